Context: an optimization exercise on an open-source flow, tuned for small area and a short achievable clock period. The choices shown serve that exercise and are no tape-out recipe.
RTL that was checked went through simulation tests only; none was proved equivalent to the original.
Order is by start time. A run may have started before the one above it ended, and the first run may already hold edits.
Not every run is shown, and edits may drop behaviour that the tests do not exercise.
The RTL of runs 2, 10, 15, 16, 26 and 28 was laid out without a check of its function.
The clock cells of runs 13 to 32 come from the design's own scripts or RTL, not from TritonCTS.
The clock port is modelled as an ideal driver, which makes a skipped or thinned clock tree look cheaper than it is; a real chip needs a root buffer or a tree.

==> flow/design.v <==
module mul_radix2 #(
    parameter int BIT_WIDTH = 32   
) (
    input  logic        clk,
    input  logic        rst,             
    input  logic        start,           
    input  logic [3:0]  data_in,         
    output logic [3:0]  data_out,        
    output logic        data_out_valid,   
    output logic        result_complete,  
    output logic        ready            
);
    localparam int NIBBLES_PER_INPUT = BIT_WIDTH / 4;   
    localparam int OUTPUT_WIDTH = BIT_WIDTH;        
    localparam int OUTPUT_NIBBLES = OUTPUT_WIDTH / 4;   
    localparam int NIBBLE_COUNTER_WIDTH = $clog2(NIBBLES_PER_INPUT);  
    localparam int BIT_COUNTER_WIDTH = $clog2(BIT_WIDTH);        
    typedef enum logic [1:0] {
        IDLE         = 2'b00,
        RECV_A       = 2'b01,
        RECV_B_MUL   = 2'b10,   
        DONE         = 2'b11    
    } state_t;
    state_t current_state;
    state_t next_state;
    logic [OUTPUT_WIDTH-1:0] product;                            
    logic [BIT_COUNTER_WIDTH-1:0] bit_counter;                   
    logic [NIBBLE_COUNTER_WIDTH-1:0] nibble_counter;             
    logic [BIT_WIDTH-1:0] recv_shift_reg;   
    always_ff @(posedge clk) begin
        if (rst)
            current_state <= IDLE;
        else
            current_state <= next_state;
    end
    always_comb begin
        next_state = current_state;
        case (current_state)
            IDLE: begin
                if (start) begin
                    next_state = RECV_A;
                end
            end
            RECV_A: begin
                if (nibble_counter == NIBBLES_PER_INPUT - 1) begin   
                    next_state = RECV_B_MUL;
                end
            end
            RECV_B_MUL: begin
                if (nibble_counter == NIBBLES_PER_INPUT - 1) begin   
                    next_state = DONE;
                end
            end
            DONE: begin
                next_state = IDLE;
            end
        endcase
    end
    always_ff @(posedge clk) begin
        if (rst) begin
            nibble_counter <= '0;
            recv_shift_reg <= '0;
        end else
        case (current_state)
            IDLE: begin
                if (start) begin
                    recv_shift_reg <= {data_in, recv_shift_reg[BIT_WIDTH-1:4]};
                    nibble_counter <= 1'b1;  
                end
                else begin
                    nibble_counter <= '0;
                    recv_shift_reg <= '0;
                end
            end
            RECV_A: begin
                recv_shift_reg <= {data_in, recv_shift_reg[BIT_WIDTH-1:4]};
                nibble_counter <= nibble_counter + 1'b1;
                if (nibble_counter == NIBBLES_PER_INPUT - 1) begin
                    nibble_counter <= '0;
                end
            end
            RECV_B_MUL: begin
                nibble_counter <= nibble_counter + 1'b1;
                if (nibble_counter == NIBBLES_PER_INPUT - 1) begin
                    nibble_counter <= '0;
                end
            end
            default: begin
                nibble_counter <= '0;
            end
        endcase
    end
    always_ff @(posedge clk) begin
        case (current_state)
            RECV_B_MUL: begin
                product <= product + 
                            (data_in[0] ? ({{(OUTPUT_WIDTH-BIT_WIDTH){1'b0}}, recv_shift_reg} << (bit_counter + 0)) : '0) +
                            (data_in[1] ? ({{(OUTPUT_WIDTH-BIT_WIDTH){1'b0}}, recv_shift_reg} << (bit_counter + 1)) : '0) +
                            (data_in[2] ? ({{(OUTPUT_WIDTH-BIT_WIDTH){1'b0}}, recv_shift_reg} << (bit_counter + 2)) : '0) +
                            (data_in[3] ? ({{(OUTPUT_WIDTH-BIT_WIDTH){1'b0}}, recv_shift_reg} << (bit_counter + 3)) : '0);
                bit_counter <= bit_counter + 4;  
            end
            default: begin
                product <= '0;
                bit_counter <= '0;
            end
        endcase
    end
    always_ff @(posedge clk) begin
        if (rst) begin
            ready <= 1'b1;
            data_out_valid <= 1'b0;
            result_complete <= 1'b0;
            data_out <= 4'h0;
        end else
        case (current_state)
            IDLE: begin
                ready <= 1'b1;
                data_out_valid <= 1'b0;
                result_complete <= 1'b0;
                data_out <= 4'h0;
            end
            RECV_A: begin
                ready <= 1'b0;
                data_out_valid <= 1'b0;
                result_complete <= 1'b0;
            end
            RECV_B_MUL: begin
                ready <= 1'b0;
                result_complete <= 1'b0;
                if (nibble_counter > 0) begin
                    data_out_valid <= 1'b1;
                    data_out <= product[(nibble_counter - 1) * 4 +: 4];
                end else begin
                    data_out_valid <= 1'b0;
                    data_out <= 4'h0;
                end
            end
            DONE: begin
                ready <= 1'b0;
                result_complete <= 1'b1;
                data_out_valid <= 1'b1;   
                data_out <= product[(OUTPUT_NIBBLES - 1) * 4 +: 4];
            end
        endcase
    end
endmodule
==> flow/run.sh <==
#!/bin/bash
# synth_recipe.tcl (not shown) runs the flow's synth.tcl, then flattens the netlist and writes it again
# the make line also repeats each setting of config.mk as NAME=value (left out here)
make -C /OpenROAD-flow-scripts/flow DESIGN_CONFIG=/design/flow/config.mk WORK_HOME=/design/flow/orfs CLKGATE_MAP_FILE= SYNTH_SCRIPT=/design/flow/synth_recipe.tcl finish
==> flow/config.mk <==
export PLATFORM = sky130hd
export DESIGN_NAME = mul_radix2
export DESIGN_NICKNAME = mul_radix2
export VERILOG_FILES = /design/flow/design.v
export SDC_FILE = /design/flow/constraint.sdc
export NUM_CORES = 4
export LEC_CHECK = 0
export CAP_MARGIN = 20
export CORE_MARGIN = 2
export CORE_UTILIZATION = 40
export SLEW_MARGIN = 20
==> flow/constraint.sdc <==
create_clock -name core_clock -period 10.0 [get_ports {clk}]
set_input_delay 2.0000 -clock core_clock [delete_from_list [all_inputs] [get_ports {clk}]]
set_output_delay 2.0000 -clock core_clock [all_outputs]
set_load 0.01 [all_outputs]
==> results of run 1 <==
[per-stage QoR]
step	std cells	util, %
final	1205	43.8
after global routing	1205	43.8
after CTS	1205	43.8
after detailed placement	1189	42.2
after global placement	1189	42.2
after floorplan	943	-
[cells in the final DEF (no fill, tap or decap), drive strengths merged, types with 11 or more instances in the layout]
cell	instances
a21oi	35
mux2i	34
nor2	81
and2	44
dfxtp	79
buf	12
nor2b	16
mux4	17
a21o	14
nand3	12
ha	42
inv	163
clkdlybuf4s50	13
a22oi	33
o21ai	24
a211oi	11
fa	88
xnor2	17
nand2	87
[worst paths after layout]
| kind | cells past startpoint | end | slack (ns) | startpoint |
|---|---|---|---|---|
| worst max-delay path | 18 | product[29]$_SDFF_PN0_ | 2.87 | data_in[1] |
| worst min-delay path | 2 | data_out[2]$_SDFFE_PP0P_ | 0.49 | data_out[2]$_SDFFE_PP0P_ |
| worst max register to register | 20 | product[31]$_SDFF_PN0_ | 4.02 | bit_counter[2]$_SDFF_PN0_ |
| worst min register to register | 2 | data_out[2]$_SDFFE_PP0P_ | 0.49 | data_out[2]$_SDFFE_PP0P_ |
[kinds of logic after synthesis]
logic type	count (synthesis)
compound gates	155
simple gates	280
flops	79
xor+xnor	27
buf+inv	211
fa+ha+maj	130
mux	61
[routing by layer]
layer / GRT usage, % / up-vias / routed length (um)
li1: - / 3031 / -
met1: 26.1 / 3142 / 8790
met2: 32.0 / 144 / 9630
met3: 4.53 / 17 / 1220
met4: 4.61 / 0 / 273
met5: 0 / - / 0
[worst min-delay path, stage by stage (launching register included)]
cell     delay, ns
dfxtp_1       0.32
a21oi_1       0.06
nor2_1        0.07
[final cells by class]
class / instances / area share, %
Multi-Input combinational cell: 653 / 65.0
Tap cell: 270 / 3.85
Inverter: 162 / 6.93
Clock inverter: 7 / 1.10
Timing Repair Buffer: 25 / 2.51
Clock buffer: 9 / 2.57
Sequential cell: 79 / 18.0
==> impl_results.md, run 1 <==
* Top-area cell type share of the netlist area at ~22%
* Fin Clk Skew at between 0.01 and 0.015 ns
* Largest delay share family, worst path: adder cells
* Post-Route WL at 19,900 um
* First-pass GRT wire length at about 33,000 um
* Post-DP Area at between 8000 and 9000 sq um
* Dpl ws at roughly 2.5 ns
* Dpl hpwl at approximately 15,000 um
* HP Class: register to register
* WP buf/inv at 5
* Mapped cell area at approximately 8000 sq um
* Crit-path cells: clkdlybuf4s50_1, buf_4, nand3_1, fa_1, inv_1, fa_1, inv_1, fa_1, inv_1, fa_1, a211oi_1, o21a_1, a211oi_1, o21ai_0, a21oi_1, a31oi_1, xor2_1, nor2_1
* Most instantiated cells after synthesis: inv_1, fa_1, nand2_1
* H-tree depth at 3
* CTS buffer count at 9
* Die Y at around 150 um
* Clk sinks at 79
* Top FF cell, synth: dfxtp_1
* I/O pin cnt at 14
* Ys Warns at 1
* Most frequent cell after synthesis: inv_1
* Register area share after synthesis at 19.5%
* RSZ-0062 raised after global routing: no
* Area of the multi-input gates at between 5000 and 6000 sq um
* Max cap viols at 0
* Clock period minus worst slack at approximately 7 ns
* Crit path required time at around 10 ns
* Min Hold Slack at just under 0.5 ns
* Slowest CP cell: clkdlybuf4s50_1
* Final hold viol count at 0
* Reg area at 1580 sq um
* Post-route setup slack at 2.87 ns
* Post-DR wirelength/cell at roughly 17 um
* First drt pass iteration count at 5
* Ant. Diodes at 0
* Vias at 6,334
* Area growth from synthesis to layout at 8.41%
* CP arrival at between 7 and 8 ns
* Initial antenna violation count at 0
* Vias in the first global route at between 6k and 7k
* Root buffer cell: clkbuf_16
* Status: timing/DRC/antenna clean
* Mux cell area share after synthesis at between 10% and 20%
* Detail Route Antenna Nets at 0
* Most area-consuming cells after synthesis: fa_1, dfxtp_1, inv_1, ha_1, mux4_2
* Layout cells sized above 1 at between 6 and 7%
* Die X-Extent at ~150 um
* Post-synth cell types at between 50 and 60
* Crit path max fanout at 20
* Final setup vio count at 0
* Fraction of the mapped netlist area in adder cells at between 20% and 30%
* Crit-path most repeated cell: fa_1
* Drt initial violations at approximately 410
* GRT overflow at 0
* Resize count post-CTS at 0
* Setup TNS at 0 ns
* Post-Synth Simple-Gate Area at about 16%
* Final worst path period share at 71.3%
* Max Root-Sink Buffers at 2
* IO Port Bufs at 13
* Synth Area in Compound Gates at 12.6%
* Delay of the slowest critical-path stage at just under 0.9 ns
* Nets@finish at 1,067
* Core box area at 20,000 sq um
* Global-route usage over all layers at 19.4%
* Cell area after layout at 8780 sq um
* Slew @ Worst Pin at about 1.0 ns
* Clock transition at path regs at ~0.070 ns
* Number of vias per cell at roughly 5.3
* Largest net degree at the start of global routing at 47
* Initial Util at 40.4%
* Ys async rst share at 0%
* Seq cells post-synth at slightly below 80
* Cts hold-fix bufs at 0
* Fill count at between 2k and 2.5k
* Post-synth EDFFs at 0
* Routability Congestion at roughly 0.86
* Xor/xnor share of the synthesized area at 2.92%
* CP endpoint kind: register
* Rel. slew slack at about 31%
* Setup CP Type: primary input to register
* Later-pin clock latency in the skew report at about 0.35 ns
* Post-synthesis cell count at around 940
* Rows at 52
* Main combinational cell family by area after synthesis: adder cells
* DRC errors left at 0
* Setup Buffers After CTS at 0
* Crit path launch type: primary input
* Avg Synthesized Cell Area at ~8.6 sq um
* Die area at around 21,000 sq um
* TritonCTS clock tree: done
* Post-Syn Nets at 1,080
* Fmax at roughly 140 MHz
* Fin. max-slew vios at 0
* Leading area contributor after synthesis: fa_1
Power of run 1 is not shown: the default activity estimate is doubtful for this run.
==> run 2: changes to the inputs <==
==> flow/design.v (replaced) <==
module mul_radix2 #(
    parameter int BIT_WIDTH = 32
) (
    input  logic        clk,
    input  logic        rst,
    input  logic        start,
    input  logic [3:0]  data_in,
    output logic [3:0]  data_out,
    output logic        data_out_valid,
    output logic        result_complete,
    output logic        ready
);
    logic [4:0]  cnt;
    logic [31:0] a_reg;
    logic [3:0]  b_reg;
    logic        b_prev;
    logic [27:0] s_reg, c_reg;
    logic        cin;
    wire idle = (cnt == 5'd0);
    wire step = cnt[4] | (cnt[3] & (cnt[2:0] != 3'd0));    
    wire a_en = ~cnt[4] & ~cnt[3];                         
    always_ff @(posedge clk) begin
        if (rst)
            cnt <= 5'd0;
        else if (idle)
            cnt <= {4'd0, start};
        else if (cnt[4])
            cnt <= 5'd0;
        else
            cnt <= cnt + 5'd1;
    end
    always_ff @(posedge clk) begin
        if (a_en)
            a_reg <= {data_in, a_reg[31:4]};
        b_reg  <= data_in;
        b_prev <= b_reg[3];
    end
    wire xm1 = b_prev & (cnt != 5'd9);
    wire [2:0] g0 = {b_reg[1], b_reg[0], xm1};
    wire [2:0] g1 = {b_reg[3], b_reg[2], b_reg[1]};
    wire one0 = step & (g0[1] ^ g0[0]);
    wire two0 = step & ((g0[2] & ~g0[1] & ~g0[0]) | (~g0[2] & g0[1] & g0[0]));
    wire neg0 = step & g0[2];
    wire one1 = step & (g1[1] ^ g1[0]);
    wire two1 = step & ((g1[2] & ~g1[1] & ~g1[0]) | (~g1[2] & g1[1] & g1[0]));
    wire neg1 = step & g1[2];
    wire [32:0] a_ext = {a_reg, 1'b0};
    logic [31:0] r0, r1;
    always_comb begin
        for (int i = 0; i < 32; i++) begin
            r0[i] = ((one0 & a_ext[i+1]) | (two0 & a_ext[i])) ^ neg0;
        end
        r1[0] = neg1;
        r1[1] = neg1;
        for (int i = 2; i < 32; i++) begin
            r1[i] = ((one1 & a_ext[i-1]) | (two1 & a_ext[i-2])) ^ neg1;
        end
    end
    wire [31:0] s_in = {4'd0, s_reg};
    wire [31:0] c_in = {4'd0, c_reg};
    wire [31:0] x  = s_in ^ c_in ^ r0;
    wire [31:0] yc = (s_in & c_in) | (s_in & r0) | (c_in & r0);
    wire [31:0] y  = {yc[30:0], neg0};
    wire [31:0] s1 = x ^ y ^ r1;
    wire [31:0] cc = (x & y) | (x & r1) | (y & r1);
    wire [31:0] c1 = {cc[30:0], neg1};
    wire [4:0] nib = {1'b0, s1[3:0]} + {1'b0, c1[3:0]} + {4'd0, cin};
    always_ff @(posedge clk) begin
        s_reg    <= s1[31:4];
        c_reg    <= c1[31:4];
        cin      <= nib[4];
        data_out <= nib[3:0];
    end
    always_ff @(posedge clk) begin
        if (rst) begin
            ready           <= 1'b1;
            data_out_valid  <= 1'b0;
            result_complete <= 1'b0;
        end else begin
            ready           <= idle;
            data_out_valid  <= step;
            result_complete <= cnt[4];
        end
    end
endmodule
==> run 2 against run 1 <==
Compared with the run above:
- worst hold slack worse by 0.023 ns
- critical path depth is 2 lower
- utilization is 1.6 points higher
- fmax is 57% higher
- largest cell class unchanged
- non-clock buffer count is 7 lower
- first-iteration DRC count is 71% lower
- global-route usage is 6.1 points lower
- synthesized cell count is 58% lower
- still clean
==> impl_results.md, run 2 <==
* Clk sinks at 106 (+34%)
* Slowest CP cell: inv_1
* Later-pin clock latency in the skew report at 0.34 ns (about the same)
* HP Class: register to register
* Leading area contributor after synthesis: dfxtp_1
* Area of the multi-input gates at 2800 sq um (-51%)
* Top-area cell type share of the netlist area at 27.2% (+5.4 points)
* Area growth from synthesis to layout at 10.8%
* Max cap viols at 0 (unchanged)
* Clock period minus worst slack at 4.55 ns (-2.58 ns)
* TritonCTS clock tree: done
* Post-Route WL at 8750 um (-56%)
* DRC errors left at 0 (unchanged)
* Most frequent cells in the layout: dfxtp_1, fa_1, xnor2_1, edfxtp_1, a22oi_2
* DR top layer: met4
* Ys async rst share at 0% (unchanged)
* Seq cells post-synth at 106 (+34%)
* Slew @ Worst Pin at 0.950 ns (-0.0835 ns)
* Setup Buffers After CTS at 0 (unchanged)
* Final hold viol count at 0 (unchanged)
* Metal3 WL at 162 um (-87%)
* Fill count at 1,180 (-43%)
* Ant. Diodes at 0 (unchanged)
* Post-DR wirelength/cell at 15.0 um (-9.3%)
* Vias in the first global route at 3,011 (-51%)
* Rel. slew slack at 36.4% (+5.3 points)
* Min Hold Slack at 0.464 ns (-0.0231 ns)
* Largest register FFs at 32
* Largest net degree at the start of global routing at 33 (-30%)
* First drt pass iteration count at 5 (unchanged)
* Post-synth cell types at 36 (-32%)
* CP endpoint kind: register
* Core box area at 13,300 sq um (-34%)
* Routability Congestion at 0.761 (-12%)
* Vias at 2,822 (-55%)
* Dpl hpwl at 6350 um (-59%)
* CP arrival at 4.76 ns (-2.60 ns)
* Fmax at 220 MHz (+57%)
* Initial antenna violation count at 0 (unchanged)
* Most instantiated cells after synthesis: dfxtp_1, fa_1, xnor2_1
* Most area-consuming cells after synthesis: dfxtp_1, fa_1, edfxtp_1, a22oi_2, xnor2_1
* Layout cells sized above 1 at 14.2% (+7.6 points)
* H-tree depth at 3 (unchanged)
* Post-synthesis cell count at 392 (-58%)
* Clock transition at path regs at 0.07 ns (about the same)
* Reg area at 2440 sq um (+54%)
* Crit path max fanout at 16 (-20%)
* Cts hold-fix bufs at 0 (unchanged)
* Crit-path cells: inv_1, ha_1, nand2b_1, a21o_1, nand2_1, inv_1, buf_4, xnor2_1, fa_1, inv_1, fa_1, inv_1, ha_1, nor4_1, a2111oi_0, o311ai_1
* Global-route usage over all layers at 13.4% (-6.1 points)
* Ys Warns at 1 (unchanged)
* Nets@finish at 477 (-55%)
* Die Y at 121 um (-17%)
* Crit path required time at 10.21 ns (-0.02 ns)
* Rows at 42 (-19%)
* Drt initial violations at 118 (-71%)
* Root buffer cell: clkbuf_16
* Detail Route Antenna Nets at 0 (unchanged)
* Worst setup startpoint: cnt[0]$_SDFF_PP0_
* Fin. max-slew vios at 0 (unchanged)
* Setup TNS at 0 ns (unchanged)
* Register area share after synthesis at 44.8% (+25 points)
* Status: timing/DRC/antenna clean
* Crit path launch type: register
* Setup CP Type: register to register
* Post-synth EDFFs at 32 (+32)
* Most frequent cell after synthesis: dfxtp_1
* CTS buffer count at 9 (unchanged)
* Fin Clk Skew at 0.00637 ns (-0.00448 ns)
* Mapped cell area at 5450 sq um (-33%)
* I/O pin cnt at 14 (unchanged)
* Most common library cell in the layout ignoring fill and taps: dfxtp_1
* Avg Synthesized Cell Area at 13.9 sq um (+62%)
* FF-to-FF Start: cnt[0]$_SDFF_PP0_
* IO Port Bufs at 13 (unchanged)
* Hold_sp: b_reg[3]$_DFF_P_
* Wire length on met1 at 4180 um (-52%)
* RSZ-0062 raised after global routing: no
* Final worst path period share at 45.5% (-26 points)
* Final setup vio count at 0 (unchanged)
* Die X-Extent at 121 um (-17%)
* DR WL met2 at 4240 um (-56%)
* Delay of the slowest critical-path stage at 0.61 ns (-0.27 ns)
* Number of vias per cell at 4.83 (-8.1%)
* Crit-path most repeated cell: inv_1
* Resize count post-CTS at 0 (unchanged)
* Post-Syn Nets at 466 (-57%)
* First-pass GRT wire length at 15,100 um (-54%)
* Die area at 14,600 sq um (-32%)
* GRT overflow at 0 (unchanged)
* Top FF cell, synth: dfxtp_1
* Max Root-Sink Buffers at 2 (unchanged)
* Initial Util at 41.0% (+0.58 points)
-- run 2: layout make-up --
| type | instances | area share [%] |
|---|---|---|
| clock inverter | 7 | 1.14 |
| tap | 176 | 3.65 |
| sequential | 106 | 40.4 |
| inverter | 25 | 1.55 |
| timing repair buffer | 18 | 3.11 |
| clock buffer | 9 | 3.73 |
| multi-input combinational | 243 | 46.4 |
-- run 2: path summary, 6_finish.rpt --
| path | to | slack, ns | cells past startpoint |
|---|---|---|---|
| hold / removal | b_prev$_DFF_P_ | 0.46 | 0 |
| hold reg to reg | b_prev$_DFF_P_ | 0.46 | 0 |
| setup reg to reg | data_out[3]$_DFF_P_ | 5.45 | 16 |
| setup / recovery | data_out[3]$_DFF_P_ | 5.45 | 16 |
-- run 2: kinds of logic (layout without fill, tap and decap cells) --
family	Yosys count	count (layout)	share of synthesized area, %
adder cells (fa/ha/maj)	67	67	23.4
AND/OR/NAND/NOR	31	31	3.01
flip-flops	106	106	44.8
multiplexers	3	3	0.551
XOR/XNOR	67	67	10.8
AO/OA/AOI/OAI	75	75	13.4
buffers and inverters	43	59	4.13
-- run 2: layer usage --
layer | global-route usage (%) | vias to the layer above
met5 | 0 | -
met4 | 5.89 | 0
met3 | 2.12 | 13
met2 | 21.3 | 25
met1 | 18.1 | 1413
li1 | - | 1371
-- run 2: critical path, delay by kind of cell, from the launching register on --
kind                       cells  cell delay [ns]
DFF                            1             0.41
xor gates and xnor gates       1             0.16
AOI/OAI and AO/OA              3             0.75
and+or+nand+nor                3             0.34
adders and majority gates      4             1.57
buffers and inverters          5             1.19
-- run 2: through the flow --
step | instances | cell area (sq um) | setup slack [ns] | util (%)
global route | 584 | 6040 | 5.05 | 45.4
CTS | 584 | 6040 | 5.41 | 45.4
global placement | 567 | 5710 | 5.43 | 43.0
floorplan | 392 | 5450 | 6.18 | -
detailed placement | 568 | 5740 | 5.48 | 43.2
finish | 584 | 6040 | 5.45 | 45.4
Power of run 2 is not shown: the default activity estimate is doubtful for this run.
==> run 3: changes to the inputs <==
--- a/flow/design.v
+++ b/flow/design.v
@@ -14,4 +14,2 @@
     logic [31:0] a_reg;
-    logic [3:0]  b_reg;
-    logic        b_prev;
     logic [27:0] s_reg, c_reg;
@@ -31,2 +29,25 @@
     end
+    logic        d3;                  
+    logic        one0, two0, neg0, one1, two1, neg1;
+    logic [3:0]  lr0;                 
+    logic [1:0]  lr1;                 
+    wire stepn = ~cnt[4] & cnt[3];                         
+    wire xm1   = d3 & (cnt[2:0] != 3'd0);                  
+    wire [2:0] g0 = {data_in[1], data_in[0], xm1};
+    wire [2:0] g1 = {data_in[3], data_in[2], data_in[1]};
+    wire n_one0 = stepn & (g0[1] ^ g0[0]);
+    wire n_two0 = stepn & ((g0[2] & ~g0[1] & ~g0[0]) | (~g0[2] & g0[1] & g0[0]));
+    wire n_neg0 = stepn & g0[2];
+    wire n_one1 = stepn & (g1[1] ^ g1[0]);
+    wire n_two1 = stepn & ((g1[2] & ~g1[1] & ~g1[0]) | (~g1[2] & g1[1] & g1[0]));
+    wire n_neg1 = stepn & g1[2];
+    wire [32:0] a_ext = {a_reg, 1'b0};
+    logic [3:0] n_lr0;
+    logic [1:0] n_lr1;
+    always_comb begin
+        for (int i = 0; i < 4; i++)
+            n_lr0[i] = ((n_one0 & a_ext[i+1]) | (n_two0 & a_ext[i])) ^ n_neg0;
+        for (int i = 2; i < 4; i++)
+            n_lr1[i-2] = ((n_one1 & a_ext[i-1]) | (n_two1 & a_ext[i-2])) ^ n_neg1;
+    end
     always_ff @(posedge clk) begin
@@ -34,25 +55,18 @@
             a_reg <= {data_in, a_reg[31:4]};
-        b_reg  <= data_in;
-        b_prev <= b_reg[3];
+        d3   <= data_in[3];
+        one0 <= n_one0; two0 <= n_two0; neg0 <= n_neg0;
+        one1 <= n_one1; two1 <= n_two1; neg1 <= n_neg1;
+        lr0  <= n_lr0;
+        lr1  <= n_lr1;
     end
-    wire xm1 = b_prev & (cnt != 5'd9);
-    wire [2:0] g0 = {b_reg[1], b_reg[0], xm1};
-    wire [2:0] g1 = {b_reg[3], b_reg[2], b_reg[1]};
-    wire one0 = step & (g0[1] ^ g0[0]);
-    wire two0 = step & ((g0[2] & ~g0[1] & ~g0[0]) | (~g0[2] & g0[1] & g0[0]));
-    wire neg0 = step & g0[2];
-    wire one1 = step & (g1[1] ^ g1[0]);
-    wire two1 = step & ((g1[2] & ~g1[1] & ~g1[0]) | (~g1[2] & g1[1] & g1[0]));
-    wire neg1 = step & g1[2];
-    wire [32:0] a_ext = {a_reg, 1'b0};
     logic [31:0] r0, r1;
     always_comb begin
-        for (int i = 0; i < 32; i++) begin
+        r0[3:0] = lr0;
+        for (int i = 4; i < 32; i++)
             r0[i] = ((one0 & a_ext[i+1]) | (two0 & a_ext[i])) ^ neg0;
-        end
         r1[0] = neg1;
         r1[1] = neg1;
-        for (int i = 2; i < 32; i++) begin
+        r1[3:2] = lr1;
+        for (int i = 4; i < 32; i++)
             r1[i] = ((one1 & a_ext[i-1]) | (two1 & a_ext[i-2])) ^ neg1;
-        end
     end
==> run 3 against run 2 <==
Compared with the run above:
- synthesized cell count grew 7.1%
- still clean on timing, DRC and antenna
- fmax grew 39%
- global-route usage grew 1.1 points
- critical endpoint is now lr1[1]$_DFF_P_
==> impl_results.md, run 3 <==
* Setup CP Type: primary input to register
* Post-synth cell types at 38 (+5.6%)
* Reg area at 2600 sq um (+6.6%)
* Status: timing/DRC/antenna clean
* Crit path required time at 10.34 ns (+0.13 ns)
* Reg2reg path depth at 4 (-12)
* CP endpoint kind: register
* HP Class: register to register
* Avg Synthesized Cell Area at 13.2 sq um (-5.3%)
* Fin Clk Skew at 0.00770 ns (+0.00133 ns)
* Final setup vio count at 0 (unchanged)
* Root buffer cell: clkbuf_16
* Later-pin clock latency in the skew report at 0.41 ns (+0.07 ns)
* Rows at 42 (unchanged)
* Global-route usage over all layers at 14.5% (+1.1 points)
* Layout cells sized above 1 at 10.1% (-4.1 points)
* WHS Path Cells at 0 (unchanged)
* Routability Congestion at 0.755 (-0.83%)
* Most frequent cell after synthesis: dfxtp_1
* Initial antenna violation count at 0 (unchanged)
* First-pass GRT wire length at 16,100 um (+6.7%)
* Most area-consuming cells after synthesis: dfxtp_1, fa_1, edfxtp_1, xnor2_1, a22oi_1
* Initial Util at 41.4% (+0.42 points)
* Clock period minus worst slack at 3.26 ns (-1.29 ns)
* Post-route setup slack at 6.74 ns (+1.29 ns)
* Post-synthesis cell count at 420 (+7.1%)
* Fill count at 1,233 (+4.5%)
* TritonCTS clock tree: done
* Register area share after synthesis at 47.1% (+2.3 points)
* Detail Route Antenna Nets at 0 (unchanged)
* DRC errors left at 0 (unchanged)
* Post-Route WL at 9350 um (+6.9%)
* Final hold viol count at 0 (unchanged)
* Cts hold-fix bufs at 0 (unchanged)
* H-tree depth at 4 (+1)
* Clock transition at path regs at 0.06 ns (about the same)
* Largest net degree at the start of global routing at 34 (+3.0%)
* Largest register FFs at 32 (unchanged)
* Post-DR wirelength/cell at 15.0 um (+0.33%)
* Top-area cell type share of the netlist area at 29.7% (+2.5 points)
* Most frequent cells in the layout: dfxtp_1, xnor2_1, fa_1, a22oi_1, edfxtp_1
* Fin. max-slew vios at 0 (unchanged)
* IO Port Bufs at 13 (unchanged)
* RSZ-0062 raised after global routing: no
* Number of vias per cell at 4.96 (+2.6%)
* Post-synth EDFFs at 32 (unchanged)
* Area growth from synthesis to layout at 13.8%
* Ys Warns at 1 (unchanged)
* I/O pin cnt at 14 (unchanged)
* Die X-Extent at 122 um (+0.68%)
* First drt pass iteration count at 4 (-1)
* Most instantiated cells after synthesis: dfxtp_1, xnor2_1, fa_1
* Max Root-Sink Buffers at 2 (unchanged)
* Seq cells post-synth at 114 (+7.5%)
* Crit path launch type: primary input
* Area of the multi-input gates at 2710 sq um (-3.2%)
* Rel. slew slack at 30.5% (-5.9 points)
* Ys async rst share at 0% (unchanged)
* Post-Syn Nets at 493 (+5.8%)
* Setup TNS at 0 ns (unchanged)
* Max cap viols at 0 (unchanged)
* Leading area contributor after synthesis: dfxtp_1
* Most common library cell in the layout ignoring fill and taps: dfxtp_1
* CP arrival at 3.60 ns (-1.16 ns)
* Vias at 3,084 (+9.3%)
* Nets@finish at 506 (+6.1%)
* Setup Buffers After CTS at 0 (unchanged)
* CTS buffer count at 17 (+8)
* Ant. Diodes at 0 (unchanged)
* Clk sinks at 114 (+7.5%)
* GRT overflow at 0 (unchanged)
* Mapped cell area at 5530 sq um (+1.4%)
* Resize count post-CTS at 0 (unchanged)
* Fmax at 307 MHz (+39%)
* Die area at 14,800 sq um (+1.4%)
* Dpl ws at 6.35 ns (+0.864 ns)
* Dpl hpwl at 6530 um (+2.9%)
* Final worst path period share at 32.6% (-13 points)
* Vias in the first global route at 3,228 (+7.2%)
* Slew @ Worst Pin at 1.04 ns (+0.0904 ns)
* Core box area at 13,300 sq um (+0.39%)
* Drt initial violations at 164 (+39%)
* Top FF cell, synth: dfxtp_1
* Die Y at 122 um (+0.68%)
* Crit path max fanout at 12 (-4)
-- run 3: routing by layer --
layer	up-vias	track usage (%)	wire length (um)
li1	1466	-	-
met1	1531	18.2	4200
met2	68	23.2	4600
met3	19	4.96	409
met4	0	5.82	139
met5	-	0	0
-- run 3: worst paths after layout --
path | from | to | slack, ns
worst max register to register | two0$_DFF_P_ | s_reg[17]$_DFF_P_ | 7.42
worst min register to register | a_reg[31]$_DFFE_PP_ | a_reg[27]$_DFFE_PP_ | 0.48
worst min-delay path | a_reg[31]$_DFFE_PP_ | a_reg[27]$_DFFE_PP_ | 0.48
worst max-delay path | data_in[1] | lr1[1]$_DFF_P_ | 6.74
-- run 3: cell families after synthesis --
| kind of cell | share of synthesized area [%] |
|---|---|
| flip-flops | 47.1 |
| AO/OA/AOI/OAI | 10.9 |
| adder cells (fa/ha/maj) | 22.8 |
| XOR/XNOR | 10.1 |
| buffers and inverters | 3.89 |
| AND/OR/NAND/NOR | 4.35 |
| multiplexers | 0.815 |
-- run 3: critical path, cell delays in order --
cell and delay (ns):
clkdlybuf4s50_1 0.64, nor2_1 0.27, mux2_4 0.32, a31o_1 0.22, a21oi_2 0.14
-- run 3: cell type report --
class | count | area share, %
well taps | 176 | 3.50
multi-input cells | 259 | 43.1
flip-flops and latches | 114 | 41.4
clock buffers | 21 | 7.00
inverters | 26 | 1.59
repair buffers | 15 | 2.31
clock inverters | 11 | 1.05
-- run 3: per-stage QoR --
step                      util [%]  std cells  hold WS [ns]  area, sq um
after floorplan                  -        420         0.427         5530
after global placement        43.3        590         0.455         5780
after detailed placement      43.3        590         0.449         5780
after CTS                     47.1        622         0.478         6290
after global routing          47.1        622         0.494         6290
final                         47.1        622         0.477         6290
Power of run 3 is not shown: the default activity estimate is doubtful for this run.
==> run 4: changes to the inputs <==
--- a/flow/config.mk
+++ b/flow/config.mk
@@ -9,3 +9,5 @@
 export CORE_MARGIN = 2
-export CORE_UTILIZATION = 40
+export CORE_UTILIZATION = 60
+export CTS_BUF_LIST = sky130_fd_sc_hd__clkbuf_4
+export CTS_CLUSTER_SIZE = 30
 export SLEW_MARGIN = 20
==> run 4 against run 3 <==
Compared with the run above:
- clock skew increased by 0.010 ns
- die area decreased by 32%
- count of clock-buffer cells in the layout shrank 4
- flip-flop and latch count did not move
- critical path type is now register to primary output
- routed wire length decreased by 2.1%
- worst setup slack lost 0.069 ns
- sequential share of layout area up 2.2 points
- highest routed layer unchanged
- still clean on timing, DRC and antenna
- fmax decreased by 2.1%
==> impl_results.md, run 4 <==
* Status: timing/DRC/antenna clean
* Post-synth EDFFs at 32 (unchanged)
* DRC errors left at 0 (unchanged)
* CP endpoint kind: primary output
* Final worst path period share at 33.3% (+0.69 points)
* Avg Synthesized Cell Area at 13.2 sq um (unchanged)
* Post-synthesis cell count at 420 (unchanged)
* Area growth from synthesis to layout at 8.17%
* Crit path max fanout at 1 (-11)
* Nets@finish at 505 (-0.20%)
* First drt pass iteration count at 4 (unchanged)
* Crit-path cells: clkdlybuf4s50_1
* I/O pin cnt at 14 (unchanged)
* Fin Clk Skew at 0.0177 ns (+0.00997 ns)
* Top-area cell type share of the netlist area at 29.7% (unchanged)
* Slowest CP cell: clkdlybuf4s50_1
* Slew @ Worst Pin at 1.07 ns (+0.0327 ns)
* Die area at 10000 sq um (-32%)
* Hold_sp: a_reg[31]$_DFFE_PP_
* Fraction of the mapped netlist area in adder cells at 22.8% (unchanged)
* Fmax at 300 MHz (-2.1%)
* Die X-Extent at 100 um (-18%)
* Die Y at 100 um (-18%)
* CTS buffer count at 17 (unchanged)
* Largest net degree at the start of global routing at 33 (-2.9%)
* Post-Layout Cell Count at 556 (-11%)
* Inst Count DP at 524 (-11%)
* Drt initial violations at 215 (+31%)
* Post-Syn Nets at 493 (unchanged)
* Reg area at 2610 sq um (about the same)
* Final setup vio count at 0 (unchanged)
* Main combinational cell family by area after synthesis: adder cells
* Global-route usage over all layers at 20.9% (+6.4 points)
* Root buffer cell: clkbuf_4
* Ys async rst share at 0% (unchanged)
* Xor/xnor share of the synthesized area at 10.1% (unchanged)
* Setup TNS at 0 ns (unchanged)
* Most common library cell in the layout ignoring fill and taps: dfxtp_1
* Clock period minus worst slack at 3.33 ns (+0.0686 ns)
* First-pass GRT wire length at 15,800 um (-1.7%)
* GRT overflow at 0 (unchanged)
* Register area share after synthesis at 47.1% (unchanged)
* Detail Route Antenna Nets at 0 (unchanged)
* Initial Util at 60.7% (+19 points)
* Clk sinks at 114 (unchanged)
* RSZ-0062 raised after global routing: no
* FF-to-FF Start: one0$_DFF_P_
* Number of vias per cell at 5.59 (+13%)
* Post-synth cell types at 38 (unchanged)
* WP buf/inv at 1 (unchanged)
* Most frequent cell after synthesis: dfxtp_1
* Synth Area in Compound Gates at 10.9% (unchanged)
* TritonCTS clock tree: done
* Vias at 3,106 (+0.71%)
* Routability Congestion at 0.757 (+0.30%)
* Setup Buffers After CTS at 0 (unchanged)
* Seq cells post-synth at 114 (unchanged)
* Initial antenna violation count at 0 (unchanged)
* Vias in the first global route at 3,213 (-0.46%)
* Max Root-Sink Buffers at 2 (unchanged)
* Resize count post-CTS at 0 (unchanged)
* Most frequent cells in the layout: dfxtp_1, xnor2_1, fa_1, a22oi_1, edfxtp_1
* CP arrival at 1.33 ns (-2.27 ns)
* Most area-consuming cells after synthesis: dfxtp_1, fa_1, edfxtp_1, xnor2_1, a22oi_1
* Delay of the slowest critical-path stage at 0.52 ns (-0.12 ns)
* Rel. slew slack at 28.4% (-2.2 points)
* Top FF cell, synth: dfxtp_1
* Reg2reg path depth at 4 (unchanged)
* Final hold viol count at 0 (unchanged)
* WHS Path Cells at 0 (unchanged)
* Fill count at 718 (-42%)
* Ant. Diodes at 0 (unchanged)
* Max cap viols at 0 (unchanged)
* Area of the multi-input gates at 2710 sq um (unchanged)
* Cts hold-fix bufs at 0 (unchanged)
* Post-DR wirelength/cell at 16.5 um (+9.6%)
* Largest delay share family, worst path: buffers and inverters
* Layout cells sized above 1 at 11.2% (+1.1 points)
* Largest register FFs at 32 (unchanged)
* Mapped cell area at 5530 sq um (unchanged)
* Worst path depth at 1 (-4)
* HP Class: register to register
* Post-Synth Simple-Gate Area at 4.35% (unchanged)
* Rows at 35 (-17%)
* H-tree depth at 4 (unchanged)
* Worst setup startpoint: ready$_SDFF_PP1_
* Dpl hpwl at 6400 um (-2.1%)
* IO Port Bufs at 13 (unchanged)
* Setup CP Type: register to primary output
* Ys Warns at 1 (unchanged)
* Clock transition at path regs at 0.12 ns (+0.06 ns)
* Later-pin clock latency in the skew report at 0.48 ns (+0.07 ns)
* Leading area contributor after synthesis: dfxtp_1
* Core box area at 9110 sq um (-32%)
* Crit path required time at 8.00 ns (-2.34 ns)
* Post-Route WL at 9160 um (-2.1%)
* Fin. max-slew vios at 0 (unchanged)
* Crit path launch type: register
* Post-DP Area at 5690 sq um (-1.5%)
* Cell area after layout at 5980 sq um (-4.9%)
* Mux cell area share after synthesis at 0.815% (unchanged)
* Most instantiated cells after synthesis: dfxtp_1, xnor2_1, fa_1
run 4: cell counts after synthesis:
No cell type changed its count.
run 4: layout make-up:
type                            count  share of cell area (%)
Tap cell                          111                    2.32
Multi-Input combinational cell    259                    45.4
Timing Repair Buffer               14                    2.30
Sequential cell                   114                    43.6
Clock buffer                       17                    2.13
Inverter                           26                    1.67
Clock inverter                     15                    2.64
run 4: layer usage:
layer	share of wire [%]	global-route usage [%]	routed length, um
met1	45	27.5	4080
met2	49	32.9	4450
met3	5.4	6.55	495
met4	1.4	7.69	131
met5	0	0	0
run 4: path summary, 6_finish.rpt:
| path | endpoint | slack (ns) |
|---|---|---|
| setup / recovery | ready | 6.67 |
| hold / removal | a_reg[27]$_DFFE_PP_ | 0.48 |
| setup reg to reg | s_reg[1]$_DFF_P_ | 7.42 |
| hold reg to reg | a_reg[27]$_DFFE_PP_ | 0.48 |
run 4: cells by family after synthesis:
group / Yosys count
flip-flops: 114
AO/OA/AOI/OAI: 82
adder cells (fa/ha/maj): 66
XOR/XNOR: 64
buffers and inverters: 47
AND/OR/NAND/NOR: 43
multiplexers: 4
run 4: metrics by stage:
stage / util (%) / hold slack (ns) / setup slack [ns]
3_5_place_dp: 62.5 / 0.463 / 6.35
2_1_floorplan: - / 0.427 / 7.15
4_1_cts: 65.6 / 0.478 / 6.61
6_report: 65.6 / 0.476 / 6.67
5_1_grt: 65.6 / 0.495 / 6.58
3_3_place_gp: 62.5 / 0.440 / 6.41
Power of run 4 is not shown: the default activity estimate is doubtful for this run.
==> run 5: changes to the inputs <==
==> flow/flow/run.sh (new file) <==
#!/bin/bash
set -euo pipefail
export BUFFER_PORTS_ARGS="-buffer_cell sky130_fd_sc_hd__buf_2"
bash standard.sh > flow_standard.log 2>&1
==> flow/standard.sh (new file) <==
#!/bin/bash
# synth_recipe.tcl (not shown) runs the flow's synth.tcl, then flattens the netlist and writes it again
# the make line also repeats each setting of config.mk as NAME=value (left out here)
make -C /OpenROAD-flow-scripts/flow DESIGN_CONFIG=/design/flow/config.mk WORK_HOME=/design/flow/orfs CLKGATE_MAP_FILE= SYNTH_SCRIPT=/design/flow/synth_recipe.tcl "${@:-finish}"
--- a/flow/config.mk
+++ b/flow/config.mk
@@ -10,4 +10,5 @@
 export CORE_UTILIZATION = 60
-export CTS_BUF_LIST = sky130_fd_sc_hd__clkbuf_4
-export CTS_CLUSTER_SIZE = 30
+export CTS_BUF_LIST = sky130_fd_sc_hd__clkbuf_8
+export CTS_CLUSTER_DIAMETER = 100
+export CTS_CLUSTER_SIZE = 40
 export SLEW_MARGIN = 20
removed: flow/run.sh
==> run 5 against run 4 <==
Compared with the run above:
- still clean on timing, DRC and antenna
- register-to-register slack worse by 0.03 ns
- worst setup slack improved by 0.48 ns
- critical path type unchanged
- die area unchanged
- global-route usage up 0.12 points
==> impl_results.md, run 5 <==
* Most frequent cell after synthesis: dfxtp_1
* Mapped cell area at 5530 sq um (unchanged)
* Seq cells post-synth at 114 (unchanged)
* Most area-consuming cells after synthesis: dfxtp_1, fa_1, edfxtp_1, xnor2_1, a22oi_1
* Die area at 10000 sq um (unchanged)
* Die Y at 100 um (unchanged)
* Ys Warns at 1 (unchanged)
* Slowest CP cell: dfxtp_1
* I/O pin cnt at 14 (unchanged)
* Delay of the slowest critical-path stage at 0.31 ns (-0.21 ns)
* Core box area at 9110 sq um (unchanged)
* Most instantiated cells after synthesis: dfxtp_1, xnor2_1, fa_1
* Largest net degree at the start of global routing at 34 (+3.0%)
* Post-Route WL at 9250 um (+0.97%)
* Register area share after synthesis at 47.1% (unchanged)
* Final hold viol count at 0 (unchanged)
* Max Root-Sink Buffers at 2 (unchanged)
* Dpl hpwl at 6260 um (-2.2%)
* CP arrival at 0.85 ns (-0.48 ns)
* Met2 Usage GRT at 33.4% (+0.47 points)
* Ant. Diodes at 0 (unchanged)
* First drt pass iteration count at 4 (unchanged)
* Final setup vio count at 0 (unchanged)
* Max cap viols at 0 (unchanged)
* Min Hold Slack at 0.462 ns (-0.0142 ns)
* Final worst path period share at 28.5% (-4.8 points)
* Post-synth cell types at 38 (unchanged)
* WP buf/inv at 1 (unchanged)
* Reg2Reg Setup Slack at 7.39 ns (-0.03 ns)
* Crit path to: result_complete
* Hold_sp: a_reg[31]$_DFFE_PP_
* TritonCTS clock tree: done
* Most common library cell in the layout ignoring fill and taps: dfxtp_1
* Detail Route Antenna Nets at 0 (unchanged)
* Clock period minus worst slack at 2.85 ns (-0.482 ns)
* CP endpoint kind: primary output
* Fin Clk Skew at 0.0129 ns (-0.00473 ns)
* Post-route setup slack at 7.15 ns (+0.482 ns)
* Vias at 3,080 (-0.84%)
* M1 GR Usage at 28.3% (+0.83 points)
* Initial Util at 60.7% (unchanged)
* HP Class: register to register
* Cts hold-fix bufs at 0 (unchanged)
* FF-to-FF Start: one0$_DFF_P_
* Ys async rst share at 0% (unchanged)
* Initial antenna violation count at 0 (unchanged)
* Clk sinks at 114 (unchanged)
* IO Port Bufs at 13 (unchanged)
* Crit path max fanout at 1 (unchanged)
* Avg Synthesized Cell Area at 13.2 sq um (unchanged)
* Crit-path cells: buf_2
* Number of vias per cell at 5.54 (-0.84%)
* Nets@finish at 505 (unchanged)
* H-tree depth at 4 (unchanged)
* Worst setup startpoint: result_complete$_SDFF_PP0_
* Vias in the first global route at 3,234 (+0.65%)
* Top-area cell type share of the netlist area at 29.7% (unchanged)
* Fmax at 351 MHz (+17%)
* Post-synth EDFFs at 32 (unchanged)
* Later-pin clock latency in the skew report at 0.41 ns (-0.07 ns)
* Largest delay share family, worst path: flip-flops
* First-pass GRT wire length at 16,000 um (+1.1%)
* Rel. slew slack at 26.9% (-1.4 points)
* Resize count post-CTS at 0 (unchanged)
* Clock transition at path regs at 0.07 ns (-0.05 ns)
* Inst Count DP at 524 (unchanged)
* Drt initial violations at 131 (-39%)
* Post-synthesis cell count at 420 (unchanged)
* Routability Congestion at 0.739 (-2.4%)
* Crit path launch type: register
* Setup TNS at 0 ns (unchanged)
* Slew @ Worst Pin at 1.09 ns (+0.0216 ns)
* Leading area contributor after synthesis: dfxtp_1
* Setup Buffers After CTS at 0 (unchanged)
* Die X-Extent at 100 um (unchanged)
* Root buffer cell: clkbuf_8
* Reg2reg path depth at 4 (unchanged)
* Reg2reg end: s_reg[3]$_DFF_P_
* RSZ-0062 raised after global routing: no
* Global-route usage over all layers at 21.0% (+0.12 points)
* Top Usage Layer GRT: met2
* Area growth from synthesis to layout at 10.8%
* Layout cells sized above 1 at 13.7% (+2.5 points)
* CTS buffer count at 17 (unchanged)
* GRT overflow at 0 (unchanged)
* Grt met3 use at 4.87% (-1.7 points)
* Post-Layout Cell Count at 556 (unchanged)
* Top FF cell, synth: dfxtp_1
* Status: timing/DRC/antenna clean
* Largest register FFs at 32 (unchanged)
* Post-DR wirelength/cell at 16.6 um (+0.97%)
* Rows at 35 (unchanged)
* Worst path depth at 1 (unchanged)
* DRC errors left at 0 (unchanged)
* Most frequent cells in the layout: dfxtp_1, xnor2_1, fa_1, a22oi_1, edfxtp_1
* Crit path required time at 8.00 ns (about the same)
* Post-Syn Nets at 493 (unchanged)
* Fin. max-slew vios at 0 (unchanged)
* Dpl ws at 6.89 ns (+0.540 ns)
* Setup CP Type: register to primary output
run 5: cell counts after synthesis:
Identical to the previous run, type by type.
run 5: through the flow:
step	instance area, sq um	utilization (%)
after floorplan	5530	-
after global placement	5630	61.8
after detailed placement	5630	61.8
after CTS	6120	67.2
after global routing	6120	67.2
final	6120	67.2
run 5: layout make-up:
class / instances / area, sq um
fill: 687 / 2990
multi-input combinational: 259 / 2710
sequential: 114 / 2610
clock buffer: 21 / 289
clock inverter: 11 / 205
tap: 111 / 139
inverter: 26 / 100
timing repair buffer: 14 / 72.6
run 5: layer usage:
| metal | wire length (um) | share of wire [%] |
|---|---|---|
| met1 | 4230 | 46 |
| met2 | 4630 | 50 |
| met3 | 318 | 3.4 |
| met4 | 69 | 0.75 |
| met5 | 0 | 0 |
run 5: kinds of logic (layout without fill, tap and decap cells):
| logic type | after synthesis | after routing | share of synthesized area (%) |
|---|---|---|---|
| mux | 4 | 4 | 0.815 |
| fa+ha+maj | 66 | 66 | 22.8 |
| buf+inv | 47 | 72 | 3.89 |
| flops | 114 | 114 | 47.1 |
| compound gates | 82 | 82 | 10.9 |
| xor+xnor | 64 | 64 | 10.1 |
| simple gates | 43 | 43 | 4.35 |
run 5: worst min-delay path by stage:
stage / endpoint / depth (start not counted)
2_1_floorplan: a_reg[27]$_DFFE_PP_ / 0
3_3_place_gp: a_reg[27]$_DFFE_PP_ / 0
3_5_place_dp: a_reg[27]$_DFFE_PP_ / 0
4_1_cts: a_reg[27]$_DFFE_PP_ / 0
5_1_grt: a_reg[27]$_DFFE_PP_ / 0
6_report: a_reg[27]$_DFFE_PP_ / 0
Power of run 5 is not shown: the default activity estimate is doubtful for this run.
==> run 6: changes to the inputs <==
==> flow/run.sh (new file) <==
#!/bin/bash
# synth_recipe.tcl (not shown) runs the flow's synth.tcl, then flattens the netlist and writes it again
# the make line also repeats each setting of config.mk as NAME=value (left out here)
make -C /OpenROAD-flow-scripts/flow DESIGN_CONFIG=/design/flow/config.mk WORK_HOME=/design/flow/orfs CLKGATE_MAP_FILE= SYNTH_SCRIPT=/design/flow/synth_recipe.tcl finish
removed: flow/flow/run.sh
removed: flow/standard.sh
==> run 6 against run 5 <==
Compared with the run above:
- still clean on timing, DRC and antenna
- cell count did not move
- routed wire length shrank 1.2%
- first-iteration DRC count grew 44%
- fmax down 12%
- register-to-register slack hardly changed
- final area shrank 0.61%
- utilization decreased by 0.41 points
- largest cell class unchanged
==> impl_results.md, run 6 <==
* H-tree depth at 4 (unchanged)
* Initial Util at 60.7% (unchanged)
* Register area share after synthesis at 47.1% (unchanged)
* Slowest CP cell: clkdlybuf4s50_1
* Crit path launch type: register
* Clk sinks at 114 (unchanged)
* Number of vias per cell at 5.60 (+1.1%)
* Fin Clk Skew at 0.0129 ns (+0.00000470 ns)
* RSZ-0062 raised after global routing: no
* Vias at 3,115 (+1.1%)
* Routability Congestion at 0.757 (+2.5%)
* Layout cells sized above 1 at 11.2% (-2.5 points)
* Top-area cell type share of the netlist area at 29.7% (unchanged)
* Die X-Extent at 100 um (unchanged)
* Fill count at 702 (+2.2%)
* Status: timing/DRC/antenna clean
* Reg2Reg Setup Slack at 7.40 ns (about the same)
* HP Class: register to register
* Most area-consuming cells after synthesis: dfxtp_1, fa_1, edfxtp_1, xnor2_1, a22oi_1
* Delay of the slowest critical-path stage at 0.53 ns (+0.22 ns)
* CP endpoint kind: primary output
* Ant. Diodes at 0 (unchanged)
* Worst setup startpoint: data_out_valid$_SDFF_PP0_
* Top FF cell, synth: dfxtp_1
* Core box area at 9110 sq um (unchanged)
* Inst Count DP at 524 (unchanged)
* Crit path required time at 8.00 ns (about the same)
* Fmax at 308 MHz (-12%)
* Worst path depth at 1 (unchanged)
* Later-pin clock latency in the skew report at 0.41 ns (about the same)
* Final core occ at 66.8% (-0.41 points)
* Cts hold-fix bufs at 0 (unchanged)
* Post-DR wirelength/cell at 16.4 um (-1.2%)
* Most common library cell in the layout ignoring fill and taps: dfxtp_1
* Final worst path period share at 32.5% (+4.0 points)
* TritonCTS clock tree: done
* First-pass GRT wire length at 15,800 um (-0.99%)
* Drt initial violations at 189 (+44%)
* WP buf/inv at 1 (unchanged)
* Leading area contributor after synthesis: dfxtp_1
* Most frequent cells in the layout: dfxtp_1, xnor2_1, fa_1, a22oi_1, edfxtp_1
* Initial antenna violation count at 0 (unchanged)
* I/O pin cnt at 14 (unchanged)
* Post-DP Area at 5690 sq um (+1.2%)
* Slew @ Worst Pin at 1.05 ns (-0.0496 ns)
* Max Root-Sink Buffers at 2 (unchanged)
* Detail Route Antenna Nets at 0 (unchanged)
* Max cap viols at 0 (unchanged)
* Most frequent cell after synthesis: dfxtp_1
* FF-to-FF Start: two0$_DFF_P_
* Rel. slew slack at 30.2% (+3.3 points)
* Nets@finish at 505 (unchanged)
* Largest register FFs at 32 (unchanged)
* Die area at 10000 sq um (unchanged)
* GRT overflow at 0 (unchanged)
* Fin. max-slew vios at 0 (unchanged)
* Seq cells post-synth at 114 (unchanged)
* Clock period minus worst slack at 3.25 ns (+0.401 ns)
* IO Port Bufs at 13 (unchanged)
* Crit-path cells: clkdlybuf4s50_1
* CTS buffer count at 17 (unchanged)
* Root buffer cell: clkbuf_8
* Setup Buffers After CTS at 0 (unchanged)
* Post-Layout Cell Count at 556 (unchanged)
* Reg2reg end: s_reg[22]$_DFF_P_
* Largest delay share family, worst path: buffers and inverters
* Die Y at 100 um (unchanged)
* Avg Synthesized Cell Area at 13.2 sq um (unchanged)
* Most instantiated cells after synthesis: dfxtp_1, xnor2_1, fa_1
* Rows at 35 (unchanged)
* Setup TNS at 0 ns (unchanged)
* Cell area after layout at 6090 sq um (-0.61%)
* Mapped cell area at 5530 sq um (unchanged)
* Post-Route WL at 9140 um (-1.2%)
* Crit path to: data_out_valid
* Area growth from synthesis to layout at 10.1%
* Resize count post-CTS at 0 (unchanged)
* Dpl hpwl at 6400 um (+2.3%)
* Post-synth cell types at 38 (unchanged)
* DRC errors left at 0 (unchanged)
* Largest net degree at the start of global routing at 33 (-2.9%)
* Ys Warns at 1 (unchanged)
* Global-route usage over all layers at 20.8% (-0.17 points)
* CP arrival at 1.25 ns (+0.40 ns)
* Ys async rst share at 0% (unchanged)
* Clock transition at path regs at 0.07 ns (about the same)
* Post-Syn Nets at 493 (unchanged)
* First drt pass iteration count at 5 (+1)
* Vias in the first global route at 3,217 (-0.53%)
* Setup CP Type: register to primary output
* Reg2reg path depth at 4 (unchanged)
* Post-synthesis cell count at 420 (unchanged)
* Final setup vio count at 0 (unchanged)
* Post-synth EDFFs at 32 (unchanged)
* Crit path max fanout at 1 (unchanged)
* Final hold viol count at 0 (unchanged)
run 6: cell count changes in the layout (fill, tap and decap cells not counted):
cell,change
buf_2,-13
clkdlybuf4s50_1,+13
inv_1,-2
clkinv_4,+3
inv_6,+3
clkinv_2,+1
clkinvlp_4,+3
bufinv_16,-4
clkbuf_8,-4
run 6: worst reg2reg max path, delay by kind of cell, from the launching register on:
family | cells | cell delay, ns
xor+xnor | 1 | 0.21
fa+ha+maj | 2 | 1.02
compound gates | 1 | 0.25
flops | 1 | 1.01
run 6: worst min path at each step:
stage                              startpoint             endpoint  slack [ns]  cells past startpoint
after floorplan           a_reg[31]$_DFFE_PP_  a_reg[27]$_DFFE_PP_        0.43                      0
after global placement    a_reg[31]$_DFFE_PP_  a_reg[27]$_DFFE_PP_        0.44                      0
after detailed placement  a_reg[31]$_DFFE_PP_  a_reg[27]$_DFFE_PP_        0.46                      0
after CTS                 a_reg[31]$_DFFE_PP_  a_reg[27]$_DFFE_PP_        0.47                      0
after global routing      a_reg[31]$_DFFE_PP_  a_reg[27]$_DFFE_PP_        0.49                      0
final                     a_reg[31]$_DFFE_PP_  a_reg[27]$_DFFE_PP_        0.47                      0
run 6: cell type report:
| class | count | area, sq um | area share [%] |
|---|---|---|---|
| clock buffer | 17 | 234 | 3.84 |
| clock inverter | 15 | 158 | 2.59 |
| inverter | 26 | 100 | 1.64 |
| multi-input combinational | 259 | 2710 | 44.6 |
| sequential | 114 | 2610 | 42.8 |
| tap | 111 | 139 | 2.28 |
| timing repair buffer | 14 | 138 | 2.26 |
run 6: stage by stage:
| stage | hold slack (ns) | setup WS [ns] |
|---|---|---|
| CTS | 0.470 | 6.72 |
| floorplan | 0.427 | 7.15 |
| global route | 0.486 | 6.69 |
| detailed placement | 0.463 | 6.35 |
| global placement | 0.440 | 6.41 |
| finish | 0.467 | 6.75 |
run 6: metal layers:
| layer | track usage [%] | wire length (um) |
|---|---|---|
| met5 | 0 | 0 |
| met4 | 8.43 | 164 |
| met3 | 5.71 | 365 |
| met2 | 33.0 | 4480 |
| met1 | 27.5 | 4130 |
run 6: logic make-up after synthesis:
group	after synthesis	share of synthesized area (%)
compound gates	82	10.9
buf+inv	47	3.89
flops	114	47.1
xor+xnor	64	10.1
simple gates	43	4.35
fa+ha+maj	66	22.8
mux	4	0.815
Power of run 6 is not shown: the default activity estimate is doubtful for this run.
==> run 7: changes to the inputs <==
==> flow/flow/run.sh (new file) <==
#!/bin/bash
set -euo pipefail
export BUFFER_PORTS_ARGS="-buffer_cell sky130_fd_sc_hd__buf_2"
export CTS_ARGS="-sink_clustering_enable -repair_clock_nets -dont_use_dummy_load -buf_list sky130_fd_sc_hd__clkbuf_4 -sink_clustering_size 25 -sink_clustering_max_diameter 60"
bash standard.sh > flow_standard.log 2>&1
==> flow/standard.sh (new file) <==
#!/bin/bash
# synth_recipe.tcl (not shown) runs the flow's synth.tcl, then flattens the netlist and writes it again
# the make line also repeats each setting of config.mk as NAME=value (left out here)
make -C /OpenROAD-flow-scripts/flow DESIGN_CONFIG=/design/flow/config.mk WORK_HOME=/design/flow/orfs CLKGATE_MAP_FILE= SYNTH_SCRIPT=/design/flow/synth_recipe.tcl "${@:-finish}"
removed: flow/run.sh
==> run 7 against run 6 <==
Compared with the run above:
- still clean
- count of clock-buffer cells in the layout unchanged
- via count fell by 2.6%
- critical path depth unchanged
- critical path type unchanged
- critical endpoint unchanged
==> impl_results.md, run 7 <==
* Max cap viols at 0 (unchanged)
* Core box area at 9110 sq um (unchanged)
* Setup CP Type: register to primary output
* TritonCTS clock tree: done
* First-pass GRT wire length at 15,600 um (-1.1%)
* Dpl hpwl at 6260 um (-2.2%)
* Crit path launch type: register
* Reg2reg path depth at 4 (unchanged)
* CP endpoint kind: primary output
* CTS buffer count at 17 (unchanged)
* Post-DR wirelength/cell at 16.6 um (+0.76%)
* Largest net degree at the start of global routing at 34 (+3.0%)
* Largest register FFs at 32 (unchanged)
* GRT overflow at 0 (unchanged)
* Vias at 3,033 (-2.6%)
* H-tree depth at 4 (unchanged)
* Final worst path period share at 29.2% (-3.3 points)
* Worst setup startpoint: data_out_valid$_SDFF_PP0_
* Setup Buffers After CTS at 0 (unchanged)
* Register area share after synthesis at 47.1% (unchanged)
* Die X-Extent at 100 um (unchanged)
* DRC errors left at 0 (unchanged)
* Final hold viol count at 0 (unchanged)
* Most frequent cells in the layout: dfxtp_1, xnor2_1, fa_1, a22oi_1, edfxtp_1
* Post-synthesis cell count at 420 (unchanged)
* Crit path to: data_out_valid
* Reg2Reg Setup Slack at 7.37 ns (-0.03 ns)
* First drt pass iteration count at 5 (unchanged)
* Clock period minus worst slack at 2.92 ns (-0.326 ns)
* Status: timing/DRC/antenna clean
* Min Hold Slack at 0.470 ns (+0.00287 ns)
* IO Port Bufs at 13 (unchanged)
* WP buf/inv at 1 (unchanged)
* Most area-consuming cells after synthesis: dfxtp_1, fa_1, edfxtp_1, xnor2_1, a22oi_1
* Initial antenna violation count at 0 (unchanged)
* Drt initial violations at 143 (-24%)
* Largest delay share family, worst path: flip-flops
* Die Y at 100 um (unchanged)
* Reg2reg end: s_reg[3]$_DFF_P_
* Fill count at 740 (+5.4%)
* Worst path depth at 1 (unchanged)
* Post-Syn Nets at 493 (unchanged)
* Ys Warns at 1 (unchanged)
* Fin Clk Skew at 0.0332 ns (+0.0203 ns)
* Fmax at 342 MHz (+11%)
* Nets@finish at 505 (unchanged)
* Area growth from synthesis to layout at 4.14%
* Mapped cell area at 5530 sq um (unchanged)
* Final core occ at 63.2% (-3.6 points)
* Post-Route WL at 8960 um (-2.0%)
* CP arrival at 0.92 ns (-0.33 ns)
* Rows at 35 (unchanged)
* Delay of the slowest critical-path stage at 0.31 ns (-0.22 ns)
* Root buffer cell: clkbuf_4
* Area of the multi-input gates at 2710 sq um (unchanged)
* Cts hold-fix bufs at 0 (unchanged)
* Clk sinks at 114 (unchanged)
* Post-synth cell types at 38 (unchanged)
* Setup TNS at 0 ns (unchanged)
* Fin. max-slew vios at 0 (unchanged)
* Crit path required time at 8.00 ns (about the same)
* Post-synth EDFFs at 32 (unchanged)
* Vias in the first global route at 3,207 (-0.31%)
* Rel. slew slack at 29.1% (-1.2 points)
* Avg Synthesized Cell Area at 13.2 sq um (unchanged)
* Top-area cell type share of the netlist area at 29.7% (unchanged)
* Max Root-Sink Buffers at 2 (unchanged)
* HP Class: register to register
* RSZ-0062 raised after global routing: no
* Slew @ Worst Pin at 1.06 ns (+0.0172 ns)
* Reg area at 2610 sq um (unchanged)
* Number of vias per cell at 5.61 (about the same)
* FF-to-FF Start: one0$_DFF_P_
* Most frequent cell after synthesis: dfxtp_1
* Crit path max fanout at 1 (unchanged)
* I/O pin cnt at 14 (unchanged)
* Seq cells post-synth at 114 (unchanged)
* Initial Util at 60.7% (unchanged)
* Ant. Diodes at 0 (unchanged)
* Clock transition at path regs at 0.10 ns (+0.03 ns)
* Most common library cell in the layout ignoring fill and taps: dfxtp_1
* Crit-path cells: buf_2
* Slowest CP cell: dfxtp_1
* Later-pin clock latency in the skew report at 0.49 ns (+0.08 ns)
* Most instantiated cells after synthesis: dfxtp_1, xnor2_1, fa_1
* Routability Congestion at 0.739 (-2.4%)
* Leading area contributor after synthesis: dfxtp_1
* Final setup vio count at 0 (unchanged)
* Die area at 10000 sq um (unchanged)
* Ys async rst share at 0% (unchanged)
* Global-route usage over all layers at 20.5% (-0.31 points)
* Resize count post-CTS at 0 (unchanged)
* Top FF cell, synth: dfxtp_1
* Detail Route Antenna Nets at 0 (unchanged)
* Layout cells sized above 1 at 11.2% (-0.073 points)
==> run 7: cell counts after synthesis <==
No cell type changed its count.
==> run 7: logic make-up after synthesis <==
family          count (synthesis)  synth area share, %
xor+xnor                       64                 10.1
simple gates                   43                 4.35
flops                         114                 47.1
fa+ha+maj                      66                 22.8
compound gates                 82                 10.9
buf+inv                        47                 3.89
mux                             4                0.815
==> run 7: through the flow <==
| stage | setup WS, ns | area, sq um | std cells |
|---|---|---|---|
| floorplan | 7.15 | 5530 | 420 |
| global placement | 6.92 | 5630 | 524 |
| detailed placement | 6.89 | 5630 | 524 |
| CTS | 7.04 | 5760 | 541 |
| global route | 7.01 | 5760 | 541 |
| finish | 7.08 | 5760 | 541 |
==> run 7: worst min path at each step <==
stage | start | to | slack (ns) | cells past startpoint
floorplan | a_reg[31]$_DFFE_PP_ | a_reg[27]$_DFFE_PP_ | 0.43 | 0
global placement | a_reg[31]$_DFFE_PP_ | a_reg[27]$_DFFE_PP_ | 0.44 | 0
detailed placement | a_reg[31]$_DFFE_PP_ | a_reg[27]$_DFFE_PP_ | 0.44 | 0
CTS | a_reg[31]$_DFFE_PP_ | a_reg[27]$_DFFE_PP_ | 0.47 | 0
global route | a_reg[31]$_DFFE_PP_ | a_reg[27]$_DFFE_PP_ | 0.49 | 0
finish | a_reg[31]$_DFFE_PP_ | a_reg[27]$_DFFE_PP_ | 0.47 | 0
==> run 7: routing by layer <==
metal / GRT usage [%] / up-vias / wire (um)
met2: 32.7 / 56 / 4430
li1: - / 1449 / -
met1: 27.6 / 1517 / 4110
met5: 0 / - / 0
met4: 6.85 / 0 / 111
met3: 5.50 / 11 / 306
==> run 7: final cells by class <==
| type | instances | share of cell area [%] |
|---|---|---|
| repair buffers | 14 | 1.26 |
| clock buffers | 17 | 2.22 |
| multi-input cells | 259 | 47.1 |
| well taps | 111 | 2.41 |
| inverters | 26 | 1.74 |
| flip-flops and latches | 114 | 45.3 |
Power of run 7 is not shown: the default activity estimate is doubtful for this run.
==> run 8: changes to the inputs <==
==> flow/flow/run.sh (replaced) <==
#!/bin/bash
set -euo pipefail
export BUFFER_PORTS_ARGS="-buffer_cell sky130_fd_sc_hd__buf_2"
export CTS_ARGS="-sink_clustering_enable -repair_clock_nets -dont_use_dummy_load -buf_list sky130_fd_sc_hd__clkbuf_8"
bash standard.sh > flow_standard.log 2>&1
==> run 8 against run 7 <==
Compared with the run above:
- final area grew 1.8%
- worst setup slack gained 0.082 ns
- utilization grew 1.2 points
- routed wire length grew 1.9%
- worst hold slack lost 0.0033 ns
- critical endpoint is now result_complete
==> impl_results.md, run 8 <==
* Rel. slew slack at 29.0% (-0.099 points)
* WP buf/inv at 1 (unchanged)
* Nets@finish at 505 (unchanged)
* Max cap viols at 0 (unchanged)
* Xor/xnor share of the synthesized area at 10.1% (unchanged)
* Most instantiated cells after synthesis: dfxtp_1, xnor2_1, fa_1
* Rows at 35 (unchanged)
* Largest register FFs at 32 (unchanged)
* Mux cell area share after synthesis at 0.815% (unchanged)
* DRC errors left at 0 (unchanged)
* Avg Synthesized Cell Area at 13.2 sq um (unchanged)
* Main combinational cell family by area after synthesis: adder cells
* Vias at 3,051 (+0.59%)
* Post-synthesis cell count at 420 (unchanged)
* Crit path max fanout at 1 (unchanged)
* GRT overflow at 0 (unchanged)
* HP Class: register to register
* Clk sinks at 114 (unchanged)
* H-tree depth at 4 (unchanged)
* Register area share after synthesis at 47.1% (unchanged)
* Routability Congestion at 0.739 (unchanged)
* Setup TNS at 0 ns (unchanged)
* Final core occ at 64.4% (+1.2 points)
* Status: timing/DRC/antenna clean
* CTS buffer count at 17 (unchanged)
* Final hold viol count at 0 (unchanged)
* Largest delay share family, worst path: flip-flops
* Initial Util at 60.7% (unchanged)
* Clock period minus worst slack at 2.84 ns (-0.0821 ns)
* Die X-Extent at 100 um (unchanged)
* Post-Syn Nets at 493 (unchanged)
* Crit-path cells: buf_2
* Drt initial violations at 187 (+31%)
* Post-Synth Simple-Gate Area at 4.35% (unchanged)
* Area growth from synthesis to layout at 6.07%
* Most frequent cells in the layout: dfxtp_1, xnor2_1, fa_1, a22oi_1, edfxtp_1
* Cts hold-fix bufs at 0 (unchanged)
* Initial antenna violation count at 0 (unchanged)
* Number of vias per cell at 5.64 (+0.59%)
* Post-DP Area at 5630 sq um (unchanged)
* RSZ-0062 raised after global routing: no
* Ys Warns at 1 (unchanged)
* Largest net degree at the start of global routing at 34 (unchanged)
* Post-synth EDFFs at 32 (unchanged)
* Post-synth cell types at 38 (unchanged)
* Mapped cell area at 5530 sq um (unchanged)
* Die Y at 100 um (unchanged)
* Leading area contributor after synthesis: dfxtp_1
* Fmax at 352 MHz (+2.9%)
* Root buffer cell: clkbuf_8
* TritonCTS clock tree: done
* Cell area after layout at 5860 sq um (+1.8%)
* IO Port Bufs at 13 (unchanged)
* Synth Area in Compound Gates at 10.9% (unchanged)
* Core box area at 9110 sq um (unchanged)
* Crit path launch type: register
* First drt pass iteration count at 4 (-1)
* Clock transition at path regs at 0.06 ns (-0.04 ns)
* Dpl ws at 6.89 ns (unchanged)
* Global-route usage over all layers at 20.9% (+0.35 points)
* Post-Route WL at 9130 um (+1.9%)
* Max Root-Sink Buffers at 2 (unchanged)
* Top FF cell, synth: dfxtp_1
* First-pass GRT wire length at 15,800 um (+0.93%)
* Fin Clk Skew at 0.0232 ns (-0.0101 ns)
* Later-pin clock latency in the skew report at 0.41 ns (-0.08 ns)
* Layout cells sized above 1 at 11.2% (unchanged)
* Top-area cell type share of the netlist area at 29.7% (unchanged)
* Dpl hpwl at 6260 um (unchanged)
* Setup Buffers After CTS at 0 (unchanged)
* Delay of the slowest critical-path stage at 0.31 ns (about the same)
* Vias in the first global route at 3,214 (+0.22%)
* CP arrival at 0.84 ns (-0.08 ns)
* Slew @ Worst Pin at 1.06 ns (+0.00149 ns)
* Fraction of the mapped netlist area in adder cells at 22.8% (unchanged)
* Resize count post-CTS at 0 (unchanged)
* Crit path required time at 8.00 ns (about the same)
* Fin. max-slew vios at 0 (unchanged)
* Most frequent cell after synthesis: dfxtp_1
* I/O pin cnt at 14 (unchanged)
* CP endpoint kind: primary output
* Seq cells post-synth at 114 (unchanged)
* Detail Route Antenna Nets at 0 (unchanged)
* Most common library cell in the layout ignoring fill and taps: dfxtp_1
* Die area at 10000 sq um (unchanged)
* Post-DR wirelength/cell at 16.9 um (+1.9%)
* Ys async rst share at 0% (unchanged)
* Most area-consuming cells after synthesis: dfxtp_1, fa_1, edfxtp_1, xnor2_1, a22oi_1
* Ant. Diodes at 0 (unchanged)
* Final worst path period share at 28.4% (-0.82 points)
* Post-route setup slack at 7.16 ns (+0.0821 ns)
* Setup CP Type: register to primary output
* Final setup vio count at 0 (unchanged)
* Slowest CP cell: dfxtp_1
## run 8: routing by layer
metal / global-route usage [%] / vias up / wire length, um
li1: - / 1446 / -
met1: 28.1 / 1547 / 4210
met2: 33.0 / 45 / 4550
met3: 4.67 / 13 / 227
met4: 9.06 / 0 / 142
met5: 0 / - / 0
## run 8: cells by family after synthesis
kind of cell	after synthesis
compound gates	82
flops	114
buf+inv	47
xor+xnor	64
fa+ha+maj	66
mux	4
simple gates	43
## run 8: path summary, 6_finish.rpt
check,start,to,slack (ns),depth (start not counted)
worst max-delay path,result_complete$_SDFF_PP0_,result_complete,7.16,1
worst min-delay path,a_reg[31]$_DFFE_PP_,a_reg[27]$_DFFE_PP_,0.47,0
worst min register to register,a_reg[31]$_DFFE_PP_,a_reg[27]$_DFFE_PP_,0.47,0
worst max register to register,two0$_DFF_P_,s_reg[22]$_DFF_P_,7.39,4
## run 8: cell type report
class / count / area, sq um
fillers: 720 / 3250
multi-input cells: 259 / 2710
flip-flops and latches: 114 / 2610
clock buffers: 17 / 234
well taps: 111 / 139
inverters: 26 / 100
repair buffers: 14 / 72.6
## run 8: stage by stage
stage / std cells / hold slack (ns)
after global placement: 524 / 0.442
after detailed placement: 524 / 0.444
final: 541 / 0.466
after global routing: 541 / 0.483
after CTS: 541 / 0.461
after floorplan: 420 / 0.427
Power of run 8 is not shown: the default activity estimate is doubtful for this run.
==> run 9: changes to the inputs <==
--- a/flow/design.v
+++ b/flow/design.v
@@ -29,3 +29,2 @@
     end
-    logic        d3;                  
     logic        one0, two0, neg0, one1, two1, neg1;
@@ -34,3 +33,3 @@
     wire stepn = ~cnt[4] & cnt[3];                         
-    wire xm1   = d3 & (cnt[2:0] != 3'd0);                  
+    wire xm1   = neg1;
     wire [2:0] g0 = {data_in[1], data_in[0], xm1};
@@ -55,3 +54,2 @@
             a_reg <= {data_in, a_reg[31:4]};
-        d3   <= data_in[3];
         one0 <= n_one0; two0 <= n_two0; neg0 <= n_neg0;
==> run 9 against run 8 <==
Compared with the run above:
- still clean
- worst hold slack gained 0.013 ns
- first-iteration DRC count shrank 26%
- area after synthesis grew 0.59%
- count of clock-buffer cells in the layout is the same
- critical path type unchanged
==> impl_results.md, run 9 <==
* Status: timing/DRC/antenna clean
* Post-DR wirelength/cell at 16.3 um (-3.4%)
* Slowest CP cell: dfxtp_1
* Number of vias per cell at 5.55 (-1.7%)
* Post-Route WL at 8950 um (-2.0%)
* Dpl ws at 7.07 ns (+0.183 ns)
* Layout cells sized above 1 at 8.90% (-2.3 points)
* Leading area contributor after synthesis: dfxtp_1
* IO Port Bufs at 13 (unchanged)
* Ys async rst share at 0% (unchanged)
* Clock transition at path regs at 0.07 ns (about the same)
* Post-Syn Nets at 503 (+2.0%)
* Max cap viols at 0 (unchanged)
* Most common library cell in the layout ignoring fill and taps: dfxtp_1
* Initial Util at 61.0% (+0.36 points)
* Core box area at 9110 sq um (unchanged)
* Rows at 35 (unchanged)
* Dpl hpwl at 6130 um (-2.0%)
* Resize count post-CTS at 0 (unchanged)
* Crit-path cells: buf_2
* Clock period minus worst slack at 2.85 ns (+0.0144 ns)
* Final hold viol count at 0 (unchanged)
* CP endpoint kind: primary output
* Post-route setup slack at 7.15 ns (-0.0144 ns)
* Reg2reg end: s_reg[3]$_DFF_P_
* Delay of the slowest critical-path stage at 0.31 ns (about the same)
* WHS Path Cells at 0 (unchanged)
* Top Usage Layer GRT: met2
* Hold EP: a_reg[27]$_DFFE_PP_
* Post-synth EDFFs at 32 (unchanged)
* Clk sinks at 113 (-0.88%)
* First drt pass iteration count at 4 (unchanged)
* Mapped cell area at 5560 sq um (+0.59%)
* Largest delay share family, worst path: flip-flops
* Max Root-Sink Buffers at 2 (unchanged)
* Nets@finish at 513 (+1.6%)
* Met2 Usage GRT at 32.5% (-0.43 points)
* Register area share after synthesis at 46.4% (-0.64 points)
* Final worst path period share at 28.5% (+0.14 points)
* Reg2reg path depth at 4 (unchanged)
* Setup TNS at 0 ns (unchanged)
* Most instantiated cells after synthesis: dfxtp_1, xnor2_1, fa_1
* First-pass GRT wire length at 15,600 um (-1.4%)
* Seq cells post-synth at 113 (-0.88%)
* H-tree depth at 4 (unchanged)
* Ys Warns at 1 (unchanged)
* Post-synthesis cell count at 430 (+2.4%)
* DRC errors left at 0 (unchanged)
* GRT overflow at 0 (unchanged)
* Most frequent cells in the layout: dfxtp_1, xnor2_1, fa_1, a22oi_1, edfxtp_1
* Fin Clk Skew at 0.0232 ns (+0.0000529 ns)
* Largest register FFs at 32 (unchanged)
* Routability Congestion at 0.726 (-1.7%)
* Largest net degree at the start of global routing at 41 (+21%)
* Drt initial violations at 139 (-26%)
* Reg area at 2580 sq um (-0.77%)
* Final setup vio count at 0 (unchanged)
* Area of the multi-input gates at 2750 sq um (+1.5%)
* Cts hold-fix bufs at 0 (unchanged)
* Fill count at 723 (+0.42%)
* CTS buffer count at 17 (unchanged)
* FF-to-FF Start: one0$_DFF_P_
* Initial antenna violation count at 0 (unchanged)
* Setup CP Type: register to primary output
* Later-pin clock latency in the skew report at 0.42 ns (about the same)
* I/O pin cnt at 14 (unchanged)
* Most frequent cell after synthesis: dfxtp_1
* Area growth from synthesis to layout at 5.92%
* CP arrival at 0.85 ns (about the same)
* Ant. Diodes at 0 (unchanged)
* Root buffer cell: clkbuf_8
* Vias in the first global route at 3,166 (-1.5%)
* Die Y at 100 um (+0.28%)
* Setup Buffers After CTS at 0 (unchanged)
* Crit path required time at 8.00 ns (about the same)
* Fin. max-slew vios at 0 (unchanged)
* Crit path launch type: register
* Top-area cell type share of the netlist area at 29.2% (-0.53 points)
* Crit path max fanout at 1 (unchanged)
* Global-route usage over all layers at 20.6% (-0.24 points)
* Die X-Extent at 100 um (+0.28%)
* Rel. slew slack at 30.0% (+0.97 points)
* Slew @ Worst Pin at 1.05 ns (-0.0146 ns)
* WP buf/inv at 1 (unchanged)
* Post-synth cell types at 37 (-2.6%)
* Most area-consuming cells after synthesis: dfxtp_1, fa_1, edfxtp_1, xnor2_1, a22oi_1
* Hold_sp: a_reg[31]$_DFFE_PP_
* Reg2Reg Setup Slack at 7.39 ns (about the same)
* RSZ-0062 raised after global routing: no
* Vias at 3,045 (-0.20%)
* HP Class: register to register
* Avg Synthesized Cell Area at 12.9 sq um (-1.8%)
* Fmax at 350 MHz (-0.51%)
* Detail Route Antenna Nets at 0 (unchanged)
* Grt met3 use at 6.96% (+2.3 points)
* Top FF cell, synth: dfxtp_1
* M1 GR Usage at 27.2% (-0.83 points)
* TritonCTS clock tree: done
* Die area at 10,100 sq um (+0.56%)
[run 9: cells by family after synthesis]
kind of cell	after synthesis	synth area share [%]
DFF	113	46.4
AOI/OAI and AO/OA	86	11.0
adders and majority gates	66	22.7
xor gates and xnor gates	64	10.1
buffers and inverters	50	4.07
and+or+nand+nor	50	5.58
muxes	1	0.180
[run 9: cell type report]
type	count	share of cell area [%]
Multi-Input combinational cell	267	46.8
Timing Repair Buffer	15	1.36
Clock buffer	17	3.97
Tap cell	111	2.36
Sequential cell	113	43.9
Inverter	26	1.66
[run 9: routing by layer]
metal  vias to the layer above  part of all wire, %
met5                         -                    0
met2                        60                   48
li1                       1481                    -
met4                         0                  1.0
met1                      1495                   47
met3                         9                  3.2
[run 9: per-stage QoR]
stage          hold WS (ns)  cells  utilization [%]  area [sq um]
3_3_place_gp          0.453    532             62.1          5660
3_5_place_dp          0.455    532             62.1          5660
4_1_cts               0.488    549             64.7          5890
5_1_grt               0.503    549             64.7          5890
6_report              0.480    549             64.7          5890
2_1_floorplan         0.427    430                -          5560
[run 9: worst max path at each step]
| stage | start | to | slack, ns | cells past startpoint |
|---|---|---|---|---|
| 3_3_place_gp | data_in[0] | lr0[0]$_DFF_P_ | 7.11 | 4 |
| 5_1_grt | data_out[0]$_DFF_P_ | data_out[0] | 7.08 | 1 |
| 2_1_floorplan | data_in[0] | two0$_DFF_P_ | 7.18 | 4 |
| 6_report | ready$_SDFF_PP1_ | ready | 7.15 | 1 |
| 4_1_cts | ready$_SDFF_PP1_ | ready | 7.11 | 1 |
| 3_5_place_dp | data_in[0] | lr0[0]$_DFF_P_ | 7.07 | 4 |
Power of run 9 is not shown: the default activity estimate is doubtful for this run.
==> run 10: changes to the inputs <==
--- a/flow/design.v
+++ b/flow/design.v
@@ -13,3 +13,3 @@
     logic [4:0]  cnt;
-    logic [31:0] a_reg;
+    logic [31:0] a_n;      
     logic [27:0] s_reg, c_reg;
@@ -42,3 +42,3 @@
     wire n_neg1 = stepn & g1[2];
-    wire [32:0] a_ext = {a_reg, 1'b0};
+    wire [32:0] a_ext = {~a_n, 1'b0};
     logic [3:0] n_lr0;
@@ -53,3 +53,3 @@
         if (a_en)
-            a_reg <= {data_in, a_reg[31:4]};
+            a_n <= {~data_in, a_n[31:4]};
         one0 <= n_one0; two0 <= n_two0; neg0 <= n_neg0;
--- a/flow/config.mk
+++ b/flow/config.mk
@@ -7,2 +7,3 @@
 export LEC_CHECK = 0
+export ABC_AREA = 1
 export CAP_MARGIN = 20
@@ -10,5 +11,2 @@
 export CORE_UTILIZATION = 60
-export CTS_BUF_LIST = sky130_fd_sc_hd__clkbuf_8
-export CTS_CLUSTER_DIAMETER = 100
-export CTS_CLUSTER_SIZE = 40
 export SLEW_MARGIN = 20
==> run 10 against run 9 <==
Compared with the run above:
- die area decreased by 3.5%
- utilization increased by 1.2 points
- routed wire length increased by 0.89%
- synthesized cell count increased by 1.6%
- via count increased by 2.4%
- flip-flop and latch count unchanged
- worst hold slack improved by 0.011 ns
- critical path type unchanged
==> impl_results.md, run 10 <==
* Crit path launch type: register
* Rel. slew slack at 32.4% (+2.4 points)
* Post-Layout Cell Count at 562 (+2.4%)
* Seq cells post-synth at 113 (unchanged)
* Main combinational cell family by area after synthesis: adder cells
* Crit path required time at 8.00 ns (about the same)
* Largest delay share family, worst path: flip-flops
* Most frequent cells in the layout: dfxtp_1, xor2_1, fa_1, o22ai_1, inv_1
* CP arrival at 0.84 ns (about the same)
* Xor/xnor share of the synthesized area at 9.81% (-0.27 points)
* Most area-consuming cells after synthesis: dfxtp_1, fa_1, edfxtp_1, xor2_1, o22ai_1
* DRC errors left at 0 (unchanged)
* Later-pin clock latency in the skew report at 0.41 ns (about the same)
* Leading area contributor after synthesis: dfxtp_1
* Initial Util at 61.7% (+0.69 points)
* Nets@finish at 529 (+3.1%)
* Detail Route Antenna Nets at 0 (unchanged)
* Clock transition at path regs at 0.06 ns (about the same)
* Resize count post-CTS at 0 (unchanged)
* Slew @ Worst Pin at 1.01 ns (-0.0352 ns)
* Global-route usage over all layers at 21.0% (+0.36 points)
* Most common library cell in the layout ignoring fill and taps: dfxtp_1
* Delay of the slowest critical-path stage at 0.31 ns (about the same)
* Max Root-Sink Buffers at 2 (unchanged)
* Fin. max-slew vios at 0 (unchanged)
* Register area share after synthesis at 48.2% (+1.8 points)
* Max cap viols at 0 (unchanged)
* Crit path max fanout at 1 (unchanged)
* Worst path depth at 1 (unchanged)
* Die Y at 98.5 um (-1.8%)
* Cts hold-fix bufs at 0 (unchanged)
* Fin Clk Skew at 0.0214 ns (-0.00187 ns)
* WP buf/inv at 1 (unchanged)
* Rows at 34 (-2.9%)
* CTS buffer count at 17 (unchanged)
* Synth Area in Compound Gates at 7.50% (-3.5 points)
* Fraction of the mapped netlist area in adder cells at 23.5% (+0.86 points)
* Most frequent cell after synthesis: dfxtp_1
* GRT overflow at 0 (unchanged)
* Ys async rst share at 0% (unchanged)
* Vias at 3,119 (+2.4%)
* Root buffer cell: clkbuf_8
* Status: timing/DRC/antenna clean
* Clk sinks at 113 (unchanged)
* HP Class: register to register
* Fmax at 352 MHz (+0.53%)
* Top-area cell type share of the netlist area at 30.3% (+1.1 points)
* Crit-path cells: buf_2
* Top FF cell, synth: dfxtp_1
* Reg area at 2580 sq um (about the same)
* Ys Warns at 1 (unchanged)
* TritonCTS clock tree: done
* Final worst path period share at 28.4% (-0.15 points)
* Layout cells sized above 1 at 9.69% (+0.79 points)
* Clock period minus worst slack at 2.84 ns (-0.0151 ns)
* Vias in the first global route at 3,237 (+2.2%)
* Largest register FFs at 32 (unchanged)
* Worst setup startpoint: result_complete$_SDFF_PP0_
* Post-synthesis cell count at 437 (+1.6%)
* FF-to-FF Start: neg0$_DFF_P_
* Avg Synthesized Cell Area at 12.3 sq um (-5.2%)
* Die area at 9700 sq um (-3.5%)
* Post-DR wirelength/cell at 16.1 um (-1.4%)
* RSZ-0062 raised after global routing: no
* Fill count at 698 (-3.5%)
* WHS Path Cells at 0 (unchanged)
* Core box area at 8680 sq um (-4.7%)
* Mapped cell area at 5360 sq um (-3.6%)
* Inst Count DP at 545 (+2.4%)
* Ant. Diodes at 0 (unchanged)
* Area of the multi-input gates at 2520 sq um (-8.3%)
* H-tree depth at 4 (unchanged)
* I/O pin cnt at 14 (unchanged)
* Final hold viol count at 0 (unchanged)
* Most instantiated cells after synthesis: dfxtp_1, fa_1, xor2_1
* Setup TNS at 0 ns (unchanged)
* IO Port Bufs at 13 (unchanged)
* Largest net degree at the start of global routing at 35 (-15%)
* Die X-Extent at 98.5 um (-1.8%)
* Initial antenna violation count at 0 (unchanged)
* Setup CP Type: register to primary output
* Reg2reg path depth at 4 (unchanged)
* Setup Buffers After CTS at 0 (unchanged)
* Post-synth EDFFs at 32 (unchanged)
* Area growth from synthesis to layout at 6.68%
* Routability Congestion at 0.790 (+8.8%)
* Post-Synth Simple-Gate Area at 6.24% (+0.65 points)
* First drt pass iteration count at 5 (+1)
* Mux cell area share after synthesis at 0% (-0.18 points)
* Slowest CP cell: dfxtp_1
* Hold_sp: a_n[30]$_DFFE_PP_
* Post-Route WL at 9030 um (+0.89%)
* Number of vias per cell at 5.55 (about the same)
* Dpl hpwl at 6250 um (+1.9%)
* CP endpoint kind: primary output
* Post-synth cell types at 26 (-30%)
* Drt initial violations at 139 (unchanged)
* Final setup vio count at 0 (unchanged)
* Post-Syn Nets at 510 (+1.4%)
* First-pass GRT wire length at 15,500 um (-0.31%)
run 10: changes by cell type after synthesis, sizes merged, moves of 14 or more:
| cell | previous run | this run |
|---|---|---|
| xnor2 | 61 | 2 |
| a22oi | 56 | 0 |
| o22ai | 0 | 55 |
| xor2 | 3 | 58 |
| nand2 | 2 | 34 |
| inv | 26 | 42 |
| nand3 | 4 | 18 |
run 10: cell type report:
type	instances	share of cell area (%)
multi-input combinational	267	44.2
timing repair buffer	15	1.40
tap	108	2.36
inverter	42	2.76
clock buffer	17	4.09
sequential	113	45.2
run 10: routing by layer:
metal  vias to the layer above  global-route usage [%]  part of all wire, %
li1                       1487                       -                    -
met1                      1551                    28.1                   46
met2                        62                    32.2                   48
met3                        19                    5.53                  3.2
met4                         0                    10.2                  2.0
met5                         -                       0                    0
run 10: path summary, 6_finish.rpt:
check	end	slack, ns
max	result_complete	7.16
min	a_n[26]$_DFFE_PP_	0.49
max reg2reg	s_reg[12]$_DFF_P_	7.42
min reg2reg	a_n[26]$_DFFE_PP_	0.49
run 10: kinds of logic after synthesis:
| group | Yosys count |
|---|---|
| buf+inv | 57 |
| fa+ha+maj | 66 |
| simple gates | 75 |
| compound gates | 66 |
| flops | 113 |
| xor+xnor | 60 |
run 10: per-stage QoR:
| stage | setup slack, ns | hold slack [ns] | cell area [sq um] | utilization [%] |
|---|---|---|---|---|
| after floorplan | 7.42 | 0.427 | 5360 | - |
| after global placement | 7.18 | 0.473 | 5480 | 63.2 |
| after detailed placement | 7.14 | 0.480 | 5480 | 63.2 |
| after CTS | 7.13 | 0.496 | 5720 | 65.9 |
| after global routing | 7.12 | 0.507 | 5720 | 65.9 |
| final | 7.16 | 0.491 | 5720 | 65.9 |
Power of run 10 is not shown: the default activity estimate is doubtful for this run.
==> run 11: changes to the inputs <==
--- a/flow/design.v
+++ b/flow/design.v
@@ -12,3 +12,31 @@
 );
-    logic [4:0]  cnt;
+    logic [2:0]  m;
+    wire  s_idle = (ready & ~m[0]) | result_complete;
+    wire  s_one  = ready & m[0];
+    wire  s_recv = ~ready & ~data_out_valid;               
+    wire  s_step = data_out_valid & ~result_complete;      
+    always_ff @(posedge clk) begin
+        if (rst) begin
+            ready           <= 1'b1;
+            data_out_valid  <= 1'b0;
+            result_complete <= 1'b0;
+            m               <= 3'd0;
+        end else if (s_idle) begin
+            ready           <= 1'b1;
+            data_out_valid  <= 1'b0;
+            result_complete <= 1'b0;
+            m               <= {2'd0, start};
+        end else if (s_one) begin
+            ready           <= 1'b0;
+            m               <= 3'd0;
+        end else if (s_recv) begin
+            if (m == 3'd7) data_out_valid <= 1'b1;
+            m <= m + 3'd1;
+        end else begin
+            if (m == 3'd6) result_complete <= 1'b1;
+            m <= m + 3'd1;
+        end
+    end
+    wire a_en  = ~((s_recv & m[2] & m[1]) | s_step);
+    wire stepn = (s_recv & m[2] & m[1]) | (s_step & ~(m[2] & m[1]));
     logic [31:0] a_n;      
@@ -16,15 +44,2 @@
     logic        cin;
-    wire idle = (cnt == 5'd0);
-    wire step = cnt[4] | (cnt[3] & (cnt[2:0] != 3'd0));    
-    wire a_en = ~cnt[4] & ~cnt[3];                         
-    always_ff @(posedge clk) begin
-        if (rst)
-            cnt <= 5'd0;
-        else if (idle)
-            cnt <= {4'd0, start};
-        else if (cnt[4])
-            cnt <= 5'd0;
-        else
-            cnt <= cnt + 5'd1;
-    end
     logic        one0, two0, neg0, one1, two1, neg1;
@@ -32,3 +47,2 @@
     logic [1:0]  lr1;                 
-    wire stepn = ~cnt[4] & cnt[3];                         
     wire xm1   = neg1;
@@ -85,13 +99,2 @@
     end
-    always_ff @(posedge clk) begin
-        if (rst) begin
-            ready           <= 1'b1;
-            data_out_valid  <= 1'b0;
-            result_complete <= 1'b0;
-        end else begin
-            ready           <= idle;
-            data_out_valid  <= step;
-            result_complete <= cnt[4];
-        end
-    end
 endmodule
==> flow/flow/run.sh (replaced) <==
#!/bin/bash
set -euo pipefail
export BUFFER_PORTS_ARGS="-buffer_cell sky130_fd_sc_hd__buf_2"
export CTS_ARGS="-sink_clustering_enable -repair_clock_nets -dont_use_dummy_load -buf_list sky130_fd_sc_hd__clkbuf_8 -root_buf sky130_fd_sc_hd__clkbuf_16"
bash standard.sh > flow_standard.log 2>&1
--- a/flow/config.mk
+++ b/flow/config.mk
@@ -10,3 +10,3 @@
 export CORE_MARGIN = 2
-export CORE_UTILIZATION = 60
+export CORE_UTILIZATION = 70
 export SLEW_MARGIN = 20
==> run 11 against run 10 <==
Compared with the run above:
- critical path depth stayed put
- synthesized cell count down 0.92%
- worst setup slack got worse by 0.099 ns
- count of clock-buffer cells in the layout shrank 8
- fmax decreased by 3.4%
- clock skew down 0.0049 ns
- via count is 1.9% lower
- critical path type unchanged
==> impl_results.md, run 11 <==
* Fin. max-slew vios at 0 (unchanged)
* Seq cells post-synth at 111 (-1.8%)
* Reg2Reg Setup Slack at 7.71 ns (+0.29 ns)
* GRT overflow at 0 (unchanged)
* Delay of the slowest critical-path stage at 0.43 ns (+0.12 ns)
* Post-Route WL at 9240 um (+2.3%)
* Largest delay share family, worst path: flip-flops
* Vias in the first global route at 3,191 (-1.4%)
* Rows at 31 (-8.8%)
* First drt pass iteration count at 5 (unchanged)
* Die Y at 91.7 um (-6.9%)
* Ys async rst share at 0% (unchanged)
* Top-area cell type share of the netlist area at 29.4% (-0.88 points)
* Most instantiated cells after synthesis: dfxtp_1, fa_1, xor2_1
* Largest net degree at the start of global routing at 35 (unchanged)
* Core box area at 7330 sq um (-16%)
* Layout cells sized above 1 at 10.9% (+1.2 points)
* WP buf/inv at 1 (unchanged)
* Fmax at 340 MHz (-3.4%)
* Detail Route Antenna Nets at 0 (unchanged)
* Setup Buffers After CTS at 0 (unchanged)
* Mapped cell area at 5380 sq um (+0.47%)
* Crit path required time at 8.00 ns (about the same)
* Post-synth cell types at 30 (+15%)
* Post-synth EDFFs at 32 (unchanged)
* Leading area contributor after synthesis: dfxtp_1
* CP endpoint kind: primary output
* Ys Warns at 1 (unchanged)
* Dpl hpwl at 6230 um (-0.24%)
* H-tree depth at 3 (-1)
* Post-Syn Nets at 507 (-0.59%)
* Initial antenna violation count at 0 (unchanged)
* Post-synthesis cell count at 433 (-0.92%)
* Vias at 3,061 (-1.9%)
* Post-DP Area at 5470 sq um (-0.30%)
* Fill count at 463 (-34%)
* Initial Util at 73.4% (+12 points)
* Final worst path period share at 29.4% (+0.99 points)
* Die X-Extent at 91.7 um (-6.9%)
* Cell area after layout at 5690 sq um (-0.44%)
* Global-route usage over all layers at 23.9% (+2.9 points)
* Drt initial violations at 167 (+20%)
* RSZ-0062 raised after global routing: no
* Clock period minus worst slack at 2.94 ns (+0.0985 ns)
* Setup CP Type: register to primary output
* HP Class: register to register
* Setup TNS at 0 ns (unchanged)
* Root buffer cell: clkbuf_16
* Most common library cell in the layout ignoring fill and taps: dfxtp_1
* Crit path max fanout at 5 (+4)
* I/O pin cnt at 14 (unchanged)
* Post-DR wirelength/cell at 17.1 um (+6.5%)
* Cts hold-fix bufs at 0 (unchanged)
* Nets@finish at 517 (-2.3%)
* Most frequent cells in the layout: dfxtp_1, fa_1, xor2_1, o22ai_1
* Most area-consuming cells after synthesis: dfxtp_1, fa_1, edfxtp_1, xor2_1, o22ai_1
* Most frequent cell after synthesis: dfxtp_1
* Clk sinks at 111 (-1.8%)
* Clock transition at path regs at 0.07 ns (about the same)
* CTS buffer count at 9 (-8)
* Status: timing/DRC/antenna clean
* Later-pin clock latency in the skew report at 0.34 ns (-0.07 ns)
* DRC errors left at 0 (unchanged)
* Number of vias per cell at 5.67 (+2.1%)
* Routability Congestion at 0.777 (-1.6%)
* CP arrival at 0.94 ns (+0.10 ns)
* Fin Clk Skew at 0.0164 ns (-0.00494 ns)
* Top FF cell, synth: dfxtp_1
* First-pass GRT wire length at 15,400 um (-0.85%)
* Slew @ Worst Pin at 1.01 ns (-0.00435 ns)
* IO Port Bufs at 13 (unchanged)
* Max cap viols at 0 (unchanged)
* Register area share after synthesis at 47.2% (-0.97 points)
* Die area at 8410 sq um (-13%)
* Final setup vio count at 0 (unchanged)
* Area growth from synthesis to layout at 5.72%
* TritonCTS clock tree: done
* Avg Synthesized Cell Area at 12.4 sq um (+1.4%)
* Final hold viol count at 0 (unchanged)
* Crit-path cells: buf_2
* Crit path launch type: register
* Slowest CP cell: dfxtp_1
* Ant. Diodes at 0 (unchanged)
* Largest register FFs at 32 (unchanged)
* Resize count post-CTS at 0 (unchanged)
* Max Root-Sink Buffers at 2 (unchanged)
* Rel. slew slack at 32.7% (+0.29 points)
==> run 11: final timing paths <==
check                                                  from                   to  cells past startpoint
worst max-delay path            data_out_valid$_SDFFE_PP0P_       data_out_valid                      1
worst min-delay path                      a_n[31]$_DFFE_PN_    a_n[27]$_DFFE_PN_                      0
worst max register to register                 neg1$_DFF_P_  data_out[3]$_DFF_P_                      5
worst min register to register            a_n[31]$_DFFE_PN_    a_n[27]$_DFFE_PN_                      0
==> run 11: final cells by class <==
class	count	area (sq um)	share of cell area, %
Clock buffer	9	225	3.96
Inverter	43	161	2.84
Multi-Input combinational cell	263	2560	44.9
Sequential cell	111	2540	44.7
Tap cell	99	124	2.18
Timing Repair Buffer	15	80.1	1.41
==> run 11: layer usage <==
layer | routed length, um | global-route usage [%] | part of all wire [%] | vias to the layer above
met5 | 0 | 0 | 0 | -
met4 | 130 | 6.72 | 1.4 | 0
met3 | 363 | 5.59 | 3.9 | 11
met2 | 4840 | 41.1 | 52 | 77
met1 | 3900 | 30.7 | 42 | 1517
li1 | - | - | - | 1456
==> run 11: per-stage QoR <==
stage	cells	hold WS, ns	utilization, %	worst slack (ns)
floorplan	433	0.427	-	7.37
finish	540	0.474	77.6	7.06
detailed placement	531	0.450	74.6	7.13
global route	540	0.490	77.6	7.03
global placement	531	0.456	74.6	7.16
CTS	540	0.478	77.6	7.05
==> run 11: kinds of logic (layout without fill, tap and decap cells) <==
kind of cell / Yosys count / count (layout) / synth area share (%)
compound gates: 65 / 65 / 7.51
fa+ha+maj: 67 / 67 / 23.7
simple gates: 72 / 72 / 6.62
buf+inv: 59 / 67 / 5.37
xor+xnor: 59 / 59 / 9.60
flops: 111 / 111 / 47.2
Power of run 11 is not shown: the default activity estimate is doubtful for this run.
==> run 12: changes to the inputs <==
==> flow/flow/run.sh (replaced) <==
#!/bin/bash
set -euo pipefail
export BUFFER_PORTS_ARGS="-buffer_cell sky130_fd_sc_hd__buf_2"
export CTS_ARGS="-sink_clustering_enable -repair_clock_nets -dont_use_dummy_load -buf_list sky130_fd_sc_hd__clkbuf_8"
bash standard.sh > flow_standard.log 2>&1
--- a/flow/config.mk
+++ b/flow/config.mk
@@ -10,3 +10,3 @@
 export CORE_MARGIN = 2
-export CORE_UTILIZATION = 70
+export CORE_UTILIZATION = 60
 export SLEW_MARGIN = 20
==> run 12 against run 11 <==
Compared with the run above:
- area after synthesis unchanged
- utilization decreased by 13 points
- fmax shrank 1.0%
- flip-flop and latch count unchanged
- highest routed layer unchanged
- sequential share of layout area increased by 0.72 points
- first-iteration DRC count shrank 25%
- routed wire length is 7.0% lower
- largest cell class unchanged
- count of clock-buffer cells in the layout stayed put
- non-clock buffer count unchanged
- critical endpoint unchanged
- synthesized cell count did not move
- global-route usage shrank 4.8 points
- cell count increased by 1.7%
==> impl_results.md, run 12 <==
* Resize count post-CTS at 0 (unchanged)
* Largest net degree at the start of global routing at 35 (unchanged)
* DRC errors left at 0 (unchanged)
* Drt initial violations at 126 (-25%)
* Ant. Diodes at 0 (unchanged)
* Fill count at 726 (+57%)
* Setup Buffers After CTS at 0 (unchanged)
* Layout cells sized above 1 at 10.9% (unchanged)
* Rows at 34 (+9.7%)
* Most frequent cells in the layout: dfxtp_1, fa_1, xor2_1, o22ai_1
* Most common library cell in the layout ignoring fill and taps: dfxtp_1
* First-pass GRT wire length at 14,400 um (-6.3%)
* Post-Synth Simple-Gate Area at 6.62% (unchanged)
* Initial antenna violation count at 0 (unchanged)
* Ys async rst share at 0% (unchanged)
* Global-route usage over all layers at 19.1% (-4.8 points)
* Dpl hpwl at 6260 um (+0.35%)
* Grt met3 use at 4.54% (-1.0 points)
* TritonCTS clock tree: done
* Final hold viol count at 0 (unchanged)
* Setup CP Type: register to primary output
* Fin Clk Skew at 0.0308 ns (+0.0144 ns)
* Area of the multi-input gates at 2560 sq um (unchanged)
* Ys Warns at 1 (unchanged)
* Crit path required time at 8.00 ns (about the same)
* Status: timing/DRC/antenna clean
* Most instantiated cells after synthesis: dfxtp_1, fa_1, xor2_1
* Top-area cell type share of the netlist area at 29.4% (unchanged)
* CP endpoint kind: primary output
* Area growth from synthesis to layout at 4.04%
* Clock transition at path regs at 0.09 ns (+0.02 ns)
* Post-Layout Cell Count at 549 (+1.7%)
* Final worst path period share at 29.7% (+0.30 points)
* Setup TNS at 0 ns (unchanged)
* Delay of the slowest critical-path stage at 0.44 ns (about the same)
* Most frequent cell after synthesis: dfxtp_1
* IO Port Bufs at 13 (unchanged)
* Final setup vio count at 0 (unchanged)
* Root buffer cell: clkbuf_8
* Top FF cell, synth: dfxtp_1
* Most area-consuming cells after synthesis: dfxtp_1, fa_1, edfxtp_1, xor2_1, o22ai_1
* I/O pin cnt at 14 (unchanged)
* Vias at 2,979 (-2.7%)
* Post-Route WL at 8590 um (-7.0%)
* Avg Synthesized Cell Area at 12.4 sq um (unchanged)
* Crit path launch type: register
* Top Usage Layer GRT: met2
* Vias in the first global route at 2,987 (-6.4%)
* HP Class: register to register
* Main combinational cell family by area after synthesis: adder cells
* Inst Count DP at 540 (+1.7%)
* RSZ-0062 raised after global routing: no
* Met2 Usage GRT at 31.1% (-10 points)
* Mux cell area share after synthesis at 0% (unchanged)
* Later-pin clock latency in the skew report at 0.37 ns (+0.03 ns)
* Post-synth EDFFs at 32 (unchanged)
* M1 GR Usage at 26.0% (-4.7 points)
* Fin. max-slew vios at 0 (unchanged)
* Post-DP Area at 5480 sq um (+0.21%)
* Mapped cell area at 5380 sq um (unchanged)
* Rel. slew slack at 33.7% (+1.0 points)
* Die Y at 98.7 um (+7.7%)
* Cell area after layout at 5600 sq um (-1.6%)
* Clock period minus worst slack at 2.97 ns (+0.0300 ns)
* Max Root-Sink Buffers at 2 (unchanged)
* Largest register FFs at 32 (unchanged)
* Reg area at 2540 sq um (unchanged)
* Die area at 9740 sq um (+16%)
* Clk sinks at 111 (unchanged)
* WP buf/inv at 1 (unchanged)
* GRT overflow at 0 (unchanged)
* Register area share after synthesis at 47.2% (unchanged)
* Crit path max fanout at 5 (unchanged)
* Reg2reg path depth at 4 (-1)
* Number of vias per cell at 5.43 (-4.3%)
* Post-DR wirelength/cell at 15.6 um (-8.6%)
* Die X-Extent at 98.7 um (+7.7%)
* CTS buffer count at 9 (unchanged)
* Synth Area in Compound Gates at 7.51% (unchanged)
* H-tree depth at 3 (unchanged)
* First drt pass iteration count at 4 (-1)
* Slew @ Worst Pin at 0.994 ns (-0.0156 ns)
* Largest delay share family, worst path: flip-flops
* Fmax at 337 MHz (-1.0%)
* Max cap viols at 0 (unchanged)
* Detail Route Antenna Nets at 0 (unchanged)
* Core box area at 8720 sq um (+19%)
* Nets@finish at 517 (unchanged)
* Fraction of the mapped netlist area in adder cells at 23.7% (unchanged)
* Worst path depth at 1 (unchanged)
* CP arrival at 0.97 ns (+0.03 ns)
* Post-Syn Nets at 507 (unchanged)
* Slowest CP cell: dfxtp_1
* WHS Path Cells at 0 (unchanged)
* Seq cells post-synth at 111 (unchanged)
* Crit-path cells: buf_2
* Initial Util at 61.7% (-12 points)
* Post-synthesis cell count at 433 (unchanged)
* Leading area contributor after synthesis: dfxtp_1
* Post-synth cell types at 30 (unchanged)
* Xor/xnor share of the synthesized area at 9.60% (unchanged)
* Cts hold-fix bufs at 0 (unchanged)
* Routability Congestion at 0.751 (-3.4%)
[run 12: worst reg2reg max path, stage by stage, from the launching register on]
cell     delay (ns)
dfxtp_2        0.99
inv_2          0.14
fa_1           0.47
fa_1           0.41
o21ai_0        0.20
[run 12: cell families after synthesis]
group | after synthesis
AOI/OAI and AO/OA | 65
xor gates and xnor gates | 59
adders and majority gates | 67
buffers and inverters | 59
DFF | 111
and+or+nand+nor | 72
[run 12: final cells by class]
type                            count  share of cell area, %
Clock buffer                        9                   2.21
Inverter                           43                   2.88
Multi-Input combinational cell    263                   45.6
Sequential cell                   111                   45.4
Tap cell                          108                   2.41
Timing Repair Buffer               15                   1.43
[run 12: worst paths after layout]
path,startpoint,slack [ns],endpoint
max,data_out_valid$_SDFFE_PP0P_,7.03,data_out_valid
min,a_n[31]$_DFFE_PN_,0.45,a_n[27]$_DFFE_PN_
max reg2reg,neg1$_DFF_P_,7.73,cin$_DFF_P_
min reg2reg,a_n[31]$_DFFE_PN_,0.45,a_n[27]$_DFFE_PN_
[run 12: metal layers]
layer | part of all wire (%) | routed length [um]
met1 | 46 | 3960
met2 | 50 | 4280
met3 | 2.5 | 211
met4 | 1.5 | 130
met5 | 0 | 0
[run 12: metrics by stage]
stage | util [%] | hold WS [ns] | setup WS [ns]
floorplan | - | 0.427 | 7.37
global placement | 62.8 | 0.460 | 7.16
detailed placement | 62.8 | 0.451 | 7.12
CTS | 64.2 | 0.453 | 7.01
global route | 64.2 | 0.459 | 6.95
finish | 64.2 | 0.453 | 7.03
Power of run 12 is not shown: the default activity estimate is doubtful for this run.
==> run 13: changes to the inputs <==
--- a/flow/flow/run.sh
+++ b/flow/flow/run.sh
@@ -4,2 +4,3 @@
 export CTS_ARGS="-sink_clustering_enable -repair_clock_nets -dont_use_dummy_load -buf_list sky130_fd_sc_hd__clkbuf_8"
+export POST_CTS_TCL="$(pwd)/flow/cts_post.tcl"
 bash standard.sh > flow_standard.log 2>&1
==> flow/flow/cts_post.tcl (new file) <==
# Replace the H-tree that clock_tree_synthesis built with a flat tree: the clock port
# drives NGRP buffers, each driving the flip-flops of one region of the core.
set ngrp 4
set bufcell sky130_fd_sc_hd__clkbuf_16
set block [ord::get_db_block]
set db [ord::get_db]
set clk_net [$block findNet clk]

# the flip-flop clock pins and the clock buffers, by walking the clock nets from the port
set sinks {}
set bufs {}
set todo [list $clk_net]
set nets {}
while {[llength $todo]} {
  set net [lindex $todo 0]
  set todo [lrange $todo 1 end]
  lappend nets $net
  foreach it [$net getITerms] {
    if {[$it isOutputSignal]} { continue }
    set inst [$it getInst]
    set m [[$inst getMaster] getName]
    if {[string match "*clkbuf*" $m] || [string match "*clkinv*" $m] || [string match "*buf*" $m] || [string match "*inv*" $m]} {
      lappend bufs $inst
      foreach o [$inst getITerms] {
        if {[$o isOutputSignal] && [$o getNet] ne "NULL"} { lappend todo [$o getNet] }
      }
    } else {
      lappend sinks $it
    }
  }
}
puts "flat clock: [llength $sinks] sinks, removing [llength $bufs] buffers"
foreach it $sinks { $it disconnect }
foreach inst $bufs {
  foreach o [$inst getITerms] { if {[$o getNet] ne "NULL"} { $o disconnect } }
  odb::dbInst_destroy $inst
}
foreach net $nets { if {$net ne $clk_net} { odb::dbNet_destroy $net } }

# split the sinks into ngrp groups: by x into halves, then each half by y
proc sink_xy {it} {
  set b [[$it getInst] getBBox]
  return [list [expr {([$b xMin] + [$b xMax]) / 2}] [expr {([$b yMin] + [$b yMax]) / 2}]]
}
set pts {}
foreach it $sinks { lappend pts [concat [sink_xy $it] [list $it]] }
set byx [lsort -integer -index 0 $pts]
set half [expr {[llength $byx] / 2}]
set groups {}
foreach part [list [lrange $byx 0 [expr {$half - 1}]] [lrange $byx $half end]] {
  if {$ngrp == 4} {
    set byy [lsort -integer -index 1 $part]
    set h2 [expr {[llength $byy] / 2}]
    lappend groups [lrange $byy 0 [expr {$h2 - 1}]] [lrange $byy $h2 end]
  } else {
    lappend groups $part
  }
}
set master [$db findMaster $bufcell]
set g 0
foreach grp $groups {
  set sx 0; set sy 0
  foreach p $grp { incr sx [lindex $p 0]; incr sy [lindex $p 1] }
  set cx [expr {$sx / [llength $grp]}]
  set cy [expr {$sy / [llength $grp]}]
  set b [odb::dbInst_create $block $master "clkflat_$g"]
  $b setLocation $cx $cy
  $b setPlacementStatus PLACED
  set n [odb::dbNet_create $block "clkflat_net_$g"]
  $n setSigType CLOCK
  [$b findITerm A] connect $clk_net
  [$b findITerm X] connect $n
  foreach p $grp { [lindex $p 2] connect $n }
  puts "group $g: [llength $grp] sinks, buffer at $cx $cy"
  incr g
}
detailed_placement
estimate_parasitics -placement
report_checks -path_delay min_max -format end -group_path_count 3
report_clock_skew
==> run 13 against run 12 <==
Compared with the run above:
- register-to-register slack got worse by 0.03 ns
- largest cell class unchanged
- routed wire length decreased by 2.0%
- die area unchanged
- area after synthesis unchanged
- still clean
- via count decreased by 0.84%
- sequential share of layout area increased by 0.19 points
- utilization decreased by 0.27 points
- critical path depth unchanged
- synthesized cell count unchanged
==> impl_results.md, run 13 <==
* Nets@finish at 512 (-0.97%)
* Crit path max fanout at 5 (unchanged)
* Most frequent cells in the layout: dfxtp_1, fa_1, xor2_1, o22ai_1
* Global-route usage over all layers at 18.5% (-0.61 points)
* Final hold viol count at 0 (unchanged)
* Crit path launch type: register
* GRT overflow at 0 (unchanged)
* Reg2reg path depth at 4 (unchanged)
* Ys async rst share at 0% (unchanged)
* Slowest CP cell: dfxtp_1
* Crit path required time at 8.00 ns (about the same)
* RSZ-0062 raised after global routing: no
* Delay of the slowest critical-path stage at 0.44 ns (about the same)
* First drt pass iteration count at 5 (+1)
* Leading area contributor after synthesis: dfxtp_1
* Most frequent cell after synthesis: dfxtp_1
* Slew @ Worst Pin at 1.01 ns (+0.0201 ns)
* Post-Route WL at 8420 um (-2.0%)
* Initial antenna violation count at 0 (unchanged)
* Number of vias per cell at 5.43 (about the same)
* Area growth from synthesis to layout at 3.60%
* Vias at 2,954 (-0.84%)
* Largest delay share family, worst path: flip-flops
* Layout cells sized above 1 at 9.86% (-1.0 points)
* Die Y at 98.7 um (unchanged)
* Routability Congestion at 0.751 (unchanged)
* Worst path depth at 1 (unchanged)
* Crit-path cells: buf_2
* Initial Util at 61.7% (unchanged)
* Detail Route Antenna Nets at 0 (unchanged)
* Post-synth cell types at 30 (unchanged)
* Die area at 9740 sq um (unchanged)
* Final worst path period share at 27.8% (-1.9 points)
* First-pass GRT wire length at 14,200 um (-1.4%)
* Clk sinks at 111 (unchanged)
* Most instantiated cells after synthesis: dfxtp_1, fa_1, xor2_1
* CP endpoint kind: primary output
* Post-synth EDFFs at 32 (unchanged)
* CP arrival at 0.78 ns (-0.19 ns)
* Setup TNS at 0 ns (unchanged)
* I/O pin cnt at 14 (unchanged)
* Fin. max-slew vios at 0 (unchanged)
* Largest register FFs at 32 (unchanged)
* DRC errors left at 0 (unchanged)
* Top FF cell, synth: dfxtp_1
* Top-area cell type share of the netlist area at 29.4% (unchanged)
* Seq cells post-synth at 111 (unchanged)
* Register area share after synthesis at 47.2% (unchanged)
* Fin Clk Skew at 0.0101 ns (-0.0208 ns)
* Post-DR wirelength/cell at 15.5 um (-1.1%)
* Most area-consuming cells after synthesis: dfxtp_1, fa_1, edfxtp_1, xor2_1, o22ai_1
* Largest net degree at the start of global routing at 35 (unchanged)
* Final setup vio count at 0 (unchanged)
* WP buf/inv at 1 (unchanged)
* Most common library cell in the layout ignoring fill and taps: dfxtp_1
* Setup CP Type: register to primary output
* Dpl hpwl at 6260 um (unchanged)
* Later-pin clock latency in the skew report at 0.16 ns (-0.21 ns)
* Rel. slew slack at 32.4% (-1.3 points)
* HP Class: register to register
* Ys Warns at 1 (unchanged)
* Post-Syn Nets at 507 (unchanged)
* Max cap viols at 0 (unchanged)
* Ant. Diodes at 0 (unchanged)
* Avg Synthesized Cell Area at 12.4 sq um (unchanged)
* Clock transition at path regs at 0.10 ns (about the same)
* Vias in the first global route at 2,926 (-2.0%)
* WHS Path Cells at 0 (unchanged)
* Post-synthesis cell count at 433 (unchanged)
* Drt initial violations at 102 (-19%)
* Clock period minus worst slack at 2.78 ns (-0.191 ns)
* Die X-Extent at 98.7 um (unchanged)
* Fmax at 360 MHz (+6.9%)
* Status: timing/DRC/antenna clean
* Core box area at 8720 sq um (unchanged)
* Mapped cell area at 5380 sq um (unchanged)
* IO Port Bufs at 13 (unchanged)
* Rows at 34 (unchanged)
[run 13: cell counts after synthesis]
No cell type changed its count.
[run 13: layout make-up]
class | count | area, sq um
buffer | 4 | 100
fill | 722 | 3140
inverter | 43 | 161
multi-input combinational | 263 | 2560
sequential | 111 | 2540
tap | 108 | 135
timing repair buffer | 15 | 80.1
[run 13: worst paths after layout]
check / start / slack [ns] / endpoint
hold / removal: a_n[31]$_DFFE_PN_ / 0.48 / a_n[27]$_DFFE_PN_
hold reg to reg: a_n[31]$_DFFE_PN_ / 0.48 / a_n[27]$_DFFE_PN_
setup reg to reg: neg1$_DFF_P_ / 7.70 / cin$_DFF_P_
setup / recovery: data_out_valid$_SDFFE_PP0P_ / 7.22 / data_out_valid
[run 13: kinds of logic after synthesis]
kind of cell             Yosys count  synth area share [%]
XOR/XNOR                          59                  9.60
adder cells (fa/ha/maj)           67                  23.7
flip-flops                       111                  47.2
AO/OA/AOI/OAI                     65                  7.51
AND/OR/NAND/NOR                   72                  6.62
buffers and inverters             59                  5.37
[run 13: routing by layer]
layer / vias up / GRT usage, % / part of all wire (%)
met4: 0 / 3.79 / 1.1
met2: 34 / 30.6 / 50
met3: 7 / 3.40 / 2.2
li1: 1442 / - / -
met5: - / 0 / 0
met1: 1471 / 26.2 / 47
[run 13: stage by stage]
stage / std cells / area, sq um / utilization (%) / setup WS, ns / hold slack, ns
floorplan: 433 / 5380 / - / 7.37 / 0.427
global placement: 540 / 5480 / 62.8 / 7.16 / 0.460
detailed placement: 540 / 5480 / 62.8 / 7.12 / 0.451
global route: 544 / 5580 / 63.9 / 7.17 / 0.493
finish: 544 / 5580 / 63.9 / 7.22 / 0.476
Power of run 13 is not shown: the default activity estimate is doubtful for this run.
==> run 14: changes to the inputs <==
--- a/flow/flow/run.sh
+++ b/flow/flow/run.sh
@@ -4,2 +4,3 @@
 export CTS_ARGS="-sink_clustering_enable -repair_clock_nets -dont_use_dummy_load -buf_list sky130_fd_sc_hd__clkbuf_8"
+export SETUP_SLACK_MARGIN=7.4
 export POST_CTS_TCL="$(pwd)/flow/cts_post.tcl"
==> run 14 against run 13 <==
Compared with the run above:
- flip-flop and latch count unchanged
- highest routed layer unchanged
- critical path type is now primary input to register
- worst hold slack worse by 0.0045 ns
- die area did not move
- critical endpoint is now lr0[3]$_DFF_P_
- still clean
==> impl_results.md, run 14 <==
* Status: timing/DRC/antenna clean
* Number of vias per cell at 5.52 (+1.7%)
* Most frequent cell after synthesis: dfxtp_1
* Register area share after synthesis at 47.2% (unchanged)
* Vias in the first global route at 3,092 (+5.7%)
* Detail Route Antenna Nets at 0 (unchanged)
* FF-to-FF Start: neg1$_DFF_P_
* WP buf/inv at 1 (unchanged)
* Most frequent cells in the layout: dfxtp_1, fa_1, xor2_1, o22ai_1, inv_1
* Initial Util at 61.7% (unchanged)
* Max cap viols at 0 (unchanged)
* Global-route usage over all layers at 18.7% (+0.20 points)
* Hold_sp: a_n[31]$_DFFE_PN_
* HP Class: register to register
* Crit-path cells: buf_8, nor2_4, nand2_2, nand2_4, nand3_2, nand2_1, nand2_1, nand2_1
* Drt initial violations at 127 (+25%)
* Hold EP: a_n[27]$_DFFE_PN_
* Ys async rst share at 0% (unchanged)
* Final core occ at 66.0% (+2.1 points)
* Seq cells post-synth at 111 (unchanged)
* Vias at 3,036 (+2.8%)
* Largest register FFs at 32 (unchanged)
* Slowest CP cell: nor2_4
* Crit path required time at 10.11 ns (+2.11 ns)
* IO Port Bufs at 13 (unchanged)
* Nets@finish at 518 (+1.2%)
* Top FF cell, synth: dfxtp_1
* Fin Clk Skew at 0.00990 ns (-0.000156 ns)
* Rel. slew slack at 29.4% (-3.0 points)
* Post-Syn Nets at 507 (unchanged)
* RSZ-0062 raised after global routing: yes
* Most instantiated cells after synthesis: dfxtp_1, fa_1, xor2_1
* Top-area cell type share of the netlist area at 29.4% (unchanged)
* Crit path launch type: primary input
* Avg Synthesized Cell Area at 12.4 sq um (unchanged)
* First-pass GRT wire length at 14,600 um (+2.3%)
* CP arrival at 2.75 ns (+1.97 ns)
* Setup CP Type: primary input to register
* Die area at 9740 sq um (unchanged)
* Clock period minus worst slack at 2.64 ns (-0.141 ns)
* Routability Congestion at 0.740 (-1.5%)
* Die Y at 98.7 um (unchanged)
* Final hold viol count at 0 (unchanged)
* Post-synthesis cell count at 433 (unchanged)
* Slew @ Worst Pin at 1.06 ns (+0.0455 ns)
* Setup TNS at 0 ns (unchanged)
* Post-Route WL at 8640 um (+2.6%)
* First drt pass iteration count at 4 (-1)
* Fmax at 379 MHz (+5.4%)
* Initial antenna violation count at 0 (unchanged)
* Area growth from synthesis to layout at 6.95%
* Crit path max fanout at 4 (-1)
* GRT overflow at 0 (unchanged)
* Later-pin clock latency in the skew report at 0.17 ns (about the same)
* Leading area contributor after synthesis: dfxtp_1
* Mapped cell area at 5380 sq um (unchanged)
* Post-DR wirelength/cell at 15.7 um (+1.5%)
* Post-synth cell types at 30 (unchanged)
* Reg2reg path depth at 4 (unchanged)
* DRC errors left at 0 (unchanged)
* Dpl hpwl at 6180 um (-1.2%)
* Most area-consuming cells after synthesis: dfxtp_1, fa_1, edfxtp_1, xor2_1, o22ai_1
* Fin. max-slew vios at 0 (unchanged)
* Delay of the slowest critical-path stage at 0.15 ns (-0.29 ns)
* Post-synth EDFFs at 32 (unchanged)
* CP endpoint kind: register
* Largest delay share family, worst path: simple AND/OR/NAND/NOR gates
* Largest net degree at the start of global routing at 35 (unchanged)
* Most common library cell in the layout ignoring fill and taps: dfxtp_1
* WHS Path Cells at 0 (unchanged)
* Ant. Diodes at 0 (unchanged)
* Crit-path most repeated cell: nand2_1
* Clock transition at path regs at 0.10 ns (about the same)
* Rows at 34 (unchanged)
* Die X-Extent at 98.7 um (unchanged)
* Ys Warns at 1 (unchanged)
* Layout cells sized above 1 at 15.6% (+5.7 points)
* I/O pin cnt at 14 (unchanged)
* Clk sinks at 111 (unchanged)
* Core box area at 8720 sq um (unchanged)
* Reg2reg end: cin$_DFF_P_
* Final setup vio count at 0 (unchanged)
* Final worst path period share at 26.4% (-1.4 points)
* Reg2Reg Setup Slack at 7.63 ns (-0.07 ns)
[run 14: cell counts after synthesis]
No cell type changed its count.
[run 14: cell families (layout without fill, tap and decap cells)]
family | after synthesis | in the layout | share of synthesized area (%)
fa+ha+maj | 67 | 67 | 23.7
compound gates | 65 | 65 | 7.51
flops | 111 | 111 | 47.2
simple gates | 72 | 72 | 6.62
xor+xnor | 59 | 59 | 9.60
buf+inv | 59 | 68 | 5.37
[run 14: worst max path at each step]
stage	startpoint	endpoint	slack, ns	cells after the start
global placement	data_in[0]	lr0[0]$_DFF_P_	7.14	6
floorplan	data_in[0]	lr0[0]$_DFF_P_	7.37	5
global route	data_in[0]	lr0[3]$_DFF_P_	7.30	8
detailed placement	data_in[0]	lr0[0]$_DFF_P_	7.13	6
finish	data_in[0]	lr0[3]$_DFF_P_	7.36	8
[run 14: final cells by class]
cell class                      count  area [sq um]
Fill cell                         662          2960
Sequential cell                   111          2550
Tap cell                          108           135
Inverter                           43           161
Buffer                              4           100
Timing Repair Buffer               21           156
Multi-Input combinational cell    263          2650
[run 14: layer usage]
metal | wire length (um) | track usage (%)
met1 | 3970 | 25.9
met2 | 4330 | 31.0
met3 | 251 | 3.76
met4 | 90 | 4.43
met5 | 0 | 0
[run 14: stage by stage]
| step | setup slack [ns] | cell area, sq um | hold WS, ns | cells |
|---|---|---|---|---|
| finish | 7.36 | 5760 | 0.472 | 550 |
| global route | 7.30 | 5760 | 0.498 | 550 |
| detailed placement | 7.13 | 5480 | 0.452 | 540 |
| global placement | 7.14 | 5480 | 0.456 | 540 |
| floorplan | 7.37 | 5390 | 0.427 | 433 |
Power of run 14 is not shown: the default activity estimate is doubtful for this run.
==> run 15: changes to the inputs <==
--- a/flow/design.v
+++ b/flow/design.v
@@ -45,4 +45,2 @@
     logic        one0, two0, neg0, one1, two1, neg1;
-    logic [3:0]  lr0;                 
-    logic [1:0]  lr1;                 
     wire xm1   = neg1;
@@ -57,10 +55,2 @@
     wire [32:0] a_ext = {~a_n, 1'b0};
-    logic [3:0] n_lr0;
-    logic [1:0] n_lr1;
-    always_comb begin
-        for (int i = 0; i < 4; i++)
-            n_lr0[i] = ((n_one0 & a_ext[i+1]) | (n_two0 & a_ext[i])) ^ n_neg0;
-        for (int i = 2; i < 4; i++)
-            n_lr1[i-2] = ((n_one1 & a_ext[i-1]) | (n_two1 & a_ext[i-2])) ^ n_neg1;
-    end
     always_ff @(posedge clk) begin
@@ -70,4 +60,2 @@
         one1 <= n_one1; two1 <= n_two1; neg1 <= n_neg1;
-        lr0  <= n_lr0;
-        lr1  <= n_lr1;
     end
@@ -75,4 +63,3 @@
     always_comb begin
-        r0[3:0] = lr0;
-        for (int i = 4; i < 32; i++)
+        for (int i = 0; i < 32; i++)
             r0[i] = ((one0 & a_ext[i+1]) | (two0 & a_ext[i])) ^ neg0;
@@ -80,4 +67,3 @@
         r1[1] = neg1;
-        r1[3:2] = lr1;
-        for (int i = 4; i < 32; i++)
+        for (int i = 2; i < 32; i++)
             r1[i] = ((one1 & a_ext[i-1]) | (two1 & a_ext[i-2])) ^ neg1;
==> run 15 against run 14 <==
Compared with the run above:
- area after synthesis is 3.5% lower
- utilization is 1.8 points higher
- via count is 4.0% lower
- worst hold slack worse by 0.0052 ns
- die area is 3.4% lower
- cell count is 1.6% lower
- routed wire length is 3.0% higher
==> impl_results.md, run 15 <==
* Status: timing/DRC/antenna clean
* Crit path max fanout at 5 (+1)
* HP Class: register to register
* Leading area contributor after synthesis: dfxtp_1
* Die X-Extent at 97.0 um (-1.7%)
* Post-Route WL at 8900 um (+3.0%)
* Clock period minus worst slack at 2.66 ns (+0.0291 ns)
* Area growth from synthesis to layout at 8.38%
* IO Port Bufs at 13 (unchanged)
* Setup TNS at 0 ns (unchanged)
* Dpl hpwl at 5900 um (-4.6%)
* Synth Area in Compound Gates at 8.19% (+0.68 points)
* Post-Syn Nets at 491 (-3.2%)
* Routability Congestion at 0.771 (+4.1%)
* Detail Route Antenna Nets at 0 (unchanged)
* Reg area at 2440 sq um (-4.4%)
* Post-Synth Simple-Gate Area at 4.07% (-2.6 points)
* Mux cell area share after synthesis at 0% (unchanged)
* Delay of the slowest critical-path stage at 0.51 ns (+0.36 ns)
* Vias in the first global route at 3,026 (-2.1%)
* Layout cells sized above 1 at 15.1% (-0.47 points)
* Number of vias per cell at 5.39 (-2.4%)
* CP arrival at 2.73 ns (-0.02 ns)
* Top-area cell type share of the netlist area at 28.1% (-1.2 points)
* Vias at 2,916 (-4.0%)
* Most frequent cells in the layout: dfxtp_1, xor2_1, fa_1, o22ai_1, inv_1
* Die area at 9420 sq um (-3.4%)
* Most common library cell in the layout ignoring fill and taps: dfxtp_1
* Clk sinks at 105 (-5.4%)
* Crit-path cells: clkinvlp_4, o22ai_2, xor2_1, fa_1, inv_2, fa_1, inv_2, ha_4, nand2_2, nand3b_1, nand3_1, nand2_1
* Post-synthesis cell count at 417 (-3.7%)
* Fmax at 375 MHz (-1.1%)
* Nets@finish at 512 (-1.2%)
* Post-synth EDFFs at 32 (unchanged)
* Slowest CP cell: fa_1
* Largest register FFs at 32 (unchanged)
* Clock transition at path regs at 0.10 ns (about the same)
* Crit path launch type: register
* Fraction of the mapped netlist area in adder cells at 24.5% (+0.86 points)
* CP endpoint kind: register
* Setup CP Type: register to register
* Post-synth cell types at 23 (-23%)
* Fin. max-slew vios at 0 (unchanged)
* Most frequent cell after synthesis: dfxtp_1
* Register area share after synthesis at 46.6% (-0.59 points)
* Area of the multi-input gates at 2550 sq um (-4.0%)
* Later-pin clock latency in the skew report at 0.16 ns (about the same)
* Ys async rst share at 0% (unchanged)
* GRT overflow at 0 (unchanged)
* Seq cells post-synth at 105 (-5.4%)
* Final hold viol count at 0 (unchanged)
* Largest net degree at the start of global routing at 37 (+5.7%)
* Reg2reg path depth at 12 (+8)
* Xor/xnor share of the synthesized area at 10.6% (+1.0 points)
* Most area-consuming cells after synthesis: dfxtp_1, fa_1, edfxtp_1, xor2_1, o22ai_1
* I/O pin cnt at 14 (unchanged)
* Post-DR wirelength/cell at 16.4 um (+4.7%)
* Initial antenna violation count at 0 (unchanged)
* WHS Path Cells at 0 (unchanged)
* Crit path required time at 10.07 ns (-0.04 ns)
* Main combinational cell family by area after synthesis: adder cells
* Initial Util at 62.6% (+0.86 points)
* Final setup vio count at 0 (unchanged)
* Rel. slew slack at 63.1% (+34 points)
* Ys Warns at 1 (unchanged)
* Ant. Diodes at 0 (unchanged)
* RSZ-0062 raised after global routing: yes
* Die Y at 97.0 um (-1.7%)
* Slew @ Worst Pin at 0.554 ns (-0.505 ns)
* Top FF cell, synth: dfxtp_1
* Final worst path period share at 26.6% (+0.29 points)
* Max cap viols at 0 (unchanged)
* DRC errors left at 0 (unchanged)
* Rows at 33 (-2.9%)
* Core box area at 8300 sq um (-4.8%)
* Most instantiated cells after synthesis: dfxtp_1, xor2_1, fa_1, o22ai_1, inv_1
* Fill count at 619 (-6.5%)
* First drt pass iteration count at 4 (unchanged)
* Mapped cell area at 5190 sq um (-3.5%)
* Fin Clk Skew at 0.0100 ns (+0.000111 ns)
* First-pass GRT wire length at 14,900 um (+2.2%)
* Reg2Reg Setup Slack at 7.34 ns (-0.29 ns)
* Avg Synthesized Cell Area at 12.5 sq um (+0.19%)
* Drt initial violations at 138 (+8.7%)
* Global-route usage over all layers at 19.7% (+1.0 points)
==> run 15: cell families after synthesis <==
kind of cell | after synthesis
buffers and inverters | 61
adders and majority gates | 67
xor gates and xnor gates | 63
AOI/OAI and AO/OA | 68
and+or+nand+nor | 53
DFF | 105
==> run 15: final cells by class <==
| type | count | area share, % |
|---|---|---|
| Tap cell | 105 | 2.33 |
| Timing Repair Buffer | 31 | 4.02 |
| Sequential cell | 105 | 43.3 |
| Multi-Input combinational cell | 251 | 45.3 |
| Inverter | 43 | 3.00 |
| Timing Repair inverter | 2 | 0.267 |
| Buffer | 4 | 1.78 |
==> run 15: final timing paths <==
check                                  startpoint                  end
worst min register to register  a_n[31]$_DFFE_PN_    a_n[27]$_DFFE_PN_
worst min-delay path            a_n[31]$_DFFE_PN_    a_n[27]$_DFFE_PN_
worst max-delay path                 one0$_DFF_P_  data_out[3]$_DFF_P_
worst max register to register       one0$_DFF_P_  data_out[3]$_DFF_P_
==> run 15: worst max-delay path, delay by kind of cell, from the launching register on <==
| kind | cells | cell delay (ns) |
|---|---|---|
| AND/OR/NAND/NOR | 4 | 0.33 |
| buffers and inverters | 3 | 0.22 |
| adder cells (fa/ha/maj) | 3 | 1.29 |
| flip-flops | 1 | 0.38 |
| XOR/XNOR | 1 | 0.12 |
| AO/OA/AOI/OAI | 1 | 0.22 |
==> run 15: metal layers <==
metal / GRT usage, % / vias to the layer above / wire length, um
li1: - / 1411 / -
met1: 28.2 / 1466 / 4150
met2: 33.0 / 30 / 4430
met3: 2.24 / 9 / 223
met4: 4.33 / 0 / 95
met5: 0 / - / 0
==> run 15: per-stage QoR <==
stage / instances / worst slack [ns] / utilization [%] / hold WS [ns] / cell area [sq um]
floorplan: 417 / 7.42 / - / 0.426 / 5190
global placement: 519 / 6.84 / 63.4 / 0.436 / 5260
detailed placement: 519 / 6.69 / 63.4 / 0.451 / 5260
global route: 541 / 7.24 / 67.8 / 0.479 / 5630
finish: 541 / 7.34 / 67.8 / 0.466 / 5630
Power of run 15 is not shown: the default activity estimate is doubtful for this run.
==> run 16: changes to the inputs <==
--- a/flow/design.v
+++ b/flow/design.v
@@ -42,5 +42,8 @@
     logic [31:0] a_n;      
-    logic [27:0] s_reg, c_reg;
-    logic        cin;
+    logic [27:0] s_reg;    
+    logic [12:0] k_reg;    
+    logic [1:0]  k0;       
     logic        one0, two0, neg0, one1, two1, neg1;
+    logic [3:0]  lr0;                 
+    logic [1:0]  lr1;                 
     wire xm1   = neg1;
@@ -55,2 +58,10 @@
     wire [32:0] a_ext = {~a_n, 1'b0};
+    logic [3:0] n_lr0;
+    logic [1:0] n_lr1;
+    always_comb begin
+        for (int i = 0; i < 4; i++)
+            n_lr0[i] = ((n_one0 & a_ext[i+1]) | (n_two0 & a_ext[i])) ^ n_neg0;
+        for (int i = 2; i < 4; i++)
+            n_lr1[i-2] = ((n_one1 & a_ext[i-1]) | (n_two1 & a_ext[i-2])) ^ n_neg1;
+    end
     always_ff @(posedge clk) begin
@@ -60,2 +71,4 @@
         one1 <= n_one1; two1 <= n_two1; neg1 <= n_neg1;
+        lr0  <= n_lr0;
+        lr1  <= n_lr1;
     end
@@ -63,3 +76,4 @@
     always_comb begin
-        for (int i = 0; i < 32; i++)
+        r0[3:0] = lr0;
+        for (int i = 4; i < 32; i++)
             r0[i] = ((one0 & a_ext[i+1]) | (two0 & a_ext[i])) ^ neg0;
@@ -67,3 +81,4 @@
         r1[1] = neg1;
-        for (int i = 2; i < 32; i++)
+        r1[3:2] = lr1;
+        for (int i = 4; i < 32; i++)
             r1[i] = ((one1 & a_ext[i-1]) | (two1 & a_ext[i-2])) ^ neg1;
@@ -71,14 +86,23 @@
     wire [31:0] s_in = {4'd0, s_reg};
-    wire [31:0] c_in = {4'd0, c_reg};
-    wire [31:0] x  = s_in ^ c_in ^ r0;
-    wire [31:0] yc = (s_in & c_in) | (s_in & r0) | (c_in & r0);
-    wire [31:0] y  = {yc[30:0], neg0};
-    wire [31:0] s1 = x ^ y ^ r1;
-    wire [31:0] cc = (x & y) | (x & r1) | (y & r1);
-    wire [31:0] c1 = {cc[30:0], neg1};
-    wire [4:0] nib = {1'b0, s1[3:0]} + {1'b0, c1[3:0]} + {4'd0, cin};
+    wire [31:0] x  = s_in ^ r0 ^ r1;
+    wire [31:0] yc = (s_in & r0) | (s_in & r1) | (r0 & r1);
+    wire [31:0] y  = {yc[30:0], neg1};      
+    wire [5:0] nib = {2'd0, x[3:0]} + {2'd0, y[3:0]} + {4'd0, ~k0} + {5'd0, neg0}
+                   + {3'd0, ~k_reg[0], 2'd0};
+    logic [31:4] sum;
+    logic [13:0] bc;                        
+    always_comb begin
+        for (int j = 0; j < 14; j++) begin
+            logic c;
+            c = (j < 12) ? ~k_reg[j+1] : 1'b0;    
+            sum[2*j+4] = x[2*j+4] ^ y[2*j+4] ^ c;
+            c = (x[2*j+4] & y[2*j+4]) | (x[2*j+4] & c) | (y[2*j+4] & c);
+            sum[2*j+5] = x[2*j+5] ^ y[2*j+5] ^ c;
+            bc[j] = (x[2*j+5] & y[2*j+5]) | (x[2*j+5] & c) | (y[2*j+5] & c);
+        end
+    end
     always_ff @(posedge clk) begin
-        s_reg    <= s1[31:4];
-        c_reg    <= c1[31:4];
-        cin      <= nib[4];
+        s_reg    <= sum[31:4];
+        k_reg    <= ~bc[12:0];
+        k0       <= ~nib[5:4];
         data_out <= nib[3:0];
==> run 16 against run 15 <==
Compared with the run above:
- worst setup slack improved by 0.014 ns
- cell count is 9.2% higher
- final area grew 2.0%
- area after synthesis is 1.6% higher
- worst hold slack improved by 0.010 ns
- critical path type is now primary input to register
- synthesized cell count is 12% higher
- first-iteration DRC count is 17% lower
- still clean on timing, DRC and antenna
- via count increased by 6.7%
==> impl_results.md, run 16 <==
* Reg2Reg Setup Slack at 7.49 ns (+0.15 ns)
* Setup CP Type: primary input to register
* I/O pin cnt at 14 (unchanged)
* CP endpoint kind: register
* Rows at 34 (+3.0%)
* Post-Layout Cell Count at 591 (+9.2%)
* Nets@finish at 562 (+9.8%)
* Post-DR wirelength/cell at 15.1 um (-8.3%)
* Die Y at 97.8 um (+0.78%)
* IO Port Bufs at 13 (unchanged)
* Seq cells post-synth at 97 (-7.6%)
* Die X-Extent at 97.8 um (+0.78%)
* Crit path launch type: primary input
* HP Class: register to register
* Leading area contributor after synthesis: dfxtp_1
* First drt pass iteration count at 4 (unchanged)
* Max cap viols at 0 (unchanged)
* Fin. max-slew vios at 0 (unchanged)
* DRC errors left at 0 (unchanged)
* Core box area at 8640 sq um (+4.1%)
* Ys Warns at 1 (unchanged)
* Final worst path period share at 26.5% (-0.14 points)
* First-pass GRT wire length at 15,100 um (+1.3%)
* Final setup vio count at 0 (unchanged)
* Top FF cell, synth: dfxtp_1
* Vias in the first global route at 3,134 (+3.6%)
* Ys async rst share at 0% (unchanged)
* Most common library cell in the layout ignoring fill and taps: inv_1
* Largest register FFs at 32 (unchanged)
* GRT overflow at 0 (unchanged)
* Most frequent cells in the layout: inv_1, dfxtp_1, xor2_1, fa_1, o22ai_1
* Area growth from synthesis to layout at 8.79%
* Clock period minus worst slack at 2.65 ns (-0.0143 ns)
* Die area at 9560 sq um (+1.6%)
* Vias at 3,110 (+6.7%)
* Setup TNS at 0 ns (unchanged)
* Area of the multi-input gates at 2690 sq um (+5.7%)
* Top-area cell type share of the netlist area at 24.7% (-3.5 points)
* Post-DP Area at 5380 sq um (+2.2%)
* Slew @ Worst Pin at 0.403 ns (-0.151 ns)
* Initial Util at 61.1% (-1.5 points)
* Drt initial violations at 114 (-17%)
* Post-Route WL at 8910 um (+0.18%)
* Clk sinks at 97 (-7.6%)
* Reg area at 2270 sq um (-6.8%)
* Inst Count DP at 575 (+11%)
* Dpl hpwl at 6120 um (+3.8%)
* Most instantiated cells after synthesis: inv_1, dfxtp_1, xor2_1
* RSZ-0062 raised after global routing: yes
* CP arrival at 2.71 ns (-0.02 ns)
* Post-synth EDFFs at 32 (unchanged)
* Crit path required time at 10.06 ns (about the same)
* Largest net degree at the start of global routing at 33 (-11%)
* Ant. Diodes at 0 (unchanged)
* Fin Clk Skew at 0.0113 ns (+0.00129 ns)
* Fmax at 377 MHz (+0.54%)
* Avg Synthesized Cell Area at 11.3 sq um (-9.4%)
* Global-route usage over all layers at 19.7% (-0.056 points)
* Rel. slew slack at 73.1% (+10 points)
* Detail Route Antenna Nets at 0 (unchanged)
* Fill count at 665 (+7.4%)
* Status: timing/DRC/antenna clean
* Number of vias per cell at 5.26 (-2.4%)
* Register area share after synthesis at 42.9% (-3.8 points)
* Cell area after layout at 5740 sq um (+2.0%)
* Post-synth cell types at 27 (+17%)
* Crit path max fanout at 4 (-1)
* Mapped cell area at 5280 sq um (+1.6%)
* Most area-consuming cells after synthesis: dfxtp_1, fa_1, edfxtp_1, xor2_1, o22ai_1
* Routability Congestion at 0.743 (-3.7%)
* Clock transition at path regs at 0.10 ns (about the same)
* Layout cells sized above 1 at 14.3% (-0.85 points)
* Initial antenna violation count at 0 (unchanged)
* Post-Syn Nets at 545 (+11%)
* Final hold viol count at 0 (unchanged)
* Post-synthesis cell count at 468 (+12%)
* Later-pin clock latency in the skew report at 0.16 ns (about the same)
* Most frequent cell after synthesis: inv_1
[run 16: worst max-delay path: stages]
cell,delay [ns]
buf_8,0.11
nor2_4,0.13
nand2_1,0.08
nand2_2,0.13
nand3_2,0.12
nand3_2,0.10
nand2_1,0.05
[run 16: path summary, 6_finish.rpt]
path	from	endpoint	cells after the start
max reg2reg	neg1$_DFF_P_	k0[0]$_DFF_P_	8
min	m[2]$_SDFF_PP0_	result_complete$_SDFFE_PP0P_	2
min reg2reg	m[2]$_SDFF_PP0_	result_complete$_SDFFE_PP0P_	2
max	data_in[0]	lr0[1]$_DFF_P_	7
[run 16: per-layer routing]
| layer | vias to the layer above | track usage, % | wire (um) |
|---|---|---|---|
| met5 | - | 0 | 0 |
| met4 | 0 | 5.56 | 125 |
| met3 | 9 | 2.79 | 221 |
| met2 | 36 | 31.9 | 4440 |
| met1 | 1528 | 28.3 | 4130 |
| li1 | 1537 | - | - |
[run 16: cell families (layout without fill, tap and decap cells)]
group | after synthesis | count (layout) | share of synthesized area [%]
flops | 97 | 97 | 42.9
buf+inv | 95 | 110 | 7.96
simple gates | 84 | 84 | 6.94
fa+ha+maj | 70 | 70 | 24.7
xor+xnor | 62 | 62 | 10.4
compound gates | 60 | 60 | 7.11
[run 16: area by class of cell]
class,instances,area share [%]
multi-input cells,276,46.9
inverters,79,5.34
repair buffers,27,4.10
well taps,108,2.35
flip-flops and latches,97,39.6
plain buffers,4,1.74
[run 16: per-stage QoR]
stage               setup slack [ns]  utilization [%]  hold WS [ns]
global route                    7.33             66.5         0.501
finish                          7.35             66.5         0.477
global placement                6.86             62.3         0.466
detailed placement              6.80             62.3         0.468
floorplan                       7.39                -         0.426
Power of run 16 is not shown: the default activity estimate is doubtful for this run.
==> run 17: changes to the inputs <==
--- a/flow/design.v
+++ b/flow/design.v
@@ -46,4 +46,2 @@
     logic        one0, two0, neg0, one1, two1, neg1;
-    logic [3:0]  lr0;                 
-    logic [1:0]  lr1;                 
     wire xm1   = neg1;
@@ -58,10 +56,2 @@
     wire [32:0] a_ext = {~a_n, 1'b0};
-    logic [3:0] n_lr0;
-    logic [1:0] n_lr1;
-    always_comb begin
-        for (int i = 0; i < 4; i++)
-            n_lr0[i] = ((n_one0 & a_ext[i+1]) | (n_two0 & a_ext[i])) ^ n_neg0;
-        for (int i = 2; i < 4; i++)
-            n_lr1[i-2] = ((n_one1 & a_ext[i-1]) | (n_two1 & a_ext[i-2])) ^ n_neg1;
-    end
     always_ff @(posedge clk) begin
@@ -71,4 +61,2 @@
         one1 <= n_one1; two1 <= n_two1; neg1 <= n_neg1;
-        lr0  <= n_lr0;
-        lr1  <= n_lr1;
     end
@@ -76,4 +64,3 @@
     always_comb begin
-        r0[3:0] = lr0;
-        for (int i = 4; i < 32; i++)
+        for (int i = 0; i < 32; i++)
             r0[i] = ((one0 & a_ext[i+1]) | (two0 & a_ext[i])) ^ neg0;
@@ -81,28 +68,33 @@
         r1[1] = neg1;
-        r1[3:2] = lr1;
-        for (int i = 4; i < 32; i++)
+        for (int i = 2; i < 32; i++)
             r1[i] = ((one1 & a_ext[i-1]) | (two1 & a_ext[i-2])) ^ neg1;
     end
-    wire [31:0] s_in = {4'd0, s_reg};
-    wire [31:0] x  = s_in ^ r0 ^ r1;
-    wire [31:0] yc = (s_in & r0) | (s_in & r1) | (r0 & r1);
+    wire [31:0] x, yc;
+    for (genvar i = 0; i < 28; i++) begin : g_csa
+        mul_radix2_fa u_fa (.a(s_reg[i]), .b(r0[i]), .c(r1[i]), .s(x[i]), .co(yc[i]));
+    end
+    for (genvar i = 28; i < 31; i++) begin : g_csa_top
+        mul_radix2_ha u_ha (.a(r0[i]), .b(r1[i]), .s(x[i]), .co(yc[i]));
+    end
+    assign x[31]  = r0[31] ^ r1[31];
+    assign yc[31] = 1'b0;               
     wire [31:0] y  = {yc[30:0], neg1};      
-    wire [5:0] nib = {2'd0, x[3:0]} + {2'd0, y[3:0]} + {4'd0, ~k0} + {5'd0, neg0}
-                   + {3'd0, ~k_reg[0], 2'd0};
-    logic [31:4] sum;
-    logic [13:0] bc;                        
-    always_comb begin
-        for (int j = 0; j < 14; j++) begin
-            logic c;
-            c = (j < 12) ? ~k_reg[j+1] : 1'b0;    
-            sum[2*j+4] = x[2*j+4] ^ y[2*j+4] ^ c;
-            c = (x[2*j+4] & y[2*j+4]) | (x[2*j+4] & c) | (y[2*j+4] & c);
-            sum[2*j+5] = x[2*j+5] ^ y[2*j+5] ^ c;
-            bc[j] = (x[2*j+5] & y[2*j+5]) | (x[2*j+5] & c) | (y[2*j+5] & c);
-        end
+    wire [5:0] nib = {2'd0, x[3:0]} + {2'd0, y[3:0]} + {4'd0, k0} + {5'd0, neg0}
+                   + {3'd0, k_reg[0], 2'd0};
+    wire [31:4] sum;
+    wire [13:0] bc;                         
+    wire [13:0] bm;                         
+    for (genvar j = 0; j < 12; j++) begin : g_blk
+        mul_radix2_fa u_lo (.a(x[2*j+4]), .b(y[2*j+4]), .c(k_reg[j+1]), .s(sum[2*j+4]), .co(bm[j]));
+        mul_radix2_fa u_hi (.a(x[2*j+5]), .b(y[2*j+5]), .c(bm[j]), .s(sum[2*j+5]), .co(bc[j]));
     end
+    mul_radix2_ha u_lo12 (.a(x[28]), .b(y[28]), .s(sum[28]), .co(bm[12]));
+    mul_radix2_fa u_hi12 (.a(x[29]), .b(y[29]), .c(bm[12]), .s(sum[29]), .co(bc[12]));
+    mul_radix2_ha u_lo13 (.a(x[30]), .b(y[30]), .s(sum[30]), .co(bm[13]));
+    assign sum[31] = x[31] ^ y[31] ^ bm[13];
+    assign bc[13]  = 1'b0;              
     always_ff @(posedge clk) begin
         s_reg    <= sum[31:4];
-        k_reg    <= ~bc[12:0];
-        k0       <= ~nib[5:4];
+        k_reg    <= bc[12:0];
+        k0       <= nib[5:4];
         data_out <= nib[3:0];
@@ -110 +102,20 @@
 endmodule
+module mul_radix2_fa (
+    input  logic a,
+    input  logic b,
+    input  logic c,
+    output logic s,
+    output logic co
+);
+    assign s  = a ^ b ^ c;
+    assign co = (a & b) | (a & c) | (b & c);
+endmodule
+module mul_radix2_ha (
+    input  logic a,
+    input  logic b,
+    output logic s,
+    output logic co
+);
+    assign s  = a ^ b;
+    assign co = a & b;
+endmodule
--- a/flow/config.mk
+++ b/flow/config.mk
@@ -12 +12,3 @@
 export SLEW_MARGIN = 20
+export SYNTH_HIERARCHICAL = 1
+export SYNTH_MINIMUM_KEEP_SIZE = 0
==> run 17 against run 16 <==
Compared with the run above:
- still clean on timing, DRC and antenna
- worst setup slack worse by 0.014 ns
- worst hold slack worse by 0.023 ns
- via count fell by 9.6%
- die area is 3.9% lower
- first-iteration DRC count grew 37%
- synthesized cell count shrank 16%
- fmax is 0.53% lower
- clock skew down 0.0036 ns
- area after synthesis fell by 4.1%
- utilization up 1.5 points
- flip-flop and latch count decreased by 6
- critical path type is now register to register
==> impl_results.md, run 17 <==
* Status: timing/DRC/antenna clean
* HP Class: register to register
* Detail Route Antenna Nets at 0 (unchanged)
* Vias in the first global route at 3,074 (-1.9%)
* Top FF cell, synth: dfxtp_1
* Largest net degree at the start of global routing at 33 (unchanged)
* Setup CP Type: register to register
* Core box area at 8220 sq um (-4.9%)
* Largest register FFs at 32 (unchanged)
* Rows at 33 (-2.9%)
* Final worst path period share at 26.6% (+0.14 points)
* Global-route usage over all layers at 21.9% (+2.2 points)
* Reg2reg path depth at 10 (+2)
* Most frequent cells in the layout: xor2_1, fa_1, dfxtp_1, o22ai_1, edfxtp_1
* Number of vias per cell at 5.39 (+2.5%)
* Post-DR wirelength/cell at 17.4 um (+15%)
* Dpl hpwl at 5730 um (-6.4%)
* Post-Syn Nets at 471 (-14%)
* WP buf/inv at 1 (unchanged)
* Layout cells sized above 1 at 22.4% (+8.1 points)
* Seq cells post-synth at 91 (-6.2%)
* Most area-consuming cells after synthesis: dfxtp_1, fa_1, edfxtp_1, xor2_1, o22ai_2
* Crit path max fanout at 3 (-1)
* Crit path required time at 10.05 ns (about the same)
* Leading area contributor after synthesis: dfxtp_1
* I/O pin cnt at 14 (unchanged)
* Avg Synthesized Cell Area at 12.9 sq um (+14%)
* Largest delay share family, worst path: adder cells
* Routability Congestion at 0.708 (-4.7%)
* Clock transition at path regs at 0.09 ns (about the same)
* Crit path launch type: register
* Register area share after synthesis at 42.3% (-0.56 points)
* CP arrival at 2.72 ns (about the same)
* Final setup vio count at 0 (unchanged)
* Clock period minus worst slack at 2.66 ns (+0.0140 ns)
* Post-synthesis cell count at 394 (-16%)
* First-pass GRT wire length at 15,000 um (-0.46%)
* First drt pass iteration count at 4 (unchanged)
* Slowest CP cell: fa_1
* Area growth from synthesis to layout at 10.3%
* Ys async rst share at 0% (unchanged)
* Delay of the slowest critical-path stage at 0.53 ns (+0.40 ns)
* IO Port Bufs at 13 (unchanged)
* Post-synth EDFFs at 32 (unchanged)
* Ant. Diodes at 0 (unchanged)
* Fmax at 375 MHz (-0.53%)
* GRT overflow at 0 (unchanged)
* Clk sinks at 91 (-6.2%)
* Fin. max-slew vios at 0 (unchanged)
* Nets@finish at 495 (-12%)
* Post-Route WL at 9060 um (+1.7%)
* Later-pin clock latency in the skew report at 0.16 ns (about the same)
* Ys Warns at 7 (+6)
* Most common library cell in the layout ignoring fill and taps: xor2_1
* RSZ-0062 raised after global routing: yes
* Die Y at 95.9 um (-2.0%)
* DRC errors left at 0 (unchanged)
* Most instantiated cells after synthesis: xor2_1, dfxtp_1, fa_1
* Die X-Extent at 95.9 um (-2.0%)
* Setup TNS at 0 ns (unchanged)
* Top-area cell type share of the netlist area at 23.3% (-1.3 points)
* Vias at 2,810 (-9.6%)
* WHS Path Cells at 0 (-2)
* Max cap viols at 0 (unchanged)
* Mapped cell area at 5060 sq um (-4.1%)
* Initial Util at 61.6% (+0.51 points)
* Rel. slew slack at 72.9% (-0.18 points)
* Fin Clk Skew at 0.00767 ns (-0.00364 ns)
* Initial antenna violation count at 0 (unchanged)
* Post-synth cell types at 23 (-15%)
* Die area at 9190 sq um (-3.9%)
* Drt initial violations at 156 (+37%)
* Crit-path cells: inv_2, nand2_2, xor2_1, fa_1, fa_1, ha_4, fa_2, nand3_2, nand3_2, xor2_1
* Worst path depth at 10 (+3)
* CP endpoint kind: register
* Cell area after layout at 5590 sq um (-2.7%)
* Slew @ Worst Pin at 0.406 ns (+0.00269 ns)
* Most frequent cell after synthesis: xor2_1
* Final hold viol count at 0 (unchanged)
* Post-DP Area at 5110 sq um (-4.9%)
==> run 17: cell count changes after synthesis, moves of 4 or more <==
cell,previous run,this run
inv_1,75,26
o22ai_2,0,20
o22ai_1,54,38
nand2_1,43,29
nand3_1,19,6
buf_2,8,0
dfxtp_1,65,59
buf_6,3,8
buf_4,4,8
xor2_1,59,63
==> run 17: area by class of cell <==
cell class / count / area (sq um)
multi-input combinational: 254 / 2720
sequential: 91 / 2170
tap: 105 / 131
buffer: 4 / 100
timing repair inverter: 2 / 15.0
fill: 596 / 2630
timing repair buffer: 34 / 307
inverter: 31 / 146
==> run 17: per-stage QoR <==
| stage | utilization, % | cells | setup WS [ns] | hold WS (ns) |
|---|---|---|---|---|
| finish | 68.0 | 521 | 7.34 | 0.453 |
| detailed placement | 62.3 | 495 | 6.69 | 0.434 |
| global placement | 62.3 | 495 | 6.76 | 0.438 |
| floorplan | - | 394 | 7.40 | 0.426 |
| global route | 68.0 | 521 | 7.21 | 0.492 |
==> run 17: worst paths after layout <==
path,to,slack (ns),start
max,k0[0]$_DFF_P_,7.34,a_n[0]$_DFFE_PN_
min,a_n[27]$_DFFE_PN_,0.45,a_n[31]$_DFFE_PN_
min reg2reg,a_n[27]$_DFFE_PN_,0.45,a_n[31]$_DFFE_PN_
max reg2reg,k0[0]$_DFF_P_,7.34,a_n[0]$_DFFE_PN_
==> run 17: worst register-to-register path, cell delays in order (launching register included) <==
cell,delay (ns)
edfxtp_1,0.44
inv_2,0.09
nand2_2,0.05
xor2_1,0.18
fa_1,0.46
fa_1,0.53
ha_4,0.19
fa_2,0.36
nand3_2,0.07
nand3_2,0.06
xor2_1,0.13
==> run 17: per-module statistics from Yosys (local to each module, per instance) <==
module	times used	flops+latches	cells inside	area (sq um)
mul_radix2_fa	53	0	1	20.0
mul_radix2	1	91	336	3940
mul_radix2_ha	5	0	1	12.5
==> run 17: routing by layer <==
layer	vias to the layer above	GRT usage [%]	part of all wire (%)
met1	1384	30.2	44
met4	0	6.79	1.9
li1	1371	-	-
met2	44	36.7	51
met5	-	0	0
met3	11	2.35	3.1
==> run 17: kinds of logic (layout without fill, tap and decap cells) <==
logic type	after synthesis	in the layout	synth area share, %
AO/OA/AOI/OAI	66	66	10.7
XOR/XNOR	63	63	10.9
adder cells (fa/ha/maj)	70	70	25.7
buffers and inverters	49	71	5.56
flip-flops	91	91	42.3
AND/OR/NAND/NOR	55	55	4.79
Power of run 17 is not shown: the default activity estimate is doubtful for this run.
==> run 18: changes to the inputs <==
--- a/flow/flow/run.sh
+++ b/flow/flow/run.sh
@@ -4,3 +4,4 @@
 export CTS_ARGS="-sink_clustering_enable -repair_clock_nets -dont_use_dummy_load -buf_list sky130_fd_sc_hd__clkbuf_8"
-export SETUP_SLACK_MARGIN=7.4
+export SETUP_SLACK_MARGIN=7.35
+export SKIP_CTS_REPAIR_TIMING=1
 export POST_CTS_TCL="$(pwd)/flow/cts_post.tcl"
--- a/flow/flow/cts_post.tcl
+++ b/flow/flow/cts_post.tcl
@@ -80 +80,7 @@
 report_clock_skew
+
+# setup repair against the flat tree (the CTS step's own repair is skipped)
+repair_timing_helper -setup
+detailed_placement
+estimate_parasitics -placement
+report_checks -path_delay max -format end -group_path_count 3
==> run 18 against run 17 <==
Compared with the run above:
- first-iteration DRC count down 33%
- critical path depth stayed put
- still clean
- sequential share of layout area grew 1.1 points
- area after synthesis unchanged
- worst hold slack better by 0.025 ns
==> impl_results.md, run 18 <==
* Status: timing/DRC/antenna clean
* Seq cells post-synth at 91 (unchanged)
* Nets@finish at 487 (-1.6%)
* Fill count at 625 (+4.9%)
* Rows at 33 (unchanged)
* Most frequent cell after synthesis: xor2_1
* Top FF cell, synth: dfxtp_1
* Max cap viols at 0 (unchanged)
* Post-synthesis cell count at 394 (unchanged)
* Post-route setup slack at 7.33 ns (-0.0105 ns)
* Post-synth cell types at 23 (unchanged)
* Final hold viol count at 0 (unchanged)
* Area growth from synthesis to layout at 7.02%
* First-pass GRT wire length at 14,800 um (-1.3%)
* Setup TNS at 0 ns (unchanged)
* Vias at 2,856 (+1.6%)
* Rel. slew slack at 72.7% (-0.29 points)
* Final setup vio count at 0 (unchanged)
* Main combinational cell family by area after synthesis: adder cells
* Post-synth EDFFs at 32 (unchanged)
* Post-Syn Nets at 471 (unchanged)
* Fmax at 374 MHz (-0.39%)
* Reg2reg end: k0[0]$_DFF_P_
* Largest net degree at the start of global routing at 33 (unchanged)
* Worst setup startpoint: a_n[0]$_DFFE_PN_
* Most common library cell in the layout ignoring fill and taps: xor2_1
* Crit path required time at 10.05 ns (about the same)
* Ant. Diodes at 0 (unchanged)
* Initial Util at 61.6% (unchanged)
* Reg2Reg Setup Slack at 7.33 ns (about the same)
* Die area at 9190 sq um (unchanged)
* Detail Route Antenna Nets at 0 (unchanged)
* Cell area after layout at 5420 sq um (-3.0%)
* Register area share after synthesis at 42.3% (unchanged)
* Mapped cell area at 5060 sq um (unchanged)
* Die Y at 95.9 um (unchanged)
* Top-area cell type share of the netlist area at 23.3% (unchanged)
* DRC errors left at 0 (unchanged)
* Ys Warns at 7 (unchanged)
* Delay of the slowest critical-path stage at 0.56 ns (+0.03 ns)
* Crit path max fanout at 3 (unchanged)
* FF-to-FF Start: a_n[0]$_DFFE_PN_
* Post-Route WL at 8850 um (-2.3%)
* Reg2reg path depth at 10 (unchanged)
* Dpl ws at 6.74 ns (+0.0468 ns)
* Synth Area in Compound Gates at 10.7% (unchanged)
* CP endpoint kind: register
* Fin. max-slew vios at 0 (unchanged)
* HP Class: register to register
* Die X-Extent at 95.9 um (unchanged)
* Post-DP Area at 5110 sq um (about the same)
* Crit path launch type: register
* Most instantiated cells after synthesis: xor2_1, dfxtp_1, fa_1
* Ys async rst share at 0% (unchanged)
* Core box area at 8220 sq um (unchanged)
* Fin Clk Skew at 0.00863 ns (+0.000961 ns)
* Most frequent cells in the layout: xor2_1, fa_1, dfxtp_1, o22ai_1, edfxtp_1
* Avg Synthesized Cell Area at 12.9 sq um (unchanged)
* Largest register FFs at 32 (unchanged)
* Fraction of the mapped netlist area in adder cells at 25.7% (unchanged)
* Post-DR wirelength/cell at 17.3 um (-0.79%)
* Mux cell area share after synthesis at 0% (unchanged)
* Post-Synth Simple-Gate Area at 4.79% (unchanged)
* Initial antenna violation count at 0 (unchanged)
* Final worst path period share at 26.7% (+0.10 points)
* Clk sinks at 91 (unchanged)
* Xor/xnor share of the synthesized area at 10.9% (unchanged)
* Leading area contributor after synthesis: dfxtp_1
* Setup CP Type: register to register
* Drt initial violations at 105 (-33%)
* Crit-path cells: inv_2, nand2_2, xor2_2, fa_1, fa_1, ha_2, fa_2, nand3_1, nand3_1, xor2_1
* Crit path to: k0[0]$_DFF_P_
* Most area-consuming cells after synthesis: dfxtp_1, fa_1, edfxtp_1, xor2_1, o22ai_2
* Later-pin clock latency in the skew report at 0.16 ns (about the same)
* Global-route usage over all layers at 21.3% (-0.55 points)
* Clock period minus worst slack at 2.67 ns (+0.0105 ns)
* Clock transition at path regs at 0.09 ns (about the same)
* RSZ-0062 raised after global routing: yes
* Slowest CP cell: fa_1
* First drt pass iteration count at 4 (unchanged)
* Number of vias per cell at 5.57 (+3.2%)
* Dpl hpwl at 5920 um (+3.3%)
* I/O pin cnt at 14 (unchanged)
* Slew @ Worst Pin at 0.410 ns (+0.00429 ns)
* IO Port Bufs at 13 (unchanged)
* CP arrival at 2.72 ns (about the same)
* Vias in the first global route at 2,977 (-3.2%)
* GRT overflow at 0 (unchanged)
* Routability Congestion at 0.733 (+3.6%)
* Layout cells sized above 1 at 19.6% (-2.7 points)
## run 18: changes by cell type in the layout (fill, tap and decap cells not counted), sizes merged
| cell | before | now |
|---|---|---|
| inv | 33 | 32 |
| buf | 34 | 27 |
## run 18: kinds of logic (layout without fill, tap and decap cells)
group                    count (synthesis)  after routing
AO/OA/AOI/OAI                           66             66
XOR/XNOR                                63             63
adder cells (fa/ha/maj)                 70             70
buffers and inverters                   49             63
flip-flops                              91             91
AND/OR/NAND/NOR                         55             55
## run 18: worst min path at each step
stage	start	to	cells past startpoint
floorplan	a_n[31]$_DFFE_PN_	a_n[27]$_DFFE_PN_	0
global placement	a_n[31]$_DFFE_PN_	a_n[27]$_DFFE_PN_	0
detailed placement	a_n[31]$_DFFE_PN_	a_n[27]$_DFFE_PN_	0
global route	a_n[31]$_DFFE_PN_	a_n[27]$_DFFE_PN_	0
finish	a_n[31]$_DFFE_PN_	a_n[27]$_DFFE_PN_	0
## run 18: layout make-up
class / count / area, sq um / area share (%)
repair buffers: 27 / 195 / 3.60
plain buffers: 4 / 100 / 1.85
inverters: 31 / 134 / 2.47
repair inverters: 1 / 3.75 / 0.0693
well taps: 105 / 131 / 2.42
multi-input cells: 254 / 2700 / 49.7
flip-flops and latches: 91 / 2160 / 39.9
## run 18: critical path: cells and delay by family (launching register included)
kind | cells | cell delay (ns)
xor+xnor | 2 | 0.29
fa+ha+maj | 4 | 1.52
buf+inv | 1 | 0.09
flops | 1 | 0.45
simple gates | 3 | 0.21
## run 18: per-layer routing
| metal | up-vias | part of all wire (%) | track usage [%] |
|---|---|---|---|
| met5 | - | 0 | 0 |
| met3 | 12 | 3.3 | 3.13 |
| met1 | 1434 | 45 | 29.3 |
| li1 | 1355 | - | - |
| met4 | 0 | 1.5 | 5.95 |
| met2 | 55 | 50 | 35.6 |
## run 18: per-module statistics from Yosys, one instance, submodules excluded
module | flip-flops and latches | copies in the design | cells | cell area [sq um]
mul_radix2_fa | 0 | 53 | 1 | 20.0
mul_radix2_ha | 0 | 5 | 1 | 12.5
mul_radix2 | 91 | 1 | 336 | 3940
## run 18: per-stage QoR
step	utilization, %	hold slack (ns)	cells
6_report	66.0	0.478	513
3_5_place_dp	62.2	0.444	495
5_1_grt	66.0	0.493	513
3_3_place_gp	62.2	0.445	495
2_1_floorplan	-	0.426	394
Power of run 18 is not shown: the default activity estimate is doubtful for this run.
==> run 19: changes to the inputs <==
--- a/flow/flow/run.sh
+++ b/flow/flow/run.sh
@@ -4,4 +4,2 @@
 export CTS_ARGS="-sink_clustering_enable -repair_clock_nets -dont_use_dummy_load -buf_list sky130_fd_sc_hd__clkbuf_8"
-export SETUP_SLACK_MARGIN=7.35
-export SKIP_CTS_REPAIR_TIMING=1
 export POST_CTS_TCL="$(pwd)/flow/cts_post.tcl"
--- a/flow/flow/cts_post.tcl
+++ b/flow/flow/cts_post.tcl
@@ -80,7 +80 @@
 report_clock_skew
-
-# setup repair against the flat tree (the CTS step's own repair is skipped)
-repair_timing_helper -setup
-detailed_placement
-estimate_parasitics -placement
-report_checks -path_delay max -format end -group_path_count 3
==> run 19 against run 18 <==
Compared with the run above:
- still clean
- worst setup slack lost 0.63 ns
- via count shrank 5.1%
- final area decreased by 3.9%
- routed wire length fell by 11%
- global-route usage is 2.3 points lower
- cell count is 2.7% lower
- highest routed layer unchanged
==> impl_results.md, run 19 <==
* Final core occ at 63.4% (-2.6 points)
* Crit path max fanout at 34 (+31)
* Slowest CP cell: dfxtp_2
* Largest net degree at the start of global routing at 37 (+12%)
* Area growth from synthesis to layout at 2.87%
* Fraction of the mapped netlist area in adder cells at 25.7% (unchanged)
* First-pass GRT wire length at 13,300 um (-9.9%)
* Crit-path most repeated cell: fa_1
* Register area share after synthesis at 42.3% (unchanged)
* Post-Route WL at 7840 um (-11%)
* Most frequent cell after synthesis: xor2_1
* Clk sinks at 91 (unchanged)
* Final hold viol count at 0 (unchanged)
* Initial antenna violation count at 0 (unchanged)
* HP Class: register to register
* Crit path launch type: register
* Dpl ws at 6.68 ns (-0.0571 ns)
* Top-area cell type share of the netlist area at 23.3% (unchanged)
* Die X-Extent at 95.9 um (unchanged)
* Post-synth EDFFs at 32 (unchanged)
* FF-to-FF Start: neg0$_DFF_P_
* Mux cell area share after synthesis at 0% (unchanged)
* Most area-consuming cells after synthesis: dfxtp_1, fa_1, edfxtp_1, xor2_1, o22ai_2
* DRC errors left at 0 (unchanged)
* GRT overflow at 0 (unchanged)
* Final worst path period share at 33.1% (+6.3 points)
* Final setup vio count at 0 (unchanged)
* RSZ-0062 raised after global routing: no
* Setup CP Type: register to register
* Initial Util at 61.6% (unchanged)
* Fin. max-slew vios at 0 (unchanged)
* Dpl hpwl at 5620 um (-5.1%)
* Worst setup startpoint: neg0$_DFF_P_
* Ys async rst share at 0% (unchanged)
* Number of vias per cell at 5.43 (-2.4%)
* Seq cells post-synth at 91 (unchanged)
* Vias at 2,710 (-5.1%)
* Delay of the slowest critical-path stage at 0.99 ns (+0.43 ns)
* Fin Clk Skew at 0.00631 ns (-0.00232 ns)
* Post-synthesis cell count at 394 (unchanged)
* Ant. Diodes at 0 (unchanged)
* Most frequent cells in the layout: xor2_1, fa_1, dfxtp_1, o22ai_1, edfxtp_1
* Mapped cell area at 5060 sq um (unchanged)
* Vias in the first global route at 2,772 (-6.9%)
* Drt initial violations at 93 (-11%)
* Leading area contributor after synthesis: dfxtp_1
* Crit-path cells: inv_1, xor2_1, fa_1, fa_1, ha_1, fa_1, nand3_1, nand3_1, xor2_1
* Core box area at 8220 sq um (unchanged)
* Later-pin clock latency in the skew report at 0.15 ns (about the same)
* Post-Layout Cell Count at 499 (-2.7%)
* Routability Congestion at 0.711 (-3.0%)
* Fmax at 302 MHz (-19%)
* Inst Count DP at 495 (unchanged)
* Die Y at 95.9 um (unchanged)
* Status: timing/DRC/antenna clean
* Hold_sp: a_n[31]$_DFFE_PN_
* Main combinational cell family by area after synthesis: adder cells
* I/O pin cnt at 14 (unchanged)
* Global-route usage over all layers at 19.0% (-2.3 points)
* Layout cells sized above 1 at 12.7% (-6.9 points)
* Most instantiated cells after synthesis: xor2_1, dfxtp_1, fa_1
* Crit path required time at 10.05 ns (about the same)
* Post-Synth Simple-Gate Area at 4.79% (unchanged)
* Reg area at 2140 sq um (-0.75%)
* Synth Area in Compound Gates at 10.7% (unchanged)
* Nets@finish at 473 (-2.9%)
* Top FF cell, synth: dfxtp_1
* Clock period minus worst slack at 3.31 ns (+0.632 ns)
* CP endpoint kind: register
* Fill count at 651 (+4.2%)
* Post-DR wirelength/cell at 15.7 um (-9.0%)
* Die area at 9190 sq um (unchanged)
* Area of the multi-input gates at 2650 sq um (-1.9%)
* Xor/xnor share of the synthesized area at 10.9% (unchanged)
* Avg Synthesized Cell Area at 12.9 sq um (unchanged)
* Rel. slew slack at 31.0% (-42 points)
* Most common library cell in the layout ignoring fill and taps: xor2_1
* Slew @ Worst Pin at 1.03 ns (+0.625 ns)
* IO Port Bufs at 13 (unchanged)
* Clock transition at path regs at 0.08 ns (about the same)
* Post-synth cell types at 23 (unchanged)
* Post-Syn Nets at 471 (unchanged)
* CP arrival at 3.36 ns (+0.64 ns)
* Ys Warns at 7 (unchanged)
* Detail Route Antenna Nets at 0 (unchanged)
* Setup TNS at 0 ns (unchanged)
* Post-route setup slack at 6.69 ns (-0.632 ns)
* Rows at 33 (unchanged)
* Max cap viols at 0 (unchanged)
* First drt pass iteration count at 4 (unchanged)
* Largest register FFs at 32 (unchanged)
[run 19: final cells by class]
cell class	count	area share, %
Timing Repair Buffer	14	1.39
Multi-Input combinational cell	254	50.8
Buffer	4	1.92
Inverter	31	2.23
Sequential cell	91	41.2
Tap cell	105	2.52
[run 19: path summary, 6_finish.rpt]
check	end	slack, ns	cells past startpoint
worst min-delay path	a_n[27]$_DFFE_PN_	0.47	0
worst max-delay path	k0[0]$_DFF_P_	6.69	9
worst max register to register	k0[0]$_DFF_P_	6.69	9
worst min register to register	a_n[27]$_DFFE_PN_	0.47	0
[run 19: critical path: cells and delay by family, from the launching register on]
kind	cells	cell delay, ns
xor+xnor	2	0.35
buf+inv	1	0.13
flops	1	0.99
simple gates	2	0.16
fa+ha+maj	4	1.57
[run 19: per-module statistics from Yosys, one instance, submodules excluded]
module	copies in the design	cell area, sq um
mul_radix2	1	3940
mul_radix2_fa	53	20.0
mul_radix2_ha	5	12.5
[run 19: routing by layer]
metal | share of wire (%) | routed length, um | vias to the layer above | global-route usage [%]
met5 | 0 | 0 | - | 0
met4 | 1.1 | 89 | 0 | 4.64
met3 | 2.9 | 227 | 6 | 2.35
met2 | 48 | 3780 | 33 | 30.5
met1 | 48 | 3740 | 1344 | 27.8
li1 | - | - | 1327 | -
[run 19: logic make-up (layout without fill, tap and decap cells)]
family / Yosys count / count (layout)
flops: 91 / 91
fa+ha+maj: 70 / 70
compound gates: 66 / 66
xor+xnor: 63 / 63
simple gates: 55 / 55
buf+inv: 49 / 49
[run 19: stage by stage]
step / instance area (sq um) / hold slack, ns
2_1_floorplan: 5060 / 0.426
3_5_place_dp: 5110 / 0.443
5_1_grt: 5210 / 0.490
6_report: 5210 / 0.468
3_3_place_gp: 5110 / 0.443
Power of run 19 is not shown: the default activity estimate is doubtful for this run.
==> run 20: changes to the inputs <==
--- a/flow/flow/run.sh
+++ b/flow/flow/run.sh
@@ -4,2 +4,4 @@
 export CTS_ARGS="-sink_clustering_enable -repair_clock_nets -dont_use_dummy_load -buf_list sky130_fd_sc_hd__clkbuf_8"
+export SETUP_SLACK_MARGIN=7.25
+export SKIP_CTS_REPAIR_TIMING=1
 export POST_CTS_TCL="$(pwd)/flow/cts_post.tcl"
--- a/flow/flow/cts_post.tcl
+++ b/flow/flow/cts_post.tcl
@@ -80 +80,7 @@
 report_clock_skew
+
+# setup repair against the flat tree (the CTS step's own repair is skipped)
+repair_timing_helper -setup
+detailed_placement
+estimate_parasitics -placement
+report_checks -path_delay max -format end -group_path_count 3
==> run 20 against run 19 <==
Compared with the run above:
- global-route usage rose by 1.5 points
- register-to-register slack improved by 0.66 ns
- synthesized cell count did not move
- critical path type is now register to primary output
- routed wire length rose by 10%
- worst setup slack improved by 0.62 ns
- flip-flop and latch count did not move
- critical path depth fell by 8
- largest cell class unchanged
- utilization rose by 2.5 points
- via count rose by 1.7%
==> impl_results.md, run 20 <==
* RSZ-0062 raised after global routing: yes
* Vias in the first global route at 2,877 (+3.8%)
* Slowest CP cell: dfxtp_2
* First drt pass iteration count at 4 (unchanged)
* Number of vias per cell at 5.41 (-0.34%)
* M1 GR Usage at 28.6% (+0.78 points)
* Vias at 2,755 (+1.7%)
* Most area-consuming cells after synthesis: dfxtp_1, fa_1, edfxtp_1, xor2_1, o22ai_2
* Area growth from synthesis to layout at 6.97%
* Mapped cell area at 5060 sq um (unchanged)
* Reg2Reg Setup Slack at 7.35 ns (+0.66 ns)
* Final setup vio count at 0 (unchanged)
* GRT overflow at 0 (unchanged)
* Slew @ Worst Pin at 0.408 ns (-0.626 ns)
* Final hold viol count at 0 (unchanged)
* Crit path required time at 8.00 ns (-2.05 ns)
* Ant. Diodes at 0 (unchanged)
* Top Usage Layer GRT: met2
* Register area share after synthesis at 42.3% (unchanged)
* Most common library cell in the layout ignoring fill and taps: xor2_1
* Fmax at 373 MHz (+23%)
* Detail Route Antenna Nets at 0 (unchanged)
* Nets@finish at 483 (+2.1%)
* Rel. slew slack at 72.8% (+42 points)
* Crit path max fanout at 5 (-85%)
* Final worst path period share at 26.8% (-6.2 points)
* Status: timing/DRC/antenna clean
* Hold EP: a_n[27]$_DFFE_PN_
* Setup CP Type: register to primary output
* Top-area cell type share of the netlist area at 23.3% (unchanged)
* Most frequent cell after synthesis: xor2_1
* I/O pin cnt at 14 (unchanged)
* Most frequent cells in the layout: xor2_1, fa_1, dfxtp_1, o22ai_1, edfxtp_1
* WP buf/inv at 1 (unchanged)
* Top FF cell, synth: dfxtp_1
* Crit path launch type: register
* Clock period minus worst slack at 2.68 ns (-0.625 ns)
* Post-DP Area at 5110 sq um (unchanged)
* Most instantiated cells after synthesis: xor2_1, dfxtp_1, fa_1
* Largest net degree at the start of global routing at 33 (-11%)
* Die X-Extent at 95.9 um (unchanged)
* Global-route usage over all layers at 20.5% (+1.5 points)
* Setup TNS at 0 ns (unchanged)
* Post-DR wirelength/cell at 17.0 um (+8.0%)
* Seq cells post-synth at 91 (unchanged)
* IO Port Bufs at 13 (unchanged)
* Largest register FFs at 32 (unchanged)
* Layout cells sized above 1 at 17.8% (+5.1 points)
* Initial Util at 61.6% (unchanged)
* Post-synthesis cell count at 394 (unchanged)
* Avg Synthesized Cell Area at 12.9 sq um (unchanged)
* First-pass GRT wire length at 14,100 um (+6.0%)
* Fin Clk Skew at 0.00698 ns (+0.000667 ns)
* DRC errors left at 0 (unchanged)
* Drt initial violations at 133 (+43%)
* Fin. max-slew vios at 0 (unchanged)
* Max cap viols at 0 (unchanged)
* Post-Route WL at 8630 um (+10%)
* Cell area after layout at 5420 sq um (+4.0%)
* Delay of the slowest critical-path stage at 0.38 ns (-0.61 ns)
* Ys Warns at 7 (unchanged)
* Later-pin clock latency in the skew report at 0.15 ns (about the same)
* CP endpoint kind: primary output
* Core box area at 8220 sq um (unchanged)
* WHS Path Cells at 0 (unchanged)
* Rows at 33 (unchanged)
* Reg2reg path depth at 10 (+1)
* FF-to-FF Start: a_n[0]$_DFFE_PN_
* Hold_sp: a_n[31]$_DFFE_PN_
* Post-synth cell types at 23 (unchanged)
* Worst path depth at 1 (-8)
* Ys async rst share at 0% (unchanged)
* CP arrival at 0.68 ns (-2.68 ns)
* Post-Syn Nets at 471 (unchanged)
* Largest delay share family, worst path: flip-flops
* Grt met3 use at 4.23% (+1.9 points)
* Routability Congestion at 0.714 (+0.52%)
* Reg2reg end: k0[0]$_DFF_P_
* Clk sinks at 91 (unchanged)
* Clock transition at path regs at 0.09 ns (about the same)
* Met2 Usage GRT at 33.3% (+2.8 points)
* HP Class: register to register
* Post-synth EDFFs at 32 (unchanged)
* Final core occ at 65.9% (+2.5 points)
* Die area at 9190 sq um (unchanged)
* Leading area contributor after synthesis: dfxtp_1
* Initial antenna violation count at 0 (unchanged)
* Crit-path cells: buf_2
* Die Y at 95.9 um (unchanged)
* Dpl hpwl at 5770 um (+2.7%)
## run 20: cell counts after synthesis
Identical to the previous run, type by type.
## run 20: how the worst max path moves through the flow
| stage | start | to | slack, ns |
|---|---|---|---|
| final | data_out_valid$_SDFFE_PP0P_ | data_out_valid | 7.32 |
| after global routing | a_n[0]$_DFFE_PN_ | k0[0]$_DFF_P_ | 7.22 |
| after global placement | neg0$_DFF_P_ | k0[0]$_DFF_P_ | 6.74 |
| after detailed placement | neg0$_DFF_P_ | k0[0]$_DFF_P_ | 6.68 |
| after floorplan | two0$_DFF_P_ | k0[0]$_DFF_P_ | 7.33 |
## run 20: layout make-up
class                   count  area (sq um)
fillers                   646          2800
multi-input cells         254          2700
flip-flops and latches     91          2160
repair buffers             23           180
inverters                  31           141
well taps                 105           131
plain buffers               4           100
repair inverters            1          8.76
## run 20: kinds of logic (layout without fill, tap and decap cells)
kind of cell             count (synthesis)  count (layout)  synth area share [%]
flip-flops                              91              91                  42.3
AO/OA/AOI/OAI                           66              66                  10.7
adder cells (fa/ha/maj)                 70              70                  25.7
buffers and inverters                   49              59                  5.56
XOR/XNOR                                63              63                  10.9
AND/OR/NAND/NOR                         55              55                  4.79
## run 20: metrics by stage
stage	cells	setup WS [ns]	hold slack, ns
after floorplan	394	7.33	0.426
after global placement	495	6.74	0.443
after detailed placement	495	6.68	0.441
after global routing	509	7.22	0.484
final	509	7.32	0.466
## run 20: metal layers
metal,share of wire [%],routed length [um]
met1,47,4100
met2,49,4240
met3,2.4,210
met4,0.98,85
met5,0,0
## run 20: Yosys stat by module, one instance, submodules excluded
module         times used  area, sq um
mul_radix2              1         3940
mul_radix2_fa          53         20.0
mul_radix2_ha           5         12.5
Power of run 20 is not shown: the default activity estimate is doubtful for this run.
==> run 21: changes to the inputs <==
--- a/flow/flow/run.sh
+++ b/flow/flow/run.sh
@@ -4,3 +4,3 @@
 export CTS_ARGS="-sink_clustering_enable -repair_clock_nets -dont_use_dummy_load -buf_list sky130_fd_sc_hd__clkbuf_8"
-export SETUP_SLACK_MARGIN=7.25
+export SETUP_SLACK_MARGIN=7.45
 export SKIP_CTS_REPAIR_TIMING=1
==> run 21 against run 20 <==
Compared with the run above:
- utilization increased by 1.2 points
- critical path depth rose by 9
- critical path type is now register to register
- flip-flop and latch count is the same
- area after synthesis did not move
- largest cell class unchanged
- critical endpoint is now k0[0]$_DFF_P_
==> impl_results.md, run 21 <==
* Wire length on met1 at 4040 um (-1.4%)
* Worst setup startpoint: a_n[0]$_DFFE_PN_
* Post-Synth Simple-Gate Area at 4.79% (unchanged)
* Post-synthesis cell count at 394 (unchanged)
* Die area at 9190 sq um (unchanged)
* I/O pin cnt at 14 (unchanged)
* Detail Route Antenna Nets at 0 (unchanged)
* Vias in the first global route at 2,890 (+0.45%)
* Most frequent cells in the layout: xor2_1, fa_1, dfxtp_1, o22ai_1, edfxtp_1
* Layout cells sized above 1 at 21.6% (+3.8 points)
* Avg Synthesized Cell Area at 12.9 sq um (unchanged)
* Post-DR wirelength/cell at 16.4 um (-3.0%)
* Xor/xnor share of the synthesized area at 10.9% (unchanged)
* RSZ-0062 raised after global routing: yes
* Die X-Extent at 95.9 um (unchanged)
* Top-area cell type share of the netlist area at 23.3% (unchanged)
* Crit path launch type: register
* Post-synth cell types at 23 (unchanged)
* Area growth from synthesis to layout at 8.89%
* HP Class: register to register
* Crit path max fanout at 4 (-1)
* Core box area at 8220 sq um (unchanged)
* CP endpoint kind: register
* Seq cells post-synth at 91 (unchanged)
* Fin. max-slew vios at 0 (unchanged)
* Rel. slew slack at 73.2% (+0.37 points)
* Clock transition at path regs at 0.09 ns (about the same)
* Status: timing/DRC/antenna clean
* Ys Warns at 7 (unchanged)
* Metal3 WL at 253 um (+20%)
* Post-Route WL at 8500 um (-1.5%)
* Largest net degree at the start of global routing at 33 (unchanged)
* Crit path to: k0[0]$_DFF_P_
* Number of vias per cell at 5.40 (-0.26%)
* Mapped cell area at 5060 sq um (unchanged)
* Ant. Diodes at 0 (unchanged)
* Clk sinks at 91 (unchanged)
* Most common library cell in the layout ignoring fill and taps: xor2_1
* Initial antenna violation count at 0 (unchanged)
* Top FF cell, synth: dfxtp_1
* Reg2reg end: k0[0]$_DFF_P_
* Most area-consuming cells after synthesis: dfxtp_1, fa_1, edfxtp_1, xor2_1, o22ai_2
* Clock period minus worst slack at 2.66 ns (-0.0263 ns)
* Setup CP Type: register to register
* GRT overflow at 0 (unchanged)
* Final hold viol count at 0 (unchanged)
* Main combinational cell family by area after synthesis: adder cells
* Vias at 2,791 (+1.3%)
* Post-Syn Nets at 471 (unchanged)
* Fraction of the mapped netlist area in adder cells at 25.7% (unchanged)
* Reg2Reg Setup Slack at 7.34 ns (about the same)
* Routability Congestion at 0.718 (+0.50%)
* Reg2reg path depth at 10 (unchanged)
* Register area share after synthesis at 42.3% (unchanged)
* Nets@finish at 491 (+1.7%)
* Max cap viols at 0 (unchanged)
* Dpl hpwl at 5690 um (-1.3%)
* DRC errors left at 0 (unchanged)
* DR WL met2 at 4090 um (-3.6%)
* Most frequent cell after synthesis: xor2_1
* Ys async rst share at 0% (unchanged)
* Leading area contributor after synthesis: dfxtp_1
* Global-route usage over all layers at 20.4% (-0.10 points)
* Fin Clk Skew at 0.00933 ns (+0.00235 ns)
* Most instantiated cells after synthesis: xor2_1, dfxtp_1, fa_1
* Final worst path period share at 26.6% (-0.26 points)
* Setup TNS at 0 ns (unchanged)
* DR top layer: met4
* Crit path required time at 10.05 ns (+2.05 ns)
* Slew @ Worst Pin at 0.403 ns (-0.00551 ns)
* Synth Area in Compound Gates at 10.7% (unchanged)
* Largest register FFs at 32 (unchanged)
* Initial Util at 61.6% (unchanged)
* First-pass GRT wire length at 14,200 um (+0.29%)
* FF-to-FF Start: a_n[0]$_DFFE_PN_
* Post-synth EDFFs at 32 (unchanged)
* Rows at 33 (unchanged)
* Die Y at 95.9 um (unchanged)
* IO Port Bufs at 13 (unchanged)
* CP arrival at 2.70 ns (+2.02 ns)
* Final setup vio count at 0 (unchanged)
* Mux cell area share after synthesis at 0% (unchanged)
* First drt pass iteration count at 4 (unchanged)
* Later-pin clock latency in the skew report at 0.15 ns (about the same)
* Hold_sp: a_n[31]$_DFFE_PN_
* Fmax at 377 MHz (+0.99%)
* Drt initial violations at 135 (+1.5%)
## run 21: layout make-up
| class | instances | area (sq um) |
|---|---|---|
| plain buffers | 4 | 100 |
| fillers | 630 | 2700 |
| inverters | 31 | 139 |
| multi-input cells | 254 | 2720 |
| flip-flops and latches | 91 | 2160 |
| well taps | 105 | 131 |
| repair buffers | 32 | 259 |
## run 21: per-layer routing
layer,vias up,GRT usage [%]
met5,-,0
met4,0,5.71
met3,9,3.37
met2,42,32.6
met1,1377,29.0
li1,1363,-
## run 21: worst min-delay path by stage
stage | endpoint | depth (start not counted)
floorplan | a_n[27]$_DFFE_PN_ | 0
global placement | a_n[27]$_DFFE_PN_ | 0
detailed placement | a_n[27]$_DFFE_PN_ | 0
global route | a_n[27]$_DFFE_PN_ | 0
finish | a_n[27]$_DFFE_PN_ | 0
## run 21: kinds of logic after synthesis
family | Yosys count
simple gates | 55
fa+ha+maj | 70
compound gates | 66
buf+inv | 49
xor+xnor | 63
flops | 91
## run 21: critical path, stage by stage, from the launching register on
cell      delay (ns)
edfxtp_1        0.42
buf_6           0.14
buf_4           0.12
o22ai_2         0.16
xor2_1          0.22
fa_1            0.49
ha_1            0.30
ha_1            0.37
nand2_1         0.11
nand3_2         0.08
xor2_1          0.14
## run 21: through the flow
stage	hold slack (ns)	worst slack, ns	util, %	area (sq um)	cells
after detailed placement	0.437	6.68	62.4	5130	495
after floorplan	0.426	7.42	-	5100	394
after global routing	0.476	7.24	67.1	5520	517
final	0.453	7.34	67.1	5520	517
after global placement	0.442	6.76	62.4	5130	495
## run 21: modules after synthesis, one instance, submodules excluded
module         area [sq um]  copies in the design  cells inside
mul_radix2_fa          20.0                    53             1
mul_radix2             3940                     1           336
mul_radix2_ha          12.5                     5             1
Power of run 21 is not shown: the default activity estimate is doubtful for this run.
==> run 22: changes to the inputs <==
--- a/flow/flow/run.sh
+++ b/flow/flow/run.sh
@@ -4,3 +4,3 @@
 export CTS_ARGS="-sink_clustering_enable -repair_clock_nets -dont_use_dummy_load -buf_list sky130_fd_sc_hd__clkbuf_8"
-export SETUP_SLACK_MARGIN=7.45
+export SETUP_SLACK_MARGIN=7.00
 export SKIP_CTS_REPAIR_TIMING=1
==> run 22 against run 21 <==
Compared with the run above:
- still clean on timing, DRC and antenna
- die area unchanged
- cell count down 3.3%
- utilization down 3.4 points
- sequential share of layout area up 1.8 points
- worst setup slack worse by 0.18 ns
- flip-flop and latch count unchanged
- via count down 3.0%
- critical path type unchanged
==> impl_results.md, run 22 <==
* Status: timing/DRC/antenna clean
* Clk sinks at 91 (unchanged)
* Largest net degree at the start of global routing at 37 (+12%)
* Crit path launch type: register
* Setup TNS at 0 ns (unchanged)
* Later-pin clock latency in the skew report at 0.15 ns (about the same)
* Post-DP Area at 5110 sq um (-0.34%)
* Crit path required time at 10.05 ns (about the same)
* Number of vias per cell at 5.41 (+0.25%)
* RSZ-0062 raised after global routing: no
* Synth Area in Compound Gates at 10.7% (unchanged)
* Final hold viol count at 0 (unchanged)
* Most instantiated cells after synthesis: xor2_1, dfxtp_1, fa_1
* Final worst path period share at 28.3% (+1.8 points)
* Delay of the slowest critical-path stage at 0.53 ns (+0.04 ns)
* Crit-path cells: inv_4, o22ai_1, xor2_1, fa_1, fa_1, fa_1, nand3_1, nand3_1, xor2_1
* Rel. slew slack at 54.9% (-18 points)
* Vias in the first global route at 2,799 (-3.1%)
* Layout cells sized above 1 at 12.9% (-8.7 points)
* Nets@finish at 474 (-3.5%)
* Post-synth EDFFs at 32 (unchanged)
* Core box area at 8220 sq um (unchanged)
* First drt pass iteration count at 4 (unchanged)
* Max cap viols at 0 (unchanged)
* Main combinational cell family by area after synthesis: adder cells
* Ant. Diodes at 0 (unchanged)
* Initial antenna violation count at 0 (unchanged)
* Fill count at 669 (+6.2%)
* Fin Clk Skew at 0.00732 ns (-0.00201 ns)
* Largest register FFs at 32 (unchanged)
* Crit path max fanout at 30 (+26)
* I/O pin cnt at 14 (unchanged)
* Die Y at 95.9 um (unchanged)
* Die X-Extent at 95.9 um (unchanged)
* Mapped cell area at 5060 sq um (unchanged)
* Initial Util at 61.6% (unchanged)
* Post-Route WL at 8210 um (-3.4%)
* CP endpoint kind: register
* Post-route setup slack at 7.17 ns (-0.177 ns)
* GRT overflow at 0 (unchanged)
* DRC errors left at 0 (unchanged)
* Fmax at 353 MHz (-6.2%)
* Most frequent cells in the layout: xor2_1, fa_1, dfxtp_1, o22ai_1, edfxtp_1
* Hold_sp: a_n[31]$_DFFE_PN_
* IO Port Bufs at 13 (unchanged)
* First-pass GRT wire length at 13,600 um (-3.8%)
* Routability Congestion at 0.714 (-0.50%)
* Post-synth cell types at 23 (unchanged)
* Worst setup startpoint: one0$_DFF_P_
* FF-to-FF Start: one0$_DFF_P_
* Most area-consuming cells after synthesis: dfxtp_1, fa_1, edfxtp_1, xor2_1, o22ai_2
* Ys Warns at 7 (unchanged)
* Clock period minus worst slack at 2.83 ns (+0.177 ns)
* Detail Route Antenna Nets at 0 (unchanged)
* Slowest CP cell: fa_1
* Global-route usage over all layers at 19.6% (-0.81 points)
* Most common library cell in the layout ignoring fill and taps: xor2_1
* Die area at 9190 sq um (unchanged)
* Ys async rst share at 0% (unchanged)
* Mux cell area share after synthesis at 0% (unchanged)
* Dpl ws at 6.68 ns (-0.00857 ns)
* Seq cells post-synth at 91 (unchanged)
* Post-Synth Simple-Gate Area at 4.79% (unchanged)
* Cell area after layout at 5240 sq um (-5.0%)
* Post-Syn Nets at 471 (unchanged)
* Rows at 33 (unchanged)
* Post-DR wirelength/cell at 16.4 um (-0.15%)
* Clock transition at path regs at 0.09 ns (about the same)
* Most frequent cell after synthesis: xor2_1
* Vias at 2,706 (-3.0%)
* Setup CP Type: register to register
* Top-area cell type share of the netlist area at 23.3% (unchanged)
* Final setup vio count at 0 (unchanged)
* Avg Synthesized Cell Area at 12.9 sq um (unchanged)
* CP arrival at 2.88 ns (+0.18 ns)
* Area growth from synthesis to layout at 3.46%
* Drt initial violations at 114 (-16%)
* Xor/xnor share of the synthesized area at 10.9% (unchanged)
* HP Class: register to register
* Top FF cell, synth: dfxtp_1
* Slew @ Worst Pin at 0.675 ns (+0.272 ns)
* Fin. max-slew vios at 0 (unchanged)
* Fraction of the mapped netlist area in adder cells at 25.7% (unchanged)
* Dpl hpwl at 5770 um (+1.3%)
* Crit-path most repeated cell: fa_1
* Register area share after synthesis at 42.3% (unchanged)
* Post-synthesis cell count at 394 (unchanged)
* Leading area contributor after synthesis: dfxtp_1
run 22: cell types whose count changed in the layout (fill, tap and decap cells not counted), sizes merged:
cell,delta
buf,-17
run 22: worst max-delay path: cells and delay by family, from the launching register on:
kind | cells | cell delay (ns)
flip-flops | 1 | 0.36
buffers and inverters | 1 | 0.25
AND/OR/NAND/NOR | 2 | 0.16
adder cells (fa/ha/maj) | 3 | 1.47
AO/OA/AOI/OAI | 1 | 0.16
XOR/XNOR | 2 | 0.32
run 22: final timing paths:
path                                          end  slack (ns)  cells past startpoint
worst min register to register  a_n[27]$_DFFE_PN_        0.46                      0
worst min-delay path            a_n[27]$_DFFE_PN_        0.46                      0
worst max-delay path                k0[0]$_DFF_P_        7.17                      9
worst max register to register      k0[0]$_DFF_P_        7.17                      9
run 22: area by class of cell:
class                           count  area [sq um]  share of cell area (%)
Multi-Input combinational cell    254          2650                    50.5
Buffer                              4           100                    1.91
Tap cell                          105           131                    2.51
Inverter                           31           121                    2.32
Timing Repair Buffer               15          92.6                    1.77
Sequential cell                    91          2150                    41.0
run 22: through the flow:
stage                     util, %  cells  hold slack, ns
after floorplan                 -    394           0.426
after global placement       62.2    495           0.443
after detailed placement     62.2    495           0.441
after global routing         63.8    500           0.484
final                        63.8    500           0.464
run 22: modules after synthesis (local to each module, per instance):
module	cells	flip-flops and latches	copies in the design	cell area, sq um
mul_radix2	336	91	1	3940
mul_radix2_fa	1	0	53	20.0
mul_radix2_ha	1	0	5	12.5
run 22: cell families after synthesis:
logic type / count (synthesis)
buf+inv: 49
simple gates: 55
compound gates: 66
flops: 91
fa+ha+maj: 70
xor+xnor: 63
run 22: per-layer routing:
layer	vias to the layer above	GRT usage [%]	wire, um
li1	1325	-	-
met1	1351	27.0	3910
met5	-	0	0
met2	24	32.5	4030
met3	6	4.07	195
met4	0	3.81	83
Power of run 22 is not shown: the default activity estimate is doubtful for this run.
==> run 23: changes to the inputs <==
--- a/flow/flow/run.sh
+++ b/flow/flow/run.sh
@@ -4,3 +4,3 @@
 export CTS_ARGS="-sink_clustering_enable -repair_clock_nets -dont_use_dummy_load -buf_list sky130_fd_sc_hd__clkbuf_8"
-export SETUP_SLACK_MARGIN=7.00
+export SETUP_SLACK_MARGIN=7.15
 export SKIP_CTS_REPAIR_TIMING=1
==> run 23 against run 22 <==
Compared with the run above:
- area after synthesis stayed put
- worst hold slack better by 0.00050 ns
- global-route usage is 0.39 points higher
- die area stayed put
- worst setup slack better by 0.081 ns
- register-to-register slack better by 0.09 ns
- critical path depth is 8 lower
- critical endpoint is now data_out_valid
- fmax is 2.9% higher
- utilization is 0.99 points higher
- flip-flop and latch count stayed put
- sequential share of layout area is 0.53 points lower
- routed wire length is 2.6% higher
==> impl_results.md, run 23 <==
* Status: timing/DRC/antenna clean
* Most instantiated cells after synthesis: xor2_1, dfxtp_1, fa_1
* Rel. slew slack at 72.7% (+18 points)
* Final worst path period share at 27.5% (-0.81 points)
* Largest register FFs at 32 (unchanged)
* Register area share after synthesis at 42.3% (unchanged)
* Die area at 9190 sq um (unchanged)
* Crit path max fanout at 5 (-83%)
* Post-synth EDFFs at 32 (unchanged)
* Layout cells sized above 1 at 14.8% (+1.8 points)
* Most area-consuming cells after synthesis: dfxtp_1, fa_1, edfxtp_1, xor2_1, o22ai_2
* I/O pin cnt at 14 (unchanged)
* Vias in the first global route at 2,835 (+1.3%)
* Post-synth cell types at 23 (unchanged)
* Seq cells post-synth at 91 (unchanged)
* Ys async rst share at 0% (unchanged)
* Worst path depth at 1 (-8)
* IO Port Bufs at 13 (unchanged)
* Initial antenna violation count at 0 (unchanged)
* Largest delay share family, worst path: flip-flops
* WP buf/inv at 1 (unchanged)
* Top-area cell type share of the netlist area at 23.3% (unchanged)
* Dpl hpwl at 5770 um (unchanged)
* Most frequent cells in the layout: xor2_1, fa_1, dfxtp_1, o22ai_1, edfxtp_1
* Reg2reg path depth at 9 (unchanged)
* Clock period minus worst slack at 2.75 ns (-0.0812 ns)
* Detail Route Antenna Nets at 0 (unchanged)
* WHS Path Cells at 0 (unchanged)
* Die Y at 95.9 um (unchanged)
* First-pass GRT wire length at 13,800 um (+1.6%)
* Avg Synthesized Cell Area at 12.9 sq um (unchanged)
* DRC errors left at 0 (unchanged)
* Crit path launch type: register
* Crit-path cells: buf_2
* Post-synthesis cell count at 394 (unchanged)
* Top FF cell, synth: dfxtp_1
* Later-pin clock latency in the skew report at 0.15 ns (about the same)
* Global-route usage over all layers at 20.0% (+0.39 points)
* Number of vias per cell at 5.47 (+1.1%)
* Most common library cell in the layout ignoring fill and taps: xor2_1
* Fin. max-slew vios at 0 (unchanged)
* Nets@finish at 479 (+1.1%)
* CP arrival at 0.75 ns (-2.13 ns)
* Post-Route WL at 8420 um (+2.6%)
* Initial Util at 61.6% (unchanged)
* Drt initial violations at 119 (+4.4%)
* Ys Warns at 7 (unchanged)
* Largest net degree at the start of global routing at 37 (unchanged)
* Rows at 33 (unchanged)
* RSZ-0062 raised after global routing: no
* Fin Clk Skew at 0.00580 ns (-0.00152 ns)
* Clk sinks at 91 (unchanged)
* Crit path required time at 8.00 ns (-2.05 ns)
* GRT overflow at 0 (unchanged)
* Post-Syn Nets at 471 (unchanged)
* Clock transition at path regs at 0.09 ns (about the same)
* Post-DR wirelength/cell at 16.7 um (+1.6%)
* CP endpoint kind: primary output
* Fill count at 658 (-1.6%)
* Mapped cell area at 5060 sq um (unchanged)
* Setup TNS at 0 ns (unchanged)
* Core box area at 8220 sq um (unchanged)
* Final setup vio count at 0 (unchanged)
* Area growth from synthesis to layout at 5.06%
* Final hold viol count at 0 (unchanged)
* Reg2Reg Setup Slack at 7.26 ns (+0.09 ns)
* Leading area contributor after synthesis: dfxtp_1
* Setup CP Type: register to primary output
* Ant. Diodes at 0 (unchanged)
* Die X-Extent at 95.9 um (unchanged)
* Delay of the slowest critical-path stage at 0.43 ns (-0.10 ns)
* Most frequent cell after synthesis: xor2_1
* HP Class: register to register
* First drt pass iteration count at 4 (unchanged)
* Max cap viols at 0 (unchanged)
* Vias at 2,763 (+2.1%)
* Routability Congestion at 0.714 (unchanged)
* Slowest CP cell: dfxtp_1
* Slew @ Worst Pin at 0.409 ns (-0.266 ns)
* Fmax at 363 MHz (+2.9%)
==> run 23: cell count changes in the layout (fill, tap and decap cells not counted), sizes merged <==
cell | before | now
buf | 15 | 20
==> run 23: final timing paths <==
| kind | from | end |
|---|---|---|
| max | data_out_valid$_SDFFE_PP0P_ | data_out_valid |
| min | a_n[31]$_DFFE_PN_ | a_n[27]$_DFFE_PN_ |
| max reg2reg | two0$_DFF_P_ | k0[0]$_DFF_P_ |
| min reg2reg | a_n[31]$_DFFE_PN_ | a_n[27]$_DFFE_PN_ |
==> run 23: per-module statistics from Yosys, one instance, submodules excluded <==
module	flip-flops and latches	area, sq um	times used
mul_radix2	91	3940	1
mul_radix2_fa	0	20.0	53
mul_radix2_ha	0	12.5	5
==> run 23: layout make-up <==
type | count | area (sq um) | share of cell area [%]
timing repair buffer | 20 | 150 | 2.82
multi-input combinational | 254 | 2650 | 49.8
tap | 105 | 131 | 2.47
inverter | 31 | 134 | 2.52
buffer | 4 | 100 | 1.88
sequential | 91 | 2150 | 40.5
==> run 23: through the flow <==
step	std cells	setup slack (ns)	util, %	instance area, sq um	hold slack, ns
floorplan	394	7.33	-	5060	0.426
global placement	495	6.74	62.2	5110	0.443
detailed placement	495	6.68	62.2	5110	0.441
global route	505	7.15	64.8	5320	0.484
finish	505	7.25	64.8	5320	0.465
==> run 23: cell families after synthesis <==
group	count (synthesis)	synth area share [%]
xor+xnor	63	10.9
fa+ha+maj	70	25.7
flops	91	42.3
simple gates	55	4.79
buf+inv	49	5.56
compound gates	66	10.7
==> run 23: layer usage <==
layer  part of all wire (%)  vias to the layer above  routed length [um]  global-route usage [%]
met5                      0                        -                   0                       0
met4                   0.93                        0                  78                    4.40
met3                    2.7                        6                 224                    3.99
met2                     49                       39                4150                    33.0
met1                     47                     1382                3970                    27.5
li1                       -                     1336                   -                       -
Power of run 23 is not shown: the default activity estimate is doubtful for this run.
==> run 24: changes to the inputs <==
--- a/flow/flow/run.sh
+++ b/flow/flow/run.sh
@@ -1,2 +1,10 @@
 #!/bin/bash
+# The standard layout (standard.sh) with three changes:
+#  - the port buffers are plain buf_2 cells;
+#  - the clock tree is flat: after CTS, flow/cts_post.tcl replaces the H-tree with
+#    four clkbuf_16, one per quarter of the flip-flops, all driven by the clock port;
+#  - repair_timing aims for a setup slack of 7.25 ns; the CTS step's own repair is
+#    skipped and run in cts_post.tcl once the flat tree is in place.
+# Each tool's output goes to the logs standard.sh writes under orfs/logs; the make
+# output goes to flow_standard.log.
 set -euo pipefail
@@ -4,3 +12,3 @@
 export CTS_ARGS="-sink_clustering_enable -repair_clock_nets -dont_use_dummy_load -buf_list sky130_fd_sc_hd__clkbuf_8"
-export SETUP_SLACK_MARGIN=7.15
+export SETUP_SLACK_MARGIN=7.25
 export SKIP_CTS_REPAIR_TIMING=1
==> run 24 against run 23 <==
Compared with the run above:
- synthesized cell count is the same
- critical path depth is the same
- die area did not move
- sequential share of layout area decreased by 0.65 points
- first-iteration DRC count increased by 12%
- final area grew 1.8%
- fmax rose by 2.6%
- highest routed layer unchanged
==> impl_results.md, run 24 <==
* Largest delay share family, worst path: flip-flops
* Crit path launch type: register
* CP arrival at 0.68 ns (-0.07 ns)
* Number of vias per cell at 5.41 (-1.1%)
* Fin. max-slew vios at 0 (unchanged)
* DRC errors left at 0 (unchanged)
* Post-synth EDFFs at 32 (unchanged)
* Most common library cell in the layout ignoring fill and taps: xor2_1
* GRT overflow at 0 (unchanged)
* Fin Clk Skew at 0.00698 ns (+0.00118 ns)
* Avg Synthesized Cell Area at 12.9 sq um (unchanged)
* Die area at 9190 sq um (unchanged)
* Top-area cell type share of the netlist area at 23.3% (unchanged)
* Max cap viols at 0 (unchanged)
* Ys async rst share at 0% (unchanged)
* Register area share after synthesis at 42.3% (unchanged)
* Die X-Extent at 95.9 um (unchanged)
* Post-DR wirelength/cell at 17.0 um (+1.7%)
* Mapped cell area at 5060 sq um (unchanged)
* Setup TNS at 0 ns (unchanged)
* Clk sinks at 91 (unchanged)
* Initial Util at 61.6% (unchanged)
* Cell area after layout at 5420 sq um (+1.8%)
* Synth Area in Compound Gates at 10.7% (unchanged)
* Dpl hpwl at 5770 um (unchanged)
* First drt pass iteration count at 4 (unchanged)
* Vias at 2,755 (-0.29%)
* Xor/xnor share of the synthesized area at 10.9% (unchanged)
* CP endpoint kind: primary output
* Slew @ Worst Pin at 0.408 ns (-0.000837 ns)
* Ys Warns at 7 (unchanged)
* Seq cells post-synth at 91 (unchanged)
* Final setup vio count at 0 (unchanged)
* Post-Route WL at 8630 um (+2.5%)
* Ant. Diodes at 0 (unchanged)
* Most area-consuming cells after synthesis: dfxtp_1, fa_1, edfxtp_1, xor2_1, o22ai_2
* Rel. slew slack at 72.8% (about the same)
* Crit-path cells: buf_2
* Post-synth cell types at 23 (unchanged)
* Fraction of the mapped netlist area in adder cells at 25.7% (unchanged)
* Routability Congestion at 0.714 (unchanged)
* Crit path max fanout at 5 (unchanged)
* Later-pin clock latency in the skew report at 0.15 ns (about the same)
* Post-DP Area at 5110 sq um (unchanged)
* Post-Synth Simple-Gate Area at 4.79% (unchanged)
* Largest net degree at the start of global routing at 33 (-11%)
* Area growth from synthesis to layout at 6.97%
* Die Y at 95.9 um (unchanged)
* Delay of the slowest critical-path stage at 0.38 ns (-0.05 ns)
* Top FF cell, synth: dfxtp_1
* Rows at 33 (unchanged)
* RSZ-0062 raised after global routing: yes
* Mux cell area share after synthesis at 0% (unchanged)
* Status: timing/DRC/antenna clean
* WP buf/inv at 1 (unchanged)
* Fmax at 373 MHz (+2.6%)
* Leading area contributor after synthesis: dfxtp_1
* Setup CP Type: register to primary output
* HP Class: register to register
* Most frequent cell after synthesis: xor2_1
* Crit path required time at 8.00 ns (about the same)
* Post-synthesis cell count at 394 (unchanged)
* Core box area at 8220 sq um (unchanged)
* Final hold viol count at 0 (unchanged)
* Drt initial violations at 133 (+12%)
* IO Port Bufs at 13 (unchanged)
* Most frequent cells in the layout: xor2_1, fa_1, dfxtp_1, o22ai_1, edfxtp_1
* Post-Syn Nets at 471 (unchanged)
* Clock transition at path regs at 0.09 ns (about the same)
* Min Hold Slack at 0.466 ns (+0.00107 ns)
* Final worst path period share at 26.8% (-0.69 points)
* Vias in the first global route at 2,877 (+1.5%)
* Clock period minus worst slack at 2.68 ns (-0.0694 ns)
* Largest register FFs at 32 (unchanged)
* Detail Route Antenna Nets at 0 (unchanged)
* I/O pin cnt at 14 (unchanged)
* Fill count at 646 (-1.8%)
* Initial antenna violation count at 0 (unchanged)
* First-pass GRT wire length at 14,100 um (+2.0%)
* Main combinational cell family by area after synthesis: adder cells
* Global-route usage over all layers at 20.5% (+0.53 points)
* Slowest CP cell: dfxtp_2
* Layout cells sized above 1 at 17.8% (+3.1 points)
* Nets@finish at 483 (+0.84%)
* Most instantiated cells after synthesis: xor2_1, dfxtp_1, fa_1
run 24: path summary, 6_finish.rpt:
| kind | from | slack [ns] | endpoint | depth (start not counted) |
|---|---|---|---|---|
| setup / recovery | data_out_valid$_SDFFE_PP0P_ | 7.32 | data_out_valid | 1 |
| hold / removal | a_n[31]$_DFFE_PN_ | 0.47 | a_n[27]$_DFFE_PN_ | 0 |
| setup reg to reg | a_n[0]$_DFFE_PN_ | 7.35 | k0[0]$_DFF_P_ | 10 |
| hold reg to reg | a_n[31]$_DFFE_PN_ | 0.47 | a_n[27]$_DFFE_PN_ | 0 |
run 24: modules after synthesis (local to each module, per instance):
| module | flops+latches | cells | cell area (sq um) |
|---|---|---|---|
| mul_radix2 | 91 | 336 | 3940 |
| mul_radix2_fa | 0 | 1 | 20.0 |
| mul_radix2_ha | 0 | 1 | 12.5 |
run 24: stage by stage:
step                setup WS (ns)  utilization (%)  instances
finish                       7.32             65.9        509
detailed placement           6.68             62.2        495
global placement             6.74             62.2        495
floorplan                    7.33                -        394
global route                 7.22             65.9        509
run 24: layout make-up:
class / count / area (sq um) / share of cell area, %
multi-input combinational: 254 / 2700 / 49.8
sequential: 91 / 2160 / 39.8
timing repair buffer: 23 / 180 / 3.33
inverter: 31 / 141 / 2.61
tap: 105 / 131 / 2.42
buffer: 4 / 100 / 1.85
timing repair inverter: 1 / 8.76 / 0.162
run 24: per-layer routing:
metal  global-route usage (%)  wire (um)
met1                     28.6       4100
met2                     33.3       4240
met3                     4.23        210
met4                     4.76         85
met5                        0          0
run 24: cells by family (layout without fill, tap and decap cells):
logic type,count (synthesis),in the layout
DFF,91,91
adders and majority gates,70,70
AOI/OAI and AO/OA,66,66
xor gates and xnor gates,63,63
and+or+nand+nor,55,55
buffers and inverters,49,59
Power of run 24 is not shown: the default activity estimate is doubtful for this run.
==> run 25: changes to the inputs <==
--- a/flow/config.mk
+++ b/flow/config.mk
@@ -10,3 +10,3 @@
 export CORE_MARGIN = 2
-export CORE_UTILIZATION = 60
+export CORE_UTILIZATION = 75
 export SLEW_MARGIN = 20
==> run 25 against run 24 <==
Compared with the run above:
- worst setup slack worse by 0.14 ns
- synthesized cell count stayed put
- clock skew is 0.0013 ns higher
- via count is 12% higher
- sequential share of layout area is 0.74 points lower
- die area is 19% lower
- register-to-register slack worse by 0.17 ns
- still clean on timing, DRC and antenna
- worst hold slack better by 0.015 ns
- fmax is 4.8% lower
==> impl_results.md, run 25 <==
* CP endpoint kind: register
* Die X-Extent at 86.2 um (-10%)
* Die Y at 86.2 um (-10%)
* Die area at 7430 sq um (-19%)
* Ant. Diodes at 0 (unchanged)
* Slew @ Worst Pin at 0.431 ns (+0.0228 ns)
* Rows at 29 (-12%)
* Setup TNS at 0 ns (unchanged)
* Most frequent cell after synthesis: xor2_1
* WHS Path Cells at 0 (unchanged)
* Top FF cell, synth: dfxtp_1
* DRC errors left at 0 (unchanged)
* Final hold viol count at 0 (unchanged)
* Vias at 3,090 (+12%)
* Layout cells sized above 1 at 21.9% (+4.1 points)
* Dpl ws at 6.63 ns (-0.0462 ns)
* Mapped cell area at 5060 sq um (unchanged)
* Fill count at 318 (-51%)
* Top-area cell type share of the netlist area at 23.3% (unchanged)
* HP Class: register to register
* Post-Syn Nets at 471 (unchanged)
* WP buf/inv at 2 (+1)
* Number of vias per cell at 6.27 (+16%)
* CP arrival at 2.87 ns (+2.19 ns)
* Vias in the first global route at 3,181 (+11%)
* Ys Warns at 7 (unchanged)
* Leading area contributor after synthesis: dfxtp_1
* Routability Congestion at 0.759 (+6.2%)
* Clock transition at path regs at 0.09 ns (about the same)
* Crit path launch type: register
* Post-Route WL at 10,600 um (+23%)
* Final worst path period share at 28.2% (+1.4 points)
* Post-synthesis cell count at 394 (unchanged)
* Fin Clk Skew at 0.00830 ns (+0.00132 ns)
* Most area-consuming cells after synthesis: dfxtp_1, fa_1, edfxtp_1, xor2_1, o22ai_2
* Largest delay share family, worst path: adder cells
* Worst path depth at 9 (+8)
* Post-route setup slack at 7.18 ns (-0.136 ns)
* Seq cells post-synth at 91 (unchanged)
* Reg2reg path depth at 9 (-1)
* Delay of the slowest critical-path stage at 0.53 ns (+0.15 ns)
* Global-route usage over all layers at 28.3% (+7.8 points)
* Clock period minus worst slack at 2.82 ns (+0.136 ns)
* Most frequent cells in the layout: xor2_1, fa_1, dfxtp_1, o22ai_1, edfxtp_1
* Ys async rst share at 0% (unchanged)
* Post-synth cell types at 23 (unchanged)
* Rel. slew slack at 71.3% (-1.5 points)
* Max cap viols at 0 (unchanged)
* Inst Count DP at 467 (-5.7%)
* Detail Route Antenna Nets at 0 (unchanged)
* Most common library cell in the layout ignoring fill and taps: xor2_1
* Nets@finish at 495 (+2.5%)
* Post-DR wirelength/cell at 21.5 um (+27%)
* First drt pass iteration count at 5 (+1)
* Crit-path cells: inv_2, nand2_2, xor2_2, fa_1, fa_1, ha_2, fa_2, buf_4, xor2_1
* Final setup vio count at 0 (unchanged)
* Most instantiated cells after synthesis: xor2_1, dfxtp_1, fa_1
* Post-Layout Cell Count at 493 (-3.1%)
* Reg area at 2160 sq um (unchanged)
* Crit-path most repeated cell: fa_1
* Register area share after synthesis at 42.3% (unchanged)
* RSZ-0062 raised after global routing: yes
* Area growth from synthesis to layout at 8.99%
* IO Port Bufs at 13 (unchanged)
* Initial antenna violation count at 0 (unchanged)
* Setup CP Type: register to register
* Avg Synthesized Cell Area at 12.9 sq um (unchanged)
* Status: timing/DRC/antenna clean
* Initial Util at 78.9% (+17 points)
* Crit path max fanout at 3 (-2)
* Later-pin clock latency in the skew report at 0.16 ns (about the same)
* Crit path required time at 10.05 ns (+2.05 ns)
* I/O pin cnt at 14 (unchanged)
* Drt initial violations at 220 (+65%)
* Post-synth EDFFs at 32 (unchanged)
* Fmax at 355 MHz (-4.8%)
* Slowest CP cell: fa_1
* GRT overflow at 0 (unchanged)
* Reg2Reg Setup Slack at 7.18 ns (-0.17 ns)
* Fin. max-slew vios at 0 (unchanged)
* Clk sinks at 91 (unchanged)
* Largest register FFs at 32 (unchanged)
* Largest net degree at the start of global routing at 33 (unchanged)
* Area of the multi-input gates at 2740 sq um (+1.5%)
* First-pass GRT wire length at 15,900 um (+12%)
* Core box area at 6420 sq um (-22%)
* Dpl hpwl at 6290 um (+9.2%)
## run 25: per-layer routing
layer	routed length [um]	part of all wire [%]	global-route usage, %
met1	4160	39	39.7
met2	5530	52	47.8
met3	484	4.6	2.95
met4	418	3.9	7.95
met5	0	0	0
## run 25: path summary, 6_finish.rpt
kind / startpoint / end
worst max register to register: a_n[0]$_DFFE_PN_ / data_out[2]$_DFF_P_
worst max-delay path: a_n[0]$_DFFE_PN_ / data_out[2]$_DFF_P_
worst min register to register: a_n[31]$_DFFE_PN_ / a_n[27]$_DFFE_PN_
worst min-delay path: a_n[31]$_DFFE_PN_ / a_n[27]$_DFFE_PN_
## run 25: cells by family (layout without fill, tap and decap cells)
group	Yosys count	count (layout)	synth area share, %
AND/OR/NAND/NOR	55	55	4.79
XOR/XNOR	63	63	10.9
buffers and inverters	49	71	5.56
AO/OA/AOI/OAI	66	66	10.7
flip-flops	91	91	42.3
adder cells (fa/ha/maj)	70	70	25.7
## run 25: area by class of cell
class | count | share of cell area (%)
buffer | 4 | 1.81
inverter | 31 | 2.65
multi-input combinational | 254 | 49.6
sequential | 91 | 39.1
tap | 77 | 1.75
timing repair buffer | 34 | 4.76
timing repair inverter | 2 | 0.317
## run 25: worst register-to-register path: stages, from the launching register on
cell and delay [ns]:
edfxtp_1 0.49, inv_2 0.12, nand2_2 0.07, xor2_2 0.15, fa_1 0.53, fa_1 0.47, ha_2 0.22, fa_2 0.36
buf_4 0.15, xor2_1 0.15
## run 25: through the flow
step	area (sq um)	util (%)	hold WS (ns)
after floorplan	5060	-	0.426
after global routing	5520	86.0	0.493
after detailed placement	5070	79.0	0.450
final	5520	86.0	0.481
after global placement	5070	79.0	0.441
## run 25: per-module statistics from Yosys, one instance, submodules excluded
module         flip-flops and latches  cells  cell area (sq um)
mul_radix2_ha                       0      1               12.5
mul_radix2                         91    336               3940
mul_radix2_fa                       0      1               20.0
Power of run 25 is not shown: the default activity estimate is doubtful for this run.
==> run 26: changes to the inputs <==
--- a/flow/design.v
+++ b/flow/design.v
@@ -13,27 +13,41 @@
     logic [2:0]  m;
-    wire  s_idle = (ready & ~m[0]) | result_complete;
-    wire  s_one  = ready & m[0];
-    wire  s_recv = ~ready & ~data_out_valid;               
-    wire  s_step = data_out_valid & ~result_complete;      
+    logic        st_r, st_v, st_c;
+    wire  s_idle = (st_r & ~m[0]) | st_c;
+    wire  s_one  = st_r & m[0];
+    wire  s_recv = ~st_r & ~st_v;                          
+    wire  s_step = st_v & ~st_c;                           
+    logic       st_r_d, st_v_d, st_c_d;
+    logic [2:0] m_d;
+    always_comb begin
+        st_r_d = st_r;
+        st_v_d = st_v;
+        st_c_d = st_c;
+        m_d    = m + 3'd1;
+        if (rst) begin
+            st_r_d = 1'b1;
+            st_v_d = 1'b0;
+            st_c_d = 1'b0;
+            m_d    = 3'd0;
+        end else if (s_idle) begin
+            st_r_d = 1'b1;
+            st_v_d = 1'b0;
+            st_c_d = 1'b0;
+            m_d    = {2'd0, start};
+        end else if (s_one) begin
+            st_r_d = 1'b0;
+            m_d    = 3'd0;
+        end else if (s_recv) begin
+            if (m == 3'd7) st_v_d = 1'b1;
+        end else begin
+            if (m == 3'd6) st_c_d = 1'b1;
+        end
+    end
     always_ff @(posedge clk) begin
-        if (rst) begin
-            ready           <= 1'b1;
-            data_out_valid  <= 1'b0;
-            result_complete <= 1'b0;
-            m               <= 3'd0;
-        end else if (s_idle) begin
-            ready           <= 1'b1;
-            data_out_valid  <= 1'b0;
-            result_complete <= 1'b0;
-            m               <= {2'd0, start};
-        end else if (s_one) begin
-            ready           <= 1'b0;
-            m               <= 3'd0;
-        end else if (s_recv) begin
-            if (m == 3'd7) data_out_valid <= 1'b1;
-            m <= m + 3'd1;
-        end else begin
-            if (m == 3'd6) result_complete <= 1'b1;
-            m <= m + 3'd1;
-        end
+        st_r            <= st_r_d;
+        st_v            <= st_v_d;
+        st_c            <= st_c_d;
+        m               <= m_d;
+        ready           <= st_r_d;
+        data_out_valid  <= st_v_d;
+        result_complete <= st_c_d;
     end
--- a/flow/config.mk
+++ b/flow/config.mk
@@ -7,6 +7,5 @@
 export LEC_CHECK = 0
-export ABC_AREA = 1
 export CAP_MARGIN = 20
 export CORE_MARGIN = 2
-export CORE_UTILIZATION = 75
+export CORE_UTILIZATION = 60
 export SLEW_MARGIN = 20
==> run 26 against run 25 <==
Compared with the run above:
- critical endpoint is now k0[0]$_DFF_P_
- worst hold slack worse by 0.0060 ns
- routed wire length down 20%
- critical path depth unchanged
- first-iteration DRC count down 57%
- critical path type unchanged
- utilization down 18 points
==> impl_results.md, run 26 <==
* Status: timing/DRC/antenna clean
* Fmax at 359 MHz (+1.1%)
* Global-route usage over all layers at 21.2% (-7.1 points)
* Clk sinks at 91 (unchanged)
* IO Port Bufs at 13 (unchanged)
* Reg2reg end: k0[0]$_DFF_P_
* Post-DR wirelength/cell at 17.9 um (-17%)
* Nets@finish at 451 (-8.9%)
* Dpl hpwl at 5340 um (-15%)
* Crit path required time at 10.09 ns (+0.04 ns)
* Crit-path cells: nand2b_4, xnor2_2, fa_1, fa_1, ha_2, fa_2, a21o_1, a21oi_2, xnor2_1
* Core box area at 7770 sq um (+21%)
* Grt met3 use at 2.82% (-0.13 points)
* Ys Warns at 7 (unchanged)
* Initial antenna violation count at 0 (unchanged)
* Rel. slew slack at 67.9% (-3.3 points)
* DRC errors left at 0 (unchanged)
* First-pass GRT wire length at 14,200 um (-11%)
* Final worst path period share at 27.9% (-0.31 points)
* M1 GR Usage at 30.0% (-9.8 points)
* Post-synthesis cell count at 355 (-9.9%)
* Reg2reg path depth at 9 (unchanged)
* Most instantiated cells after synthesis: o22ai_1, dfxtp_1, xor2_1
* Area of the multi-input gates at 2600 sq um (-5.1%)
* Top-area cell type share of the netlist area at 24.5% (+1.2 points)
* Avg Synthesized Cell Area at 13.6 sq um (+5.6%)
* Most frequent cell after synthesis: o22ai_1
* Drt initial violations at 94 (-57%)
* Mapped cell area at 4820 sq um (-4.8%)
* Crit path launch type: register
* Fill count at 589 (+85%)
* Ys async rst share at 0% (unchanged)
* CP arrival at 2.88 ns (about the same)
* Hold EP: a_n[27]$_DFFE_PN_
* Setup TNS at 0 ns (unchanged)
* Max cap viols at 0 (unchanged)
* Die X-Extent at 93.6 um (+8.7%)
* Hold_sp: a_n[31]$_DFFE_PN_
* Reg area at 2160 sq um (about the same)
* FF-to-FF Start: a_n[0]$_DFFE_PN_
* Final hold viol count at 0 (unchanged)
* Setup CP Type: register to register
* Number of vias per cell at 5.68 (-9.4%)
* Crit-path most repeated cell: fa_1
* Ant. Diodes at 0 (unchanged)
* Area growth from synthesis to layout at 9.76%
* Most area-consuming cells after synthesis: dfxtp_1, fa_1, edfxtp_1, xor2_1, o22ai_1
* Fin. max-slew vios at 0 (unchanged)
* Clock period minus worst slack at 2.79 ns (-0.0310 ns)
* Rows at 32 (+10%)
* WP buf/inv at 0 (-2)
* Post-Route WL at 8480 um (-20%)
* Die Y at 93.6 um (+8.7%)
* Initial Util at 62.1% (-17 points)
* Seq cells post-synth at 91 (unchanged)
* Top FF cell, synth: dfxtp_1
* Leading area contributor after synthesis: dfxtp_1
* CP endpoint kind: register
* Post-synth cell types at 30 (+30%)
* Register area share after synthesis at 44.4% (+2.1 points)
* Slowest CP cell: fa_1
* Detail Route Antenna Nets at 0 (unchanged)
* Clock transition at path regs at 0.09 ns (about the same)
* Slew @ Worst Pin at 0.480 ns (+0.0491 ns)
* HP Class: register to register
* Fin Clk Skew at 0.00800 ns (-0.000291 ns)
* GRT overflow at 0 (unchanged)
* Reg2Reg Setup Slack at 7.21 ns (+0.03 ns)
* Die area at 8770 sq um (+18%)
* Post-synth EDFFs at 32 (unchanged)
* Post-Syn Nets at 432 (-8.3%)
* Final core occ at 68.1% (-18 points)
* Largest register FFs at 32 (unchanged)
* Met2 Usage GRT at 33.5% (-14 points)
* Top Usage Layer GRT: met2
* Delay of the slowest critical-path stage at 0.52 ns (about the same)
* RSZ-0062 raised after global routing: yes
* I/O pin cnt at 14 (unchanged)
* WHS Path Cells at 0 (unchanged)
* Largest net degree at the start of global routing at 33 (unchanged)
* Vias at 2,692 (-13%)
* Final setup vio count at 0 (unchanged)
* Vias in the first global route at 2,891 (-9.1%)
* Layout cells sized above 1 at 18.5% (-3.3 points)
* First drt pass iteration count at 4 (-1)
* Later-pin clock latency in the skew report at 0.15 ns (about the same)
* Crit path max fanout at 3 (unchanged)
* Routability Congestion at 0.728 (-4.1%)
* Largest delay share family, worst path: adder cells
* Most frequent cells in the layout: xor2_1, o22ai_1, fa_1, dfxtp_1, edfxtp_1
==> run 26: worst register-to-register path, stage by stage (launching register included) <==
cell      delay (ns)
edfxtp_1        0.45
nand2b_4        0.18
xnor2_2         0.14
fa_1            0.52
fa_1            0.43
ha_2            0.21
fa_2            0.38
a21o_1          0.17
a21oi_2         0.13
xnor2_1         0.12
==> run 26: kinds of logic after synthesis <==
| family | synth area share (%) |
|---|---|
| DFF | 44.4 |
| AOI/OAI and AO/OA | 9.24 |
| adders and majority gates | 27.0 |
| xor gates and xnor gates | 13.0 |
| buffers and inverters | 3.82 |
| and+or+nand+nor | 2.49 |
==> run 26: worst max path at each step <==
stage,startpoint,end,cells after the start
2_1_floorplan,two0$_DFF_P_,k0[0]$_DFF_P_,10
3_3_place_gp,two0$_DFF_P_,k0[0]$_DFF_P_,9
3_5_place_dp,two0$_DFF_P_,k0[1]$_DFF_P_,9
5_1_grt,a_n[0]$_DFFE_PN_,k0[0]$_DFF_P_,9
6_report,a_n[0]$_DFFE_PN_,k0[0]$_DFF_P_,9
==> run 26: cell type report <==
cell class	instances	share of cell area, %
multi-input cells	233	49.1
flip-flops and latches	91	40.8
plain buffers	4	1.89
inverters	11	0.922
repair inverters	2	0.284
repair buffers	31	4.54
well taps	102	2.41
==> run 26: per-module statistics from Yosys (local to each module, per instance) <==
module	flip-flops and latches	area [sq um]	times used	cells
mul_radix2	91	3700	1	297
mul_radix2_ha	0	12.5	5	1
mul_radix2_fa	0	20.0	53	1
==> run 26: metrics by stage <==
step | worst slack (ns) | instance area [sq um] | hold WS (ns) | instances
6_report | 7.21 | 5290 | 0.475 | 474
5_1_grt | 7.15 | 5290 | 0.496 | 474
3_5_place_dp | 6.59 | 4900 | 0.481 | 451
3_3_place_gp | 6.70 | 4900 | 0.466 | 451
2_1_floorplan | 7.25 | 4850 | 0.427 | 355
==> run 26: routing by layer <==
metal,wire (um),vias up
met3,177,15
met5,0,-
met2,4110,39
li1,-,1270
met1,3980,1368
met4,212,0
Power of run 26 is not shown: the default activity estimate is doubtful for this run.
==> run 27: changes to the inputs <==
--- a/flow/design.v
+++ b/flow/design.v
@@ -13,41 +13,27 @@
     logic [2:0]  m;
-    logic        st_r, st_v, st_c;
-    wire  s_idle = (st_r & ~m[0]) | st_c;
-    wire  s_one  = st_r & m[0];
-    wire  s_recv = ~st_r & ~st_v;                          
-    wire  s_step = st_v & ~st_c;                           
-    logic       st_r_d, st_v_d, st_c_d;
-    logic [2:0] m_d;
-    always_comb begin
-        st_r_d = st_r;
-        st_v_d = st_v;
-        st_c_d = st_c;
-        m_d    = m + 3'd1;
+    wire  s_idle = (ready & ~m[0]) | result_complete;
+    wire  s_one  = ready & m[0];
+    wire  s_recv = ~ready & ~data_out_valid;               
+    wire  s_step = data_out_valid & ~result_complete;      
+    always_ff @(posedge clk) begin
         if (rst) begin
-            st_r_d = 1'b1;
-            st_v_d = 1'b0;
-            st_c_d = 1'b0;
-            m_d    = 3'd0;
+            ready           <= 1'b1;
+            data_out_valid  <= 1'b0;
+            result_complete <= 1'b0;
+            m               <= 3'd0;
         end else if (s_idle) begin
-            st_r_d = 1'b1;
-            st_v_d = 1'b0;
-            st_c_d = 1'b0;
-            m_d    = {2'd0, start};
+            ready           <= 1'b1;
+            data_out_valid  <= 1'b0;
+            result_complete <= 1'b0;
+            m               <= {2'd0, start};
         end else if (s_one) begin
-            st_r_d = 1'b0;
-            m_d    = 3'd0;
+            ready           <= 1'b0;
+            m               <= 3'd0;
         end else if (s_recv) begin
-            if (m == 3'd7) st_v_d = 1'b1;
+            if (m == 3'd7) data_out_valid <= 1'b1;
+            m <= m + 3'd1;
         end else begin
-            if (m == 3'd6) st_c_d = 1'b1;
+            if (m == 3'd6) result_complete <= 1'b1;
+            m <= m + 3'd1;
         end
-    end
-    always_ff @(posedge clk) begin
-        st_r            <= st_r_d;
-        st_v            <= st_v_d;
-        st_c            <= st_c_d;
-        m               <= m_d;
-        ready           <= st_r_d;
-        data_out_valid  <= st_v_d;
-        result_complete <= st_c_d;
     end
==> run 27 against run 26 <==
Compared with the run above:
- area after synthesis rose by 3.3%
- register-to-register slack barely moved
- fmax rose by 0.19%
- final area rose by 1.5%
==> impl_results.md, run 27 <==
* Fin Clk Skew at 0.00748 ns (-0.000524 ns)
* Die Y at 95.1 um (+1.6%)
* Most frequent cells in the layout: xor2_1, fa_1, dfxtp_1, o22ai_1, edfxtp_1
* Crit-path cells: nand2b_4, xnor2_2, fa_1, fa_1, ha_4, fa_2, a21o_1, a21oi_2, xnor2_1
* Area of the multi-input gates at 2710 sq um (+4.2%)
* Final hold viol count at 0 (unchanged)
* Clock period minus worst slack at 2.78 ns (-0.00524 ns)
* Fin. max-slew vios at 0 (unchanged)
* Final worst path period share at 27.8% (-0.052 points)
* FF-to-FF Start: a_n[0]$_DFFE_PN_
* I/O pin cnt at 14 (unchanged)
* Drt initial violations at 100 (+6.4%)
* Crit-path most repeated cell: fa_1
* Clk sinks at 91 (unchanged)
* Top FF cell, synth: dfxtp_1
* Largest delay share family, worst path: adder cells
* Seq cells post-synth at 91 (unchanged)
* Post-DR wirelength/cell at 18.2 um (+1.9%)
* Largest net degree at the start of global routing at 37 (+12%)
* Core box area at 8130 sq um (+4.7%)
* Crit path max fanout at 3 (unchanged)
* Status: timing/DRC/antenna clean
* Reg2reg path depth at 9 (unchanged)
* First-pass GRT wire length at 13,800 um (-2.4%)
* Slew @ Worst Pin at 0.410 ns (-0.0697 ns)
* Reg2reg end: k0[0]$_DFF_P_
* Post-synth cell types at 32 (+6.7%)
* Nets@finish at 444 (-1.6%)
* Reg area at 2160 sq um (about the same)
* Largest register FFs at 32 (unchanged)
* DRC errors left at 0 (unchanged)
* Setup CP Type: register to register
* Ant. Diodes at 0 (unchanged)
* Global-route usage over all layers at 19.9% (-1.3 points)
* Vias in the first global route at 2,749 (-4.9%)
* Delay of the slowest critical-path stage at 0.52 ns (about the same)
* Layout cells sized above 1 at 20.5% (+2.0 points)
* Die X-Extent at 95.1 um (+1.6%)
* Detail Route Antenna Nets at 0 (unchanged)
* Fill count at 610 (+3.6%)
* IO Port Bufs at 13 (unchanged)
* Hold_sp: a_n[31]$_DFFE_PN_
* Rel. slew slack at 72.6% (+4.7 points)
* Met2 Usage GRT at 30.7% (-2.8 points)
* Hold EP: a_n[27]$_DFFE_PN_
* WP buf/inv at 0 (unchanged)
* Most instantiated cells after synthesis: dfxtp_1, xor2_1, fa_1
* Min Hold Slack at 0.465 ns (-0.00974 ns)
* Vias at 2,627 (-2.4%)
* Worst path depth at 9 (unchanged)
* Area growth from synthesis to layout at 7.81%
* WHS Path Cells at 0 (unchanged)
* Post-synthesis cell count at 355 (unchanged)
* Top-area cell type share of the netlist area at 23.7% (-0.79 points)
* Setup TNS at 0 ns (unchanged)
* Post-Syn Nets at 432 (unchanged)
* GRT overflow at 0 (unchanged)
* Top Usage Layer GRT: met2
* Clock transition at path regs at 0.09 ns (about the same)
* Reg2Reg Setup Slack at 7.22 ns (about the same)
* Most common library cell in the layout ignoring fill and taps: xor2_1
* Later-pin clock latency in the skew report at 0.16 ns (about the same)
* First drt pass iteration count at 4 (unchanged)
* HP Class: register to register
* Crit path launch type: register
* Register area share after synthesis at 43.0% (-1.4 points)
* Leading area contributor after synthesis: dfxtp_1
* RSZ-0062 raised after global routing: yes
* Fmax at 359 MHz (+0.19%)
* Final setup vio count at 0 (unchanged)
* Slowest CP cell: fa_1
* Ys async rst share at 0% (unchanged)
* Die area at 9050 sq um (+3.2%)
* Initial Util at 61.2% (-0.83 points)
* CP arrival at 2.87 ns (about the same)
* Post-synth EDFFs at 32 (unchanged)
* Avg Synthesized Cell Area at 14.0 sq um (+3.3%)
* Mapped cell area at 4980 sq um (+3.3%)
* Max cap viols at 0 (unchanged)
* Crit path required time at 10.09 ns (about the same)
* CP endpoint kind: register
* Rows at 33 (+3.1%)
* Most area-consuming cells after synthesis: dfxtp_1, fa_1, edfxtp_1, xor2_1, o22ai_1
* M1 GR Usage at 30.0% (about the same)
* Post-Route WL at 8570 um (+1.0%)
* Grt met3 use at 2.61% (-0.21 points)
* Routability Congestion at 0.775 (+6.5%)
* Initial antenna violation count at 0 (unchanged)
* Dpl hpwl at 5500 um (+3.2%)
* Ys Warns at 7 (unchanged)
* Number of vias per cell at 5.59 (-1.6%)
==> run 27: worst register-to-register path, delay by kind of cell (launching register included) <==
kind	cells	cell delay (ns)
and+or+nand+nor	1	0.17
adders and majority gates	4	1.56
AOI/OAI and AO/OA	2	0.31
DFF	1	0.43
xor gates and xnor gates	2	0.24
==> run 27: layout make-up <==
class	count	share of cell area (%)
inverter	11	1.19
multi-input combinational	233	50.4
buffer	4	1.86
timing repair inverter	2	0.233
timing repair buffer	24	3.59
sequential	91	40.2
tap	105	2.45
==> run 27: logic make-up after synthesis <==
kind of cell	Yosys count	synth area share, %
flip-flops	91	43.0
XOR/XNOR	69	12.6
AO/OA/AOI/OAI	71	11.5
buffers and inverters	31	4.09
AND/OR/NAND/NOR	23	2.71
adder cells (fa/ha/maj)	70	26.2
==> run 27: worst max-delay path by stage <==
stage | from | to | slack, ns
5_1_grt | a_n[0]$_DFFE_PN_ | k0[0]$_DFF_P_ | 7.14
2_1_floorplan | neg0$_DFF_P_ | k0[0]$_DFF_P_ | 7.27
3_3_place_gp | neg0$_DFF_P_ | k0[0]$_DFF_P_ | 6.83
3_5_place_dp | neg0$_DFF_P_ | k0[0]$_DFF_P_ | 6.77
6_report | a_n[0]$_DFFE_PN_ | k0[0]$_DFF_P_ | 7.22
==> run 27: through the flow <==
stage	setup slack [ns]	instance area [sq um]	cells	utilization, %
3_3_place_gp	6.83	5060	454	62.2
3_5_place_dp	6.77	5060	454	62.2
2_1_floorplan	7.27	5020	355	-
5_1_grt	7.14	5370	470	66.0
6_report	7.22	5370	470	66.0
==> run 27: routing by layer <==
| layer | vias to the layer above | wire length, um | part of all wire, % |
|---|---|---|---|
| li1 | 1251 | - | - |
| met1 | 1335 | 4080 | 48 |
| met2 | 33 | 4190 | 49 |
| met3 | 8 | 195 | 2.3 |
| met4 | 0 | 97 | 1.1 |
| met5 | - | 0 | 0 |
==> run 27: modules after synthesis (local to each module, per instance) <==
module         flops+latches  times used  cells
mul_radix2                91           1    297
mul_radix2_fa              0          53      1
mul_radix2_ha              0           5      1
Power of run 27 is not shown: the default activity estimate is doubtful for this run.
==> run 28: changes to the inputs <==
--- a/flow/design.v
+++ b/flow/design.v
@@ -13,27 +13,41 @@
     logic [2:0]  m;
-    wire  s_idle = (ready & ~m[0]) | result_complete;
-    wire  s_one  = ready & m[0];
-    wire  s_recv = ~ready & ~data_out_valid;               
-    wire  s_step = data_out_valid & ~result_complete;      
+    logic        st_r, st_v, st_c;
+    wire  s_idle = (st_r & ~m[0]) | st_c;
+    wire  s_one  = st_r & m[0];
+    wire  s_recv = ~st_r & ~st_v;                          
+    wire  s_step = st_v & ~st_c;                           
+    logic       st_r_d, st_v_d, st_c_d;
+    logic [2:0] m_d;
+    always_comb begin
+        st_r_d = st_r;
+        st_v_d = st_v;
+        st_c_d = st_c;
+        m_d    = m + 3'd1;
+        if (rst) begin
+            st_r_d = 1'b1;
+            st_v_d = 1'b0;
+            st_c_d = 1'b0;
+            m_d    = 3'd0;
+        end else if (s_idle) begin
+            st_r_d = 1'b1;
+            st_v_d = 1'b0;
+            st_c_d = 1'b0;
+            m_d    = {2'd0, start};
+        end else if (s_one) begin
+            st_r_d = 1'b0;
+            m_d    = 3'd0;
+        end else if (s_recv) begin
+            if (m == 3'd7) st_v_d = 1'b1;
+        end else begin
+            if (m == 3'd6) st_c_d = 1'b1;
+        end
+    end
     always_ff @(posedge clk) begin
-        if (rst) begin
-            ready           <= 1'b1;
-            data_out_valid  <= 1'b0;
-            result_complete <= 1'b0;
-            m               <= 3'd0;
-        end else if (s_idle) begin
-            ready           <= 1'b1;
-            data_out_valid  <= 1'b0;
-            result_complete <= 1'b0;
-            m               <= {2'd0, start};
-        end else if (s_one) begin
-            ready           <= 1'b0;
-            m               <= 3'd0;
-        end else if (s_recv) begin
-            if (m == 3'd7) data_out_valid <= 1'b1;
-            m <= m + 3'd1;
-        end else begin
-            if (m == 3'd6) result_complete <= 1'b1;
-            m <= m + 3'd1;
-        end
+        st_r            <= st_r_d;
+        st_v            <= st_v_d;
+        st_c            <= st_c_d;
+        m               <= m_d;
+        ready           <= st_r_d;
+        data_out_valid  <= st_v_d;
+        result_complete <= st_c_d;
     end
--- a/flow/config.mk
+++ b/flow/config.mk
@@ -7,2 +7,3 @@
 export LEC_CHECK = 0
+export ABC_AREA = 1
 export CAP_MARGIN = 20
==> run 28 against run 27 <==
Compared with the run above:
- still clean on timing, DRC and antenna
- routed wire length is 3.9% higher
- worst hold slack improved by 0.026 ns
- area after synthesis increased by 0.95%
- first-iteration DRC count up 32%
- die area grew 0.91%
- register-to-register slack better by 0.07 ns
- flip-flop and latch count stayed put
- critical endpoint is now data_out[3]$_DFF_P_
- largest cell class unchanged
- highest routed layer unchanged
==> impl_results.md, run 28 <==
* Status: timing/DRC/antenna clean
* Nets@finish at 489 (+10%)
* Avg Synthesized Cell Area at 12.8 sq um (-9.0%)
* Post-Synth Simple-Gate Area at 4.58% (+1.9 points)
* Fraction of the mapped netlist area in adder cells at 25.9% (-0.25 points)
* Final worst path period share at 27.1% (-0.71 points)
* HP Class: register to register
* Die X-Extent at 95.5 um (+0.45%)
* RSZ-0062 raised after global routing: yes
* Post-Layout Cell Count at 515 (+9.6%)
* Rows at 33 (unchanged)
* Most frequent cells in the layout: xor2_1, fa_1, dfxtp_1, nand2_1, o22ai_1
* Post-DP Area at 5100 sq um (+0.77%)
* Ys async rst share at 0% (unchanged)
* Hold EP: result_complete$_SDFFE_PP0P_
* Fin Clk Skew at 0.00651 ns (-0.000974 ns)
* CP endpoint kind: register
* Area of the multi-input gates at 2770 sq um (+2.1%)
* Area growth from synthesis to layout at 9.55%
* Post-route setup slack at 7.29 ns (+0.0708 ns)
* Mapped cell area at 5030 sq um (+0.95%)
* Post-Syn Nets at 471 (+9.0%)
* CP arrival at 2.76 ns (-0.11 ns)
* Number of vias per cell at 5.47 (-2.2%)
* Post-synth cell types at 22 (-31%)
* Post-Route WL at 8910 um (+3.9%)
* Leading area contributor after synthesis: dfxtp_1
* Layout cells sized above 1 at 19.8% (-0.79 points)
* I/O pin cnt at 14 (unchanged)
* Vias at 2,815 (+7.2%)
* Inst Count DP at 494 (+8.8%)
* WP buf/inv at 1 (+1)
* Most common library cell in the layout ignoring fill and taps: xor2_1
* First drt pass iteration count at 4 (unchanged)
* Post-DR wirelength/cell at 17.3 um (-5.1%)
* Largest net degree at the start of global routing at 33 (-11%)
* Cell area after layout at 5510 sq um (+2.6%)
* Fin. max-slew vios at 0 (unchanged)
* Setup TNS at 0 ns (unchanged)
* Synth Area in Compound Gates at 10.7% (-0.71 points)
* Hold_sp: m[2]$_SDFF_PP0_
* Die area at 9130 sq um (+0.91%)
* DRC errors left at 0 (unchanged)
* Setup CP Type: register to register
* Most frequent cell after synthesis: xor2_1
* Global-route usage over all layers at 21.1% (+1.2 points)
* First-pass GRT wire length at 14,600 um (+5.5%)
* Most area-consuming cells after synthesis: dfxtp_1, fa_1, edfxtp_1, xor2_1, o22ai_2
* Routability Congestion at 0.748 (-3.5%)
* Reg area at 2160 sq um (-0.12%)
* Mux cell area share after synthesis at 0% (unchanged)
* GRT overflow at 0 (unchanged)
* FF-to-FF Start: two0$_DFF_P_
* Initial Util at 61.5% (+0.27 points)
* Most instantiated cells after synthesis: xor2_1, dfxtp_1, fa_1
* Detail Route Antenna Nets at 0 (unchanged)
* IO Port Bufs at 13 (unchanged)
* Xor/xnor share of the synthesized area at 11.3% (-1.2 points)
* Dpl hpwl at 5800 um (+5.3%)
* Vias in the first global route at 2,898 (+5.4%)
* Clock period minus worst slack at 2.71 ns (-0.0708 ns)
* Top-area cell type share of the netlist area at 23.5% (-0.22 points)
* Max cap viols at 0 (unchanged)
* Post-synth EDFFs at 32 (unchanged)
* Final setup vio count at 0 (unchanged)
* Reg2Reg Setup Slack at 7.29 ns (+0.07 ns)
* Initial antenna violation count at 0 (unchanged)
* Ys Warns at 7 (unchanged)
* Largest register FFs at 32 (unchanged)
* Largest delay share family, worst path: adder cells
* Reg2reg end: data_out[3]$_DFF_P_
* Top FF cell, synth: dfxtp_1
* Drt initial violations at 132 (+32%)
* Main combinational cell family by area after synthesis: adder cells
* Delay of the slowest critical-path stage at 0.58 ns (+0.06 ns)
* Clk sinks at 91 (unchanged)
* Dpl ws at 6.72 ns (-0.0519 ns)
* Fmax at 369 MHz (+2.6%)
* Crit path max fanout at 4 (+1)
* Seq cells post-synth at 91 (unchanged)
* Slowest CP cell: fa_1
* Crit-path cells: clkinvlp_4, o22ai_2, xor2_1, fa_1, fa_1, ha_4, a21oi_2, nand2_2, xor2_1
* Post-synthesis cell count at 394 (+11%)
* Core box area at 8180 sq um (+0.51%)
* Clock transition at path regs at 0.09 ns (about the same)
* Later-pin clock latency in the skew report at 0.15 ns (about the same)
* Final hold viol count at 0 (unchanged)
* Rel. slew slack at 31.7% (-41 points)
* Crit path required time at 10.05 ns (-0.04 ns)
* Reg2reg path depth at 9 (unchanged)
* Crit path launch type: register
* Fill count at 600 (-1.6%)
* Ant. Diodes at 0 (unchanged)
* WHS Path Cells at 2 (+2)
* Die Y at 95.5 um (+0.45%)
* Slew @ Worst Pin at 1.02 ns (+0.611 ns)
* Register area share after synthesis at 42.6% (-0.41 points)
[run 28: cell count changes in the layout (fill, tap and decap cells not counted), moves of 3 or more]
cell / delta
o22ai_2: +4
inv_1: +15
nand3_1: +3
o22ai_1: -6
nand2_1: +30
clkinvlp_4: +4
nor2_1: +7
buf_4: +3
xor2_1: +3
xnor2_1: -6
[run 28: metal layers]
metal  share of wire, %  global-route usage [%]
met5                  0                       0
met1                 45                    29.5
met2                 50                    34.1
met3                3.1                    4.43
met4                1.1                    4.76
[run 28: layout make-up]
type,instances,share of cell area (%)
Timing Repair Buffer,28,4.09
Timing Repair inverter,2,0.273
Buffer,4,1.82
Sequential cell,91,39.2
Tap cell,105,2.38
Inverter,27,2.07
Multi-Input combinational cell,258,50.2
[run 28: worst max-delay path by stage]
stage,endpoint,start,cells past startpoint
after detailed placement,k0[0]$_DFF_P_,one0$_DFF_P_,9
final,data_out[3]$_DFF_P_,two0$_DFF_P_,9
after global placement,k0[0]$_DFF_P_,one0$_DFF_P_,9
after floorplan,k0[0]$_DFF_P_,neg0$_DFF_P_,9
after global routing,k0[1]$_DFF_P_,two0$_DFF_P_,10
[run 28: cells by family (layout without fill, tap and decap cells)]
family,Yosys count,in the layout
compound gates,66,66
xor+xnor,65,65
fa+ha+maj,70,70
buf+inv,45,61
flops,91,91
simple gates,57,57
[run 28: per-module statistics from Yosys (local to each module, per instance)]
| module | copies in the design | cells | area (sq um) | flip-flops and latches |
|---|---|---|---|---|
| mul_radix2_ha | 5 | 1 | 12.5 | 0 |
| mul_radix2_fa | 53 | 1 | 20.0 | 0 |
| mul_radix2 | 1 | 336 | 3900 | 91 |
[run 28: metrics by stage]
step | utilization (%) | hold slack [ns]
global route | 67.4 | 0.518
floorplan | - | 0.426
finish | 67.4 | 0.491
detailed placement | 62.4 | 0.480
global placement | 62.4 | 0.473
[run 28: worst min-delay path, delay by kind of cell (launching register included)]
family / cells / cell delay, ns
AND/OR/NAND/NOR: 2 / 0.11
flip-flops: 1 / 0.34
Power of run 28 is not shown: the default activity estimate is doubtful for this run.
==> run 29: changes to the inputs <==
--- a/flow/design.v
+++ b/flow/design.v
@@ -13,41 +13,27 @@
     logic [2:0]  m;
-    logic        st_r, st_v, st_c;
-    wire  s_idle = (st_r & ~m[0]) | st_c;
-    wire  s_one  = st_r & m[0];
-    wire  s_recv = ~st_r & ~st_v;                          
-    wire  s_step = st_v & ~st_c;                           
-    logic       st_r_d, st_v_d, st_c_d;
-    logic [2:0] m_d;
-    always_comb begin
-        st_r_d = st_r;
-        st_v_d = st_v;
-        st_c_d = st_c;
-        m_d    = m + 3'd1;
+    wire  s_idle = (ready & ~m[0]) | result_complete;
+    wire  s_one  = ready & m[0];
+    wire  s_recv = ~ready & ~data_out_valid;               
+    wire  s_step = data_out_valid & ~result_complete;      
+    always_ff @(posedge clk) begin
         if (rst) begin
-            st_r_d = 1'b1;
-            st_v_d = 1'b0;
-            st_c_d = 1'b0;
-            m_d    = 3'd0;
+            ready           <= 1'b1;
+            data_out_valid  <= 1'b0;
+            result_complete <= 1'b0;
+            m               <= 3'd0;
         end else if (s_idle) begin
-            st_r_d = 1'b1;
-            st_v_d = 1'b0;
-            st_c_d = 1'b0;
-            m_d    = {2'd0, start};
+            ready           <= 1'b1;
+            data_out_valid  <= 1'b0;
+            result_complete <= 1'b0;
+            m               <= {2'd0, start};
         end else if (s_one) begin
-            st_r_d = 1'b0;
-            m_d    = 3'd0;
+            ready           <= 1'b0;
+            m               <= 3'd0;
         end else if (s_recv) begin
-            if (m == 3'd7) st_v_d = 1'b1;
+            if (m == 3'd7) data_out_valid <= 1'b1;
+            m <= m + 3'd1;
         end else begin
-            if (m == 3'd6) st_c_d = 1'b1;
+            if (m == 3'd6) result_complete <= 1'b1;
+            m <= m + 3'd1;
         end
-    end
-    always_ff @(posedge clk) begin
-        st_r            <= st_r_d;
-        st_v            <= st_v_d;
-        st_c            <= st_c_d;
-        m               <= m_d;
-        ready           <= st_r_d;
-        data_out_valid  <= st_v_d;
-        result_complete <= st_c_d;
     end
--- a/flow/config.mk
+++ b/flow/config.mk
@@ -10,3 +10,3 @@
 export CORE_MARGIN = 2
-export CORE_UTILIZATION = 60
+export CORE_UTILIZATION = 50
 export SLEW_MARGIN = 20
==> run 29 against run 28 <==
Compared with the run above:
- die area is 20% higher
- worst hold slack worse by 0.035 ns
- utilization is 11 points lower
- sequential share of layout area is 0.38 points lower
- still clean on timing, DRC and antenna
- flip-flop and latch count stayed put
- critical path type unchanged
- register-to-register slack hardly changed
==> impl_results.md, run 29 <==
* Clock transition at path regs at 0.09 ns (about the same)
* Post-route setup slack at 7.29 ns (+0.00184 ns)
* CP endpoint kind: register
* Mapped cell area at 5060 sq um (+0.72%)
* DRC errors left at 0 (unchanged)
* Hold EP: a_n[27]$_DFFE_PN_
* Post-DP Area at 5140 sq um (+0.93%)
* Fin. max-slew vios at 0 (unchanged)
* Ant. Diodes at 0 (unchanged)
* Leading area contributor after synthesis: dfxtp_1
* Most common library cell in the layout ignoring fill and taps: xor2_1
* RSZ-0062 raised after global routing: yes
* I/O pin cnt at 14 (unchanged)
* Fraction of the mapped netlist area in adder cells at 25.7% (-0.19 points)
* Die Y at 105 um (+9.5%)
* Status: timing/DRC/antenna clean
* CP arrival at 2.76 ns (about the same)
* Area growth from synthesis to layout at 9.83%
* GRT overflow at 0 (unchanged)
* Top FF cell, synth: dfxtp_1
* Max cap viols at 0 (unchanged)
* Nets@finish at 494 (+1.0%)
* Post-Syn Nets at 471 (unchanged)
* WHS Path Cells at 0 (-2)
* Crit path launch type: register
* Rel. slew slack at 72.6% (+41 points)
* Fmax at 369 MHz (about the same)
* Xor/xnor share of the synthesized area at 10.9% (-0.43 points)
* Post-synth cell types at 23 (+4.5%)
* Clock period minus worst slack at 2.71 ns (-0.00184 ns)
* Reg2reg end: data_out[2]$_DFF_P_
* Crit path required time at 10.05 ns (about the same)
* Setup TNS at 0 ns (unchanged)
* Reg2Reg Setup Slack at 7.29 ns (about the same)
* Drt initial violations at 136 (+3.0%)
* Post-Route WL at 9020 um (+1.3%)
* Core box area at 9820 sq um (+20%)
* Register area share after synthesis at 42.3% (-0.31 points)
* Global-route usage over all layers at 16.6% (-4.5 points)
* Dpl hpwl at 5780 um (-0.23%)
* Final hold viol count at 0 (unchanged)
* Rows at 36 (+9.1%)
* Most frequent cells in the layout: xor2_1, fa_1, dfxtp_1, o22ai_1, edfxtp_1
* Slew @ Worst Pin at 0.412 ns (-0.610 ns)
* Ys async rst share at 0% (unchanged)
* Detail Route Antenna Nets at 0 (unchanged)
* Initial antenna violation count at 0 (unchanged)
* Clk sinks at 91 (unchanged)
* Mux cell area share after synthesis at 0% (unchanged)
* Routability Congestion at 0.757 (+1.1%)
* Reg2reg path depth at 8 (-1)
* Avg Synthesized Cell Area at 12.9 sq um (+0.72%)
* Synth Area in Compound Gates at 10.7% (-0.028 points)
* Main combinational cell family by area after synthesis: adder cells
* Largest net degree at the start of global routing at 33 (unchanged)
* Most instantiated cells after synthesis: xor2_1, dfxtp_1, fa_1
* Final worst path period share at 27.1% (about the same)
* Vias in the first global route at 2,881 (-0.59%)
* Layout cells sized above 1 at 20.7% (+0.97 points)
* FF-to-FF Start: a_n[1]$_DFFE_PN_
* Post-Synth Simple-Gate Area at 4.79% (+0.21 points)
* IO Port Bufs at 13 (unchanged)
* Post-synthesis cell count at 394 (unchanged)
* Seq cells post-synth at 91 (unchanged)
* Cell area after layout at 5560 sq um (+0.98%)
* Post-synth EDFFs at 32 (unchanged)
* Number of vias per cell at 5.24 (-4.2%)
* Top-area cell type share of the netlist area at 23.3% (-0.17 points)
* Ys Warns at 7 (unchanged)
* Largest register FFs at 32 (unchanged)
* First drt pass iteration count at 4 (unchanged)
* Most frequent cell after synthesis: xor2_1
* First-pass GRT wire length at 14,300 um (-2.1%)
* Dpl ws at 6.70 ns (-0.0230 ns)
* Crit path max fanout at 4 (unchanged)
* Hold_sp: a_n[31]$_DFFE_PN_
* Die area at 11,000 sq um (+20%)
* Vias at 2,869 (+1.9%)
* Later-pin clock latency in the skew report at 0.15 ns (about the same)
* HP Class: register to register
* Post-DR wirelength/cell at 16.5 um (-4.8%)
* Initial Util at 51.6% (-9.9 points)
* Die X-Extent at 105 um (+9.5%)
* Setup CP Type: register to register
* Final setup vio count at 0 (unchanged)
* Most area-consuming cells after synthesis: dfxtp_1, fa_1, edfxtp_1, xor2_1, o22ai_2
* Fin Clk Skew at 0.00529 ns (-0.00121 ns)
==> run 29: changes by cell type in the layout (fill, tap and decap cells not counted), sizes merged, moves of 2 or more <==
cell and change:
buf +5, clkinv +2, clkinvlp -4, inv +6, nand2 -4, nor2 +2
==> run 29: cells by family after synthesis <==
kind of cell / count (synthesis)
compound gates: 66
xor+xnor: 63
fa+ha+maj: 70
buf+inv: 49
flops: 91
simple gates: 55
==> run 29: worst max-delay path by stage <==
stage	from	to	slack, ns	cells past startpoint
after floorplan	two0$_DFF_P_	k0[0]$_DFF_P_	7.33	10
after global placement	neg0$_DFF_P_	k0[0]$_DFF_P_	6.73	9
after detailed placement	neg0$_DFF_P_	k0[0]$_DFF_P_	6.70	9
after global routing	a_n[1]$_DFFE_PN_	k0[0]$_DFF_P_	7.17	9
final	a_n[1]$_DFFE_PN_	data_out[2]$_DFF_P_	7.29	8
==> run 29: Yosys stat by module, one instance, submodules excluded <==
| module | cells | flip-flops and latches | copies in the design |
|---|---|---|---|
| mul_radix2 | 336 | 91 | 1 |
| mul_radix2_fa | 1 | 0 | 53 |
| mul_radix2_ha | 1 | 0 | 5 |
==> run 29: worst max-delay path: stages, from the launching register on <==
cell      delay, ns
edfxtp_1       0.48
buf_6          0.16
o22ai_2        0.10
xor2_1         0.22
fa_1           0.44
fa_1           0.53
fa_2           0.38
buf_4          0.15
xor2_1         0.15
==> run 29: stage by stage <==
step	cells	hold WS [ns]	util, %
after floorplan	394	0.426	-
after global placement	523	0.442	52.4
after detailed placement	523	0.436	52.4
after global routing	548	0.463	56.7
final	548	0.456	56.7
==> run 29: layout make-up <==
class / instances / area (sq um)
plain buffers: 4 / 100
fillers: 850 / 4260
inverters: 31 / 146
multi-input cells: 254 / 2710
flip-flops and latches: 91 / 2160
well taps: 133 / 166
repair buffers: 33 / 264
repair inverters: 2 / 17.5
==> run 29: routing by layer <==
| metal | GRT usage (%) | vias to the layer above | wire length, um |
|---|---|---|---|
| met5 | 0 | - | 0 |
| met4 | 4.57 | 0 | 103 |
| met3 | 1.87 | 5 | 268 |
| met2 | 27.0 | 47 | 4450 |
| met1 | 23.7 | 1446 | 4200 |
| li1 | - | 1371 | - |
Power of run 29 is not shown: the default activity estimate is doubtful for this run.
==> run 30: changes to the inputs <==
--- a/flow/config.mk
+++ b/flow/config.mk
@@ -10,3 +10,3 @@
 export CORE_MARGIN = 2
-export CORE_UTILIZATION = 50
+export CORE_UTILIZATION = 68
 export SLEW_MARGIN = 20
==> run 30 against run 29 <==
Compared with the run above:
- still clean
- worst hold slack improved by 0.023 ns
- cell count down 8.6%
- routed wire length fell by 7.2%
- via count decreased by 2.3%
==> impl_results.md, run 30 <==
* Register area share after synthesis at 42.3% (unchanged)
* Post-Syn Nets at 471 (unchanged)
* Clk sinks at 91 (unchanged)
* Ant. Diodes at 0 (unchanged)
* Drt initial violations at 174 (+28%)
* HP Class: register to register
* Ys Warns at 7 (unchanged)
* Ys async rst share at 0% (unchanged)
* Detail Route Antenna Nets at 0 (unchanged)
* Max cap viols at 0 (unchanged)
* First-pass GRT wire length at 14,500 um (+1.7%)
* First drt pass iteration count at 4 (unchanged)
* Crit path required time at 10.05 ns (about the same)
* Core box area at 7210 sq um (-27%)
* Seq cells post-synth at 91 (unchanged)
* Final setup vio count at 0 (unchanged)
* Most instantiated cells after synthesis: xor2_1, dfxtp_1, fa_1
* Delay of the slowest critical-path stage at 0.52 ns (about the same)
* Number of vias per cell at 5.59 (+6.8%)
* WHS Path Cells at 0 (unchanged)
* Post-synthesis cell count at 394 (unchanged)
* Top FF cell, synth: dfxtp_1
* GRT overflow at 0 (unchanged)
* Largest delay share family, worst path: adder cells
* Avg Synthesized Cell Area at 12.9 sq um (unchanged)
* DRC errors left at 0 (unchanged)
* Top-area cell type share of the netlist area at 23.3% (unchanged)
* Most frequent cells in the layout: xor2_1, fa_1, dfxtp_1, o22ai_1, edfxtp_1
* Rows at 31 (-14%)
* Layout cells sized above 1 at 16.4% (-4.3 points)
* CP arrival at 2.77 ns (about the same)
* Post-DR wirelength/cell at 16.7 um (+1.6%)
* Later-pin clock latency in the skew report at 0.16 ns (about the same)
* RSZ-0062 raised after global routing: yes
* Routability Congestion at 0.724 (-4.4%)
* Slew @ Worst Pin at 0.402 ns (-0.00965 ns)
* Global-route usage over all layers at 22.6% (+6.0 points)
* Initial Util at 70.2% (+19 points)
* Fin Clk Skew at 0.00883 ns (+0.00354 ns)
* WP buf/inv at 1 (-1)
* Clock transition at path regs at 0.09 ns (about the same)
* Reg2reg path depth at 10 (+2)
* I/O pin cnt at 14 (unchanged)
* Largest net degree at the start of global routing at 33 (unchanged)
* Largest register FFs at 32 (unchanged)
* Mapped cell area at 5060 sq um (unchanged)
* Rel. slew slack at 73.2% (+0.64 points)
* Nets@finish at 481 (-2.6%)
* Most area-consuming cells after synthesis: dfxtp_1, fa_1, edfxtp_1, xor2_1, o22ai_2
* Area growth from synthesis to layout at 5.85%
* Die X-Extent at 90.3 um (-14%)
* Post-Route WL at 8370 um (-7.2%)
* Worst path depth at 10 (+2)
* Crit path max fanout at 3 (-1)
* Die area at 8150 sq um (-26%)
* Fin. max-slew vios at 0 (unchanged)
* CP endpoint kind: register
* Reg2Reg Setup Slack at 7.28 ns (about the same)
* Vias in the first global route at 2,960 (+2.7%)
* Dpl hpwl at 5630 um (-2.7%)
* Most common library cell in the layout ignoring fill and taps: xor2_1
* Final hold viol count at 0 (unchanged)
* Crit path launch type: register
* Most frequent cell after synthesis: xor2_1
* Status: timing/DRC/antenna clean
* Setup TNS at 0 ns (unchanged)
* IO Port Bufs at 13 (unchanged)
* Post-synth EDFFs at 32 (unchanged)
* Vias at 2,802 (-2.3%)
* Post-synth cell types at 23 (unchanged)
* Crit-path cells: inv_1, nand2_1, xor2_1, fa_1, fa_1, ha_1, fa_2, nand3_1, nand3_1, xor2_1
* Die Y at 90.3 um (-14%)
* Clock period minus worst slack at 2.72 ns (+0.0121 ns)
* Slowest CP cell: fa_1
* Min Hold Slack at 0.479 ns (+0.0229 ns)
* Setup CP Type: register to register
* Fmax at 367 MHz (-0.45%)
* Leading area contributor after synthesis: dfxtp_1
* Initial antenna violation count at 0 (unchanged)
* Final worst path period share at 27.2% (+0.12 points)
-- run 30: changes by cell type in the layout (fill, tap and decap cells not counted), moves of 2 or more --
cell and change:
nand2_2 -2, nand2_1 +2, buf_4 -9, inv_8 +2, inv_6 -2, clkinv_8 -2
-- run 30: worst reg2reg max path, delay by kind of cell (launching register included) --
kind / cells / cell delay [ns]
xor gates and xnor gates: 2 / 0.30
adders and majority gates: 4 / 1.51
buffers and inverters: 1 / 0.11
DFF: 1 / 0.47
and+or+nand+nor: 3 / 0.22
-- run 30: area by class of cell --
class                      instances  area, sq um
buffer                             4          100
sequential                        91         2160
fill                             505         1850
inverter                          31          136
timing repair buffer              22          165
multi-input combinational        254         2680
tap                               99          124
-- run 30: worst paths after layout --
check                    start           endpoint
min reg2reg  a_n[31]$_DFFE_PN_  a_n[27]$_DFFE_PN_
max reg2reg   a_n[0]$_DFFE_PN_      k0[0]$_DFF_P_
min          a_n[31]$_DFFE_PN_  a_n[27]$_DFFE_PN_
max           a_n[0]$_DFFE_PN_      k0[0]$_DFF_P_
-- run 30: through the flow --
step / instance area, sq um / worst slack [ns] / cells / utilization [%]
final: 5360 / 7.28 / 501 / 74.3
after global routing: 5360 / 7.14 / 501 / 74.3
after detailed placement: 5100 / 6.69 / 489 / 70.7
after global placement: 5100 / 6.74 / 489 / 70.7
after floorplan: 5060 / 7.33 / 394 / -
-- run 30: layer usage --
layer	share of wire (%)	track usage, %	vias up
li1	-	-	1338
met1	45	31.8	1414
met2	51	38.3	42
met3	2.8	2.50	8
met4	1.2	5.00	0
met5	0	0	-
-- run 30: cells by family after synthesis --
kind of cell               count (synthesis)  synth area share, %
xor gates and xnor gates                  63                 10.9
DFF                                       91                 42.3
adders and majority gates                 70                 25.7
buffers and inverters                     49                 5.56
AOI/OAI and AO/OA                         66                 10.7
and+or+nand+nor                           55                 4.79
-- run 30: modules after synthesis (local to each module, per instance) --
module | cell area, sq um | flip-flops and latches | cells inside
mul_radix2 | 3940 | 91 | 336
mul_radix2_fa | 20.0 | 0 | 1
mul_radix2_ha | 12.5 | 0 | 1
Power of run 30 is not shown: the default activity estimate is doubtful for this run.
==> run 31: changes to the inputs <==
--- a/flow/flow/run.sh
+++ b/flow/flow/run.sh
@@ -5,3 +5,3 @@
 #    four clkbuf_16, one per quarter of the flip-flops, all driven by the clock port;
-#  - repair_timing aims for a setup slack of 7.25 ns; the CTS step's own repair is
+#  - repair_timing aims for a setup slack of 7.40 ns; the CTS step's own repair is
 #    skipped and run in cts_post.tcl once the flat tree is in place.
@@ -12,3 +12,3 @@
 export CTS_ARGS="-sink_clustering_enable -repair_clock_nets -dont_use_dummy_load -buf_list sky130_fd_sc_hd__clkbuf_8"
-export SETUP_SLACK_MARGIN=7.25
+export SETUP_SLACK_MARGIN=7.40
 export SKIP_CTS_REPAIR_TIMING=1
--- a/flow/config.mk
+++ b/flow/config.mk
@@ -7,6 +7,5 @@
 export LEC_CHECK = 0
-export ABC_AREA = 1
 export CAP_MARGIN = 20
 export CORE_MARGIN = 2
-export CORE_UTILIZATION = 68
+export CORE_UTILIZATION = 60
 export SLEW_MARGIN = 20
==> run 31 against run 30 <==
Compared with the run above:
- still clean
- die area rose by 11%
- flip-flop and latch count unchanged
- clock skew fell by 0.0017 ns
- critical path depth unchanged
- routed wire length is 5.5% higher
- utilization shrank 7.5 points
- first-iteration DRC count down 24%
- via count shrank 4.7%
- fmax is 1.8% lower
- critical endpoint unchanged
==> impl_results.md, run 31 <==
* GRT overflow at 0 (unchanged)
* First drt pass iteration count at 4 (unchanged)
* Post-route setup slack at 7.23 ns (-0.0501 ns)
* CP endpoint kind: register
* Top FF cell, synth: dfxtp_1
* Final worst path period share at 27.7% (+0.50 points)
* Reg2Reg Setup Slack at 7.23 ns (-0.05 ns)
* Area growth from synthesis to layout at 9.14%
* Fin. max-slew vios at 0 (unchanged)
* Final setup vio count at 0 (unchanged)
* Top Usage Layer GRT: met2
* Largest net degree at the start of global routing at 33 (unchanged)
* Rows at 33 (+6.5%)
* Met2 Usage GRT at 34.2% (-4.2 points)
* Rel. slew slack at 72.8% (-0.36 points)
* Die Y at 95.1 um (+5.3%)
* Fill count at 585 (+16%)
* Fmax at 361 MHz (-1.8%)
* Dpl hpwl at 5760 um (+2.3%)
* Max cap viols at 0 (unchanged)
* Status: timing/DRC/antenna clean
* Clock period minus worst slack at 2.77 ns (+0.0501 ns)
* Die area at 9050 sq um (+11%)
* Ant. Diodes at 0 (unchanged)
* I/O pin cnt at 14 (unchanged)
* Post-synthesis cell count at 355 (-9.9%)
* Leading area contributor after synthesis: dfxtp_1
* Mapped cell area at 4980 sq um (-1.7%)
* Post-synth cell types at 32 (+39%)
* Reg2reg path depth at 10 (unchanged)
* Post-Syn Nets at 432 (-8.3%)
* Drt initial violations at 133 (-24%)
* Worst setup startpoint: one0$_DFF_P_
* Avg Synthesized Cell Area at 14.0 sq um (+9.1%)
* DRC errors left at 0 (unchanged)
* Final hold viol count at 0 (unchanged)
* Grt met3 use at 2.37% (-0.13 points)
* Seq cells post-synth at 91 (unchanged)
* Crit path max fanout at 3 (unchanged)
* Crit path required time at 10.08 ns (+0.03 ns)
* Register area share after synthesis at 43.0% (+0.71 points)
* FF-to-FF Start: one0$_DFF_P_
* CP arrival at 2.85 ns (+0.08 ns)
* Most instantiated cells after synthesis: dfxtp_1, xor2_1, fa_1
* Area of the multi-input gates at 2710 sq um (+0.98%)
* Nets@finish at 448 (-6.9%)
* Core box area at 8130 sq um (+13%)
* Most frequent cells in the layout: xor2_1, fa_1, dfxtp_1, o22ai_1, edfxtp_1
* Initial Util at 61.2% (-9.0 points)
* Top-area cell type share of the netlist area at 23.7% (+0.39 points)
* Fin Clk Skew at 0.00714 ns (-0.00169 ns)
* Crit path launch type: register
* Post-Route WL at 8830 um (+5.5%)
* Crit path to: k0[0]$_DFF_P_
* Reg area at 2170 sq um (+0.58%)
* Clk sinks at 91 (unchanged)
* Most common library cell in the layout ignoring fill and taps: xor2_1
* Largest register FFs at 32 (unchanged)
* Post-DR wirelength/cell at 18.6 um (+12%)
* Layout cells sized above 1 at 22.5% (+6.1 points)
* Number of vias per cell at 5.64 (+0.75%)
* Vias at 2,671 (-4.7%)
* IO Port Bufs at 13 (unchanged)
* Die X-Extent at 95.1 um (+5.3%)
* Slew @ Worst Pin at 0.407 ns (+0.00535 ns)
* M1 GR Usage at 30.8% (-1.1 points)
* Ys Warns at 7 (unchanged)
* RSZ-0062 raised after global routing: yes
* Ys async rst share at 0% (unchanged)
* Reg2reg end: k0[0]$_DFF_P_
* Clock transition at path regs at 0.09 ns (about the same)
* Detail Route Antenna Nets at 0 (unchanged)
* Post-synth EDFFs at 32 (unchanged)
* Vias in the first global route at 2,841 (-4.0%)
* Most area-consuming cells after synthesis: dfxtp_1, fa_1, edfxtp_1, xor2_1, o22ai_1
* Setup TNS at 0 ns (unchanged)
* Global-route usage over all layers at 21.2% (-1.4 points)
* Dpl ws at 6.74 ns (+0.0532 ns)
* HP Class: register to register
* Later-pin clock latency in the skew report at 0.15 ns (about the same)
* Setup CP Type: register to register
* First-pass GRT wire length at 14,500 um (-0.14%)
* Routability Congestion at 0.707 (-2.2%)
* Initial antenna violation count at 0 (unchanged)
run 31: cell types whose count changed after synthesis, sizes merged, moves of 4 or more:
| cell | previous run | this run |
|---|---|---|
| a21oi | 2 | 6 |
| nand2 | 30 | 3 |
| xnor2 | 0 | 9 |
| xor2 | 63 | 59 |
| nor2 | 16 | 8 |
| buf | 16 | 20 |
| inv | 31 | 11 |
run 31: kinds of logic (layout without fill, tap and decap cells):
logic type | Yosys count | count (layout) | synth area share [%]
flip-flops | 91 | 91 | 43.0
AO/OA/AOI/OAI | 71 | 71 | 11.5
adder cells (fa/ha/maj) | 70 | 70 | 26.2
XOR/XNOR | 69 | 69 | 12.6
buffers and inverters | 31 | 45 | 4.09
AND/OR/NAND/NOR | 23 | 23 | 2.71
run 31: Yosys stat by module, one instance, submodules excluded:
module | flops+latches | cell area [sq um] | copies in the design | cells inside
mul_radix2 | 91 | 3860 | 1 | 297
mul_radix2_fa | 0 | 20.0 | 53 | 1
mul_radix2_ha | 0 | 12.5 | 5 | 1
run 31: final cells by class:
type                    instances  share of cell area (%)
repair inverters                2                   0.230
multi-input cells             233                    49.8
inverters                      11                    1.27
well taps                     105                    2.42
repair buffers                 28                    4.58
plain buffers                   4                    1.84
flip-flops and latches         91                    39.9
run 31: worst min-delay path by stage:
| stage | start | endpoint | cells past startpoint |
|---|---|---|---|
| global placement | a_n[31]$_DFFE_PN_ | a_n[27]$_DFFE_PN_ | 0 |
| finish | a_n[31]$_DFFE_PN_ | a_n[27]$_DFFE_PN_ | 0 |
| detailed placement | a_n[31]$_DFFE_PN_ | a_n[27]$_DFFE_PN_ | 0 |
| floorplan | a_n[31]$_DFFE_PN_ | a_n[27]$_DFFE_PN_ | 0 |
| global route | a_n[31]$_DFFE_PN_ | a_n[27]$_DFFE_PN_ | 0 |
run 31: per-layer routing:
layer	wire length [um]	part of all wire, %
met5	0	0
met4	101	1.1
met3	233	2.6
met2	4340	49
met1	4160	47
run 31: critical path: stages (launching register included):
cell and delay [ns]:
dfxtp_4 0.40, buf_4 0.13, nand2b_4 0.05, xnor2_2 0.13, fa_1 0.52, fa_1 0.43, ha_2 0.20, fa_2 0.39
a21o_1 0.18, a21oi_2 0.13, xnor2_1 0.13
run 31: metrics by stage:
| stage | hold slack [ns] | cell area, sq um | cells | utilization [%] |
|---|---|---|---|---|
| 2_1_floorplan | 0.428 | 5030 | 355 | - |
| 3_3_place_gp | 0.450 | 5060 | 454 | 62.2 |
| 3_5_place_dp | 0.448 | 5060 | 454 | 62.2 |
| 5_1_grt | 0.503 | 5440 | 474 | 66.8 |
| 6_report | 0.462 | 5440 | 474 | 66.8 |
Power of run 31 is not shown: the default activity estimate is doubtful for this run.
==> run 32: changes to the inputs <==
--- a/flow/flow/run.sh
+++ b/flow/flow/run.sh
@@ -5,3 +5,3 @@
 #    four clkbuf_16, one per quarter of the flip-flops, all driven by the clock port;
-#  - repair_timing aims for a setup slack of 7.40 ns; the CTS step's own repair is
+#  - repair_timing aims for a setup slack of 7.50 ns; the CTS step's own repair is
 #    skipped and run in cts_post.tcl once the flat tree is in place.
@@ -12,3 +12,3 @@
 export CTS_ARGS="-sink_clustering_enable -repair_clock_nets -dont_use_dummy_load -buf_list sky130_fd_sc_hd__clkbuf_8"
-export SETUP_SLACK_MARGIN=7.40
+export SETUP_SLACK_MARGIN=7.50
 export SKIP_CTS_REPAIR_TIMING=1
==> run 32 against run 31 <==
Compared with the run above:
- area after synthesis is the same
- cell count grew 3.2%
- synthesized cell count is the same
- critical path type unchanged
- largest cell class unchanged
==> impl_results.md, run 32 <==
* Status: timing/DRC/antenna clean
* Initial Util at 61.2% (unchanged)
* IO Port Bufs at 13 (unchanged)
* Mapped cell area at 4980 sq um (unchanged)
* Most area-consuming cells after synthesis: dfxtp_1, fa_1, edfxtp_1, xor2_1, o22ai_1
* Dpl hpwl at 5740 um (-0.23%)
* Nets@finish at 463 (+3.3%)
* FF-to-FF Start: a_n[0]$_DFFE_PN_
* Final setup vio count at 0 (unchanged)
* Fin. max-slew vios at 0 (unchanged)
* Setup TNS at 0 ns (unchanged)
* Fin Clk Skew at 0.00933 ns (+0.00219 ns)
* Area of the multi-input gates at 2740 sq um (+1.1%)
* Post-Route WL at 8980 um (+1.6%)
* Top-area cell type share of the netlist area at 23.7% (unchanged)
* Layout cells sized above 1 at 27.3% (+4.9 points)
* Seq cells post-synth at 91 (unchanged)
* Clock period minus worst slack at 2.73 ns (-0.0410 ns)
* Max cap viols at 0 (unchanged)
* Routability Congestion at 0.722 (+2.0%)
* Largest net degree at the start of global routing at 33 (unchanged)
* WHS Path Cells at 0 (unchanged)
* Slew @ Worst Pin at 0.406 ns (-0.000918 ns)
* Post-synthesis cell count at 355 (unchanged)
* Crit-path cells: buf_6, or2b_1, xnor2_1, fa_1, fa_1, ha_4, a21o_1, a21oi_2, xnor2_1
* Avg Synthesized Cell Area at 14.0 sq um (unchanged)
* First-pass GRT wire length at 14,700 um (+1.2%)
* Rel. slew slack at 72.9% (about the same)
* Most common library cell in the layout ignoring fill and taps: xor2_1
* Crit path launch type: register
* First drt pass iteration count at 4 (unchanged)
* Ys async rst share at 0% (unchanged)
* Rows at 33 (unchanged)
* Final hold viol count at 0 (unchanged)
* Die Y at 95.1 um (unchanged)
* Post-Syn Nets at 432 (unchanged)
* Crit path to: k0[0]$_DFF_P_
* Crit path max fanout at 3 (unchanged)
* Vias at 2,769 (+3.7%)
* Fmax at 366 MHz (+1.5%)
* Reg2Reg Setup Slack at 7.27 ns (+0.04 ns)
* Post-DR wirelength/cell at 18.4 um (-1.5%)
* Crit path required time at 10.08 ns (about the same)
* Clock transition at path regs at 0.09 ns (about the same)
* Post-synth cell types at 32 (unchanged)
* Final worst path period share at 27.3% (-0.41 points)
* Initial antenna violation count at 0 (unchanged)
* Die X-Extent at 95.1 um (unchanged)
* Die area at 9050 sq um (unchanged)
* Most instantiated cells after synthesis: dfxtp_1, xor2_1, fa_1
* Reg area at 2170 sq um (unchanged)
* Delay of the slowest critical-path stage at 0.55 ns (+0.03 ns)
* CP arrival at 2.81 ns (-0.04 ns)
* Area growth from synthesis to layout at 12.6%
* Vias in the first global route at 2,892 (+1.8%)
* Reg2reg path depth at 9 (-1)
* Ys Warns at 7 (unchanged)
* Post-synth EDFFs at 32 (unchanged)
* Worst setup startpoint: a_n[0]$_DFFE_PN_
* Most frequent cells in the layout: xor2_1, fa_1, dfxtp_1, o22ai_1, edfxtp_1
* Fill count at 558 (-4.6%)
* Later-pin clock latency in the skew report at 0.16 ns (about the same)
* Leading area contributor after synthesis: dfxtp_1
* Setup CP Type: register to register
* Number of vias per cell at 5.66 (+0.49%)
* Slowest CP cell: fa_1
* Core box area at 8130 sq um (unchanged)
* DRC errors left at 0 (unchanged)
* GRT overflow at 0 (unchanged)
* Largest register FFs at 32 (unchanged)
* HP Class: register to register
* Ant. Diodes at 0 (unchanged)
* Top FF cell, synth: dfxtp_1
* Global-route usage over all layers at 21.7% (+0.47 points)
* Reg2reg end: k0[0]$_DFF_P_
* CP endpoint kind: register
* Drt initial violations at 98 (-26%)
* I/O pin cnt at 14 (unchanged)
* Register area share after synthesis at 43.0% (unchanged)
* Clk sinks at 91 (unchanged)
* Detail Route Antenna Nets at 0 (unchanged)
* RSZ-0062 raised after global routing: yes
[run 32: area by class of cell]
class | count | share of cell area [%]
Multi-Input combinational cell | 233 | 48.8
Sequential cell | 91 | 38.6
Timing Repair Buffer | 43 | 6.89
Tap cell | 105 | 2.34
Buffer | 4 | 1.78
Inverter | 11 | 1.40
Timing Repair inverter | 2 | 0.178
[run 32: worst max-delay path, delay by kind of cell (launching register included)]
kind / cells / cell delay, ns
AO/OA/AOI/OAI: 2 / 0.32
XOR/XNOR: 2 / 0.29
adder cells (fa/ha/maj): 3 / 1.23
buffers and inverters: 1 / 0.15
flip-flops: 1 / 0.44
AND/OR/NAND/NOR: 1 / 0.22
[run 32: worst min path at each step]
stage	from	to	slack, ns
floorplan	a_n[31]$_DFFE_PN_	a_n[27]$_DFFE_PN_	0.43
global placement	a_n[31]$_DFFE_PN_	a_n[27]$_DFFE_PN_	0.45
detailed placement	a_n[31]$_DFFE_PN_	a_n[27]$_DFFE_PN_	0.45
global route	a_n[31]$_DFFE_PN_	a_n[27]$_DFFE_PN_	0.50
finish	a_n[31]$_DFFE_PN_	a_n[27]$_DFFE_PN_	0.46
[run 32: per-module statistics from Yosys, one instance, submodules excluded]
module | cell area [sq um] | cells inside
mul_radix2 | 3860 | 297
mul_radix2_fa | 20.0 | 1
mul_radix2_ha | 12.5 | 1
[run 32: kinds of logic after synthesis]
kind of cell | count (synthesis) | share of synthesized area (%)
flip-flops | 91 | 43.0
AO/OA/AOI/OAI | 71 | 11.5
adder cells (fa/ha/maj) | 70 | 26.2
XOR/XNOR | 69 | 12.6
buffers and inverters | 31 | 4.09
AND/OR/NAND/NOR | 23 | 2.71
[run 32: metal layers]
metal,wire (um),track usage [%]
met4,133,4.59
met2,4400,35.2
met5,0,0
met1,4010,30.7
met3,432,4.03
[run 32: metrics by stage]
stage	instance area (sq um)	utilization (%)	worst slack, ns	hold slack (ns)	instances
3_3_place_gp	5070	62.4	6.83	0.453	454
2_1_floorplan	5050	-	7.30	0.428	355
3_5_place_dp	5070	62.4	6.76	0.452	454
5_1_grt	5610	69.0	7.14	0.502	489
6_report	5610	69.0	7.27	0.459	489
Power of run 32 is not shown: the default activity estimate is doubtful for this run.

## afterwards: timing with drivers on the ports
No port has a modelled driver above. Below, the same layouts with a new extraction and two added sets of constraints.
Step 1 (the two cells are an assumption about what drives the block):
set clk [get_ports {clk}]
set_driving_cell -lib_cell sky130_fd_sc_hd__clkbuf_16 $clk
set_driving_cell -lib_cell sky130_fd_sc_hd__buf_2 [delete_from_list [all_inputs] $clk]
Step 2 moves the port delays by t, midway between the first and last clock arrival at a register: inputs arrive t later, outputs are due t later. That takes back most of the time a late clock gives input paths.
a / b / c = ideal / step 1 / step 2; a / b = the first two.
run | t (ns) | setup WS [ns] | latest minus earliest clock arrival (ns) | slew at the worst register clock pin (ns)
run 1 | 0.387 | 2.871 / 2.890 / 2.504 | 0.011 / 0.011 | 0.07 / 0.07
run 2 | 0.380 | 5.454 / 5.454 / 5.454 | 0.006 / 0.006 | 0.07 / 0.07
run 3 | 0.447 | 6.739 / 6.711 / 6.309 | 0.009 / 0.008 | 0.06 / 0.06
run 4 | 0.506 | 6.671 / 6.637 / 6.322 | 0.019 / 0.019 | 0.12 / 0.12
run 5 | 0.440 | 7.153 / 7.121 / 6.878 | 0.013 / 0.013 | 0.07 / 0.07
run 6 | 0.441 | 6.752 / 6.719 / 6.326 | 0.014 / 0.013 | 0.08 / 0.08
run 7 | 0.504 | 7.078 / 7.047 / 6.863 | 0.039 / 0.039 | 0.11 / 0.11
run 8 | 0.436 | 7.160 / 7.128 / 6.861 | 0.026 / 0.026 | 0.07 / 0.07
run 9 | 0.444 | 7.146 / 7.113 / 7.037 | 0.025 / 0.025 | 0.07 / 0.07
run 10 | 0.438 | 7.161 / 7.128 / 7.123 | 0.023 / 0.023 | 0.07 / 0.07
run 11 | 0.364 | 7.062 / 7.028 / 7.114 | 0.017 / 0.017 | 0.07 / 0.07
run 12 | 0.390 | 7.032 / 6.998 / 7.117 | 0.032 / 0.033 | 0.11 / 0.11
run 13 | 0.238 | 7.223 / 7.144 / 7.134 | 0.011 / 0.011 | 0.10 / 0.10
run 14 | 0.247 | 7.365 / 7.283 / 7.166 | 0.010 / 0.010 | 0.10 / 0.10
run 15 | 0.238 | 7.336 / 7.305 / 7.336 | 0.010 / 0.010 | 0.10 / 0.10
run 16 | 0.235 | 7.350 / 7.285 / 7.158 | 0.012 / 0.012 | 0.10 / 0.10
run 17 | 0.235 | 7.336 / 7.292 / 7.336 | 0.010 / 0.009 | 0.09 / 0.09
run 18 | 0.234 | 7.325 / 7.248 / 7.326 | 0.009 / 0.008 | 0.09 / 0.09
run 19 | 0.227 | 6.693 / 6.693 / 6.693 | 0.006 / 0.006 | 0.09 / 0.09
run 20 | 0.233 | 7.318 / 7.236 / 7.347 | 0.009 / 0.009 | 0.09 / 0.09
run 21 | 0.227 | 7.344 / 7.308 / 7.344 | 0.010 / 0.010 | 0.09 / 0.09
run 22 | 0.232 | 7.167 / 7.167 / 7.167 | 0.009 / 0.009 | 0.09 / 0.09
run 23 | 0.233 | 7.249 / 7.167 / 7.260 | 0.007 / 0.007 | 0.09 / 0.09
run 24 | 0.233 | 7.318 / 7.236 / 7.347 | 0.009 / 0.009 | 0.09 / 0.09
run 25 | 0.232 | 7.182 / 7.182 / 7.182 | 0.008 / 0.008 | 0.09 / 0.09
run 26 | 0.230 | 7.213 / 7.213 / 7.213 | 0.009 / 0.009 | 0.09 / 0.09
run 27 | 0.232 | 7.218 / 7.218 / 7.218 | 0.008 / 0.009 | 0.09 / 0.09
run 28 | 0.233 | 7.289 / 7.218 / 7.289 | 0.006 / 0.006 | 0.09 / 0.09
run 29 | 0.234 | 7.290 / 7.230 / 7.290 | 0.005 / 0.006 | 0.09 / 0.09
run 30 | 0.229 | 7.278 / 7.209 / 7.278 | 0.008 / 0.009 | 0.09 / 0.09
run 31 | 0.234 | 7.228 / 7.228 / 7.228 | 0.007 / 0.007 | 0.09 / 0.09
run 32 | 0.234 | 7.269 / 7.269 / 7.269 | 0.011 / 0.011 | 0.09 / 0.09
After both steps setup and hold are still met in every run listed. The setup slack of run 3, which loses most, moves by -0.028 ns with the drivers and by -0.430 ns with both steps.
